Source: an optimization exercise on an open RTL-to-GDS flow (aim: small area). Production flows keep margins and buffers that such runs may drop.
Function was checked by simulation only, so behaviour that the tests miss may differ from the original.
Runs are listed by start time; runs that overlapped did not see each other's results, and the first one shown may already differ from the original design.
Not every run is shown, and edits may drop behaviour that the tests do not exercise.
The clock cells of runs 8, 9 and 11 to 20 come from the design's own scripts or RTL, not from TritonCTS.
The flow treats the clock pin as an ideal source. Dropping or thinning the clock tree relies on that and would not hold on a real chip.
No activity file was given, so power comes from the tool's default toggle rates.

==> config.mk <==
export PLATFORM = sky130hd
export DESIGN_NAME = counterLight
export DESIGN_NICKNAME = counterLight
export VERILOG_FILES = /design/flow/design.v
export SDC_FILE = /design/flow/constraint.sdc
export NUM_CORES = 4
export LEC_CHECK = 0
export CAP_MARGIN = 20
export CORE_MARGIN = 2
export CORE_UTILIZATION = 40
export SLEW_MARGIN = 20
==> run.sh <==
#!/bin/bash
# synth_recipe.tcl (not shown) runs the flow's synth.tcl, then flattens the netlist and writes it again
# the make line also repeats each setting of config.mk as NAME=value (left out here)
make -C /OpenROAD-flow-scripts/flow DESIGN_CONFIG=/design/flow/config.mk WORK_HOME=/design/flow/orfs CLKGATE_MAP_FILE= SYNTH_SCRIPT=/design/flow/synth_recipe.tcl finish
==> design.v <==
module counterState(begin_A,begin_B,clk,en,count_A,count_B);
	input [6:0]begin_A,begin_B;
	input clk,en;
	output reg [6:0]count_A,count_B;
	always@(posedge clk) begin
		if(~en) count_A[6:0]<=begin_A[6:0];
		else count_A[6:0]<=count_A[6:0]-1;
		end
	always@(posedge clk) begin
		if(~en) count_B[6:0]<=begin_B[6:0];
		else count_B[6:0]<=count_B[6:0]-1;
		end
endmodule
module counterLight(sel,r_end,y_end,g_end,clk,counter_A,counter_B);
	input [2:0]sel;
	input [6:0]r_end,y_end,g_end;
	input clk;
	output reg [6:0]counter_A,counter_B;
	wire [6:0]w1,w2,w3;
	wire [6:0]countA1,countA2,countA3,countA4,countA5,countA6,countA7;
	wire [6:0]countB1,countB2,countB3,countB4,countB5,countB6,countB7;
	assign w1=r_end+g_end;
	assign w2=w1+y_end;
	counterState counter1(r_end,r_end,clk,(sel[2:0]==3'd0),countA1,countB1);
	counterState counter2(w2,y_end,clk,(sel[2:0]==3'd1),countA2,countB2);
	counterState counter3(w1,g_end,clk,(sel[2:0]==3'd2),countA3,countB3);
	counterState counter4(r_end,y_end,clk,(sel[2:0]==3'd3),countA4,countB4);
	counterState counter5(y_end,w1,clk,(sel[2:0]==3'd4),countA5,countB5);
	counterState counter6(g_end,w2,clk,(sel[2:0]==3'd5),countA6,countB6);
	counterState counter7(y_end,r_end,clk,(sel[2:0]==3'd6),countA7,countB7);
	always@(*) begin
	case(sel)
		3'd0:counter_A=countA1;
		3'd1:counter_A=countA2;
		3'd2:counter_A=countA3;
		3'd3:counter_A=countA4;
		3'd4:counter_A=countA5;
		3'd5:counter_A=countA6;
		3'd6:counter_A=countA7;
		default:counter_A=7'd0;
	endcase
	end
	always@(*) begin
	case(sel)
		3'd0:counter_B=countB1;
		3'd1:counter_B=countB2;
		3'd2:counter_B=countB3;
		3'd3:counter_B=countB4;
		3'd4:counter_B=countB5;
		3'd5:counter_B=countB6;
		3'd6:counter_B=countB7;
		default:counter_B=7'd0;
	endcase
	end
endmodule
==> constraint.sdc <==
create_clock -name core_clock -period 5.0 [get_ports {clk}]
set_input_delay 1.0000 -clock core_clock [delete_from_list [all_inputs] [get_ports {clk}]]
set_output_delay 1.0000 -clock core_clock [all_outputs]
set_load 0.01 [all_outputs]
==> results of run 1 <==
[where the power goes]
part	switching (W)	total (W)	leakage [nW]	internal, W
clock network	0.000295	0.000710	0.147	0.000415
logic	0.000305	0.000575	1.68	0.000270
registers	0.000142	0.00104	0.827	0.000896
[kinds of logic after synthesis]
group / count (synthesis) / share of synthesized area, %
flops: 98 / 35.9
buf+inv: 65 / 4.83
mux: 19 / 4.03
compound gates: 169 / 17.6
simple gates: 217 / 18.1
xor+xnor: 78 / 12.6
fa+ha+maj: 29 / 6.91
[per-stage QoR]
step / hold WS (ps) / worst slack, ps / utilization [%] / cell area, um2
2_1_floorplan: 440 / 1800 / - / 5470
3_3_place_gp: 461 / 569 / 45.4 / 6040
3_5_place_dp: 474 / 589 / 45.4 / 6040
4_1_cts: 486 / 583 / 47.6 / 6330
5_1_grt: 525 / 440 / 47.6 / 6330
6_report: 479 / 491 / 47.6 / 6330
[final cells by class]
type | instances | share of cell area (%)
Tap cell | 176 | 3.48
Clock buffer | 14 | 4.17
Multi-Input combinational cell | 512 | 51.2
Inverter | 36 | 2.13
Timing Repair Buffer | 51 | 7.54
Clock inverter | 2 | 0.553
Sequential cell | 98 | 31.0
[flip-flops by register name (all words and copies together), names as in the netlist]
| register | cells |
|---|---|
| counter7.count_A | 7 |
| counter4.count_B | 7 |
| counter3.count_A | 7 |
| counter5.count_A | 7 |
| counter3.count_B | 7 |
| counter2.count_B | 7 |
| counter7.count_B | 7 |
| counter6.count_A | 7 |
| counter4.count_A | 7 |
| counter1.count_A | 7 |
| counter6.count_B | 7 |
| counter5.count_B | 7 |
| counter1.count_B | 7 |
| counter2.count_A | 7 |
[how the worst max path moves through the flow]
stage	from	end	cells past startpoint	slack, ps
after floorplan	r_end[0]	counter6.count_B[6]$_DFF_P_	13	1800
after global placement	sel[1]	counter_A[0]	7	570
after detailed placement	sel[1]	counter_B[0]	7	590
after CTS	sel[1]	counter_B[0]	7	580
after global routing	sel[1]	counter_B[0]	7	440
final	sel[1]	counter_B[0]	7	490
[worst max-delay path: cells and delay by family]
kind | cells | cell delay (ps)
simple gates | 3 | 650
compound gates | 1 | 510
buf+inv | 3 | 1330
[placed cells by master (no fill, tap or decap), types with 4 or more instances in the layout]
master,synthesis,layout
ha_1,27,27
o21ai_1,29,29
inv_1,36,36
mux2_2,4,4
nor3_1,24,24
a21oi_1,42,42
mux2i_1,13,13
nor2b_1,4,4
nor2_1,51,51
xor2_1,35,35
or3_1,13,13
a22oi_1,12,12
dfxtp_1,98,98
clkbuf_16,0,9
nand2_1,94,94
o21ai_0,59,59
a22o_1,8,8
buf_4,0,13
xnor2_1,42,42
nor3b_1,12,12
and2_1,4,4
clkdlybuf4s50_1,0,38
nand3_1,7,7
[layer usage]
metal	global-route usage, %	vias up
met5	0	-
met4	9.45	0
met3	3.34	27
met2	37.8	176
met1	30.8	2218
li1	-	2371
==> impl_metrics.env, run 1 <==
export IMPL_status="complete, no violations"
export IMPL_synthTopCellsByCount="dfxtp_1 (98), nand2_1 (94), o21ai_0 (59)"
export IMPL_seq_area_frac_synth_pct=35.9
export IMPL_wl_met1_um=7170
export IMPL_synthToLayoutAreaGrowth_pct=15.9
export IMPL_maxCapViolCount=0
export IMPL_ctsHoldBuffers=0
export IMPL_holdPathStages=1
export IMPL_tns_ps=0
export IMPL_clk_latency_ps=350
export IMPL_cp_max_fo=21
export IMPL_hold_path_class="reg2reg"
export IMPL_r2r_slack_ps=3440
export IMPL_coreArea_um2=13300
export IMPL_synth_edf_count=0
export IMPL_ctsResizeCount=0
export IMPL_drt_total_wl_um=16400
export IMPL_synth_top_cell_area_share_pct=35.9
export IMPL_root_buffer="clkbuf_16"
export IMPL_fin_nets=762
export IMPL_multi_input_area_um2=3240
export IMPL_ys_flop_type="dfxtp_1"
export IMPL_worstReg2RegEnd="counter6.count_B[6]$_DFF_P_"
export IMPL_rows=42
export IMPL_crit_top_cell="clkdlybuf4s50_1"
export IMPL_async_flop_share_pct=0
export IMPL_grt_antenna_before_repair=0
export IMPL_fmax_ghz=0.222
export IMPL_cp_end_kind="output port"
export IMPL_drive_above_1_share_pct=5.05
export IMPL_dp_hpwl_um=12800
export IMPL_final_max_slew_viol_count=0
export IMPL_syn_instance_count=675
export IMPL_place_gp_congestion=0.979
export IMPL_dr_wl_met3_um=1130
export IMPL_die_height_um=121
export IMPL_min_from="counter6.count_A[0]$_DFF_P_"
export IMPL_worst_pin_slew_ps=891
export IMPL_rr_worst_depth=6
export IMPL_vdd_drop_max_mv=0.162
export IMPL_place_inst=873
export IMPL_detailroute_via_count=4792
export IMPL_vias_per_cell=5.39
export IMPL_cp_cell_sequence="clkdlybuf4s50_1 > buf_4 > and2b_4 > and2_1 > a221oi_1 > nand2_1 > clkdlybuf4s50_1"
export IMPL_wl_per_cell_um=18.5
export IMPL_finalPower_w=0.00232
export IMPL_ys_seq_elements=98
export IMPL_wl_met2_um=7710
export IMPL_syn_area_per_cell_um2=8.10
export IMPL_relSlewSlack_pct=40.6
export IMPL_post_route_drc_count=0
export IMPL_rsz0062_at_grt="false"
export IMPL_cts_htree_levels=3
export IMPL_slowest_stage="a221oi_1"
export IMPL_globalRoute_totalOverflow=0
export IMPL_crit_path_start_kind="input pin"
export IMPL_yosys_warnings=2
export IMPL_drt_iter0_markers=415
export IMPL_fillers=1305
export IMPL_track_usage_pct=23.2
export IMPL_port_buffers=38
export IMPL_die_area_um2=14600
export IMPL_path_class="in2out"
export IMPL_n_antenna_cell=0
export IMPL_finalClockSkew_ps=4.09
export IMPL_cts_inserted_buffers=9
export IMPL_instances_no_fill=889
export IMPL_drtPass1Iterations=6
export IMPL_grt_pass1_vias=4548
export IMPL_io_pins=39
export IMPL_synth_area_um2=5470
export IMPL_critPathRequiredTime_ps=4000
export IMPL_grt_pass1_wl_um=25400
export IMPL_cts_tree="done"
export IMPL_synth_nets=729
export IMPL_cts_max_path_buffers=2
export IMPL_p_leak_nw=2.65
export IMPL_synth_top_cell_by_area="dfxtp_1"
export IMPL_ys_types=42
export IMPL_die_x_um=121
export IMPL_yosysMostFrequentCell="dfxtp_1"
export IMPL_whs_endpoint="counter6.count_A[0]$_DFF_P_"
export IMPL_routed_top_layer="met4"
export IMPL_r2r_start="counter6.count_B[0]$_DFF_P_"
export IMPL_max_stage_delay_ps=510
export IMPL_finalSetupViolCount=0
export IMPL_post_route_period_util_pct=90.2
export IMPL_hold_viol=0
export IMPL_min_period_ps=4510
export IMPL_clk_pin_slew_ps=70
export IMPL_cp_arrival_ps=3510
export IMPL_regArea_um2=1960
export IMPL_synth_area_leaders="dfxtp_1 (36%), xnor2_1 (6.7%), nand2_1 (6.5%)"
export IMPL_initial_utilization_pct=41.1
export IMPL_clock_sink_count=98
export IMPL_grt_max_degree=29
export IMPL_p_per_area_nw_per_um2=367
export IMPL_post_cts_buffers=0
export IMPL_antenna_left=0
==> run 2: changes to the inputs <==
==> design.v (replaced) <==
module counterState(sel,r_end,y_end,g_end,cur_A,cur_B,clk,
                    last_sel,r,y,g,cnt_A,cnt_B);
	input [2:0]sel;
	input [6:0]r_end,y_end,g_end;
	input [6:0]cur_A,cur_B;
	input clk;
	output reg [2:0]last_sel;
	output reg [6:0]r,y,g;
	output reg [6:0]cnt_A,cnt_B;
	always@(posedge clk) begin
		last_sel<=sel;
		r<=r_end;
		y<=y_end;
		g<=g_end;
		cnt_A<=cur_A-1;
		cnt_B<=cur_B-1;
	end
endmodule
module counterLight(sel,r_end,y_end,g_end,clk,counter_A,counter_B);
	input [2:0]sel;
	input [6:0]r_end,y_end,g_end;
	input clk;
	output [6:0]counter_A,counter_B;
	wire [6:0]r,y,g,cnt_A,cnt_B;
	wire [2:0]last_sel;
	counterState state(sel,r_end,y_end,g_end,counter_A,counter_B,clk,
	                   last_sel,r,y,g,cnt_A,cnt_B);
	wire [6:0]w1=r+g;
	wire [6:0]w2=w1+y;
	wire run=(sel==last_sel)&(sel!=3'd7);
	reg [6:0]start_A,start_B;
	always@(*) begin
	case(sel)
		3'd0:begin start_A=r;  start_B=r;  end
		3'd1:begin start_A=w2; start_B=y;  end
		3'd2:begin start_A=w1; start_B=g;  end
		3'd3:begin start_A=r;  start_B=y;  end
		3'd4:begin start_A=y;  start_B=w1; end
		3'd5:begin start_A=g;  start_B=w2; end
		3'd6:begin start_A=y;  start_B=r;  end
		default:begin start_A=7'd0; start_B=7'd0; end
	endcase
	end
	assign counter_A=run?cnt_A:start_A;
	assign counter_B=run?cnt_B:start_B;
endmodule
==> impl_metrics.env, run 2 <==
export IMPL_final_max_slew_viol_count=0
export IMPL_min_period_ps=4810
export IMPL_globalRoute_totalOverflow=0
export IMPL_detailroute_via_count=2244
export IMPL_place_ws_ps=433
export IMPL_synthSimpleGateAreaFrac_pct=16.0
export IMPL_grt_max_degree=17
export IMPL_synth_nets=323
export IMPL_crit_path_start_kind="flip-flop"
export IMPL_die_height_um=84.3
export IMPL_wl_met2_um=2870
export IMPL_path_class="reg2out"
export IMPL_fin_nets=373
export IMPL_coreArea_um2=6280
export IMPL_ys_flop_type="dfxtp_1"
export IMPL_post_route_drc_count=0
export IMPL_syn_instance_count=282
export IMPL_hold_viol=0
export IMPL_io_pins=39
export IMPL_yosys_warnings=2
export IMPL_initial_utilization_pct=41.1
export IMPL_port_buffers=38
export IMPL_p_per_area_nw_per_um2=312
export IMPL_status="complete, no violations"
export IMPL_track_usage_pct=18.8
export IMPL_muxShareOfSynthArea_pct=6.94
export IMPL_die_area_um2=7100
export IMPL_drive_above_1_share_pct=14.4
export IMPL_post_route_period_util_pct=96.1
export IMPL_slowest_stage="clkdlybuf4s50_1"
export IMPL_cts_htree_levels=2
export IMPL_final_cell_mix="clkdlybuf4s50_1 (38), dfxtp_1 (38), buf_4 (20)"
export IMPL_critPathBufInv=1
export IMPL_clk_latency_ps=310
export IMPL_clock_sink_count=38
export IMPL_grt_antenna_before_repair=0
export IMPL_fillers=607
export IMPL_vdd_drop_max_mv=0.167
export IMPL_synth_area_leaders="dfxtp_1 (30%), ha_1 (6.8%), mux2i_1 (3.9%)"
export IMPL_drt_iter0_markers=107
export IMPL_fmax_ghz=0.208
export IMPL_ys_seq_elements=38
export IMPL_tns_ps=0
export IMPL_drt_total_wl_um=6420
export IMPL_critical_path_top_delay_family="compound AO/OA/AOI/OAI gates"
export IMPL_ys_types=66
export IMPL_root_buffer="clkbuf_8"
export IMPL_regArea_um2=761
export IMPL_rsz0062_at_grt="false"
export IMPL_yosysMostFrequentCell="dfxtp_1"
export IMPL_wl_met1_um=3070
export IMPL_syn_area_per_cell_um2=9.14
export IMPL_dr_wl_met3_um=389
export IMPL_finalClockSkew_ps=13.0
export IMPL_synthXorXnorAreaFrac_pct=8.74
export IMPL_die_x_um=84.3
export IMPL_multi_input_area_um2=1650
export IMPL_cp_cell_sequence="ha_1 > fa_1 > xor2_1 > ha_1 > o21ai_1 > o21bai_1 > a21oi_1 > mux2_2 > a21oi_1 > a21o_1 > clkdlybuf4s50_1"
export IMPL_hold_path_class="reg2reg"
export IMPL_synth_compound_area_share_pct=24.2
export IMPL_cp_arrival_ps=3810
export IMPL_synth_top_cell_area_share_pct=29.5
export IMPL_r2r_slack_ps=1340
export IMPL_grt_pass1_wl_um=10600
export IMPL_p_leak_nw=1.31
export IMPL_synthTopCellsByCount="dfxtp_1 (38), nand2_1 (19), a21oi_1 (14), ha_1 (14), inv_1 (14)"
export IMPL_synthToLayoutAreaGrowth_pct=23.9
export IMPL_synth_edf_count=0
export IMPL_grt_pass1_vias=2203
export IMPL_async_flop_share_pct=0
export IMPL_relSlewSlack_pct=64.0
export IMPL_max_stage_delay_ps=540
export IMPL_antenna_left=0
export IMPL_vias_per_cell=5.47
export IMPL_cts_tree="done"
export IMPL_worst_pin_slew_ps=536
export IMPL_synth_fa_ha_area_share_pct=8.35
export IMPL_maxCapViolCount=0
export IMPL_rows=29
export IMPL_n_antenna_cell=0
export IMPL_place_gp_congestion=0.885
export IMPL_finalSetupViolCount=0
export IMPL_synth_area_um2=2580
export IMPL_drtPass1Iterations=4
export IMPL_synth_top_family_by_area="compound AO/OA/AOI/OAI gates"
export IMPL_cp_end_kind="output port"
export IMPL_seq_area_frac_synth_pct=29.5
export IMPL_clk_pin_slew_ps=70
export IMPL_wl_per_cell_um=15.7
export IMPL_setup_slack_ps=194
export IMPL_dp_hpwl_um=5110
export IMPL_routed_top_layer="met4"
export IMPL_critPathRequiredTime_ps=4000
export IMPL_cp_max_fo=4
export IMPL_synth_top_cell_by_area="dfxtp_1"
export IMPL_cts_max_path_buffers=2
export IMPL_cts_inserted_buffers=5
-- run 2: cell count changes after synthesis, sizes merged, moves of 9 or more --
| cell | delta |
|---|---|
| nand2 | -74 |
| o21ai | -74 |
| dfxtp | -60 |
| nor2 | -38 |
| xnor2 | -30 |
| a21oi | -28 |
| xor2 | -27 |
| inv | -21 |
| nor3 | -19 |
| ha | -13 |
| or3 | -12 |
| clkbuf | -10 |
| nor3b | -9 |
-- run 2: where the power goes --
group / internal, W / switching, W / leakage (nW)
registers: 0.000353 / 0.0000258 / 0.320
logic: 0.000197 / 0.000192 / 0.937
clock network: 0.000111 / 0.000119 / 0.0472
-- run 2: area by class of cell --
class | instances | area share, %
Multi-Input combinational cell | 214 | 51.8
Sequential cell | 38 | 23.8
Timing Repair Buffer | 58 | 16.6
Tap cell | 77 | 3.02
Clock buffer | 6 | 2.59
Inverter | 15 | 1.76
Clock inverter | 2 | 0.392
-- run 2: through the flow --
stage               util, %  total power (W)  hold slack, ps  cell area (um2)  cells
detailed placement     49.4         0.000772             566             3100    402
global route           50.9          0.00106             622             3190    410
CTS                    50.9          0.00100             578             3190    410
floorplan                 -         0.000631             526             2580    282
global placement       49.4         0.000768             564             3100    402
finish                 50.9         0.000997             578             3190    410
-- run 2: worst min-delay path, delay by kind of cell, from the launching register on --
kind | cells | cell delay, ps
and+or+nand+nor | 1 | 60
AOI/OAI and AO/OA | 1 | 140
DFF | 1 | 320
-- run 2: cells by family (layout without fill, tap and decap cells) --
| logic type | Yosys count | in the layout |
|---|---|---|
| adders and majority gates | 16 | 16 |
| and+or+nand+nor | 76 | 76 |
| muxes | 16 | 16 |
| xor gates and xnor gates | 22 | 22 |
| buffers and inverters | 30 | 81 |
| AOI/OAI and AO/OA | 84 | 84 |
| DFF | 38 | 38 |
-- run 2: final timing paths --
kind / startpoint / endpoint / depth (start not counted)
max: state.r[0]$_DFF_P_ / counter_A[5] / 11
min reg2reg: state.cnt_A[0]$_DFF_P_ / state.cnt_A[0]$_DFF_P_ / 2
min: state.cnt_A[0]$_DFF_P_ / state.cnt_A[0]$_DFF_P_ / 2
max reg2reg: state.r[0]$_DFF_P_ / state.cnt_A[5]$_DFF_P_ / 12
-- run 2: what timing repair did --
action,4_1_cts,5_1_grt
setup buffers,0,0
setup endpoints to repair,0,1
gates resized for setup,0,1
hold buffers,0,0
-- run 2: routing by layer --
layer	global-route usage, %	vias to the layer above
li1	-	1137
met3	3.74	8
met5	0	-
met1	26.5	1039
met2	29.1	60
met4	5.72	0
==> run 3: changes to the inputs <==
--- a/design.v
+++ b/design.v
@@ -26,21 +26,26 @@
 	counterState state(sel,r_end,y_end,g_end,counter_A,counter_B,clk,
 	                   last_sel,r,y,g,cnt_A,cnt_B);
-	wire [6:0]w1=r+g;
-	wire [6:0]w2=w1+y;
+	wire [6:0]w1,w2;
+	wire [7:0]c1,c2;
+	assign c1[0]=1'b0;
+	assign c2[0]=1'b0;
+	genvar i;
+	generate for(i=0;i<7;i=i+1) begin:add
+		assign w1[i]=r[i]^g[i]^c1[i];
+		assign c1[i+1]=(r[i]&g[i])|(c1[i]&(r[i]^g[i]));
+		assign w2[i]=w1[i]^y[i]^c2[i];
+		assign c2[i+1]=(w1[i]&y[i])|(c2[i]&(w1[i]^y[i]));
+	end endgenerate
 	wire run=(sel==last_sel)&(sel!=3'd7);
-	reg [6:0]start_A,start_B;
-	always@(*) begin
-	case(sel)
-		3'd0:begin start_A=r;  start_B=r;  end
-		3'd1:begin start_A=w2; start_B=y;  end
-		3'd2:begin start_A=w1; start_B=g;  end
-		3'd3:begin start_A=r;  start_B=y;  end
-		3'd4:begin start_A=y;  start_B=w1; end
-		3'd5:begin start_A=g;  start_B=w2; end
-		3'd6:begin start_A=y;  start_B=r;  end
-		default:begin start_A=7'd0; start_B=7'd0; end
-	endcase
-	end
-	assign counter_A=run?cnt_A:start_A;
-	assign counter_B=run?cnt_B:start_B;
+	wire s0=~run&(sel==3'd0);
+	wire s1=~run&(sel==3'd1);
+	wire s2=~run&(sel==3'd2);
+	wire s3=~run&(sel==3'd3);
+	wire s4=~run&(sel==3'd4);
+	wire s5=~run&(sel==3'd5);
+	wire s6=~run&(sel==3'd6);
+	assign counter_A=({7{run}}&cnt_A)|({7{s0|s3}}&r)|({7{s1}}&w2)|({7{s2}}&w1)|
+	                 ({7{s4|s6}}&y)|({7{s5}}&g);
+	assign counter_B=({7{run}}&cnt_B)|({7{s0|s6}}&r)|({7{s1|s3}}&y)|({7{s2}}&g)|
+	                 ({7{s4}}&w1)|({7{s5}}&w2);
 endmodule
==> impl_metrics.env, run 3 <==
export IMPL_initial_utilization_pct=41.3
export IMPL_drtPass1Iterations=4
export IMPL_cp_arrival_ps=3840
export IMPL_relSlewSlack_pct=61.9
export IMPL_rows=26
export IMPL_cp_startpoint="state.r[0]$_DFF_P_"
export IMPL_utilization_pct=53.2
export IMPL_yosysMostFrequentCell="dfxtp_1"
export IMPL_stdcell_area_um2=2720
export IMPL_hold_viol=0
export IMPL_globalRoute_totalOverflow=0
export IMPL_track_usage_pct=18.7
export IMPL_grt_pass1_wl_um=8620
export IMPL_hold_path_class="reg2reg"
export IMPL_clock_sink_count=38
export IMPL_drt_total_wl_um=5040
export IMPL_synthTopCellsByCount="dfxtp_1 (38), inv_1 (28), a22oi_1 (22)"
export IMPL_cp_cell_sequence="ha_2 > fa_2 > fa_2 > inv_1 > fa_2 > fa_2 > inv_2 > fa_2 > fa_2 > a222oi_1 > nand3_1 > buf_2"
export IMPL_ys_flop_type="dfxtp_1"
export IMPL_clk_latency_ps=280
export IMPL_vdd_drop_max_mv=0.180
export IMPL_drive_above_1_share_pct=23.6
export IMPL_top_usage_layer="met2"
export IMPL_switching_share_pct=31.6
export IMPL_ys_seq_elements=38
export IMPL_synthToLayoutAreaGrowth_pct=29.0
export IMPL_critPathBufInv=3
export IMPL_synth_nets=239
export IMPL_min_from="state.cnt_B[3]$_DFF_P_"
export IMPL_final_cell_mix="dfxtp_1 (37), clkdlybuf4s50_1 (33), inv_1 (27)"
export IMPL_vias_per_cell=5.14
export IMPL_yosys_warnings=1
export IMPL_place_gp_congestion=0.763
export IMPL_rsz0062_at_grt="false"
export IMPL_synth_area_um2=2110
export IMPL_finalClockSkew_ps=10.1
export IMPL_maxCapViolCount=0
export IMPL_fmax_ghz=0.207
export IMPL_dp_hpwl_um=3680
export IMPL_synth_top_cell_by_area="dfxtp_1"
export IMPL_cts_inserted_buffers=5
export IMPL_p_seq_share_pct=41.7
export IMPL_r2r_start="state.r[0]$_DFF_P_"
export IMPL_met1_usage_pct=24.3
export IMPL_worst_pin_slew_ps=572
export IMPL_cp_max_fo=2
export IMPL_post_route_period_util_pct=96.8
export IMPL_grt_max_degree=15
export IMPL_root_buffer="clkbuf_8"
export IMPL_detailroute_via_count=1664
export IMPL_die_area_um2=5860
export IMPL_pwr_share_clk_pct=23.7
export IMPL_crit_path_start_kind="flip-flop"
export IMPL_finalSetupViolCount=0
export IMPL_async_flop_share_pct=0
export IMPL_syn_instance_count=200
export IMPL_place_inst=316
export IMPL_clk_pin_slew_ps=70
export IMPL_seq_area_frac_synth_pct=36.1
export IMPL_instances_no_fill=324
export IMPL_die_height_um=76.6
export IMPL_max_stage_delay_ps=540
export IMPL_die_x_um=76.6
export IMPL_status="complete, no violations"
export IMPL_critical_path_top_delay_family="adder cells"
export IMPL_p_per_area_nw_per_um2=336
export IMPL_wl_per_cell_um=15.6
export IMPL_coreArea_um2=5110
export IMPL_synth_top_cell_area_share_pct=36.1
export IMPL_placed_area_um2=2620
export IMPL_ctsHoldBuffers=0
export IMPL_final_common_cell="dfxtp_1"
export IMPL_cts_tree="done"
export IMPL_slowest_stage="fa_2"
export IMPL_intPower_w=0.000625
export IMPL_grt_pass1_vias=1719
export IMPL_final_max_slew_viol_count=0
export IMPL_fin_nets=292
export IMPL_drt_iter0_markers=97
export IMPL_combPwrFrac_pct=34.6
export IMPL_n_antenna_cell=0
export IMPL_path_class="reg2out"
export IMPL_ys_types=45
export IMPL_critPathRequiredTime_ps=4000
export IMPL_cts_max_path_buffers=2
export IMPL_grt_antenna_before_repair=0
export IMPL_p_leak_nw=1.12
export IMPL_crit_top_cell="fa_2"
export IMPL_synth_area_leaders="dfxtp_1 (36%), fa_1 (9.5%), a22oi_1 (7.8%)"
export IMPL_post_route_drc_count=0
export IMPL_cp_end_kind="output port"
export IMPL_synth_edf_count=0
export IMPL_antenna_left=0
export IMPL_p_switching_w=0.000288
export IMPL_io_pins=39
export IMPL_min_period_ps=4840
export IMPL_gr_usage_met2_pct=31.5
export IMPL_use_met3_pct=4.50
export IMPL_syn_area_per_cell_um2=10.5
export IMPL_cts_htree_levels=2
export IMPL_port_buffers=38
==> run 3: area by class of cell <==
cell class	count	area (um2)
fill	494	2390
multi-input combinational	122	1170
sequential	38	762
timing repair buffer	55	492
inverter	31	116
tap	70	87.6
clock buffer	7	86.3
clock inverter	1	5.00
==> run 3: what timing repair did <==
item	CTS	global route
pin swaps	4	5
setup endpoints to repair	5	6
buffers inserted	0	0
gates resized for setup	8	15
endpoints found under the hold margin	0	0
==> run 3: final timing paths <==
kind	to	slack, ps	depth (start not counted)
worst max-delay path	counter_A[5]	160	12
worst min-delay path	state.cnt_B[3]$_DFF_P_	600	3
worst max register to register	state.cnt_B[6]$_DFF_P_	910	13
worst min register to register	state.cnt_B[3]$_DFF_P_	600	3
==> run 3: tightest hold or removal path, delay by kind of cell, from the launching register on <==
kind	cells	cell delay (ps)
XOR/XNOR	1	70
AND/OR/NAND/NOR	1	110
flip-flops	1	310
AO/OA/AOI/OAI	1	70
==> run 3: per-stage QoR <==
stage | hold slack [ps] | setup WS (ps) | setup TNS (ps) | total power, W
after floorplan | 600 | 483 | 0 | 0.000574
after global placement | 587 | 8.40 | 0 | 0.000703
final | 597 | 161 | 0 | 0.000913
after global routing | 624 | 9.31 | 0 | 0.000980
after CTS | 599 | -88.4 | -170 | 0.000919
after detailed placement | 592 | -37.4 | -37.4 | 0.000705
==> run 3: logic make-up after synthesis <==
| family | count (synthesis) | synth area share (%) |
|---|---|---|
| and+or+nand+nor | 51 | 15.9 |
| buffers and inverters | 40 | 9.32 |
| AOI/OAI and AO/OA | 39 | 18.5 |
| DFF | 38 | 36.1 |
| xor gates and xnor gates | 18 | 8.37 |
| adders and majority gates | 14 | 11.9 |
==> run 3: power by group through the flow <==
stage,Combinational [W],Sequential [W],Clock [W]
finish,0.000316,0.000381,0.000216
floorplan,0.000199,0.000375,0
CTS,0.000316,0.000380,0.000223
global route,0.000355,0.000385,0.000240
detailed placement,0.000318,0.000386,0
global placement,0.000316,0.000387,0
==> run 3: per-layer routing <==
metal | vias up | part of all wire (%)
li1 | 813 | -
met1 | 791 | 44
met2 | 56 | 50
met3 | 4 | 5.3
met4 | 0 | 0.62
met5 | - | 0
==> run 4: changes to the inputs <==
==> flow/run.sh (new file) <==
#!/bin/bash
# Standard layout with two changes:
#  - the combinational logic of the standard synthesis is re-mapped for area
#    (flip-flops, full and half adders untouched, see remap.tcl);
#  - the port buffers are the smallest buffer, sky130_fd_sc_hd__buf_1.
set -euo pipefail
export BUFFER_PORTS_ARGS="-buffer_cell sky130_fd_sc_hd__buf_1"
R=$PWD/orfs/results/$FLOW_PLATFORM/counterLight/base

bash standard.sh synth > synth.log 2>&1
cp $R/1_2_yosys.v $R/1_2_yosys.std.v

export LIB=$FLOW_HOME/platforms/$FLOW_PLATFORM/lib/sky130_fd_sc_hd__tt_025C_1v80.lib
export NETLIST_IN=$R/1_2_yosys.std.v NETLIST_OUT=$R/1_2_yosys.v TOP=$FLOW_TOP
DONT_USE_ARGS=""
for c in $(sed -n '/^export DONT_USE_CELLS/,/^#/p' $FLOW_HOME/platforms/$FLOW_PLATFORM/config.mk | grep -o 'sky130_fd_sc_hd__[a-z0-9_]*'); do
  DONT_USE_ARGS="$DONT_USE_ARGS -dont_use $c"
done
export DONT_USE_ARGS
yosys -c flow/remap.tcl > remap.log 2>&1
rm -f $R/1_synth.odb $R/1_synth.sdc

bash standard.sh finish > standard.log 2>&1
==> flow/remap.tcl (new file) <==
# Re-map the combinational logic of the standard synthesis netlist for area.
# Flip-flops, full and half adders stay as the standard synthesis made them
# (same instances, same names); everything else is handed to abc again.
yosys read_liberty -ignore_miss_func $::env(LIB)
yosys read_verilog $::env(NETLIST_IN)
yosys hierarchy -top $::env(TOP)
yosys setattr -mod -set keep_hierarchy 1 sky130_fd_sc_hd__dfxtp_1 sky130_fd_sc_hd__fa_1 sky130_fd_sc_hd__ha_1
yosys rename -hide c:* t:sky130_fd_sc_hd__dfxtp_1 %d
yosys flatten
yosys opt -purge
yosys cd $::env(TOP)
yosys abc -liberty $::env(LIB) {*}$::env(DONT_USE_ARGS) -script "+strash;&get,-n;&dch;&nf,-R,1000;&put;topo"
yosys cd
yosys opt_clean -purge
yosys stat -liberty $::env(LIB)
yosys blackbox sky130_fd_sc_hd__*

yosys write_verilog -noattr $::env(NETLIST_OUT)
==> standard.sh (new file) <==
#!/bin/bash
# synth_recipe.tcl (not shown) runs the flow's synth.tcl, then flattens the netlist and writes it again
# the make line also repeats each setting of config.mk as NAME=value (left out here)
make -C /OpenROAD-flow-scripts/flow DESIGN_CONFIG=/design/flow/config.mk WORK_HOME=/design/flow/orfs CLKGATE_MAP_FILE= SYNTH_SCRIPT=/design/flow/synth_recipe.tcl "${@:-finish}"
--- a/config.mk
+++ b/config.mk
@@ -9,3 +9,4 @@
 export CORE_MARGIN = 2
 export CORE_UTILIZATION = 40
+export GPL_TIMING_DRIVEN = 0
 export SLEW_MARGIN = 20
removed: run.sh
==> impl_metrics.env, run 4 <==
export IMPL_die_height_um=71.7
export IMPL_p_per_area_nw_per_um2=376
export IMPL_min_period_ps=4940
export IMPL_track_usage_pct=18.8
export IMPL_r2r_slack_ps=1100
export IMPL_synth_nets=228
export IMPL_yosys_warnings=1
export IMPL_synth_area_um2=1830
export IMPL_grt_antenna_before_repair=0
export IMPL_syn_instance_count=189
export IMPL_place_gp_congestion=0.778
export IMPL_clk_latency_ps=290
export IMPL_n_antenna_cell=0
export IMPL_vdd_drop_max_mv=0.247
export IMPL_worst_pin_slew_ps=1120
export IMPL_maxCapViolCount=0
export IMPL_clock_sink_count=38
export IMPL_globalRoute_totalOverflow=0
export IMPL_place_inst=281
export IMPL_combPwrFrac_pct=30.2
export IMPL_whs_endpoint="state.cnt_A[6]$_DFF_P_"
export IMPL_p_switching_w=0.000277
export IMPL_grt_max_degree=13
export IMPL_worstReg2RegEnd="state.cnt_B[6]$_DFF_P_"
export IMPL_final_max_slew_viol_count=0
export IMPL_hold_path_class="reg2reg"
export IMPL_detailroute_via_count=1639
export IMPL_cts_tree="done"
export IMPL_cp_startpoint="state.g[0]$_DFF_P_"
export IMPL_die_area_um2=5140
export IMPL_post_route_drc_count=0
export IMPL_fin_nets=282
export IMPL_cts_max_path_buffers=2
export IMPL_instances_no_fill=296
export IMPL_finalSetupViolCount=0
export IMPL_cts_inserted_buffers=5
export IMPL_pwr_share_clk_pct=25.8
export IMPL_crit_top_cell="fa_2"
export IMPL_clk_pin_slew_ps=80
export IMPL_path_class="reg2out"
export IMPL_use_met3_pct=4.92
export IMPL_rsz0062_at_grt="true"
export IMPL_ctsHoldBuffers=0
export IMPL_drt_iter0_markers=239
export IMPL_drtPass1Iterations=8
export IMPL_drt_total_wl_um=4690
export IMPL_post_route_period_util_pct=98.7
export IMPL_met1_usage_pct=24.7
export IMPL_wl_per_cell_um=15.8
export IMPL_cp_arrival_ps=3940
export IMPL_grt_pass1_vias=1542
export IMPL_slowest_stage="fa_1"
export IMPL_max_stage_delay_ps=480
export IMPL_cp_cell_sequence="ha_4 > fa_2 > fa_2 > fa_1 > clkinv_2 > fa_2 > clkinv_2 > fa_2 > fa_2 > xnor2_2 > xnor2_2 > a222oi_1 > nand2_1 > buf_2"
export IMPL_die_x_um=71.7
export IMPL_io_pins=39
export IMPL_placed_area_um2=2080
export IMPL_tns_ps=0
export IMPL_cp_max_fo=2
export IMPL_port_buffers=38
export IMPL_root_buffer="clkbuf_8"
export IMPL_relSlewSlack_pct=25.3
export IMPL_p_leak_nw=0.877
export IMPL_final_cell_mix="buf_1 (36), dfxtp_1 (36), nand2_1 (18), clkinv_1 (18), a222oi_1 (13)"
export IMPL_drive_above_1_share_pct=15.6
export IMPL_fillers=418
export IMPL_finalClockSkew_ps=5.97
export IMPL_cp_end_kind="output port"
export IMPL_r2r_start="state.g[0]$_DFF_P_"
export IMPL_multi_input_area_um2=1050
export IMPL_synthToLayoutAreaGrowth_pct=24.4
export IMPL_antenna_left=0
export IMPL_place_ws_ps=94.3
export IMPL_gr_usage_met2_pct=29.5
export IMPL_top_usage_layer="met2"
export IMPL_intPower_w=0.000581
export IMPL_status="complete, no violations"
export IMPL_grt_pass1_wl_um=7450
export IMPL_rows=24
export IMPL_syn_area_per_cell_um2=9.70
export IMPL_vias_per_cell=5.54
export IMPL_coreArea_um2=4380
export IMPL_hold_viol=0
export IMPL_rr_worst_depth=15
export IMPL_initial_utilization_pct=41.8
export IMPL_critPathRequiredTime_ps=4000
export IMPL_fmax_ghz=0.203
export IMPL_cts_htree_levels=2
export IMPL_stdcell_area_um2=2280
export IMPL_holdPathStages=3
export IMPL_p_seq_share_pct=44.0
export IMPL_setup_slack_ps=64.8
export IMPL_min_from="state.cnt_A[6]$_DFF_P_"
export IMPL_regArea_um2=763
export IMPL_dp_hpwl_um=3420
export IMPL_switching_share_pct=32.3
export IMPL_crit_path_start_kind="flip-flop"
[run 4: worst max path at each step]
stage / to / slack, ps
4_1_cts: counter_B[6] / -50
5_1_grt: counter_B[6] / -120
6_report: counter_B[6] / 60
3_3_place_gp: counter_B[6] / 120
2_1_floorplan: counter_B[6] / 410
3_5_place_dp: counter_A[5] / 90
[run 4: stage by stage]
| step | hold WS, ps | util [%] | power [W] |
|---|---|---|---|
| finish | 615 | 52.0 | 0.000858 |
| global route | 656 | 52.0 | 0.000907 |
| CTS | 597 | 51.2 | 0.000847 |
| detailed placement | 593 | 47.4 | 0.000613 |
| global placement | 589 | 46.5 | 0.000607 |
| floorplan | 626 | - | 0.000543 |
[run 4: final cells by class]
class                   instances  area share (%)
inverters                      23            3.95
repair buffers                 47            9.76
clock inverters                 1           0.219
multi-input cells             128            46.0
flip-flops and latches         38            33.5
clock buffers                   7            3.78
well taps                      52            2.85
[run 4: routing by layer]
metal  part of all wire (%)  wire [um]
met1                     46       2140
met2                     47       2220
met3                    6.4        301
met4                   0.66         31
met5                      0          0
[run 4: power by group through the flow]
stage               registers (W)  clock network, W  logic [W]
global route             0.000384          0.000236   0.000287
global placement         0.000383                 0   0.000224
detailed placement       0.000383                 0   0.000230
floorplan                0.000376                 0   0.000167
finish                   0.000377          0.000221   0.000259
CTS                      0.000377          0.000225   0.000246
[run 4: critical path: cells and delay by family, from the launching register on]
family | cells | cell delay, ps
flip-flops | 1 | 340
buffers and inverters | 3 | 280
AND/OR/NAND/NOR | 1 | 110
adder cells (fa/ha/maj) | 7 | 2280
AO/OA/AOI/OAI | 1 | 320
XOR/XNOR | 2 | 310
[run 4: repair_timing]
item	CTS	global route
endpoints found under the setup margin	5	4
resized for setup	16	5
setup buffers	5	2
pin swaps	8	14
==> run 5: changes to the inputs <==
--- a/flow/run.sh
+++ b/flow/run.sh
@@ -3,7 +3,9 @@
 #  - the combinational logic of the standard synthesis is re-mapped for area
 #    (flip-flops, full and half adders untouched, see remap.tcl);
-#  - the port buffers are the smallest buffer, sky130_fd_sc_hd__buf_1.
+#  - the port buffers are the smallest buffer, sky130_fd_sc_hd__buf_1;
+#  - the clock is one buffer instead of an H-tree (see cts_hook.tcl).
 set -euo pipefail
 export BUFFER_PORTS_ARGS="-buffer_cell sky130_fd_sc_hd__buf_1"
+export PRE_CTS_TCL=$PWD/flow/cts_hook.tcl FLOW_CLOCK_PORT=clk FLOW_CLOCK_BUF=sky130_fd_sc_hd__clkbuf_16
 R=$PWD/orfs/results/$FLOW_PLATFORM/counterLight/base
 
@@ -18,4 +20,5 @@
 done
 export DONT_USE_ARGS
+export ABC_SCRIPT="+strash;&get,-n;&deepsyn,-T,20;&dch,-f;&nf,-R,1000;&put;topo"
 yosys -c flow/remap.tcl > remap.log 2>&1
 rm -f $R/1_synth.odb $R/1_synth.sdc
==> flow/cts_hook.tcl (new file) <==
# Sourced by ORFS's cts.tcl before its clock_tree_synthesis call (PRE_CTS_TCL).
# The design has only a few dozen flip-flops, so instead of an H-tree the clock
# port drives one clkbuf_16 placed at the centroid of the flip-flops, which
# drives every clock pin. Everything else in cts.tcl (timing repair, detailed
# placement) runs as usual.
rename clock_tree_synthesis my_unused_clock_tree_synthesis
proc clock_tree_synthesis { args } {
  set block [ord::get_db_block]
  set dbu [$block getDbUnitsPerMicron]
  set clk [$block findNet $::env(FLOW_CLOCK_PORT)]
  set sx 0.0
  set sy 0.0
  set n 0
  foreach it [$clk getITerms] {
    set b [[$it getInst] getBBox]
    set sx [expr {$sx + ([$b xMin] + [$b xMax]) / 2.0}]
    set sy [expr {$sy + ([$b yMin] + [$b yMax]) / 2.0}]
    incr n
  }
  set x [expr {$sx / $n / $dbu}]
  set y [expr {$sy / $n / $dbu}]
  puts "flow: one clock buffer for $n sinks at ($x, $y)"
  insert_buffer -buffer_cell $::env(FLOW_CLOCK_BUF) -net $::env(FLOW_CLOCK_PORT) \
    -buffer_name clkbuf_0_clk -net_name clknet_0_clk -location [list $x $y]
  [$block findNet clknet_0_clk] setSigType CLOCK
  set_propagated_clock [all_clocks]
}
--- a/flow/remap.tcl
+++ b/flow/remap.tcl
@@ -10,5 +10,5 @@
 yosys opt -purge
 yosys cd $::env(TOP)
-yosys abc -liberty $::env(LIB) {*}$::env(DONT_USE_ARGS) -script "+strash;&get,-n;&dch;&nf,-R,1000;&put;topo"
+yosys abc -liberty $::env(LIB) {*}$::env(DONT_USE_ARGS) -script $::env(ABC_SCRIPT)
 yosys cd
 yosys opt_clean -purge
==> impl_metrics.env, run 5 <==
export IMPL_status="stopped before the end"
export IMPL_place_gp_congestion=0.789
export IMPL_error="Error: cts.tcl, 36 invalid command name \"NULL\""
export IMPL_syn_area_per_cell_um2=10.2
export IMPL_yosys_warnings=1
export IMPL_die_height_um=70.3
export IMPL_rows=24
export IMPL_flow_stopped_at="4_1_cts"
export IMPL_synth_nets=212
export IMPL_initial_utilization_pct=41.0
export IMPL_dp_hpwl_um=3010
export IMPL_io_pins=39
export IMPL_synth_area_um2=1760
export IMPL_syn_instance_count=173
export IMPL_die_x_um=70.3
export IMPL_port_buffers=38
[run 5: power by group through the flow]
stage | Combinational, W | Sequential, W | Clock (W)
floorplan | 0.000161 | 0.000372 | 0
global placement | 0.000216 | 0.000379 | 0
detailed placement | 0.000222 | 0.000378 | 0
[run 5: through the flow]
stage / instance area [um2] / hold slack [ps] / setup slack (ps) / cells / utilization, %
floorplan: 1760 / 505 / 345 / 173 / -
global placement: 1970 / 577 / -1000 / 263 / 45.8
detailed placement: 1990 / 574 / -340 / 264 / 46.4
[run 5: worst max-delay path by stage]
stage	to	slack [ps]	cells past startpoint
after floorplan	counter_B[5]	340	12
after global placement	counter_A[0]	-1000	12
after detailed placement	counter_A[0]	-340	13
==> run 6: changes to the inputs <==
==> flow/run.sh (replaced) <==
#!/bin/bash
# Standard layout with these changes:
#  - the full adders of the standard synthesis get the polarity that needs the
#    fewest inverters (fa_polarity.py), and the combinational logic is then
#    re-mapped for area (flip-flops, adders and their names kept, remap.tcl);
#  - the port buffers are the smallest buffer, sky130_fd_sc_hd__buf_1;
#  - the clock is three buffers on the port instead of an H-tree (see cts_hook.tcl).
set -euo pipefail
export BUFFER_PORTS_ARGS="-buffer_cell sky130_fd_sc_hd__buf_1"
export PRE_CTS_TCL=$PWD/flow/cts_hook.tcl FLOW_CLOCK_PORT=clk FLOW_CLOCK_BUF=sky130_fd_sc_hd__clkbuf_8 FLOW_CLOCK_NBUF=3
R=$PWD/orfs/results/$FLOW_PLATFORM/counterLight/base

bash standard.sh synth > synth.log 2>&1
cp $R/1_2_yosys.v $R/1_2_yosys.std.v

export LIB=$FLOW_HOME/platforms/$FLOW_PLATFORM/lib/sky130_fd_sc_hd__tt_025C_1v80.lib
python3 flow/fa_polarity.py $R/1_2_yosys.std.v $R/1_2_yosys.pol.v > fa_polarity.log 2>&1
export NETLIST_IN=$R/1_2_yosys.pol.v NETLIST_OUT=$R/1_2_yosys.v TOP=$FLOW_TOP
DONT_USE_ARGS=""
for c in $(sed -n '/^export DONT_USE_CELLS/,/^#/p' $FLOW_HOME/platforms/$FLOW_PLATFORM/config.mk | grep -o 'sky130_fd_sc_hd__[a-z0-9_]*'); do
  DONT_USE_ARGS="$DONT_USE_ARGS -dont_use $c"
done
export DONT_USE_ARGS
export ABC_SCRIPT="+strash;&get,-n;&dch;&nf,-R,1000;&put;topo"
yosys -c flow/remap.tcl > remap.log 2>&1
rm -f $R/1_synth.odb $R/1_synth.sdc

bash standard.sh finish > standard.log 2>&1
==> flow/cts_hook.tcl (replaced) <==
rename clock_tree_synthesis my_unused_clock_tree_synthesis
proc clock_tree_synthesis { args } {
  set block [ord::get_db_block]
  set dbu [$block getDbUnitsPerMicron]
  set clk [$block findNet $::env(FLOW_CLOCK_PORT)]
  set sinks {}
  foreach it [$clk getITerms] {
    set b [[$it getInst] getBBox]
    lappend sinks [list [expr {([$b xMin] + [$b xMax]) / 2.0}] \
                        [expr {([$b yMin] + [$b yMax]) / 2.0}] \
                        "[[$it getInst] getName]/[[$it getMTerm] getName]"]
  }
  set sinks [lsort -real -index 0 $sinks]
  set k $::env(FLOW_CLOCK_NBUF)
  set n [llength $sinks]
  for {set c 0} {$c < $k} {incr c} {
    set part [lrange $sinks [expr {$c * $n / $k}] [expr {($c + 1) * $n / $k - 1}]]
    set sx 0.0
    set sy 0.0
    set pins {}
    foreach s $part {
      set sx [expr {$sx + [lindex $s 0]}]
      set sy [expr {$sy + [lindex $s 1]}]
      lappend pins [get_pins [lindex $s 2]]
    }
    set x [expr {$sx / [llength $part] / $dbu}]
    set y [expr {$sy / [llength $part] / $dbu}]
    puts "flow: clock buffer $c for [llength $part] sinks at ($x, $y)"
    insert_buffer -buffer_cell $::env(FLOW_CLOCK_BUF) -net $::env(FLOW_CLOCK_PORT) \
      -load_pins $pins -buffer_name clkbuf_$c -net_name clknet_$c -location [list $x $y]
  }
  foreach it [$clk getITerms] {
    [[[$it getInst] findITerm X] getNet] setSigType CLOCK
  }
  set_propagated_clock [all_clocks]
}
==> flow/fa_polarity.py (new file) <==
#!/usr/bin/env python3
"""Choose the polarity of each full adder in a mapped netlist.

A full adder is self-dual: inverting its three inputs inverts both outputs.
Yosys's extract_fa picks the polarity of each adder it finds on its own, which
leaves inverters between chained adders and between flip-flops and adders.
This script picks, for every sky130 fa cell, whether to use it inverted, so
that as few adder inputs as possible need an inverter from a flip-flop, port,
half adder or other full adder. A flipped adder gets explicit inversions on
its pins ("assign" statements); the re-mapping that follows (remap.tcl) merges
them into the surrounding logic. The function of the netlist is unchanged.

usage: fa_polarity.py IN.v OUT.v
"""
import itertools
import re
import sys

src = open(sys.argv[1]).read()
inst_re = re.compile(r'^(\s*)(sky130_fd_sc_hd__\w+)\s+(\S+)\s*\((.*?)\);', re.M | re.S)
pin_re = re.compile(r'\.(\w+)\(\s*(.*?)\s*\)\s*(?=,|$)', re.S)

insts = []
for m in inst_re.finditer(src):
    pins = {p: n.strip() for p, n in pin_re.findall(m.group(4))}
    insts.append((m.group(2), m.group(3), pins, m.span()))

OUTS = ('X', 'Y', 'Q', 'SUM', 'COUT')
drv = {}
for t, name, pins, _ in insts:
    for p, n in pins.items():
        if p in OUTS:
            drv[n] = (t, name, p)

def is_inv(t):
    return re.match(r'sky130_fd_sc_hd__(clk)?inv_\d+$', t) is not None

def is_buf(t):
    return re.match(r'sky130_fd_sc_hd__(clk)?buf_\d+$', t) is not None

def trace(net):
    """Follow inverters and buffers back; return (source, parity)."""
    par = 0
    for _ in range(100):
        d = drv.get(net)
        if d is None:
            return ('port', net), par
        t, name, _p = d
        pins = next(i[2] for i in insts if i[1] == name)
        if is_inv(t):
            par ^= 1
            net = pins['A']
        elif is_buf(t):
            net = pins['A']
        elif '__fa_' in t:
            return ('fa', name), par
        elif '__ha_' in t or '__df' in t:
            return ('fixed', name), par
        else:
            return None, par
    return None, par

fas = [i for i in insts if '__fa_' in i[0]]
names = [i[1] for i in fas]
edges = []   # (this fa, source fa or None, parity)
for t, name, pins, _ in fas:
    for p in ('A', 'B', 'CIN'):
        s, par = trace(pins[p])
        if s is None:
            continue
        if s[0] == 'port' and re.match(r"\d+'b", s[1]):
            continue
        edges.append((name, s[1] if s[0] == 'fa' else None, par))

def cost(flip):
    c = 0
    for n, s, par in edges:
        c += par ^ flip[n] ^ (flip[s] if s else 0)
    return c

best = None
if len(names) <= 20:
    for bits in itertools.product((0, 1), repeat=len(names)):
        f = dict(zip(names, bits))
        k = cost(f)
        if best is None or k < best[0]:
            best = (k, f)
else:
    f = {n: 0 for n in names}
    best = (cost(f), f)
    improved = True
    while improved:
        improved = False
        for n in names:
            f[n] ^= 1
            k = cost(f)
            if k < best[0]:
                best = (k, dict(f))
                improved = True
            else:
                f[n] ^= 1
flip = best[1]
print(f"fa_polarity: {len(names)} full adders, inverted inputs {cost({n: 0 for n in names})} -> {best[0]}, "
      f"flipped {sum(flip.values())}")

out = []
pos = 0
extra = []
k = 0
for t, name, pins, (a, b) in insts:
    if '__fa_' not in t or not flip.get(name):
        continue
    body = src[a:b]
    for p, n in pins.items():
        w = f"fapol_{k}"
        k += 1
        extra.append(f"  wire {w};\n")
        if p in OUTS:
            extra.append(f"  assign {n} = ~{w};\n")
        else:
            extra.append(f"  assign {w} = ~{n};\n")
        body = re.sub(r'(\.' + p + r'\()\s*' + re.escape(n) + r'\s*\)', r'\g<1>' + w + ')', body)
    out.append(src[pos:a])
    out.append(body)
    pos = b
out.append(src[pos:])
res = ''.join(out)
i = res.rindex('endmodule')
res = res[:i] + ''.join(extra) + res[i:]
open(sys.argv[2], 'w').write(res)
--- a/config.mk
+++ b/config.mk
@@ -10,3 +10,4 @@
 export CORE_UTILIZATION = 40
 export GPL_TIMING_DRIVEN = 0
+export SETUP_SLACK_MARGIN = 0.05
 export SLEW_MARGIN = 20
==> impl_metrics.env, run 6 <==
export IMPL_yosys_warnings=1
export IMPL_error="[ERROR STA-0171] /design/flow/orfs/results/sky130hd/counterLight/base/1_2_yosys.v line 990, syntax error"
export IMPL_status="stopped before the end"
export IMPL_flow_stopped_at="1_synth"
==> run 7: changes to the inputs <==
--- a/flow/run.sh
+++ b/flow/run.sh
@@ -22,5 +22,5 @@
 done
 export DONT_USE_ARGS
-export ABC_SCRIPT="+strash;&get,-n;&dch;&nf,-R,1000;&put;topo"
+export ABC_SCRIPT="+strash;&get,-n;&deepsyn,-T,20;&dch,-f;&nf,-R,1000;&put;topo"
 yosys -c flow/remap.tcl > remap.log 2>&1
 rm -f $R/1_synth.odb $R/1_synth.sdc
==> impl_metrics.env, run 7 <==
export IMPL_status="stopped before the end"
export IMPL_flow_stopped_at="1_synth"
export IMPL_error="[ERROR STA-0171] /design/flow/orfs/results/sky130hd/counterLight/base/1_2_yosys.v line 898, syntax error"
export IMPL_yosys_warnings=1
==> run 8: changes to the inputs <==
--- a/flow/run.sh
+++ b/flow/run.sh
@@ -22,5 +22,5 @@
 done
 export DONT_USE_ARGS
-export ABC_SCRIPT="+strash;&get,-n;&deepsyn,-T,20;&dch,-f;&nf,-R,1000;&put;topo"
+export ABC_SCRIPT="+strash;&get,-n;&dch;&nf,-R,1000;&put;topo"
 yosys -c flow/remap.tcl > remap.log 2>&1
 rm -f $R/1_synth.odb $R/1_synth.sdc
--- a/flow/remap.tcl
+++ b/flow/remap.tcl
@@ -8,4 +8,5 @@
 yosys rename -hide c:* t:sky130_fd_sc_hd__dfxtp_1 %d
 yosys flatten
+yosys simplemap
 yosys opt -purge
 yosys cd $::env(TOP)
==> impl_metrics.env, run 8 <==
export IMPL_fmax_ghz=0.199
export IMPL_io_pins=39
export IMPL_path_class="reg2out"
export IMPL_post_route_drc_count=0
export IMPL_final_cell_mix="buf_1 (36), dfxtp_1 (36), nand2_1 (22)"
export IMPL_slowest_stage="fa_2"
export IMPL_synthToLayoutAreaGrowth_pct=22.8
export IMPL_place_inst=261
export IMPL_min_from="state.cnt_A[0]$_DFF_P_"
export IMPL_cp_arrival_ps=4040
export IMPL_antenna_left=0
export IMPL_multi_input_area_um2=1030
export IMPL_cp_cell_sequence="ha_4 > fa_2 > fa_2 > fa_2 > fa_2 > fa_2 > fa_2 > xnor2_2 > xnor2_1 > a222oi_1 > nand2_1 > buf_2"
export IMPL_ctsHoldBuffers=0
export IMPL_critPathRequiredTime_ps=4000
export IMPL_hold_viol=0
export IMPL_p_leak_nw=0.822
export IMPL_n_antenna_cell=0
export IMPL_fin_nets=260
export IMPL_combPwrFrac_pct=33.2
export IMPL_maxCapViolCount=0
export IMPL_p_switching_w=0.000237
export IMPL_port_buffers=38
export IMPL_pwr_share_clk_pct=17.2
export IMPL_rows=24
export IMPL_fillers=412
export IMPL_worstReg2RegEnd="state.cnt_B[6]$_DFF_P_"
export IMPL_holdPathStages=1
export IMPL_setup_slack_ps=-36.6
export IMPL_worst_pin_slew_ps=1030
export IMPL_r2r_start="state.r[0]$_DFF_P_"
export IMPL_yosys_warnings=1
export IMPL_grt_pass1_vias=1464
export IMPL_place_gp_congestion=0.791
export IMPL_drt_iter0_markers=143
export IMPL_die_area_um2=4930
export IMPL_drive_above_1_share_pct=15.1
export IMPL_track_usage_pct=16.3
export IMPL_p_seq_share_pct=49.7
export IMPL_r2r_slack_ps=690
export IMPL_grt_antenna_before_repair=0
export IMPL_crit_path_start_kind="flip-flop"
export IMPL_switching_share_pct=31.0
export IMPL_coreArea_um2=4290
export IMPL_critPathBufInv=1
export IMPL_p_per_area_nw_per_um2=355
export IMPL_hold_path_class="reg2reg"
export IMPL_drt_total_wl_um=4190
export IMPL_critical_path_top_delay_family="adder cells"
export IMPL_vdd_drop_max_mv=0.229
export IMPL_clk_pin_slew_ps=90
export IMPL_syn_instance_count=169
export IMPL_intPower_w=0.000527
export IMPL_relSlewSlack_pct=31.0
export IMPL_grt_max_degree=15
export IMPL_stdcell_area_um2=2150
export IMPL_globalRoute_totalOverflow=0
export IMPL_vias_per_cell=5.69
export IMPL_die_x_um=70.2
export IMPL_synth_nets=208
export IMPL_dp_hpwl_um=3070
export IMPL_drtPass1Iterations=6
export IMPL_placed_area_um2=2000
export IMPL_initial_utilization_pct=40.9
export IMPL_so_faults="setup timing"
export IMPL_syn_area_per_cell_um2=10.4
export IMPL_synth_area_um2=1750
export IMPL_finalSetupViolCount=1
export IMPL_post_route_period_util_pct=101
export IMPL_instances_no_fill=271
export IMPL_status="complete, but fails checks"
export IMPL_rsz0062_at_grt="true"
export IMPL_clk_latency_ps=150
export IMPL_rr_worst_depth=12
export IMPL_regArea_um2=763
export IMPL_max_stage_delay_ps=460
export IMPL_crit_top_cell="fa_2"
export IMPL_detailroute_via_count=1543
export IMPL_cp_max_fo=3
export IMPL_whs_endpoint="state.cnt_A[0]$_DFF_P_"
export IMPL_min_period_ps=5040
export IMPL_wl_per_cell_um=15.4
export IMPL_finalClockSkew_ps=17.0
export IMPL_cp_end_kind="output port"
export IMPL_grt_pass1_wl_um=6690
export IMPL_die_height_um=70.2
export IMPL_final_max_slew_viol_count=0
-- run 8: through the flow --
step,TNS [ps],total power (W),worst slack [ps],hold WS (ps),util [%]
2_1_floorplan,0,0.000541,137,436,-
3_3_place_gp,-12540,0.000599,-892,466,45.7
3_5_place_dp,-227,0.000608,-168,473,46.5
4_1_cts,0,0.000749,14.3,487,48.9
5_1_grt,-144,0.000817,-95.7,514,50.1
6_report,-36.6,0.000764,-36.6,481,50.1
-- run 8: worst reg2reg max path: stages (launching register included) --
cell and delay (ps):
dfxtp_2 370, ha_4 140, fa_2 460, fa_2 420, fa_2 370, fa_2 370
fa_2 380, fa_2 480, a222oi_1 360, nand3_1 210, buf_4 180, nor3_1 300
xor2_1 170
-- run 8: how the worst max path moves through the flow --
stage | start | endpoint | slack (ps) | cells past startpoint
global placement | sel[1] | counter_A[4] | -890 | 6
floorplan | state.r[0]$_DFF_P_ | counter_B[6] | 140 | 11
CTS | state.r[0]$_DFF_P_ | counter_B[6] | 10 | 12
finish | state.r[0]$_DFF_P_ | counter_B[6] | -40 | 12
global route | state.r[0]$_DFF_P_ | counter_B[6] | -100 | 12
detailed placement | state.r[0]$_DFF_P_ | counter_B[6] | -170 | 12
-- run 8: layout make-up, without the clock buffers --
type                       instances  share of cell area (%)
multi-input combinational        121                    47.8
sequential                        38                    35.4
inverter                          10                    1.74
tap                               52                    3.02
timing repair buffer              47                    10.1
-- run 8: layer usage --
metal | vias to the layer above | share of wire, % | global-route usage, %
met2 | 39 | 55 | 30.8
met1 | 758 | 40 | 20.2
li1 | 739 | - | -
met3 | 7 | 3.4 | 1.30
met5 | - | 0 | 0
met4 | 0 | 1.5 | 3.21
-- run 8: timing repair --
| item | 4_1_cts | 5_1_grt |
|---|---|---|
| buffers inserted | 3 | 4 |
| setup endpoints to repair | 4 | 3 |
| endpoints found under the hold margin | 0 | 0 |
| resized for setup | 14 | 6 |
| pin swaps | 9 | 9 |
-- run 8: power by group through the flow --
stage | registers, W | clock network [W] | logic [W]
detailed placement | 0.000387 | 0 | 0.000222
floorplan | 0.000378 | 0 | 0.000163
global route | 0.000385 | 0.000151 | 0.000281
CTS | 0.000380 | 0.000136 | 0.000233
global placement | 0.000385 | 0 | 0.000215
finish | 0.000379 | 0.000131 | 0.000253
==> run 9: changes to the inputs <==
--- a/flow/run.sh
+++ b/flow/run.sh
@@ -3,5 +3,5 @@
 #  - the full adders of the standard synthesis get the polarity that needs the
 #    fewest inverters (fa_polarity.py), and the combinational logic is then
-#    re-mapped for area (flip-flops, adders and their names kept, remap.tcl);
+#    re-mapped for area (flip-flops, full adders and their names kept, remap.tcl);
 #  - the port buffers are the smallest buffer, sky130_fd_sc_hd__buf_1;
 #  - the clock is three buffers on the port instead of an H-tree (see cts_hook.tcl).
@@ -22,5 +22,5 @@
 done
 export DONT_USE_ARGS
-export ABC_SCRIPT="+strash;&get,-n;&dch;&nf,-R,1000;&put;topo"
+export ABC_SCRIPT="+strash;&get,-n;&deepsyn,-J,20,-T,100;&dch,-f;&nf,-R,1000;&put;topo"
 yosys -c flow/remap.tcl > remap.log 2>&1
 rm -f $R/1_synth.odb $R/1_synth.sdc
--- a/flow/remap.tcl
+++ b/flow/remap.tcl
@@ -1,9 +1,9 @@
 # Re-map the combinational logic of the standard synthesis netlist for area.
-# Flip-flops, full and half adders stay as the standard synthesis made them
+# Flip-flops and full adders stay as the standard synthesis made them
 # (same instances, same names); everything else is handed to abc again.
 yosys read_liberty -ignore_miss_func $::env(LIB)
 yosys read_verilog $::env(NETLIST_IN)
 yosys hierarchy -top $::env(TOP)
-yosys setattr -mod -set keep_hierarchy 1 sky130_fd_sc_hd__dfxtp_1 sky130_fd_sc_hd__fa_1 sky130_fd_sc_hd__ha_1
+yosys setattr -mod -set keep_hierarchy 1 sky130_fd_sc_hd__dfxtp_1 sky130_fd_sc_hd__fa_1
 yosys rename -hide c:* t:sky130_fd_sc_hd__dfxtp_1 %d
 yosys flatten
--- a/config.mk
+++ b/config.mk
@@ -8,6 +8,6 @@
 export CAP_MARGIN = 20
 export CORE_MARGIN = 2
-export CORE_UTILIZATION = 40
-export GPL_TIMING_DRIVEN = 0
+export CORE_UTILIZATION = 70
+export GPL_TIMING_DRIVEN = 1
 export SETUP_SLACK_MARGIN = 0.05
 export SLEW_MARGIN = 20
==> impl_metrics.env, run 9 <==
export IMPL_clk_pin_slew_ps=80
export IMPL_max_stage_delay_ps=470
export IMPL_vias_per_cell=7.22
export IMPL_cp_arrival_ps=4140
export IMPL_p_leak_nw=0.814
export IMPL_relSlewSlack_pct=27.7
export IMPL_fmax_ghz=0.195
export IMPL_cp_cell_sequence="and2_4 > fa_2 > fa_2 > fa_2 > fa_2 > fa_2 > fa_2 > a222oi_1 > nand2_1 > a21oi_2 > clkinv_1 > clkbuf_2"
export IMPL_rsz0062_at_grt="true"
export IMPL_globalRoute_totalOverflow=0
export IMPL_worstReg2RegEnd="state.cnt_B[6]$_DFF_P_"
export IMPL_antenna_left=0
export IMPL_min_from="state.cnt_B[0]$_DFF_P_"
export IMPL_cp_max_fo=2
export IMPL_stdcell_area_um2=2080
export IMPL_die_x_um=52.7
export IMPL_synth_area_um2=1660
export IMPL_fin_nets=251
export IMPL_crit_top_cell="fa_2"
export IMPL_drtPass1Iterations=8
export IMPL_coreArea_um2=2230
export IMPL_instances_no_fill=242
export IMPL_synthToLayoutAreaGrowth_pct=25.2
export IMPL_track_usage_pct=40.2
export IMPL_place_gp_congestion=0.869
export IMPL_holdPathStages=4
export IMPL_grt_max_degree=19
export IMPL_post_route_period_util_pct=103
export IMPL_whs_endpoint="state.cnt_B[1]$_DFF_P_"
export IMPL_wl_per_cell_um=24.6
export IMPL_placed_area_um2=1960
export IMPL_setup_slack_ps=-140
export IMPL_crit_path_start_kind="flip-flop"
export IMPL_final_max_slew_viol_count=0
export IMPL_die_area_um2=2780
export IMPL_hold_viol=0
export IMPL_synth_nets=189
export IMPL_drt_iter0_markers=206
export IMPL_place_ws_ps=-138
export IMPL_r2r_slack_ps=630
export IMPL_syn_instance_count=154
export IMPL_n_antenna_cell=0
export IMPL_drive_above_1_share_pct=19.2
export IMPL_syn_area_per_cell_um2=10.8
export IMPL_drt_total_wl_um=5950
export IMPL_maxCapViolCount=0
export IMPL_yosys_warnings=1
export IMPL_finalSetupViolCount=1
export IMPL_port_buffers=38
export IMPL_ctsHoldBuffers=0
export IMPL_finalClockSkew_ps=25.5
export IMPL_clk_latency_ps=160
export IMPL_place_inst=234
export IMPL_p_per_area_nw_per_um2=393
export IMPL_vdd_drop_max_mv=0.331
export IMPL_critPathRequiredTime_ps=4000
export IMPL_slowest_stage="fa_2"
export IMPL_r2r_start="state.g[0]$_DFF_P_"
export IMPL_min_period_ps=5140
export IMPL_rows=17
export IMPL_path_class="reg2out"
export IMPL_die_height_um=52.7
export IMPL_grt_pass1_wl_um=7900
export IMPL_post_route_drc_count=0
export IMPL_rr_worst_depth=14
export IMPL_io_pins=39
export IMPL_grt_antenna_before_repair=0
export IMPL_cp_end_kind="output port"
export IMPL_fin_hold_ws_ps=697
export IMPL_so_faults="setup timing"
export IMPL_grt_pass1_vias=1693
export IMPL_initial_utilization_pct=74.4
export IMPL_final_cell_mix="buf_1 (36), dfxtp_1 (36), nand2_1 (19), buf_4 (19), a222oi_1 (13)"
export IMPL_status="complete, but fails checks"
export IMPL_dp_hpwl_um=3230
export IMPL_worst_pin_slew_ps=1080
export IMPL_detailroute_via_count=1748
export IMPL_hold_path_class="reg2reg"
## run 9: area by class of cell, without the clock buffers
class | instances | area [um2]
inverters | 5 | 18.8
well taps | 28 | 35.0
flip-flops and latches | 38 | 763
repair buffers | 57 | 288
multi-input cells | 111 | 933
fillers | 79 | 154
## run 9: critical path, delay by kind of cell, from the launching register on
family	cells	cell delay, ps
adders and majority gates	6	2490
AOI/OAI and AO/OA	2	620
DFF	1	330
and+or+nand+nor	2	350
buffers and inverters	2	210
## run 9: worst max path at each step
stage / start / to / slack (ps) / depth (start not counted)
finish: state.g[0]$_DFF_P_ / counter_B[5] / -140 / 12
global route: sel[2] / counter_A[3] / -200 / 11
CTS: state.g[0]$_DFF_P_ / counter_B[5] / 60 / 12
detailed placement: state.g[0]$_DFF_P_ / counter_B[5] / -140 / 12
global placement: state.g[0]$_DFF_P_ / counter_B[5] / 40 / 12
floorplan: state.g[0]$_DFF_P_ / counter_B[5] / 90 / 11
## run 9: layer usage
| layer | routed length, um | GRT usage, % |
|---|---|---|
| met5 | 0 | 0 |
| met4 | 482 | 23.5 |
| met3 | 853 | 10.0 |
| met2 | 2760 | 70.6 |
| met1 | 1860 | 43.0 |
## run 9: power breakdown
| group | internal (W) | total [W] | switching, W |
|---|---|---|---|
| Sequential | 0.000353 | 0.000380 | 0.0000271 |
| Clock | 0.0000552 | 0.000136 | 0.0000803 |
| Combinational | 0.000129 | 0.000302 | 0.000173 |
| Total | 0.000537 | 0.000817 | 0.000280 |
## run 9: what timing repair did
item                                   in CTS  in global routing
pin swaps                                   9                  1
resized for setup                          12                  6
setup buffers                               4                  1
setup endpoints to repair                   4                  6
endpoints found under the hold margin       0                  0
## run 9: per-stage QoR
stage	power, W	TNS [ps]	util (%)
after global routing	0.000838	-704	93.1
after floorplan	0.000536	0	-
final	0.000817	-140	93.1
after CTS	0.000766	0	92.1
after detailed placement	0.000618	-138	87.6
after global placement	0.000601	0	87.6
==> run 10: changes to the inputs <==
--- a/flow/run.sh
+++ b/flow/run.sh
@@ -3,5 +3,5 @@
 #  - the full adders of the standard synthesis get the polarity that needs the
 #    fewest inverters (fa_polarity.py), and the combinational logic is then
-#    re-mapped for area (flip-flops, full adders and their names kept, remap.tcl);
+#    re-mapped for area (flip-flops, adders and their names kept, remap.tcl);
 #  - the port buffers are the smallest buffer, sky130_fd_sc_hd__buf_1;
 #  - the clock is three buffers on the port instead of an H-tree (see cts_hook.tcl).
@@ -22,5 +22,5 @@
 done
 export DONT_USE_ARGS
-export ABC_SCRIPT="+strash;&get,-n;&deepsyn,-J,20,-T,100;&dch,-f;&nf,-R,1000;&put;topo"
+export ABC_SCRIPT="+strash;&get,-n;&deepsyn,-T,20;&dch,-f;&nf,-R,1000;&put;topo"
 yosys -c flow/remap.tcl > remap.log 2>&1
 rm -f $R/1_synth.odb $R/1_synth.sdc
--- a/flow/remap.tcl
+++ b/flow/remap.tcl
@@ -1,9 +1,9 @@
 # Re-map the combinational logic of the standard synthesis netlist for area.
-# Flip-flops and full adders stay as the standard synthesis made them
+# Flip-flops, full and half adders stay as the standard synthesis made them
 # (same instances, same names); everything else is handed to abc again.
 yosys read_liberty -ignore_miss_func $::env(LIB)
 yosys read_verilog $::env(NETLIST_IN)
 yosys hierarchy -top $::env(TOP)
-yosys setattr -mod -set keep_hierarchy 1 sky130_fd_sc_hd__dfxtp_1 sky130_fd_sc_hd__fa_1
+yosys setattr -mod -set keep_hierarchy 1 sky130_fd_sc_hd__dfxtp_1 sky130_fd_sc_hd__fa_1 sky130_fd_sc_hd__ha_1
 yosys rename -hide c:* t:sky130_fd_sc_hd__dfxtp_1 %d
 yosys flatten
==> impl_metrics.env, run 10 <==
export IMPL_syn_instance_count=155
export IMPL_syn_area_per_cell_um2=10.9
export IMPL_synth_area_um2=1690
export IMPL_ctsResizeCount=18
export IMPL_status="stopped before the end"
export IMPL_dp_hpwl_um=3390
export IMPL_error="[ERROR DPL-0033] detailed placement checks failed during check placement."
export IMPL_port_buffers=38
export IMPL_io_pins=39
export IMPL_yosys_warnings=1
export IMPL_ctsHoldBuffers=0
export IMPL_place_gp_congestion=0.863
export IMPL_post_cts_buffers=11
export IMPL_die_height_um=53.2
export IMPL_place_ws_ps=-367
export IMPL_flow_stopped_at="4_1_cts"
export IMPL_synth_nets=194
export IMPL_initial_utilization_pct=75.0
export IMPL_die_x_um=53.2
export IMPL_rows=17
[run 10: how the worst max path moves through the flow]
| stage | cells after the start | slack (ps) | from | end |
|---|---|---|---|---|
| after global placement | 13 | -80 | state.r[0]$_DFF_P_ | counter_B[6] |
| after detailed placement | 13 | -370 | state.r[0]$_DFF_P_ | counter_B[6] |
| after floorplan | 6 | 50 | sel[0] | counter_B[4] |
[run 10: through the flow]
| step | area [um2] | std cells | total power, W |
|---|---|---|---|
| detailed placement | 1990 | 233 | 0.000641 |
| floorplan | 1710 | 155 | 0.000551 |
| global placement | 1990 | 233 | 0.000622 |
[run 10: power groups by stage]
stage / clock network (W) / logic [W] / registers, W
detailed placement: 0 / 0.000252 / 0.000389
floorplan: 0 / 0.000172 / 0.000379
global placement: 0 / 0.000236 / 0.000386
==> run 11: changes to the inputs <==
==> flow/run.sh (replaced) <==
#!/bin/bash
# Standard layout with three changes:
#  - the combinational logic of the standard synthesis is re-mapped for area
#    (flip-flops, full and half adders untouched, see remap.tcl);
#  - the port buffers are the smallest buffer, sky130_fd_sc_hd__buf_1;
#  - the clock is three buffers on the port instead of an H-tree (see cts_hook.tcl).
set -euo pipefail
export BUFFER_PORTS_ARGS="-buffer_cell sky130_fd_sc_hd__buf_1"
export PRE_CTS_TCL=$PWD/flow/cts_hook.tcl FLOW_CLOCK_PORT=clk FLOW_CLOCK_BUF=sky130_fd_sc_hd__clkbuf_8 FLOW_CLOCK_NBUF=3
R=$PWD/orfs/results/$FLOW_PLATFORM/counterLight/base

bash standard.sh synth > synth.log 2>&1
cp $R/1_2_yosys.v $R/1_2_yosys.std.v

export LIB=$FLOW_HOME/platforms/$FLOW_PLATFORM/lib/sky130_fd_sc_hd__tt_025C_1v80.lib
export NETLIST_IN=$R/1_2_yosys.std.v NETLIST_OUT=$R/1_2_yosys.v TOP=$FLOW_TOP
DONT_USE_ARGS=""
for c in $(sed -n '/^export DONT_USE_CELLS/,/^#/p' $FLOW_HOME/platforms/$FLOW_PLATFORM/config.mk | grep -o 'sky130_fd_sc_hd__[a-z0-9_]*'); do
  DONT_USE_ARGS="$DONT_USE_ARGS -dont_use $c"
done
export DONT_USE_ARGS
export ABC_SCRIPT="+strash;&get,-n;&dch;&nf,-R,1000;&put;topo"
yosys -c flow/remap.tcl > remap.log 2>&1
rm -f $R/1_synth.odb $R/1_synth.sdc

bash standard.sh finish > standard.log 2>&1
--- a/flow/remap.tcl
+++ b/flow/remap.tcl
@@ -8,5 +8,4 @@
 yosys rename -hide c:* t:sky130_fd_sc_hd__dfxtp_1 %d
 yosys flatten
-yosys simplemap
 yosys opt -purge
 yosys cd $::env(TOP)
--- a/config.mk
+++ b/config.mk
@@ -8,6 +8,5 @@
 export CAP_MARGIN = 20
 export CORE_MARGIN = 2
-export CORE_UTILIZATION = 70
-export GPL_TIMING_DRIVEN = 1
-export SETUP_SLACK_MARGIN = 0.05
+export CORE_UTILIZATION = 40
+export GPL_TIMING_DRIVEN = 0
 export SLEW_MARGIN = 20
removed: flow/fa_polarity.py
==> impl_metrics.env, run 11 <==
export IMPL_io_pins=39
export IMPL_grt_pass1_wl_um=7360
export IMPL_fillers=425
export IMPL_clk_pin_slew_ps=90
export IMPL_setup_slack_ps=125
export IMPL_drtPass1Iterations=6
export IMPL_n_antenna_cell=0
export IMPL_critical_path_top_delay_family="adder cells"
export IMPL_final_cell_mix="buf_1 (37), dfxtp_1 (36), clkinv_1 (19)"
export IMPL_finalClockSkew_ps=14.4
export IMPL_drt_total_wl_um=4620
export IMPL_grt_antenna_before_repair=0
export IMPL_die_area_um2=5140
export IMPL_crit_path_start_kind="flip-flop"
export IMPL_clk_latency_ps=150
export IMPL_wl_per_cell_um=16.1
export IMPL_cp_end_kind="output port"
export IMPL_p_leak_nw=0.829
export IMPL_status="complete, no violations"
export IMPL_finalSetupViolCount=0
export IMPL_final_common_cell="buf_1"
export IMPL_min_period_ps=4870
export IMPL_initial_utilization_pct=41.8
export IMPL_maxCapViolCount=0
export IMPL_rows=24
export IMPL_critPathBufInv=3
export IMPL_cp_arrival_ps=3870
export IMPL_rsz0062_at_grt="true"
export IMPL_dp_hpwl_um=3420
export IMPL_cp_max_fo=3
export IMPL_grt_max_degree=14
export IMPL_post_route_period_util_pct=97.5
export IMPL_utilization_pct=50.1
export IMPL_synth_area_um2=1830
export IMPL_vdd_drop_max_mv=0.289
export IMPL_coreArea_um2=4380
export IMPL_synth_nets=228
export IMPL_drive_above_1_share_pct=12.3
export IMPL_fin_nets=277
export IMPL_syn_area_per_cell_um2=9.70
export IMPL_path_class="reg2out"
export IMPL_tns_ps=0
export IMPL_track_usage_pct=17.8
export IMPL_synthToLayoutAreaGrowth_pct=19.9
export IMPL_place_gp_congestion=0.778
export IMPL_relSlewSlack_pct=27.4
export IMPL_hold_path_class="reg2reg"
export IMPL_die_height_um=71.7
export IMPL_cp_cell_sequence="ha_4 > fa_2 > fa_2 > fa_1 > inv_2 > fa_2 > inv_2 > fa_2 > fa_2 > xnor2_2 > xnor2_2 > a222oi_1 > nand2_1 > buf_2"
export IMPL_worst_pin_slew_ps=1090
export IMPL_syn_instance_count=189
export IMPL_post_route_drc_count=0
export IMPL_grt_pass1_vias=1497
export IMPL_max_stage_delay_ps=480
export IMPL_vias_per_cell=5.48
export IMPL_final_max_slew_viol_count=0
export IMPL_p_per_area_nw_per_um2=348
export IMPL_antenna_left=0
export IMPL_globalRoute_totalOverflow=0
export IMPL_fmax_ghz=0.205
export IMPL_port_buffers=38
export IMPL_crit_top_cell="fa_2"
export IMPL_yosys_warnings=1
export IMPL_drt_iter0_markers=245
export IMPL_place_ws_ps=94.3
export IMPL_hold_viol=0
export IMPL_detailroute_via_count=1579
export IMPL_slowest_stage="fa_1"
export IMPL_critPathRequiredTime_ps=4000
export IMPL_die_x_um=71.7
[run 11: repair_timing]
action                     4_1_cts  5_1_grt
hold buffers                     0        0
gates resized for setup          6       12
pin swaps                        6       14
setup endpoints to repair        3        4
setup buffers                    2        2
[run 11: report_power, final]
part | leakage, nW | internal (W) | total, W | switching (W)
combinational | 0.487 | 0.000110 | 0.000251 | 0.000142
clock | 0.0216 | 0.0000552 | 0.000135 | 0.0000802
sequential | 0.320 | 0.000353 | 0.000377 | 0.0000238
total | 0.829 | 0.000518 | 0.000764 | 0.000245
[run 11: final cells by class, without the clock buffers]
| class | count | area, um2 | area share (%) |
|---|---|---|---|
| inverter | 23 | 86.3 | 3.93 |
| multi-input combinational | 128 | 1050 | 47.7 |
| sequential | 38 | 763 | 34.7 |
| tap | 52 | 65.1 | 2.96 |
| timing repair buffer | 44 | 193 | 8.77 |
[run 11: worst paths after layout]
kind | from | end | slack [ps] | cells after the start
min | state.cnt_A[6]$_DFF_P_ | state.cnt_A[6]$_DFF_P_ | 630 | 3
max | state.r[0]$_DFF_P_ | counter_B[6] | 130 | 14
max reg2reg | state.r[0]$_DFF_P_ | state.cnt_B[6]$_DFF_P_ | 1010 | 15
min reg2reg | state.cnt_A[6]$_DFF_P_ | state.cnt_A[6]$_DFF_P_ | 630 | 3
[run 11: stage by stage]
step	cells	total power (W)	instance area [um2]	hold WS, ps
after global placement	279	0.000607	2040	589
after detailed placement	281	0.000613	2080	593
after global routing	288	0.000816	2200	660
final	288	0.000764	2200	627
after floorplan	189	0.000543	1830	626
after CTS	286	0.000755	2150	597
[run 11: worst min-delay path: cells and delay by family, from the launching register on]
| kind | cells | cell delay [ps] |
|---|---|---|
| flip-flops | 1 | 330 |
| AO/OA/AOI/OAI | 1 | 80 |
| XOR/XNOR | 1 | 70 |
| AND/OR/NAND/NOR | 1 | 110 |
[run 11: layer usage]
metal / part of all wire (%) / GRT usage, % / vias up
met4: 0.95 / 2.73 / 0
met3: 6.9 / 1.69 / 6
met5: 0 / 0 / -
li1: - / - / 781
met1: 44 / 24.9 / 735
met2: 48 / 30.6 / 57
==> run 12: changes to the inputs <==
==> flow/run.sh (replaced) <==
#!/bin/bash
# Standard layout with these changes:
#  - the full adders of the standard synthesis get the polarity that needs the
#    fewest inverters (fa_polarity.py), and the combinational logic is then
#    re-mapped for area (flip-flops, full adders and their names kept, remap.tcl);
#  - the port buffers are the smallest buffer, sky130_fd_sc_hd__buf_1;
#  - the clock is three buffers on the port instead of an H-tree (see cts_hook.tcl).
set -euo pipefail
export BUFFER_PORTS_ARGS="-buffer_cell sky130_fd_sc_hd__buf_1"
export PRE_CTS_TCL=$PWD/flow/cts_hook.tcl FLOW_CLOCK_PORT=clk FLOW_CLOCK_BUF=sky130_fd_sc_hd__clkbuf_8 FLOW_CLOCK_NBUF=3
R=$PWD/orfs/results/$FLOW_PLATFORM/counterLight/base

bash standard.sh synth > synth.log 2>&1
cp $R/1_2_yosys.v $R/1_2_yosys.std.v

export LIB=$FLOW_HOME/platforms/$FLOW_PLATFORM/lib/sky130_fd_sc_hd__tt_025C_1v80.lib
python3 flow/fa_polarity.py $R/1_2_yosys.std.v $R/1_2_yosys.pol.v > fa_polarity.log 2>&1
export NETLIST_IN=$R/1_2_yosys.pol.v NETLIST_OUT=$R/1_2_yosys.v TOP=$FLOW_TOP
DONT_USE_ARGS=""
for c in $(sed -n '/^export DONT_USE_CELLS/,/^#/p' $FLOW_HOME/platforms/$FLOW_PLATFORM/config.mk | grep -o 'sky130_fd_sc_hd__[a-z0-9_]*'); do
  DONT_USE_ARGS="$DONT_USE_ARGS -dont_use $c"
done
export DONT_USE_ARGS
export ABC_SCRIPT="+strash;&get,-n;&deepsyn,-J,20,-T,100;&dch,-f;&nf,-R,1000;&put;topo"
yosys -c flow/remap.tcl > remap.log 2>&1
rm -f $R/1_synth.odb $R/1_synth.sdc

bash standard.sh finish > standard.log 2>&1
==> flow/fa_polarity.py (new file) <==
#!/usr/bin/env python3
"""Choose the polarity of each full adder in a mapped netlist.

A full adder is self-dual: inverting its three inputs inverts both outputs.
Yosys's extract_fa picks the polarity of each adder it finds on its own, which
leaves inverters between chained adders and between flip-flops and adders.
This script picks, for every sky130 fa cell, whether to use it inverted, so
that as few adder inputs as possible need an inverter from a flip-flop, port,
half adder or other full adder. A flipped adder gets explicit inversions on
its pins ("assign" statements); the re-mapping that follows (remap.tcl) merges
them into the surrounding logic. The function of the netlist is unchanged.

usage: fa_polarity.py IN.v OUT.v
"""
import itertools
import re
import sys

src = open(sys.argv[1]).read()
inst_re = re.compile(r'^(\s*)(sky130_fd_sc_hd__\w+)\s+(\S+)\s*\((.*?)\);', re.M | re.S)
pin_re = re.compile(r'\.(\w+)\(\s*(.*?)\s*\)\s*(?=,|$)', re.S)

insts = []
for m in inst_re.finditer(src):
    pins = {p: n.strip() for p, n in pin_re.findall(m.group(4))}
    insts.append((m.group(2), m.group(3), pins, m.span()))

OUTS = ('X', 'Y', 'Q', 'SUM', 'COUT')
drv = {}
for t, name, pins, _ in insts:
    for p, n in pins.items():
        if p in OUTS:
            drv[n] = (t, name, p)

def is_inv(t):
    return re.match(r'sky130_fd_sc_hd__(clk)?inv_\d+$', t) is not None

def is_buf(t):
    return re.match(r'sky130_fd_sc_hd__(clk)?buf_\d+$', t) is not None

def trace(net):
    """Follow inverters and buffers back; return (source, parity)."""
    par = 0
    for _ in range(100):
        d = drv.get(net)
        if d is None:
            return ('port', net), par
        t, name, _p = d
        pins = next(i[2] for i in insts if i[1] == name)
        if is_inv(t):
            par ^= 1
            net = pins['A']
        elif is_buf(t):
            net = pins['A']
        elif '__fa_' in t:
            return ('fa', name), par
        elif '__ha_' in t or '__df' in t:
            return ('fixed', name), par
        else:
            return None, par
    return None, par

fas = [i for i in insts if '__fa_' in i[0]]
names = [i[1] for i in fas]
edges = []   # (this fa, source fa or None, parity)
for t, name, pins, _ in fas:
    for p in ('A', 'B', 'CIN'):
        s, par = trace(pins[p])
        if s is None:
            continue
        if s[0] == 'port' and re.match(r"\d+'b", s[1]):
            continue
        edges.append((name, s[1] if s[0] == 'fa' else None, par))

def cost(flip):
    c = 0
    for n, s, par in edges:
        c += par ^ flip[n] ^ (flip[s] if s else 0)
    return c

best = None
if len(names) <= 20:
    for bits in itertools.product((0, 1), repeat=len(names)):
        f = dict(zip(names, bits))
        k = cost(f)
        if best is None or k < best[0]:
            best = (k, f)
else:
    f = {n: 0 for n in names}
    best = (cost(f), f)
    improved = True
    while improved:
        improved = False
        for n in names:
            f[n] ^= 1
            k = cost(f)
            if k < best[0]:
                best = (k, dict(f))
                improved = True
            else:
                f[n] ^= 1
flip = best[1]
print(f"fa_polarity: {len(names)} full adders, inverted inputs {cost({n: 0 for n in names})} -> {best[0]}, "
      f"flipped {sum(flip.values())}")

out = []
pos = 0
extra = []
k = 0
for t, name, pins, (a, b) in insts:
    if '__fa_' not in t or not flip.get(name):
        continue
    body = src[a:b]
    for p, n in pins.items():
        ref = n + ' ' if n.startswith('\\') else n  # escaped names end at a space
        w = f"fapol_{k}"
        k += 1
        extra.append(f"  wire {w};\n")
        if p in OUTS:
            extra.append(f"  assign {ref} = ~{w};\n")
        else:
            extra.append(f"  assign {w} = ~{ref};\n")
        body = re.sub(r'(\.' + p + r'\()\s*' + re.escape(n) + r'\s*\)', r'\g<1>' + w + ')', body)
    out.append(src[pos:a])
    out.append(body)
    pos = b
out.append(src[pos:])
res = ''.join(out)
i = res.rindex('endmodule')
res = res[:i] + ''.join(extra) + res[i:]
open(sys.argv[2], 'w').write(res)
==> flow/remap.tcl (replaced) <==
# Re-map the combinational logic of the standard synthesis netlist for area.
# Flip-flops and full adders stay as the standard synthesis made them
# (same instances, same names); everything else is handed to abc again.
yosys read_liberty -ignore_miss_func $::env(LIB)
yosys read_verilog $::env(NETLIST_IN)
yosys hierarchy -top $::env(TOP)
yosys setattr -mod -set keep_hierarchy 1 sky130_fd_sc_hd__dfxtp_1 sky130_fd_sc_hd__fa_1
yosys rename -hide c:* t:sky130_fd_sc_hd__dfxtp_1 %d
yosys flatten
yosys simplemap
yosys opt -purge
yosys cd $::env(TOP)
yosys abc -liberty $::env(LIB) {*}$::env(DONT_USE_ARGS) -script $::env(ABC_SCRIPT)
yosys cd
yosys opt_clean -purge
yosys stat -liberty $::env(LIB)
yosys blackbox sky130_fd_sc_hd__*

yosys write_verilog -noattr $::env(NETLIST_OUT)
--- a/config.mk
+++ b/config.mk
@@ -9,4 +9,5 @@
 export CORE_MARGIN = 2
 export CORE_UTILIZATION = 40
-export GPL_TIMING_DRIVEN = 0
+export GPL_TIMING_DRIVEN = 1
+export SETUP_SLACK_MARGIN = 0.05
 export SLEW_MARGIN = 20
==> impl_metrics.env, run 12 <==
export IMPL_antenna_left=0
export IMPL_path_class="reg2out"
export IMPL_fin_nets=249
export IMPL_placed_area_um2=1980
export IMPL_syn_area_per_cell_um2=10.8
export IMPL_finalSetupViolCount=0
export IMPL_drive_above_1_share_pct=17.5
export IMPL_worst_pin_slew_ps=671
export IMPL_synthToLayoutAreaGrowth_pct=26.0
export IMPL_die_height_um=68.5
export IMPL_vias_per_cell=5.61
export IMPL_finalClockSkew_ps=8.00
export IMPL_place_gp_congestion=0.823
export IMPL_cp_cell_sequence="and2_4 > fa_2 > fa_2 > fa_2 > fa_2 > fa_2 > fa_2 > a222oi_1 > nand2_1 > a21oi_2 > clkinv_1 > buf_1"
export IMPL_wl_per_cell_um=16.2
export IMPL_grt_pass1_vias=1464
export IMPL_dp_hpwl_um=3210
export IMPL_status="complete, no violations"
export IMPL_n_antenna_cell=0
export IMPL_fillers=366
export IMPL_cp_end_kind="output port"
export IMPL_track_usage_pct=19.3
export IMPL_fin_hold_ws_ps=635
export IMPL_rsz0062_at_grt="false"
export IMPL_ctsHoldBuffers=0
export IMPL_min_period_ps=4790
export IMPL_post_route_drc_count=0
export IMPL_rows=23
export IMPL_clk_latency_ps=140
export IMPL_stdcell_area_um2=2090
export IMPL_critical_path_top_delay_family="adder cells"
export IMPL_post_route_period_util_pct=95.7
export IMPL_vdd_drop_max_mv=0.246
export IMPL_hold_viol=0
export IMPL_detailroute_via_count=1470
export IMPL_fmax_ghz=0.209
export IMPL_final_cell_mix="buf_1 (38), dfxtp_1 (37), nand2_1 (19)"
export IMPL_io_pins=39
export IMPL_grt_max_degree=19
export IMPL_p_leak_nw=0.798
export IMPL_synth_nets=189
export IMPL_place_inst=255
export IMPL_syn_instance_count=154
export IMPL_final_max_slew_viol_count=0
export IMPL_drt_total_wl_um=4260
export IMPL_grt_antenna_before_repair=0
export IMPL_max_stage_delay_ps=460
export IMPL_crit_top_cell="fa_2"
export IMPL_globalRoute_totalOverflow=0
export IMPL_critPathRequiredTime_ps=4000
export IMPL_final_common_cell="buf_1"
export IMPL_drtPass1Iterations=4
export IMPL_maxCapViolCount=0
export IMPL_critPathBufInv=2
export IMPL_cp_max_fo=2
export IMPL_tns_ps=0
export IMPL_hold_path_class="reg2reg"
export IMPL_slowest_stage="fa_2"
export IMPL_relSlewSlack_pct=55.0
export IMPL_cp_arrival_ps=3790
export IMPL_port_buffers=38
export IMPL_yosys_warnings=1
export IMPL_grt_pass1_wl_um=6850
export IMPL_coreArea_um2=4000
export IMPL_clk_pin_slew_ps=80
export IMPL_drt_iter0_markers=151
export IMPL_finalPower_w=0.000763
export IMPL_initial_utilization_pct=41.5
export IMPL_die_area_um2=4690
export IMPL_p_per_area_nw_per_um2=364
export IMPL_instances_no_fill=262
export IMPL_synth_area_um2=1660
export IMPL_crit_path_start_kind="flip-flop"
export IMPL_die_x_um=68.5
## run 12: worst paths after layout
| kind | start | endpoint | slack [ps] | depth (start not counted) |
|---|---|---|---|---|
| setup reg to reg | state.g[0]$_DFF_P_ | state.cnt_B[6]$_DFF_P_ | 1030 | 14 |
| hold / removal | state.cnt_B[1]$_DFF_P_ | state.cnt_B[1]$_DFF_P_ | 640 | 4 |
| setup / recovery | state.g[0]$_DFF_P_ | counter_B[5] | 210 | 12 |
| hold reg to reg | state.cnt_B[1]$_DFF_P_ | state.cnt_B[1]$_DFF_P_ | 640 | 4 |
## run 12: per-layer routing
layer  track usage, %  vias to the layer above  share of wire [%]
met5                0                        -                  0
li1                 -                      699                  -
met2             37.0                       73                 55
met4             3.25                        0                1.2
met3             1.15                        6                8.4
met1             23.6                      692                 35
## run 12: tightest hold or removal path: cells and delay by family (launching register included)
kind	cells	cell delay (ps)
flip-flops	1	320
AO/OA/AOI/OAI	1	100
AND/OR/NAND/NOR	3	190
## run 12: repair_timing
| item | 4_1_cts | 5_1_grt |
|---|---|---|
| pin swaps | 4 | 5 |
| hold endpoints to repair | 0 | 0 |
| setup endpoints to repair | 3 | 3 |
| gates resized for setup | 12 | 3 |
| buffers inserted | 3 | 1 |
## run 12: final cells by class, without the clock buffers
cell class | count | area [um2] | area share, %
Multi-Input combinational cell | 111 | 938 | 44.8
Tap cell | 50 | 62.6 | 2.99
Sequential cell | 38 | 762 | 36.4
Inverter | 5 | 18.8 | 0.897
Timing Repair Buffer | 55 | 270 | 12.9
## run 12: power breakdown
group          total (W)  leakage, nW  internal [W]  switching (W)
sequential      0.000376        0.321      0.000353      0.0000231
combinational   0.000257        0.456      0.000121       0.000136
clock           0.000130       0.0216     0.0000551      0.0000751
## run 12: per-stage QoR
stage / worst slack, ps / utilization [%]
finish: 214 / 52.3
global route: 53.7 / 52.3
CTS: 84.4 / 51.9
detailed placement: -10.4 / 49.4
global placement: 61.7 / 49.4
floorplan: 85.9 / -
==> run 13: changes to the inputs <==
--- a/design.v
+++ b/design.v
@@ -26,7 +26,8 @@
 	counterState state(sel,r_end,y_end,g_end,counter_A,counter_B,clk,
 	                   last_sel,r,y,g,cnt_A,cnt_B);
-	wire [6:0]w1,w2;
-	wire [7:0]c1,c2;
+	wire [6:0]w1,w2,s;
+	wire [7:0]c1,k,c2;
 	assign c1[0]=1'b0;
+	assign k[0]=1'b0;
 	assign c2[0]=1'b0;
 	genvar i;
@@ -34,6 +35,8 @@
 		assign w1[i]=r[i]^g[i]^c1[i];
 		assign c1[i+1]=(r[i]&g[i])|(c1[i]&(r[i]^g[i]));
-		assign w2[i]=w1[i]^y[i]^c2[i];
-		assign c2[i+1]=(w1[i]&y[i])|(c2[i]&(w1[i]^y[i]));
+		assign s[i]=r[i]^g[i]^y[i];
+		assign k[i+1]=(r[i]&g[i])|(y[i]&(r[i]^g[i]));
+		assign w2[i]=s[i]^k[i]^c2[i];
+		assign c2[i+1]=(s[i]&k[i])|(c2[i]&(s[i]^k[i]));
 	end endgenerate
 	wire run=(sel==last_sel)&(sel!=3'd7);
==> impl_metrics.env, run 13 <==
export IMPL_detailroute_via_count=1493
export IMPL_die_height_um=70.4
export IMPL_p_per_area_nw_per_um2=355
export IMPL_p_leak_nw=0.828
export IMPL_finalClockSkew_ps=14.0
export IMPL_cp_end_kind="output port"
export IMPL_port_buffers=38
export IMPL_syn_instance_count=164
export IMPL_drt_total_wl_um=4300
export IMPL_die_area_um2=4950
export IMPL_multi_input_area_um2=970
export IMPL_fin_nets=257
export IMPL_rsz0062_at_grt="false"
export IMPL_vdd_drop_max_mv=0.194
export IMPL_clk_pin_slew_ps=90
export IMPL_min_from="state.cnt_A[6]$_DFF_P_"
export IMPL_critPathRequiredTime_ps=4000
export IMPL_clk_latency_ps=150
export IMPL_grt_pass1_wl_um=7130
export IMPL_fmax_ghz=0.214
export IMPL_drtPass1Iterations=5
export IMPL_worst_pin_slew_ps=961
export IMPL_hold_viol=0
export IMPL_initial_utilization_pct=41.0
export IMPL_final_cell_mix="buf_1 (37), dfxtp_1 (36), nand2_1 (24)"
export IMPL_maxCapViolCount=0
export IMPL_grt_pass1_vias=1514
export IMPL_post_route_drc_count=0
export IMPL_holdPathStages=3
export IMPL_grt_max_degree=14
export IMPL_dp_hpwl_um=3230
export IMPL_wl_per_cell_um=16.1
export IMPL_rr_worst_depth=13
export IMPL_relSlewSlack_pct=35.5
export IMPL_drive_above_1_share_pct=8.37
export IMPL_vias_per_cell=5.59
export IMPL_cp_max_fo=4
export IMPL_grt_antenna_before_repair=0
export IMPL_coreArea_um2=4290
export IMPL_synth_nets=204
export IMPL_place_gp_congestion=0.803
export IMPL_post_route_period_util_pct=93.6
export IMPL_regArea_um2=763
export IMPL_syn_area_per_cell_um2=10.7
export IMPL_track_usage_pct=17.5
export IMPL_instances_no_fill=267
export IMPL_crit_path_start_kind="flip-flop"
export IMPL_place_inst=263
export IMPL_synth_area_um2=1760
export IMPL_fillers=436
export IMPL_antenna_left=0
export IMPL_final_common_cell="buf_1"
export IMPL_io_pins=39
export IMPL_hold_path_class="reg2reg"
export IMPL_die_x_um=70.4
export IMPL_tns_ps=0
export IMPL_rows=24
export IMPL_globalRoute_totalOverflow=0
export IMPL_n_antenna_cell=0
export IMPL_r2r_start="state.r[1]$_DFF_P_"
export IMPL_cp_arrival_ps=3680
export IMPL_worstReg2RegEnd="state.cnt_B[6]$_DFF_P_"
export IMPL_drt_iter0_markers=144
export IMPL_path_class="reg2out"
export IMPL_status="complete, no violations"
export IMPL_synthToLayoutAreaGrowth_pct=18.8
export IMPL_finalSetupViolCount=0
export IMPL_r2r_slack_ps=1250
export IMPL_min_period_ps=4680
export IMPL_yosys_warnings=1
export IMPL_whs_endpoint="state.cnt_A[6]$_DFF_P_"
export IMPL_final_max_slew_viol_count=0
run 13: worst max path at each step:
stage | start | to | slack [ps] | cells past startpoint
floorplan | state.g[1]$_DFF_P_ | counter_A[6] | 610 | 11
global placement | state.g[1]$_DFF_P_ | counter_A[6] | 370 | 12
detailed placement | state.g[1]$_DFF_P_ | counter_A[6] | 300 | 12
CTS | state.g[1]$_DFF_P_ | counter_A[6] | 130 | 12
global route | state.r[1]$_DFF_P_ | counter_A[6] | 90 | 12
finish | state.r[1]$_DFF_P_ | counter_A[6] | 320 | 12
run 13: worst max-delay path, cell delays in order (launching register included):
cell	delay, ps
dfxtp_2	360
fa_1	480
and2_1	190
fa_1	380
fa_1	390
fa_1	390
fa_2	350
xor2_1	180
xnor2_1	210
inv_2	50
a222oi_1	270
nand2_1	130
clkbuf_2	150
run 13: area by class of cell, without the clock buffers:
cell class | count | share of cell area [%]
Timing Repair Buffer | 48 | 10.5
Inverter | 9 | 1.61
Tap cell | 52 | 3.11
Multi-Input combinational cell | 117 | 46.4
Sequential cell | 38 | 36.5
run 13: repair_timing:
item | CTS | global route
resized for setup | 0 | 6
endpoints found under the setup margin | 0 | 3
hold buffers | 0 | 0
setup buffers | 0 | 1
endpoints found under the hold margin | 0 | 0
run 13: power breakdown:
group          switching, W  internal (W)  leakage, nW
clock             0.0000789     0.0000552       0.0216
combinational      0.000131     0.0000991        0.486
sequential        0.0000249      0.000353        0.320
run 13: routing by layer:
metal / up-vias / GRT usage [%] / part of all wire, %
li1: 717 / - / -
met1: 714 / 23.6 / 44
met2: 56 / 29.7 / 48
met3: 6 / 1.88 / 6.3
met4: 0 / 4.70 / 1.5
met5: - / 0 / 0
run 13: through the flow:
stage	hold WS (ps)	power (W)	setup WS, ps	util [%]	area (um2)
after global placement	584	0.000607	370	47.4	2040
after detailed placement	601	0.000610	300	47.4	2040
after global routing	669	0.000788	93.3	48.7	2090
after floorplan	614	0.000536	613	-	1760
final	621	0.000742	322	48.7	2090
after CTS	615	0.000746	133	48.4	2080
==> run 14: changes to the inputs <==
--- a/design.v
+++ b/design.v
@@ -26,8 +26,7 @@
 	counterState state(sel,r_end,y_end,g_end,counter_A,counter_B,clk,
 	                   last_sel,r,y,g,cnt_A,cnt_B);
-	wire [6:0]w1,w2,s;
-	wire [7:0]c1,k,c2;
+	wire [6:0]w1,w2;
+	wire [7:0]c1,c2;
 	assign c1[0]=1'b0;
-	assign k[0]=1'b0;
 	assign c2[0]=1'b0;
 	genvar i;
@@ -35,8 +34,6 @@
 		assign w1[i]=r[i]^g[i]^c1[i];
 		assign c1[i+1]=(r[i]&g[i])|(c1[i]&(r[i]^g[i]));
-		assign s[i]=r[i]^g[i]^y[i];
-		assign k[i+1]=(r[i]&g[i])|(y[i]&(r[i]^g[i]));
-		assign w2[i]=s[i]^k[i]^c2[i];
-		assign c2[i+1]=(s[i]&k[i])|(c2[i]&(s[i]^k[i]));
+		assign w2[i]=w1[i]^y[i]^c2[i];
+		assign c2[i+1]=(w1[i]&y[i])|(c2[i]&(w1[i]^y[i]));
 	end endgenerate
 	wire run=(sel==last_sel)&(sel!=3'd7);
--- a/flow/run.sh
+++ b/flow/run.sh
@@ -5,6 +5,9 @@
 #    re-mapped for area (flip-flops, full adders and their names kept, remap.tcl);
 #  - the port buffers are the smallest buffer, sky130_fd_sc_hd__buf_1;
-#  - the clock is three buffers on the port instead of an H-tree (see cts_hook.tcl).
+#  - the clock is three buffers on the port instead of an H-tree (see cts_hook.tcl);
+#  - timing-driven global placement does not keep its buffers, and gates off
+#    the critical paths are downsized after global routing (RECOVER_POWER).
 set -euo pipefail
+export GPL_KEEP_OVERFLOW=0 RECOVER_POWER=100
 export BUFFER_PORTS_ARGS="-buffer_cell sky130_fd_sc_hd__buf_1"
 export PRE_CTS_TCL=$PWD/flow/cts_hook.tcl FLOW_CLOCK_PORT=clk FLOW_CLOCK_BUF=sky130_fd_sc_hd__clkbuf_8 FLOW_CLOCK_NBUF=3
==> impl_metrics.env, run 14 <==
export IMPL_cp_end_kind="output port"
export IMPL_worst_pin_slew_ps=1020
export IMPL_place_gp_congestion=0.807
export IMPL_drive_above_1_share_pct=18.2
export IMPL_post_route_drc_count=0
export IMPL_grt_max_degree=14
export IMPL_final_cell_mix="dfxtp_1 (36), buf_1 (34), nand2_1 (19)"
export IMPL_min_period_ps=4910
export IMPL_coreArea_um2=4000
export IMPL_slowest_stage="fa_1"
export IMPL_instances_no_fill=259
export IMPL_hold_path_class="reg2reg"
export IMPL_tns_ps=0
export IMPL_n_antenna_cell=0
export IMPL_rows=23
export IMPL_ctsHoldBuffers=0
export IMPL_final_max_slew_viol_count=0
export IMPL_maxCapViolCount=0
export IMPL_grt_pass1_wl_um=7040
export IMPL_crit_path_start_kind="flip-flop"
export IMPL_fillers=372
export IMPL_drtPass1Iterations=6
export IMPL_syn_area_per_cell_um2=10.8
export IMPL_crit_top_cell="fa_2"
export IMPL_die_area_um2=4690
export IMPL_synth_nets=189
export IMPL_die_height_um=68.5
export IMPL_dp_hpwl_um=3160
export IMPL_vias_per_cell=5.80
export IMPL_cp_max_fo=3
export IMPL_detailroute_via_count=1502
export IMPL_cp_arrival_ps=3910
export IMPL_relSlewSlack_pct=31.7
export IMPL_die_x_um=68.5
export IMPL_finalClockSkew_ps=14.3
export IMPL_grt_antenna_before_repair=0
export IMPL_cp_cell_sequence="and2_4 > fa_2 > fa_2 > fa_2 > fa_2 > fa_2 > fa_1 > a222oi_1 > nand2_1 > a21oi_2 > clkinv_1 > clkbuf_2"
export IMPL_synthToLayoutAreaGrowth_pct=26.4
export IMPL_finalSetupViolCount=0
export IMPL_p_leak_nw=0.789
export IMPL_placed_area_um2=1930
export IMPL_fmax_ghz=0.204
export IMPL_clk_pin_slew_ps=90
export IMPL_post_route_period_util_pct=98.2
export IMPL_path_class="reg2out"
export IMPL_antenna_left=0
export IMPL_rsz0062_at_grt="true"
export IMPL_synth_area_um2=1660
export IMPL_wl_per_cell_um=16.9
export IMPL_vdd_drop_max_mv=0.318
export IMPL_syn_instance_count=154
export IMPL_p_per_area_nw_per_um2=365
export IMPL_grt_pass1_vias=1505
export IMPL_drt_total_wl_um=4370
export IMPL_place_inst=245
export IMPL_max_stage_delay_ps=480
export IMPL_utilization_pct=52.5
export IMPL_final_common_cell="dfxtp_1"
export IMPL_globalRoute_totalOverflow=0
export IMPL_stdcell_area_um2=2100
export IMPL_port_buffers=38
export IMPL_status="complete, no violations"
export IMPL_io_pins=39
export IMPL_critPathRequiredTime_ps=4000
export IMPL_track_usage_pct=19.9
export IMPL_initial_utilization_pct=41.5
export IMPL_hold_viol=0
export IMPL_drt_iter0_markers=204
export IMPL_clk_latency_ps=150
export IMPL_fin_nets=246
export IMPL_yosys_warnings=1
## run 14: final cells by class, without the clock buffers
class / count / area, um2 / share of cell area [%]
multi-input cells: 111 / 968 / 46.1
flip-flops and latches: 38 / 763 / 36.3
repair buffers: 52 / 246 / 11.7
well taps: 50 / 62.6 / 2.98
inverters: 5 / 18.8 / 0.893
## run 14: critical path: cells and delay by family, from the launching register on
family / cells / cell delay [ps]
compound gates: 2 / 480
flops: 1 / 330
fa+ha+maj: 6 / 2470
simple gates: 2 / 270
buf+inv: 2 / 210
## run 14: final timing paths
path	slack, ps	cells after the start	startpoint	endpoint
worst max-delay path	90	12	state.g[0]$_DFF_P_	counter_B[5]
worst min-delay path	640	3	state.cnt_B[2]$_DFF_P_	state.cnt_B[2]$_DFF_P_
worst min register to register	640	3	state.cnt_B[2]$_DFF_P_	state.cnt_B[2]$_DFF_P_
worst max register to register	910	14	state.g[0]$_DFF_P_	state.cnt_B[6]$_DFF_P_
## run 14: what timing repair did
action / 4_1_cts / 5_1_grt
resized for setup: 14 / 5
setup endpoints to repair: 5 / 7
pin swaps: 6 / 10
setup buffers: 6 / 5
## run 14: metrics by stage
step / setup slack [ps] / hold slack, ps / total power, W
after detailed placement: -169 / 615 / 0.000608
after CTS: 31.4 / 630 / 0.000759
after floorplan: 85.9 / 612 / 0.000536
final: 89.8 / 636 / 0.000766
after global placement: -1490 / 621 / 0.000596
after global routing: -60.8 / 693 / 0.000819
## run 14: layer usage
layer  global-route usage (%)  part of all wire [%]
met5                        0                     0
met2                     37.6                    53
met3                     1.81                   7.8
met4                     5.50                   2.0
met1                     23.6                    37
## run 14: power breakdown
part           switching, W  total (W)  internal, W
registers         0.0000222   0.000375     0.000353
logic              0.000139   0.000259     0.000120
clock network     0.0000776   0.000133    0.0000551
==> run 15: changes to the inputs <==
--- a/design.v
+++ b/design.v
@@ -26,7 +26,8 @@
 	counterState state(sel,r_end,y_end,g_end,counter_A,counter_B,clk,
 	                   last_sel,r,y,g,cnt_A,cnt_B);
-	wire [6:0]w1,w2;
-	wire [7:0]c1,c2;
+	wire [6:0]w1,w2,s;
+	wire [7:0]c1,k,c2;
 	assign c1[0]=1'b0;
+	assign k[0]=1'b0;
 	assign c2[0]=1'b0;
 	genvar i;
@@ -34,6 +35,8 @@
 		assign w1[i]=r[i]^g[i]^c1[i];
 		assign c1[i+1]=(r[i]&g[i])|(c1[i]&(r[i]^g[i]));
-		assign w2[i]=w1[i]^y[i]^c2[i];
-		assign c2[i+1]=(w1[i]&y[i])|(c2[i]&(w1[i]^y[i]));
+		assign s[i]=r[i]^g[i]^y[i];
+		assign k[i+1]=(r[i]&g[i])|(y[i]&(r[i]^g[i]));
+		assign w2[i]=s[i]^k[i]^c2[i];
+		assign c2[i+1]=(s[i]&k[i])|(c2[i]&(s[i]^k[i]));
 	end endgenerate
 	wire run=(sel==last_sel)&(sel!=3'd7);
--- a/flow/run.sh
+++ b/flow/run.sh
@@ -5,9 +5,6 @@
 #    re-mapped for area (flip-flops, full adders and their names kept, remap.tcl);
 #  - the port buffers are the smallest buffer, sky130_fd_sc_hd__buf_1;
-#  - the clock is three buffers on the port instead of an H-tree (see cts_hook.tcl);
-#  - timing-driven global placement does not keep its buffers, and gates off
-#    the critical paths are downsized after global routing (RECOVER_POWER).
+#  - the clock is three buffers on the port instead of an H-tree (see cts_hook.tcl).
 set -euo pipefail
-export GPL_KEEP_OVERFLOW=0 RECOVER_POWER=100
 export BUFFER_PORTS_ARGS="-buffer_cell sky130_fd_sc_hd__buf_1"
 export PRE_CTS_TCL=$PWD/flow/cts_hook.tcl FLOW_CLOCK_PORT=clk FLOW_CLOCK_BUF=sky130_fd_sc_hd__clkbuf_8 FLOW_CLOCK_NBUF=3
--- a/config.mk
+++ b/config.mk
@@ -6,8 +6,8 @@
 export NUM_CORES = 4
 export LEC_CHECK = 0
-export CAP_MARGIN = 20
+export CAP_MARGIN = 0
 export CORE_MARGIN = 2
 export CORE_UTILIZATION = 40
 export GPL_TIMING_DRIVEN = 1
 export SETUP_SLACK_MARGIN = 0.05
-export SLEW_MARGIN = 20
+export SLEW_MARGIN = 0
==> impl_metrics.env, run 15 <==
export IMPL_status="complete, no violations"
export IMPL_r2r_slack_ps=1250
export IMPL_synthToLayoutAreaGrowth_pct=18.8
export IMPL_clk_latency_ps=150
export IMPL_tns_ps=0
export IMPL_path_class="reg2out"
export IMPL_crit_path_start_kind="flip-flop"
export IMPL_place_inst=263
export IMPL_final_cell_mix="buf_1 (37), dfxtp_1 (36), nand2_1 (24)"
export IMPL_die_height_um=70.4
export IMPL_hold_viol=0
export IMPL_maxCapViolCount=0
export IMPL_wl_per_cell_um=16.1
export IMPL_globalRoute_totalOverflow=0
export IMPL_syn_area_per_cell_um2=10.7
export IMPL_finalClockSkew_ps=14.0
export IMPL_post_route_drc_count=0
export IMPL_relSlewSlack_pct=35.5
export IMPL_intPower_w=0.000508
export IMPL_antenna_left=0
export IMPL_critPathRequiredTime_ps=4000
export IMPL_min_period_ps=4680
export IMPL_yosys_warnings=1
export IMPL_grt_pass1_wl_um=7130
export IMPL_cp_end_kind="output port"
export IMPL_fmax_ghz=0.214
export IMPL_vdd_drop_max_mv=0.194
export IMPL_rows=24
export IMPL_rr_worst_depth=13
export IMPL_synth_nets=204
export IMPL_n_antenna_cell=0
export IMPL_place_gp_congestion=0.803
export IMPL_drt_iter0_markers=144
export IMPL_final_common_cell="buf_1"
export IMPL_coreArea_um2=4290
export IMPL_min_from="state.cnt_A[6]$_DFF_P_"
export IMPL_instances_no_fill=267
export IMPL_track_usage_pct=17.5
export IMPL_die_x_um=70.4
export IMPL_clk_pin_slew_ps=90
export IMPL_synth_area_um2=1760
export IMPL_whs_endpoint="state.cnt_A[6]$_DFF_P_"
export IMPL_grt_antenna_before_repair=0
export IMPL_grt_pass1_vias=1514
export IMPL_combPwrFrac_pct=31.0
export IMPL_p_leak_nw=0.828
export IMPL_cp_max_fo=4
export IMPL_switching_share_pct=31.6
export IMPL_fillers=436
export IMPL_final_max_slew_viol_count=0
export IMPL_rsz0062_at_grt="false"
export IMPL_dp_hpwl_um=3230
export IMPL_drt_total_wl_um=4300
export IMPL_hold_path_class="reg2reg"
export IMPL_cp_arrival_ps=3680
export IMPL_port_buffers=38
export IMPL_worstReg2RegEnd="state.cnt_B[6]$_DFF_P_"
export IMPL_drive_above_1_share_pct=8.37
export IMPL_finalSetupViolCount=0
export IMPL_syn_instance_count=164
export IMPL_detailroute_via_count=1493
export IMPL_drtPass1Iterations=5
export IMPL_post_route_period_util_pct=93.6
export IMPL_io_pins=39
export IMPL_holdPathStages=3
export IMPL_r2r_start="state.r[1]$_DFF_P_"
export IMPL_vias_per_cell=5.59
export IMPL_p_seq_share_pct=51.0
export IMPL_p_per_area_nw_per_um2=355
export IMPL_p_switching_w=0.000235
export IMPL_pwr_share_clk_pct=18.1
export IMPL_grt_max_degree=14
export IMPL_fin_nets=257
export IMPL_initial_utilization_pct=41.0
export IMPL_die_area_um2=4950
export IMPL_worst_pin_slew_ps=961
## run 15: worst max path at each step
stage	startpoint	endpoint	slack (ps)	cells past startpoint
after CTS	state.g[1]$_DFF_P_	counter_A[6]	130	12
after detailed placement	state.g[1]$_DFF_P_	counter_A[6]	300	12
after global routing	state.r[1]$_DFF_P_	counter_A[6]	90	12
after global placement	state.g[1]$_DFF_P_	counter_A[6]	370	12
final	state.r[1]$_DFF_P_	counter_A[6]	320	12
after floorplan	state.g[1]$_DFF_P_	counter_A[6]	610	11
## run 15: routing by layer
| metal | vias up | global-route usage, % | share of wire (%) |
|---|---|---|---|
| met5 | - | 0 | 0 |
| li1 | 717 | - | - |
| met2 | 56 | 29.7 | 48 |
| met4 | 0 | 4.70 | 1.5 |
| met3 | 6 | 1.88 | 6.3 |
| met1 | 714 | 23.6 | 44 |
## run 15: final cells by class, without the clock buffers
| type | instances | area, um2 | area share [%] |
|---|---|---|---|
| multi-input combinational | 117 | 970 | 46.4 |
| sequential | 38 | 763 | 36.5 |
| timing repair buffer | 48 | 219 | 10.5 |
| tap | 52 | 65.1 | 3.11 |
| inverter | 9 | 33.8 | 1.61 |
## run 15: power by group through the flow
stage | Clock, W | Combinational (W) | Sequential (W)
3_3_place_gp | 0 | 0.000222 | 0.000385
6_report | 0.000134 | 0.000230 | 0.000378
5_1_grt | 0.000149 | 0.000257 | 0.000382
2_1_floorplan | 0 | 0.000159 | 0.000377
4_1_cts | 0.000142 | 0.000226 | 0.000378
3_5_place_dp | 0 | 0.000225 | 0.000385
## run 15: worst max-delay path, stage by stage, from the launching register on
cell      delay, ps
dfxtp_2         360
fa_1            480
and2_1          190
fa_1            380
fa_1            390
fa_1            390
fa_2            350
xor2_1          180
xnor2_1         210
inv_2            50
a222oi_1        270
nand2_1         130
clkbuf_2        150
## run 15: through the flow
stage / util [%] / hold slack [ps] / worst slack, ps / total power [W] / area [um2]
6_report: 48.7 / 621 / 322 / 0.000742 / 2090
5_1_grt: 48.7 / 669 / 93.3 / 0.000788 / 2090
4_1_cts: 48.4 / 615 / 133 / 0.000746 / 2080
3_5_place_dp: 47.4 / 601 / 300 / 0.000610 / 2040
3_3_place_gp: 47.4 / 584 / 370 / 0.000607 / 2040
2_1_floorplan: - / 614 / 613 / 0.000536 / 1760
## run 15: repair_timing
action | 4_1_cts | 5_1_grt
setup buffers | 0 | 1
hold buffers | 0 | 0
gates resized for setup | 0 | 6
setup endpoints to repair | 0 | 3
==> run 16: changes to the inputs <==
--- a/flow/run.sh
+++ b/flow/run.sh
@@ -5,6 +5,9 @@
 #    re-mapped for area (flip-flops, full adders and their names kept, remap.tcl);
 #  - the port buffers are the smallest buffer, sky130_fd_sc_hd__buf_1;
-#  - the clock is three buffers on the port instead of an H-tree (see cts_hook.tcl).
+#  - the clock is three buffers on the port instead of an H-tree (see cts_hook.tcl);
+#  - timing-driven global placement does not keep its buffers, and gates off
+#    the critical paths are downsized after global routing (RECOVER_POWER).
 set -euo pipefail
+export GPL_KEEP_OVERFLOW=0 RECOVER_POWER=100
 export BUFFER_PORTS_ARGS="-buffer_cell sky130_fd_sc_hd__buf_1"
 export PRE_CTS_TCL=$PWD/flow/cts_hook.tcl FLOW_CLOCK_PORT=clk FLOW_CLOCK_BUF=sky130_fd_sc_hd__clkbuf_8 FLOW_CLOCK_NBUF=3
==> impl_metrics.env, run 16 <==
export IMPL_clk_pin_slew_ps=90
export IMPL_die_area_um2=4950
export IMPL_setup_slack_ps=254
export IMPL_yosys_warnings=1
export IMPL_rr_worst_depth=13
export IMPL_clk_latency_ps=150
export IMPL_hold_viol=0
export IMPL_final_common_cell="dfxtp_1"
export IMPL_detailroute_via_count=1473
export IMPL_cp_cell_sequence="fa_1 > and2_1 > fa_1 > fa_1 > fa_1 > fa_2 > xor2_1 > xnor2_1 > clkinv_1 > a222oi_1 > nand2_1 > buf_1"
export IMPL_instances_no_fill=258
export IMPL_drive_above_1_share_pct=4.37
export IMPL_p_per_area_nw_per_um2=362
export IMPL_final_max_slew_viol_count=0
export IMPL_fillers=440
export IMPL_io_pins=39
export IMPL_worstReg2RegEnd="state.cnt_B[6]$_DFF_P_"
export IMPL_worst_pin_slew_ps=1100
export IMPL_hold_path_class="reg2reg"
export IMPL_cp_end_kind="output port"
export IMPL_r2r_start="state.r[1]$_DFF_P_"
export IMPL_rsz0062_at_grt="true"
export IMPL_grt_antenna_before_repair=0
export IMPL_grt_max_degree=19
export IMPL_finalClockSkew_ps=12.6
export IMPL_antenna_left=0
export IMPL_drt_iter0_markers=131
export IMPL_final_cell_mix="dfxtp_1 (36), buf_1 (35), nand2_1 (24)"
export IMPL_relSlewSlack_pct=26.2
export IMPL_die_height_um=70.4
export IMPL_finalSetupViolCount=0
export IMPL_finalPower_w=0.000738
export IMPL_coreArea_um2=4290
export IMPL_ctsHoldBuffers=0
export IMPL_place_ws_ps=191
export IMPL_grt_pass1_wl_um=7330
export IMPL_post_route_period_util_pct=94.9
export IMPL_wl_per_cell_um=16.9
export IMPL_syn_instance_count=164
export IMPL_utilization_pct=47.5
export IMPL_cp_startpoint="state.r[1]$_DFF_P_"
export IMPL_drtPass1Iterations=6
export IMPL_cp_max_fo=4
export IMPL_crit_path_start_kind="flip-flop"
export IMPL_track_usage_pct=18.2
export IMPL_dp_hpwl_um=3180
export IMPL_post_route_drc_count=0
export IMPL_synth_nets=204
export IMPL_syn_area_per_cell_um2=10.7
export IMPL_drt_total_wl_um=4370
export IMPL_path_class="reg2out"
export IMPL_critPathRequiredTime_ps=4000
export IMPL_synth_area_um2=1760
export IMPL_slowest_stage="fa_1"
export IMPL_r2r_slack_ps=1150
export IMPL_fin_nets=248
export IMPL_tns_ps=0
export IMPL_p_leak_nw=0.777
export IMPL_synthToLayoutAreaGrowth_pct=15.8
export IMPL_place_inst=254
export IMPL_min_period_ps=4750
export IMPL_vdd_drop_max_mv=0.227
export IMPL_die_x_um=70.4
export IMPL_fmax_ghz=0.211
export IMPL_initial_utilization_pct=41.0
export IMPL_status="complete, no violations"
export IMPL_maxCapViolCount=0
export IMPL_max_stage_delay_ps=490
export IMPL_n_antenna_cell=0
export IMPL_cp_arrival_ps=3750
export IMPL_globalRoute_totalOverflow=0
export IMPL_place_gp_congestion=0.793
export IMPL_grt_pass1_vias=1529
export IMPL_port_buffers=38
export IMPL_crit_top_cell="fa_1"
export IMPL_vias_per_cell=5.71
export IMPL_rows=24
export IMPL_crit_end="counter_A[6]"
[run 16: worst min path at each step]
stage,start,endpoint,slack [ps],depth (start not counted)
final,state.cnt_A[6]$_DFF_P_,state.cnt_A[6]$_DFF_P_,610,3
after global routing,state.cnt_A[4]$_DFF_P_,state.cnt_A[4]$_DFF_P_,670,3
after CTS,state.cnt_A[6]$_DFF_P_,state.cnt_A[6]$_DFF_P_,620,3
after detailed placement,state.cnt_A[6]$_DFF_P_,state.cnt_A[6]$_DFF_P_,600,3
after global placement,state.cnt_B[6]$_DFF_P_,state.cnt_B[6]$_DFF_P_,590,3
after floorplan,state.cnt_A[5]$_DFF_P_,state.cnt_A[5]$_DFF_P_,610,4
[run 16: area by class of cell, without the clock buffers]
type                            instances  area [um2]  share of cell area [%]
Inverter                                9        33.8                    1.66
Multi-Input combinational cell        117         986                    48.3
Sequential cell                        38         763                    37.4
Tap cell                               52        65.1                    3.19
Timing Repair Buffer                   39         150                    7.36
[run 16: per-stage QoR]
stage / hold slack (ps) / area [um2]
after floorplan: 614 / 1760
after global placement: 586 / 1970
after detailed placement: 604 / 1980
after CTS: 622 / 2020
after global routing: 672 / 2040
final: 610 / 2040
[run 16: power by group]
| part | internal (W) | switching (W) | total, W |
|---|---|---|---|
| Combinational | 0.0000941 | 0.000130 | 0.000224 |
| Clock | 0.0000552 | 0.0000791 | 0.000134 |
| Sequential | 0.000353 | 0.0000255 | 0.000379 |
[run 16: critical path, delay by kind of cell, from the launching register on]
kind / cells / cell delay [ps]
adders and majority gates: 5 / 2020
DFF: 1 / 360
xor gates and xnor gates: 2 / 350
and+or+nand+nor: 2 / 320
AOI/OAI and AO/OA: 1 / 300
buffers and inverters: 2 / 250
[run 16: timing repair]
action | in CTS | in global routing
setup endpoints to repair | 0 | 4
setup buffers | 0 | 1
resized for setup | 0 | 6
[run 16: layer usage]
layer  vias to the layer above  part of all wire, %  GRT usage [%]
met1                       711                   41           23.9
met2                        56                   51           31.8
li1                        702                    -              -
met3                         4                  6.2           2.16
met4                         0                  1.2           4.27
met5                         -                    0              0
==> run 17: changes to the inputs <==
--- a/design.v
+++ b/design.v
@@ -26,8 +26,7 @@
 	counterState state(sel,r_end,y_end,g_end,counter_A,counter_B,clk,
 	                   last_sel,r,y,g,cnt_A,cnt_B);
-	wire [6:0]w1,w2,s;
-	wire [7:0]c1,k,c2;
+	wire [6:0]w1,w2;
+	wire [7:0]c1,c2;
 	assign c1[0]=1'b0;
-	assign k[0]=1'b0;
 	assign c2[0]=1'b0;
 	genvar i;
@@ -35,8 +34,6 @@
 		assign w1[i]=r[i]^g[i]^c1[i];
 		assign c1[i+1]=(r[i]&g[i])|(c1[i]&(r[i]^g[i]));
-		assign s[i]=r[i]^g[i]^y[i];
-		assign k[i+1]=(r[i]&g[i])|(y[i]&(r[i]^g[i]));
-		assign w2[i]=s[i]^k[i]^c2[i];
-		assign c2[i+1]=(s[i]&k[i])|(c2[i]&(s[i]^k[i]));
+		assign w2[i]=w1[i]^y[i]^c2[i];
+		assign c2[i+1]=(w1[i]&y[i])|(c2[i]&(w1[i]^y[i]));
 	end endgenerate
 	wire run=(sel==last_sel)&(sel!=3'd7);
==> impl_metrics.env, run 17 <==
export IMPL_synth_area_um2=1660
export IMPL_post_route_drc_count=0
export IMPL_track_usage_pct=19.7
export IMPL_p_seq_share_pct=48.6
export IMPL_status="complete, but fails checks"
export IMPL_wl_per_cell_um=16.8
export IMPL_antenna_left=0
export IMPL_place_ws_ps=-262
export IMPL_finalClockSkew_ps=13.4
export IMPL_critPathRequiredTime_ps=4000
export IMPL_min_period_ps=5000
export IMPL_post_route_period_util_pct=100
export IMPL_clk_pin_slew_ps=80
export IMPL_tns_ps=-1.93
export IMPL_hold_path_class="reg2reg"
export IMPL_final_max_slew_viol_count=0
export IMPL_intPower_w=0.000533
export IMPL_crit_end="counter_B[5]"
export IMPL_yosys_warnings=1
export IMPL_place_gp_congestion=0.807
export IMPL_worstReg2RegEnd="state.cnt_B[6]$_DFF_P_"
export IMPL_cp_max_fo=3
export IMPL_die_x_um=68.5
export IMPL_grt_pass1_vias=1501
export IMPL_utilization_pct=52.8
export IMPL_final_cell_mix="buf_1 (36), dfxtp_1 (36), nand2_1 (19)"
export IMPL_drive_above_1_share_pct=17.8
export IMPL_path_class="reg2out"
export IMPL_fillers=381
export IMPL_n_antenna_cell=0
export IMPL_instances_no_fill=258
export IMPL_vdd_drop_max_mv=0.237
export IMPL_hold_viol=0
export IMPL_drt_total_wl_um=4350
export IMPL_setup_slack_ps=-1.93
export IMPL_fin_nets=245
export IMPL_p_switching_w=0.000238
export IMPL_die_height_um=68.5
export IMPL_detailroute_via_count=1460
export IMPL_cp_arrival_ps=4000
export IMPL_rsz0062_at_grt="true"
export IMPL_fmax_ghz=0.200
export IMPL_r2r_start="state.g[0]$_DFF_P_"
export IMPL_maxCapViolCount=0
export IMPL_synth_nets=189
export IMPL_die_area_um2=4690
export IMPL_coreArea_um2=4000
export IMPL_drtPass1Iterations=4
export IMPL_cp_end_kind="output port"
export IMPL_clk_latency_ps=150
export IMPL_pwr_share_clk_pct=16.8
export IMPL_io_pins=39
export IMPL_vias_per_cell=5.66
export IMPL_switching_share_pct=30.9
export IMPL_p_leak_nw=0.795
export IMPL_syn_instance_count=154
export IMPL_finalSetupViolCount=1
export IMPL_globalRoute_totalOverflow=0
export IMPL_place_inst=244
export IMPL_p_per_area_nw_per_um2=365
export IMPL_initial_utilization_pct=41.5
export IMPL_syn_area_per_cell_um2=10.8
export IMPL_crit_path_start_kind="flip-flop"
export IMPL_rr_worst_depth=14
export IMPL_r2r_slack_ps=810
export IMPL_grt_max_degree=19
export IMPL_synthToLayoutAreaGrowth_pct=27.0
export IMPL_port_buffers=38
export IMPL_cp_startpoint="state.g[0]$_DFF_P_"
export IMPL_combPwrFrac_pct=34.6
export IMPL_relSlewSlack_pct=30.1
export IMPL_dp_hpwl_um=3090
export IMPL_grt_antenna_before_repair=0
export IMPL_ctsHoldBuffers=0
export IMPL_worst_pin_slew_ps=1040
export IMPL_drt_iter0_markers=173
export IMPL_so_faults="setup timing"
export IMPL_rows=23
export IMPL_grt_pass1_wl_um=7080
export IMPL_holdPathStages=3
==> run 17: worst max-delay path: stages, from the launching register on <==
cell and delay [ps]:
dfxtp_2 340, and2_4 160, fa_2 360, fa_1 390, fa_2 470, fa_2 410, fa_2 370, fa_1 490
a222oi_1 370, nand2_1 130, a21oi_2 170, clkinv_1 80, buf_1 120
==> run 17: power groups by stage <==
stage / sequential [W] / combinational, W / clock (W)
after floorplan: 0.000373 / 0.000162 / 0
after global placement: 0.000382 / 0.000214 / 0
after global routing: 0.000380 / 0.000297 / 0.000149
after CTS: 0.000374 / 0.000246 / 0.000133
after detailed placement: 0.000381 / 0.000226 / 0
final: 0.000375 / 0.000267 / 0.000130
==> run 17: layout make-up, without the clock buffers <==
class | instances | area (um2) | share of cell area, %
inverter | 5 | 18.8 | 0.889
multi-input combinational | 111 | 980 | 46.4
sequential | 38 | 763 | 36.2
tap | 50 | 62.6 | 2.96
timing repair buffer | 51 | 245 | 11.6
==> run 17: worst min-delay path by stage <==
stage / from / to
2_1_floorplan: state.cnt_B[1]$_DFF_P_ / state.cnt_B[1]$_DFF_P_
3_3_place_gp: state.cnt_A[6]$_DFF_P_ / state.cnt_A[6]$_DFF_P_
3_5_place_dp: state.cnt_B[2]$_DFF_P_ / state.cnt_B[2]$_DFF_P_
4_1_cts: state.cnt_B[2]$_DFF_P_ / state.cnt_B[2]$_DFF_P_
5_1_grt: state.cnt_B[2]$_DFF_P_ / state.cnt_B[2]$_DFF_P_
6_report: state.cnt_B[2]$_DFF_P_ / state.cnt_B[2]$_DFF_P_
==> run 17: per-layer routing <==
metal  wire length (um)  vias to the layer above  part of all wire (%)  track usage, %
met5                  0                        -                     0               0
met4                 65                        0                   1.5            6.25
met3                277                        9                   6.4            2.63
met2               2330                       60                    53            35.6
met1               1680                      699                    39            24.0
li1                   -                      692                     -               -
==> run 17: repair_timing <==
action | in CTS | in global routing
pin swaps | 7 | 9
cloned | 0 | 0
setup buffers | 6 | 5
resized for setup | 13 | 8
endpoints found under the setup margin | 15 | 11
==> run 17: through the flow <==
stage	instance area, um2	total power [W]	hold slack (ps)
6_report	2110	0.000771	639
3_5_place_dp	1920	0.000606	622
3_3_place_gp	1870	0.000596	621
5_1_grt	2110	0.000827	698
2_1_floorplan	1670	0.000536	612
4_1_cts	2040	0.000754	633
==> run 18: changes to the inputs <==
--- a/design.v
+++ b/design.v
@@ -26,7 +26,8 @@
 	counterState state(sel,r_end,y_end,g_end,counter_A,counter_B,clk,
 	                   last_sel,r,y,g,cnt_A,cnt_B);
-	wire [6:0]w1,w2;
-	wire [7:0]c1,c2;
+	wire [6:0]w1,w2,s;
+	wire [7:0]c1,k,c2;
 	assign c1[0]=1'b0;
+	assign k[0]=1'b0;
 	assign c2[0]=1'b0;
 	genvar i;
@@ -34,6 +35,8 @@
 		assign w1[i]=r[i]^g[i]^c1[i];
 		assign c1[i+1]=(r[i]&g[i])|(c1[i]&(r[i]^g[i]));
-		assign w2[i]=w1[i]^y[i]^c2[i];
-		assign c2[i+1]=(w1[i]&y[i])|(c2[i]&(w1[i]^y[i]));
+		assign s[i]=r[i]^g[i]^y[i];
+		assign k[i+1]=(r[i]&g[i])|(y[i]&(r[i]^g[i]));
+		assign w2[i]=s[i]^k[i]^c2[i];
+		assign c2[i+1]=(s[i]&k[i])|(c2[i]&(s[i]^k[i]));
 	end endgenerate
 	wire run=(sel==last_sel)&(sel!=3'd7);
--- a/flow/run.sh
+++ b/flow/run.sh
@@ -5,5 +5,5 @@
 #    re-mapped for area (flip-flops, full adders and their names kept, remap.tcl);
 #  - the port buffers are the smallest buffer, sky130_fd_sc_hd__buf_1;
-#  - the clock is three buffers on the port instead of an H-tree (see cts_hook.tcl);
+#  - the clock is two buffers on the port instead of an H-tree (see cts_hook.tcl);
 #  - timing-driven global placement does not keep its buffers, and gates off
 #    the critical paths are downsized after global routing (RECOVER_POWER).
@@ -11,5 +11,5 @@
 export GPL_KEEP_OVERFLOW=0 RECOVER_POWER=100
 export BUFFER_PORTS_ARGS="-buffer_cell sky130_fd_sc_hd__buf_1"
-export PRE_CTS_TCL=$PWD/flow/cts_hook.tcl FLOW_CLOCK_PORT=clk FLOW_CLOCK_BUF=sky130_fd_sc_hd__clkbuf_8 FLOW_CLOCK_NBUF=3
+export PRE_CTS_TCL=$PWD/flow/cts_hook.tcl FLOW_CLOCK_PORT=clk FLOW_CLOCK_BUF=sky130_fd_sc_hd__clkbuf_8 FLOW_CLOCK_NBUF=2
 R=$PWD/orfs/results/$FLOW_PLATFORM/counterLight/base
 
==> impl_metrics.env, run 18 <==
export IMPL_status="complete, no violations"
export IMPL_finalSetupViolCount=0
export IMPL_vdd_drop_max_mv=0.229
export IMPL_cp_max_fo=4
export IMPL_ctsHoldBuffers=0
export IMPL_regArea_um2=763
export IMPL_synth_area_um2=1760
export IMPL_utilization_pct=47.4
export IMPL_crit_top_cell="fa_1"
export IMPL_fin_nets=248
export IMPL_post_route_period_util_pct=94.4
export IMPL_drt_total_wl_um=4280
export IMPL_grt_pass1_vias=1507
export IMPL_cp_end_kind="output port"
export IMPL_critPathBufInv=2
export IMPL_fillers=436
export IMPL_rsz0062_at_grt="false"
export IMPL_stdcell_area_um2=2040
export IMPL_syn_area_per_cell_um2=10.7
export IMPL_port_buffers=38
export IMPL_cp_cell_sequence="fa_1 > and2_1 > fa_1 > fa_1 > fa_2 > fa_2 > xor2_1 > xnor2_1 > clkinv_1 > a222oi_1 > nand2_1 > buf_1"
export IMPL_hold_viol=0
export IMPL_antenna_left=0
export IMPL_cp_arrival_ps=3720
export IMPL_drtPass1Iterations=6
export IMPL_synthToLayoutAreaGrowth_pct=15.6
export IMPL_post_route_drc_count=0
export IMPL_final_max_slew_viol_count=0
export IMPL_min_period_ps=4720
export IMPL_path_class="reg2out"
export IMPL_syn_instance_count=164
export IMPL_grt_pass1_wl_um=7200
export IMPL_fin_hold_ws_ps=636
export IMPL_drt_iter0_markers=133
export IMPL_relSlewSlack_pct=22.5
export IMPL_detailroute_via_count=1483
export IMPL_n_antenna_cell=0
export IMPL_fmax_ghz=0.212
export IMPL_placed_area_um2=1980
export IMPL_hold_path_class="reg2reg"
export IMPL_dp_hpwl_um=3180
export IMPL_tns_ps=0
export IMPL_finalClockSkew_ps=13.2
export IMPL_io_pins=39
export IMPL_worst_pin_slew_ps=1150
export IMPL_grt_max_degree=20
export IMPL_critPathRequiredTime_ps=4000
export IMPL_place_ws_ps=191
export IMPL_place_gp_congestion=0.793
export IMPL_clk_latency_ps=180
export IMPL_maxCapViolCount=0
export IMPL_max_stage_delay_ps=490
export IMPL_die_x_um=70.4
export IMPL_die_area_um2=4950
export IMPL_rows=24
export IMPL_globalRoute_totalOverflow=0
export IMPL_wl_per_cell_um=16.6
export IMPL_synth_nets=204
export IMPL_grt_antenna_before_repair=0
export IMPL_crit_path_start_kind="flip-flop"
export IMPL_final_cell_mix="dfxtp_1 (36), buf_1 (35), nand2_1 (24)"
export IMPL_p_per_area_nw_per_um2=355
export IMPL_p_leak_nw=0.774
export IMPL_clk_pin_slew_ps=120
export IMPL_track_usage_pct=17.8
export IMPL_yosys_warnings=1
export IMPL_multi_input_area_um2=988
export IMPL_final_common_cell="dfxtp_1"
export IMPL_vias_per_cell=5.75
export IMPL_drive_above_1_share_pct=4.85
export IMPL_initial_utilization_pct=41.0
export IMPL_die_height_um=70.4
export IMPL_setup_slack_ps=280
export IMPL_slowest_stage="fa_1"
export IMPL_critical_path_top_delay_family="adder cells"
export IMPL_coreArea_um2=4290
-- run 18: worst paths after layout --
path	from	end	slack, ps	cells past startpoint
worst max-delay path	state.r[1]$_DFF_P_	counter_B[6]	280	12
worst min-delay path	state.cnt_B[5]$_DFF_P_	state.cnt_B[5]$_DFF_P_	640	3
worst max register to register	state.r[1]$_DFF_P_	state.cnt_B[6]$_DFF_P_	1180	13
worst min register to register	state.cnt_B[5]$_DFF_P_	state.cnt_B[5]$_DFF_P_	640	3
-- run 18: per-stage QoR --
step           total power, W  std cells
6_report             0.000722        258
5_1_grt              0.000767        258
4_1_cts              0.000719        256
3_5_place_dp         0.000606        254
3_3_place_gp         0.000601        254
2_1_floorplan        0.000536        164
-- run 18: area by class of cell, without the clock buffers --
cell class | instances | share of cell area (%)
repair buffers | 40 | 7.74
multi-input cells | 117 | 48.6
inverters | 9 | 1.66
flip-flops and latches | 38 | 37.5
well taps | 52 | 3.20
-- run 18: worst register-to-register path: stages, from the launching register on --
cell and delay [ps]:
dfxtp_2 370, fa_1 490, and2_1 200, fa_1 380, fa_1 390, fa_2 350
fa_2 350, xor2_1 180, xnor2_1 170, clkinv_1 100, a222oi_1 300, nand2_1 110
buf_4 150, xor2_1 150
-- run 18: power by group --
group          internal (W)  switching (W)  total (W)
registers          0.000353      0.0000249   0.000378
clock network     0.0000376      0.0000797   0.000117
logic             0.0000968       0.000129   0.000226
total              0.000488       0.000234   0.000722
-- run 18: timing repair --
item / in CTS / in global routing
setup buffers: 0 / 2
hold endpoints to repair: 0 / 0
resized for setup: 0 / 8
endpoints found under the setup margin: 0 / 4
-- run 18: metal layers --
metal	share of wire, %	global-route usage [%]
met1	41	23.6
met2	50	30.5
met3	6.8	2.31
met4	1.7	4.70
met5	0	0
==> run 19: changes to the inputs <==
--- a/flow/run.sh
+++ b/flow/run.sh
@@ -5,5 +5,5 @@
 #    re-mapped for area (flip-flops, full adders and their names kept, remap.tcl);
 #  - the port buffers are the smallest buffer, sky130_fd_sc_hd__buf_1;
-#  - the clock is two buffers on the port instead of an H-tree (see cts_hook.tcl);
+#  - the clock is three buffers on the port instead of an H-tree (see cts_hook.tcl);
 #  - timing-driven global placement does not keep its buffers, and gates off
 #    the critical paths are downsized after global routing (RECOVER_POWER).
@@ -11,5 +11,5 @@
 export GPL_KEEP_OVERFLOW=0 RECOVER_POWER=100
 export BUFFER_PORTS_ARGS="-buffer_cell sky130_fd_sc_hd__buf_1"
-export PRE_CTS_TCL=$PWD/flow/cts_hook.tcl FLOW_CLOCK_PORT=clk FLOW_CLOCK_BUF=sky130_fd_sc_hd__clkbuf_8 FLOW_CLOCK_NBUF=2
+export PRE_CTS_TCL=$PWD/flow/cts_hook.tcl FLOW_CLOCK_PORT=clk FLOW_CLOCK_BUF=sky130_fd_sc_hd__clkbuf_8 FLOW_CLOCK_NBUF=3
 R=$PWD/orfs/results/$FLOW_PLATFORM/counterLight/base
 
--- a/config.mk
+++ b/config.mk
@@ -8,5 +8,5 @@
 export CAP_MARGIN = 0
 export CORE_MARGIN = 2
-export CORE_UTILIZATION = 40
+export CORE_UTILIZATION = 55
 export GPL_TIMING_DRIVEN = 1
 export SETUP_SLACK_MARGIN = 0.05
==> impl_metrics.env, run 19 <==
export IMPL_status="complete, no violations"
export IMPL_finalPower_w=0.000734
export IMPL_max_stage_delay_ps=500
export IMPL_drt_iter0_markers=259
export IMPL_detailroute_via_count=1488
export IMPL_fmax_ghz=0.211
export IMPL_clk_latency_ps=150
export IMPL_synth_area_um2=1760
export IMPL_yosys_warnings=1
export IMPL_synth_nets=204
export IMPL_placed_area_um2=1960
export IMPL_cp_cell_sequence="fa_1 > and2_1 > fa_1 > fa_2 > fa_1 > fa_1 > xor2_1 > xnor2_1 > clkinv_1 > a222oi_1 > nand2_1 > buf_1"
export IMPL_die_area_um2=3670
export IMPL_combPwrFrac_pct=30.1
export IMPL_port_buffers=38
export IMPL_crit_top_cell="fa_1"
export IMPL_syn_instance_count=164
export IMPL_grt_max_degree=19
export IMPL_dp_hpwl_um=2950
export IMPL_synthToLayoutAreaGrowth_pct=14.8
export IMPL_vias_per_cell=5.98
export IMPL_pwr_share_clk_pct=18.1
export IMPL_p_seq_share_pct=51.8
export IMPL_relSlewSlack_pct=24.1
export IMPL_initial_utilization_pct=57.7
export IMPL_holdPathStages=3
export IMPL_p_per_area_nw_per_um2=363
export IMPL_grt_pass1_vias=1349
export IMPL_coreArea_um2=3050
export IMPL_final_max_slew_viol_count=0
export IMPL_syn_area_per_cell_um2=10.7
export IMPL_worstReg2RegEnd="state.cnt_A[6]$_DFF_P_"
export IMPL_wl_met1_um=1730
export IMPL_p_switching_w=0.000233
export IMPL_drt_total_wl_um=4050
export IMPL_post_route_drc_count=0
export IMPL_dr_wl_met3_um=295
export IMPL_rsz0062_at_grt="true"
export IMPL_crit_path_start_kind="flip-flop"
export IMPL_r2r_slack_ps=1260
export IMPL_grt_pass1_wl_um=6400
export IMPL_worst_pin_slew_ps=1130
export IMPL_rows=20
export IMPL_cp_arrival_ps=3730
export IMPL_io_pins=39
export IMPL_hold_path_class="reg2reg"
export IMPL_clk_pin_slew_ps=90
export IMPL_fin_hold_ws_ps=608
export IMPL_n_antenna_cell=0
export IMPL_globalRoute_totalOverflow=0
export IMPL_drtPass1Iterations=5
export IMPL_hold_viol=0
export IMPL_path_class="reg2out"
export IMPL_post_cts_buffers=0
export IMPL_vdd_drop_max_mv=0.285
export IMPL_p_leak_nw=0.772
export IMPL_slowest_stage="fa_1"
export IMPL_drive_above_1_share_pct=3.90
export IMPL_wl_per_cell_um=16.3
export IMPL_finalSetupViolCount=0
export IMPL_wl_met2_um=1970
export IMPL_r2r_start="state.last_sel[0]$_DFF_P_"
export IMPL_antenna_left=0
export IMPL_grt_antenna_before_repair=0
export IMPL_track_usage_pct=22.9
export IMPL_cp_max_fo=4
export IMPL_critical_path_top_delay_family="adder cells"
export IMPL_critPathBufInv=2
export IMPL_place_gp_congestion=0.833
export IMPL_maxCapViolCount=0
export IMPL_whs_endpoint="state.cnt_B[6]$_DFF_P_"
export IMPL_routed_top_layer="met4"
export IMPL_post_route_period_util_pct=94.6
export IMPL_stdcell_area_um2=2020
export IMPL_final_cell_mix="dfxtp_1 (36), buf_1 (35), nand2_1 (24)"
export IMPL_fin_nets=247
export IMPL_switching_share_pct=31.7
export IMPL_cp_end_kind="output port"
export IMPL_rr_worst_depth=14
export IMPL_min_from="state.cnt_B[6]$_DFF_P_"
export IMPL_min_period_ps=4730
export IMPL_die_x_um=60.6
export IMPL_critPathRequiredTime_ps=4000
export IMPL_finalClockSkew_ps=18.5
export IMPL_intPower_w=0.000501
export IMPL_die_height_um=60.6
export IMPL_final_common_cell="dfxtp_1"
[run 19: layout make-up, without the clock buffers]
type,count,area [um2]
Fill cell,256,1030
Tap cell,44,55.1
Multi-Input combinational cell,117,986
Timing Repair Buffer,38,143
Inverter,9,33.8
Sequential cell,38,763
[run 19: worst reg2reg max path, cell delays in order (launching register included)]
cell	delay [ps]
dfxtp_1	350
nand2b_1	160
a311o_1	400
a21oi_4	460
nor2_1	120
a22o_1	350
a222oi_1	410
nand2_1	150
nor2_1	130
clkinv_1	140
nor2_1	210
clkinv_1	130
nor3_1	360
nand2_1	130
xnor2_1	140
[run 19: what timing repair did]
action,CTS,global route
gates resized for setup,1,5
hold buffers,0,0
endpoints found under the setup margin,15,4
pin swaps,0,4
[run 19: worst max-delay path by stage]
stage,end,slack (ps),start,cells after the start
after global routing,counter_B[6],30,state.g[1]$_DFF_P_,12
after CTS,counter_B[6],150,state.g[1]$_DFF_P_,12
after floorplan,counter_A[6],610,state.g[1]$_DFF_P_,11
after detailed placement,state.cnt_A[6]$_DFF_P_,-290,sel[2],15
final,counter_B[6],270,state.g[1]$_DFF_P_,12
after global placement,state.cnt_A[6]$_DFF_P_,-300,sel[1],14
[run 19: routing by layer]
layer / vias to the layer above / GRT usage (%)
li1: 696 / -
met1: 715 / 33.4
met2: 70 / 37.3
met3: 7 / 2.56
met4: 0 / 4.66
met5: - / 0
[run 19: power groups by stage]
stage / clock (W) / sequential [W] / combinational [W]
floorplan: 0 / 0.000377 / 0.000159
global placement: 0 / 0.000385 / 0.000213
detailed placement: 0 / 0.000385 / 0.000219
CTS: 0.000134 / 0.000379 / 0.000220
global route: 0.000148 / 0.000385 / 0.000249
finish: 0.000133 / 0.000380 / 0.000221
[run 19: per-stage QoR]
step	setup TNS [ps]	std cells	setup slack (ps)	utilization, %
finish	0	249	270	66.2
global route	0	249	29.7	66.2
CTS	0	249	151	65.8
detailed placement	-1190	246	-292	64.3
global placement	-2070	246	-296	64.2
floorplan	0	164	613	-
==> run 20: changes to the inputs <==
--- a/flow/run.sh
+++ b/flow/run.sh
@@ -5,5 +5,5 @@
 #    re-mapped for area (flip-flops, full adders and their names kept, remap.tcl);
 #  - the port buffers are the smallest buffer, sky130_fd_sc_hd__buf_1;
-#  - the clock is three buffers on the port instead of an H-tree (see cts_hook.tcl);
+#  - the clock is two buffers on the port instead of an H-tree (see cts_hook.tcl);
 #  - timing-driven global placement does not keep its buffers, and gates off
 #    the critical paths are downsized after global routing (RECOVER_POWER).
@@ -11,5 +11,5 @@
 export GPL_KEEP_OVERFLOW=0 RECOVER_POWER=100
 export BUFFER_PORTS_ARGS="-buffer_cell sky130_fd_sc_hd__buf_1"
-export PRE_CTS_TCL=$PWD/flow/cts_hook.tcl FLOW_CLOCK_PORT=clk FLOW_CLOCK_BUF=sky130_fd_sc_hd__clkbuf_8 FLOW_CLOCK_NBUF=3
+export PRE_CTS_TCL=$PWD/flow/cts_hook.tcl FLOW_CLOCK_PORT=clk FLOW_CLOCK_BUF=sky130_fd_sc_hd__clkbuf_8 FLOW_CLOCK_NBUF=2
 R=$PWD/orfs/results/$FLOW_PLATFORM/counterLight/base
 
==> impl_metrics.env, run 20 <==
export IMPL_finalClockSkew_ps=15.6
export IMPL_grt_max_degree=20
export IMPL_fin_hold_ws_ps=612
export IMPL_intPower_w=0.000485
export IMPL_post_route_period_util_pct=94.0
export IMPL_vdd_drop_max_mv=0.265
export IMPL_die_x_um=60.6
export IMPL_switching_share_pct=32.1
export IMPL_hold_viol=0
export IMPL_drt_iter0_markers=211
export IMPL_detailroute_via_count=1479
export IMPL_die_area_um2=3670
export IMPL_post_route_drc_count=0
export IMPL_cp_arrival_ps=3700
export IMPL_place_gp_congestion=0.833
export IMPL_dp_hpwl_um=2950
export IMPL_status="complete, no violations"
export IMPL_path_class="reg2out"
export IMPL_drive_above_1_share_pct=5.39
export IMPL_initial_utilization_pct=57.7
export IMPL_port_buffers=38
export IMPL_coreArea_um2=3050
export IMPL_final_cell_mix="dfxtp_1 (35), buf_1 (33), nand2_1 (24)"
export IMPL_p_switching_w=0.000230
export IMPL_crit_path_start_kind="flip-flop"
export IMPL_track_usage_pct=22.6
export IMPL_min_period_ps=4700
export IMPL_cp_end_kind="output port"
export IMPL_p_per_area_nw_per_um2=355
export IMPL_fmax_ghz=0.213
export IMPL_grt_antenna_before_repair=0
export IMPL_grt_pass1_wl_um=6320
export IMPL_drt_total_wl_um=3960
export IMPL_antenna_left=0
export IMPL_relSlewSlack_pct=24.1
export IMPL_n_antenna_cell=0
export IMPL_syn_area_per_cell_um2=10.7
export IMPL_final_common_cell="dfxtp_1"
export IMPL_yosys_warnings=1
export IMPL_tns_ps=0
export IMPL_worst_pin_slew_ps=1130
export IMPL_p_seq_share_pct=53.1
export IMPL_finalSetupViolCount=0
export IMPL_rsz0062_at_grt="false"
export IMPL_die_height_um=60.6
export IMPL_maxCapViolCount=0
export IMPL_vias_per_cell=5.96
export IMPL_final_max_slew_viol_count=0
export IMPL_clk_latency_ps=170
export IMPL_syn_instance_count=164
export IMPL_globalRoute_totalOverflow=0
export IMPL_drtPass1Iterations=6
export IMPL_critPathRequiredTime_ps=4000
export IMPL_grt_pass1_vias=1342
export IMPL_hold_path_class="reg2reg"
export IMPL_rows=20
export IMPL_synth_area_um2=1760
export IMPL_cp_max_fo=4
export IMPL_synthToLayoutAreaGrowth_pct=14.4
export IMPL_p_leak_nw=0.769
export IMPL_combPwrFrac_pct=31.3
export IMPL_fin_nets=246
export IMPL_wl_per_cell_um=16.0
export IMPL_io_pins=39
export IMPL_pwr_share_clk_pct=15.6
export IMPL_clk_pin_slew_ps=120
export IMPL_synth_nets=204
==> run 20: final cells by class, without the clock buffers <==
class	count	area, um2
fillers	260	1040
inverters	9	33.8
multi-input cells	117	991
flip-flops and latches	38	764
well taps	44	55.1
repair buffers	38	144
==> run 20: critical path: stages (launching register included) <==
cell and delay (ps):
dfxtp_2 370, fa_1 510, and2_4 190, fa_1 370
fa_2 350, fa_1 390, fa_2 350, xor2_1 170
xnor2_1 170, clkinv_1 100, a222oi_1 270, nand2_1 130
clkbuf_2 150
==> run 20: per-stage QoR <==
stage	util [%]	power (W)	std cells	area, um2	setup WS (ps)
3_5_place_dp	64.3	0.000604	246	1960	-292
6_report	66.0	0.000715	248	2020	301
4_1_cts	65.4	0.000713	248	2000	117
5_1_grt	66.0	0.000764	248	2020	60.2
2_1_floorplan	-	0.000536	164	1760	613
3_3_place_gp	64.2	0.000598	246	1960	-296
==> run 20: path summary, 6_finish.rpt <==
kind                                  start                     end  slack (ps)  cells past startpoint
hold / removal       state.cnt_B[6]$_DFF_P_  state.cnt_B[6]$_DFF_P_         610                      3
hold reg to reg      state.cnt_B[6]$_DFF_P_  state.cnt_B[6]$_DFF_P_         610                      3
setup / recovery         state.g[1]$_DFF_P_            counter_A[6]         300                     12
setup reg to reg  state.last_sel[0]$_DFF_P_  state.cnt_A[6]$_DFF_P_        1260                     14
==> run 20: what timing repair did <==
item                                    in CTS  in global routing
hold buffers                                 0                  0
buffers inserted                             0                  0
endpoints found under the setup margin      14                  4
gates resized for setup                      1                 11
pin swaps                                    0                  5
cloned                                       0                  0
==> run 20: power groups by stage <==
stage / Sequential [W] / Clock, W / Combinational [W]
floorplan: 0.000377 / 0 / 0.000159
global placement: 0.000385 / 0 / 0.000213
detailed placement: 0.000385 / 0 / 0.000219
CTS: 0.000379 / 0.000114 / 0.000220
global route: 0.000385 / 0.000127 / 0.000252
finish: 0.000380 / 0.000112 / 0.000223
==> run 20: layer usage <==
metal	track usage [%]	vias to the layer above	share of wire [%]
met5	0	-	0
met3	2.35	4	6.2
li1	-	696	-
met4	4.97	0	0.76
met2	36.1	66	49
met1	33.4	713	44

-- separate check: timing with driven ports --
In the flow no input, the clock included, has a driving cell. The finished layouts below were timed again as built, in two steps.
Step 1 sets driving cells, clkbuf_16 on the clock port and buf_2 on the other inputs (assumed; they add their load-dependent delay and slew).
Step 2 also shifts input and output timing later by t, the mid clock arrival at the registers, as if the neighbouring blocks saw the same clock.
a / b / c = no drivers / after step 1 / after step 2; a / b = the first two.
| run | shift t [ns] | setup slack, ns | clock arrival spread, ns |
|---|---|---|---|
| run 1 | 0.389 | 0.491 / 0.466 / 0.466 | 0.006 / 0.006 |
| run 2 | 0.329 | 0.194 / 0.164 / 0.417 | 0.013 / 0.013 |
| run 3 | 0.306 | 0.161 / 0.133 / 0.348 | 0.010 / 0.011 |
| run 4 | 0.309 | 0.065 / 0.039 / 0.348 | 0.006 / 0.006 |
| run 8 | 0.189 | -0.037 / -0.083 / 0.105 | 0.017 / 0.017 |
| run 9 | 0.182 | -0.140 / -0.179 / -0.063 | 0.025 / 0.025 |
| run 11 | 0.184 | 0.125 / 0.083 / 0.267 | 0.015 / 0.014 |
| run 12 | 0.179 | 0.214 / 0.174 / 0.353 | 0.008 / 0.008 |
| run 13 | 0.182 | 0.322 / 0.282 / 0.464 | 0.015 / 0.014 |
| run 14 | 0.182 | 0.090 / 0.047 / 0.230 | 0.014 / 0.015 |
| run 15 | 0.182 | 0.322 / 0.282 / 0.464 | 0.015 / 0.014 |
| run 16 | 0.183 | 0.254 / 0.212 / 0.395 | 0.013 / 0.012 |
| run 17 | 0.182 | -0.002 / -0.046 / 0.137 | 0.013 / 0.013 |
| run 18 | 0.206 | 0.280 / 0.243 / 0.441 | 0.013 / 0.013 |
| run 19 | 0.184 | 0.270 / 0.226 / 0.396 | 0.018 / 0.019 |
| run 20 | 0.195 | 0.301 / 0.269 / 0.411 | 0.016 / 0.016 |
For run 1, which loses most, drivers alone change the setup slack by -0.025 ns; drivers and shift together by -0.025 ns.
